What follows belongs to an exercise in optimizing a design on an open flow for small area and a short achievable clock period; a production flow would make more cautious choices.
Where RTL was checked, it was by simulation tests only, not by an equivalence proof against the original.
The runs stand in the order in which they began. Some may have run side by side, so a run need not build on the results above it, and the first need not be the original design.
Not every run is shown, and edits may drop behaviour that the tests do not exercise.
Only the layout flow was run in runs 1 to 7, 10, 11, 16 and 17; the RTL was not checked for function there.
No driver is modelled on the clock port, so clocking that relies on it looks cheaper here than on a real chip.
Power and IR drop assume default switching activity.

$ cat design/flow/run.sh
#!/bin/bash
# synth_recipe.tcl (not shown) runs the flow's synth.tcl, then flattens the netlist and writes it again
# the make line also repeats each setting of config.mk as NAME=value (left out here)
make -C /OpenROAD-flow-scripts/flow DESIGN_CONFIG=/design/flow/config.mk WORK_HOME=/design/flow/orfs CLKGATE_MAP_FILE= SYNTH_SCRIPT=/design/flow/synth_recipe.tcl finish
$ cat design/flow/design.v
`timescale 1ns/1ps
module sync_fifo #
(
    parameter int DWIDTH = 32,
    parameter int DEPTH = 512
)
(
    input logic clk,
    input logic rst,
    input logic [DWIDTH-1:0] wr_data,
    input logic wr_en,
    input logic rd_en,
    output logic [DWIDTH-1:0] rd_data,
    output logic wr_full,
    output logic rd_empty
);
    localparam int LUT_DEPTH = DEPTH < 16 ? DEPTH : 16;
    localparam int BRAM_DEPTH = 1 << $clog2(DEPTH-LUT_DEPTH);
    localparam RAM_STYLE = BRAM_DEPTH > 32 ? "block" : "distributed";
    logic [DWIDTH-1:0] fifo_lutram[LUT_DEPTH-1:0];
    logic [$clog2(LUT_DEPTH)-1:0] lutram_rd_addr;
    logic [$clog2(LUT_DEPTH)-1:0] lutram_wr_addr;
    logic [$clog2(LUT_DEPTH):0] lutram_rd_ptr;
    logic [$clog2(LUT_DEPTH):0] lutram_wr_ptr;
    logic [DWIDTH-1:0] data_from_fifo;
    logic lutram_empty;
    logic lutram_full;
    logic input_to_output;
    logic input_to_lutram;
    if (DEPTH > 16) begin
        (* ram_style = RAM_STYLE *) logic [DWIDTH-1:0] fifo_bram[BRAM_DEPTH-1:0];
        logic [$clog2(BRAM_DEPTH)-1:0] bram_rd_addr;
        logic [$clog2(BRAM_DEPTH)-1:0] bram_wr_addr;
        logic [$clog2(BRAM_DEPTH):0] bram_rd_ptr;
        logic [$clog2(BRAM_DEPTH):0] bram_wr_ptr;
        logic [DWIDTH-1:0] bram_reg_1, bram_reg_2;
        logic bram_valid_1, bram_valid_2;
        logic bram_to_lutram, bram_to_lutram_1, bram_to_lutram_2;
        logic input_to_bram;
        logic bram_full;
        logic bram_empty;
        always_ff @(posedge clk) begin
            bram_reg_1 <= fifo_bram[bram_rd_addr];
            bram_reg_2 <= bram_reg_1;
        end
        always_ff @(posedge clk) begin
            if (rst) begin
                lutram_rd_ptr <= {{$clog2(LUT_DEPTH)+1}{1'b0}};
                lutram_wr_ptr <= {{$clog2(LUT_DEPTH)+1}{1'b0}};
                bram_rd_ptr <= {{$clog2(BRAM_DEPTH)+1}{1'b0}};
                bram_wr_ptr <= {{$clog2(BRAM_DEPTH)+1}{1'b0}};
                bram_valid_1 <= 1'b0;
                bram_valid_2 <= 1'b0;
                bram_to_lutram <= 1'b0;
                bram_to_lutram_1 <= 1'b0;
                bram_to_lutram_2 <= 1'b0;
            end
            else begin
                if (~bram_full & input_to_bram) begin
                    fifo_bram[bram_wr_addr] <= wr_data;
                    bram_wr_ptr <= bram_wr_ptr + 1'b1;
                end
                if (input_to_lutram)
                    fifo_lutram[lutram_wr_addr] <= wr_data;
                else if (bram_to_lutram_2 & bram_valid_2)
                    fifo_lutram[lutram_wr_addr] <= bram_reg_2;
                if (input_to_lutram | (bram_to_lutram_2 & bram_valid_2))
                    lutram_wr_ptr <= lutram_wr_ptr + 1'b1;
                if (bram_rd_ptr != bram_wr_ptr && bram_to_lutram)
                    bram_rd_ptr <= bram_rd_ptr + 1'b1;
                bram_valid_1 <= bram_rd_ptr != bram_wr_ptr;
                bram_valid_2 <= bram_valid_1;
                bram_to_lutram_1 <= bram_to_lutram;
                bram_to_lutram_2 <= bram_to_lutram_1;
                if (lutram_wr_ptr - lutram_rd_ptr <= 5'd8)
                    bram_to_lutram <= 1'b1;
                else
                    bram_to_lutram <= 1'b0;
                if (rd_en && lutram_rd_ptr != lutram_wr_ptr)
                    lutram_rd_ptr <= lutram_rd_ptr + 1'b1;
            end
        end
        assign wr_full = bram_full;
        assign bram_full = bram_rd_ptr == {~bram_wr_ptr[$clog2(BRAM_DEPTH)], bram_wr_addr};
        assign bram_empty = bram_rd_ptr == bram_wr_ptr && ~bram_valid_1 && ~bram_valid_2;
        assign bram_wr_addr = bram_wr_ptr[$clog2(BRAM_DEPTH)-1:0];
        assign bram_rd_addr = bram_rd_ptr[$clog2(BRAM_DEPTH)-1:0];
        assign input_to_output = lutram_empty & bram_empty & rd_en;
        assign input_to_bram = wr_en && (~bram_empty || lutram_full);
        assign input_to_lutram = (~lutram_empty | ~rd_en) & bram_empty & wr_en & ~lutram_full;
        assign rd_data = (lutram_empty & bram_empty) ? wr_data : data_from_fifo;
        assign rd_empty = lutram_empty & (~wr_en | ~bram_empty);
    end
    else begin
        always_ff @(posedge clk) begin
            if (rst) begin
                lutram_rd_ptr <= {($clog2(LUT_DEPTH)+1){1'b0}};
                lutram_wr_ptr <= {($clog2(LUT_DEPTH)+1){1'b0}};
            end
            else begin
                if (input_to_lutram) begin
                    fifo_lutram[lutram_wr_addr] <= wr_data;
                    lutram_wr_ptr <= lutram_wr_ptr + 1'b1;
                end
                if (rd_en && lutram_rd_ptr != lutram_wr_ptr)
                    lutram_rd_ptr <= lutram_rd_ptr + 1'b1;
            end
        end
        assign wr_full = lutram_full;
        assign input_to_output = lutram_empty & rd_en;
        assign input_to_lutram = ~input_to_output & wr_en & ~lutram_full;
        assign rd_data = lutram_empty ? wr_data : data_from_fifo;
        assign rd_empty = lutram_empty & ~wr_en;
    end
    assign lutram_wr_addr = lutram_wr_ptr[$clog2(LUT_DEPTH)-1:0];
    assign lutram_rd_addr = lutram_rd_ptr[$clog2(LUT_DEPTH)-1:0];
    assign lutram_full = lutram_rd_ptr == {~lutram_wr_ptr[$clog2(LUT_DEPTH)],lutram_wr_addr};
    assign lutram_empty = lutram_rd_ptr == lutram_wr_ptr;
    assign data_from_fifo = fifo_lutram[lutram_rd_addr];
endmodule
`timescale 1ns/1ps
module easy_fifo_axis_sync #
(
    parameter int DWIDTH = 32,
    parameter int DEPTH = 16,
    parameter int INPUT_REG = 0,
    parameter int OUTPUT_REG = 0
)
(
    input logic rst,
    input logic clk,
    input logic [DWIDTH-1:0] s_axis_tdata,
    input logic s_axis_tvalid,
    output logic s_axis_tready,
    output logic [DWIDTH-1:0] m_axis_tdata,
    output logic m_axis_tvalid,
    input logic m_axis_tready
);
    logic wr_clk_int, rd_clk_int;
    logic [DWIDTH-1:0] wr_data_int, rd_data_int;
    logic wr_en_int, rd_en_int;
    logic wr_full_int, rd_empty_int;
    assign wr_clk_int = clk;
    assign rd_clk_int = clk;
    if (INPUT_REG) begin
        always_ff @(posedge wr_clk_int) begin
            if (rst) begin
                wr_data_int <= {DWIDTH{1'b0}};
                wr_en_int <= 1'b0;
            end
            else if (s_axis_tready) begin
                wr_data_int <= s_axis_tdata;
                wr_en_int <= s_axis_tvalid;
            end
		end
		assign s_axis_tready = ~wr_full_int | ~wr_en_int;
    end
    else begin
        assign wr_data_int = s_axis_tdata;
        assign wr_en_int = s_axis_tvalid;
		assign s_axis_tready = ~wr_full_int;
    end
    if (OUTPUT_REG) begin
        always_ff @(posedge rd_clk_int) begin
            if (rst) begin
                m_axis_tdata <= {DWIDTH{1'b0}};
                m_axis_tvalid <= 1'b0;
            end
            else if (rd_en_int) begin
                m_axis_tdata <= rd_data_int;
                m_axis_tvalid <= ~rd_empty_int;
            end
        end
		assign rd_en_int = m_axis_tready | ~m_axis_tvalid;
    end
    else begin
        assign m_axis_tdata = rd_data_int;
        assign m_axis_tvalid = ~rd_empty_int;
		assign rd_en_int = m_axis_tready;
    end
    sync_fifo #(
        .DWIDTH   (DWIDTH),
        .DEPTH    (DEPTH)
    ) u_sync_fifo (
    	.clk      (clk),
        .rst      (rst),
        .wr_data  (wr_data_int),
        .wr_en    (wr_en_int),
        .rd_en    (rd_en_int),
        .rd_data  (rd_data_int),
        .wr_full  (wr_full_int),
        .rd_empty (rd_empty_int)
    );
endmodule
`timescale 1ns/1ps
module axis_gen #
(
    parameter int DWIDTH = 32,
    parameter bit HAS_READY = 0,
    parameter bit HAS_KEEP = 0,
    parameter bit HAS_LAST = 0,
    parameter bit HAS_STRB = 0,
    parameter int DEST_WIDTH = 0,
    parameter int USER_WIDTH = 0,
    parameter int ID_WIDTH = 0,
    parameter int DEFAULT_TIMEOUT_VAL = 65535,
    parameter int TIMEOUT_BITS = 0,
    parameter int REPEAT_BITS = 0,
    parameter bit PAUSE_ON_NRDY = 1,
    parameter int INSTR_WIDTH = 32
)
(
    input logic clk,
    input logic rst,
    input logic pause,
    input logic clear,
    output logic timeout,
    input logic [INSTR_WIDTH-1:0] instr_tdata,
    input logic instr_tvalid,
    output logic instr_tready,
    output logic [DWIDTH-1:0] traffic_tdata,
    output logic traffic_tvalid,
    output logic [DWIDTH/8-1:0] traffic_tkeep,
    output logic traffic_tlast,
    output logic [DWIDTH/8-1:0] traffic_tstrb,
    output logic [DEST_WIDTH <= 0 ? 1 : DEST_WIDTH-1:0] traffic_tdest,
    output logic [USER_WIDTH <= 0 ? 1 : USER_WIDTH-1:0] traffic_tuser,
    output logic [ID_WIDTH <= 0 ? 1 : ID_WIDTH-1:0] traffic_tid,
    input logic traffic_tready
);
    localparam int TDATA_IDX = DWIDTH-1;
    localparam int TVALID_IDX = TDATA_IDX+1;
    localparam int TREADY_IDX = TVALID_IDX+2*HAS_READY;
    localparam int TKEEP_IDX = TREADY_IDX+DWIDTH/8*HAS_KEEP;
    localparam int TLAST_IDX = TKEEP_IDX+HAS_LAST;
    localparam int TSTRB_IDX = TLAST_IDX+DWIDTH/8*HAS_STRB;
    localparam int TDEST_IDX = TSTRB_IDX+DEST_WIDTH;
    localparam int TUSER_IDX = TDEST_IDX+USER_WIDTH;
    localparam int TID_IDX = TUSER_IDX+ID_WIDTH;
    localparam int TIMEOUT_IDX = TID_IDX+TIMEOUT_BITS;
    localparam int REPEAT_IDX = TIMEOUT_IDX+REPEAT_BITS;
    localparam int TIMEOUT_WIDTH = TIMEOUT_BITS == 0 ? $clog2(DEFAULT_TIMEOUT_VAL+1) : TIMEOUT_BITS;
    localparam bit [TIMEOUT_WIDTH-1:0] TIMEOUT_VAL = (1<<TIMEOUT_WIDTH)-1 > DEFAULT_TIMEOUT_VAL ? DEFAULT_TIMEOUT_VAL : (1<<TIMEOUT_WIDTH)-1;
    logic tready_int;
    if (HAS_READY | PAUSE_ON_NRDY)
        assign tready_int = traffic_tready;
    else
        assign tready_int = 1'b1;
    logic tready_user;
    logic tready_mask;
    if (~HAS_READY) begin
        assign tready_user = 1'b1;
        assign tready_mask = 1'b0;
    end
    else begin
        always_ff @(posedge clk) begin
            if (rst) begin
                tready_user <= 1'b1;
                tready_mask <=  1'b0;
            end
            else begin
                if (instr_tvalid) begin
                    tready_user <= instr_tdata[TREADY_IDX-1];
                    tready_mask <=  instr_tdata[TREADY_IDX];
                end
                else begin
                    tready_user <= 1'b1;
                    tready_mask <=  1'b0;
                end
            end
        end
    end
    logic tready_output;
    assign tready_output = ~pause & (tready_mask | (tready_user ~^ tready_int));
    logic [INSTR_WIDTH-1:0] instr_tdata_reg;
    if (REPEAT_BITS == 0) begin
        assign instr_tready = tready_output; 
        assign instr_tdata_reg = instr_tdata & {INSTR_WIDTH{instr_tvalid}};
    end
    else begin
        logic [REPEAT_BITS-1:0] repeat_cnt;
        always_ff @(posedge clk) begin
            if (rst)
                repeat_cnt <= {REPEAT_BITS{1'b0}};
            else if (tready_output) begin
                if (repeat_cnt != {REPEAT_BITS{1'b0}})
                    repeat_cnt <= repeat_cnt - 1'b1;
                else if (instr_tvalid && instr_tdata[REPEAT_IDX-:REPEAT_BITS] != {REPEAT_BITS{1'b0}})
                    repeat_cnt <= instr_tdata[REPEAT_IDX-:REPEAT_BITS]-1'b1;
            end
        end
        always_ff @(posedge clk) begin
            if (rst)
                instr_tdata_reg <= {INSTR_WIDTH{1'b0}};
            else if (instr_tready) begin
                if (instr_tvalid)
                    instr_tdata_reg <= instr_tdata;
                else
                    instr_tdata_reg <= {INSTR_WIDTH{1'b0}};
            end
        end
        assign instr_tready = repeat_cnt == {REPEAT_BITS{1'b0}} && tready_output;
    end
    if (HAS_READY | PAUSE_ON_NRDY) begin
        logic [TIMEOUT_WIDTH-1:0] timeout_cnt;
        if (TIMEOUT_BITS == 0) begin
            always_ff @(posedge clk) begin
                if (rst)
                    timeout_cnt <= TIMEOUT_VAL;
                else if (tready_mask | (tready_user ~^ tready_int))
                    timeout_cnt <= TIMEOUT_VAL;
                else if (timeout_cnt != {TIMEOUT_WIDTH{1'b0}})
                    timeout_cnt <= timeout_cnt - 1'b1;
            end
        end
        else begin
            always_ff @(posedge clk) begin
                if (rst)
                    timeout_cnt <= TIMEOUT_VAL;
                else if (clear)
                    timeout_cnt <= TIMEOUT_VAL;
                else if (tready_mask | (tready_user ~^ tready_int))
                    if (instr_tdata[TIMEOUT_IDX-:TIMEOUT_WIDTH] == {TIMEOUT_WIDTH{1'b0}})
                        timeout_cnt <= TIMEOUT_VAL;
                    else
                        timeout_cnt <= instr_tdata[TIMEOUT_IDX-:TIMEOUT_WIDTH];
                else if (timeout_cnt != {TIMEOUT_WIDTH{1'b0}})
                    timeout_cnt <= timeout_cnt - 1'b1;
            end            
        end
        always_ff @(posedge clk) begin
            if (rst)
                timeout <= 1'b0;
            else if (clear)
                timeout <= 1'b0;
            else if (timeout_cnt == {TIMEOUT_WIDTH{1'b0}})
                timeout <= 1'b1;
        end
    end
    else
        assign timeout = 1'b0;
    always_ff @(posedge clk) begin
        if (rst)
            traffic_tdata <= {DWIDTH{1'b0}};
        else if (tready_output)
            traffic_tdata <= instr_tdata_reg[TDATA_IDX-:DWIDTH];
    end
    always_ff @(posedge clk) begin
        if (rst)
            traffic_tvalid <= 1'b0;
        else if (tready_output)
            traffic_tvalid <= instr_tdata_reg[TVALID_IDX];
    end
    if (HAS_KEEP) begin
        always_ff @(posedge clk) begin
            if (rst)
                traffic_tkeep <= {DWIDTH/8{1'b0}};
            else if (tready_output)
                traffic_tkeep <= instr_tdata_reg[TKEEP_IDX-:DWIDTH/8];
        end
    end
    else
        assign traffic_tkeep = {DWIDTH/8{1'b0}};
    if (HAS_LAST) begin
        always_ff @(posedge clk) begin
            if (rst)
                traffic_tlast <= 1'b0;
            else if (tready_output)
                traffic_tlast <= instr_tdata_reg[TLAST_IDX];
        end
    end
    else
        assign traffic_tlast = 1'b0;
    if (HAS_STRB) begin
        always_ff @(posedge clk) begin
            if (rst)
                traffic_tstrb <= {DWIDTH/8{1'b0}};
            else if (tready_output)
                traffic_tstrb <= instr_tdata_reg[TSTRB_IDX-:DWIDTH/8];
        end
    end
    else
        assign traffic_tstrb = {DWIDTH/8{1'b0}};
    if (DEST_WIDTH !=0) begin
        always_ff @(posedge clk) begin
            if (rst)
                traffic_tdest <= {DEST_WIDTH{1'b0}};
            else if (tready_output)
                traffic_tdest <= instr_tdata_reg[TDEST_IDX-:DEST_WIDTH];
        end
    end
    else
        assign traffic_tdest = {DEST_WIDTH <= 0 ? 1 : DEST_WIDTH{1'b0}};
    if (USER_WIDTH !=0) begin
        always_ff @(posedge clk) begin
            if (rst)
                traffic_tuser <= {USER_WIDTH{1'b0}};
            else if (tready_output)
                traffic_tuser <= instr_tdata_reg[TUSER_IDX-:USER_WIDTH];
        end
    end
    else
        assign traffic_tuser = {USER_WIDTH <= 0 ? 1 : USER_WIDTH{1'b0}};
    if (ID_WIDTH !=0) begin
        always_ff @(posedge clk) begin
            if (rst)
                traffic_tid <= {ID_WIDTH{1'b0}};
            else if (tready_output)
                traffic_tid <= instr_tdata_reg[TID_IDX-:ID_WIDTH];
        end
    end
    else
        assign traffic_tid = {ID_WIDTH <= 0 ? 1 : ID_WIDTH{1'b0}};
endmodule
`timescale 1ns/1ps
module axis_mon #
(
    parameter int DWIDTH = 32,
    parameter bit HAS_READY = 0,
    parameter bit HAS_KEEP = 0,
    parameter bit HAS_LAST = 0,
    parameter bit HAS_STRB = 0,
    parameter int DEST_WIDTH = 0,
    parameter int USER_WIDTH = 0,
    parameter int ID_WIDTH = 0,
    parameter bit LOOPBACK = 0,
    parameter int CMP_FIFO_DEPTH = 16,
    parameter int CNT_WIDTH = 64
)
(
    input logic clk,
    input logic rst,
    input logic [DWIDTH-1:0] tx_mon_tdata,
    input logic tx_mon_tvalid,
    input logic tx_mon_tready,
    input logic [DWIDTH/8-1:0] tx_mon_tkeep,
    input logic tx_mon_tlast,
    input logic [DWIDTH/8-1:0] tx_mon_tstrb,
    input logic [DEST_WIDTH <= 0 ? 1 : DEST_WIDTH-1:0] tx_mon_tdest,
    input logic [USER_WIDTH <= 0 ? 1 : USER_WIDTH-1:0] tx_mon_tuser,
    input logic [ID_WIDTH <= 0 ? 1 : ID_WIDTH-1:0] tx_mon_tid,
    input logic [DWIDTH-1:0] rx_mon_tdata,
    input logic rx_mon_tvalid,
    input logic rx_mon_tready,
    input logic [DWIDTH/8-1:0] rx_mon_tkeep,
    input logic rx_mon_tlast,
    input logic [DWIDTH/8-1:0] rx_mon_tstrb,
    input logic [DEST_WIDTH <= 0 ? 1 : DEST_WIDTH-1:0] rx_mon_tdest,
    input logic [USER_WIDTH <= 0 ? 1 : USER_WIDTH-1:0] rx_mon_tuser,
    input logic [ID_WIDTH <= 0 ? 1 : ID_WIDTH-1:0] rx_mon_tid,
    output logic mismatch,
    output logic [CNT_WIDTH-1:0] time_cnt,
    output logic [CNT_WIDTH-1:0] tx_pkt_cnt,
    output logic [CNT_WIDTH-1:0] tx_time_elapsed,
    output logic [CNT_WIDTH-1:0] tx_transferred_size,
    output logic [CNT_WIDTH-1:0] rx_pkt_cnt,
    output logic [CNT_WIDTH-1:0] rx_time_elapsed,
    output logic [CNT_WIDTH-1:0] rx_transferred_size,
    output logic [CNT_WIDTH-1:0] latency_sum
);
    logic [CNT_WIDTH-1:0] tx_start_time;
    logic tx_started;
    logic [$clog2(DWIDTH/8):0] tx_byte_cnt;
    always_ff @(posedge clk) begin
        if (rst)
            time_cnt <= {CNT_WIDTH{1'b0}};
        else
            time_cnt <= time_cnt + 1'b1;
    end
    always_ff @(posedge clk) begin
        if (rst) begin
            tx_started <= 1'b0;
            tx_start_time <= {CNT_WIDTH{1'b0}};
        end
        else if (~tx_started && (tx_mon_tready & tx_mon_tvalid)) begin
            tx_started <= 1'b1;
            tx_start_time <= time_cnt;
        end
    end
    always_ff @(posedge clk) begin
        if (rst)
            tx_time_elapsed <= {CNT_WIDTH{1'b0}};
        else if (tx_mon_tready & tx_mon_tvalid) begin
            if (tx_started)
                tx_time_elapsed <= time_cnt - tx_start_time;
            else
                tx_time_elapsed <= {{(CNT_WIDTH-1){1'b0}},1'b1};
        end
    end
    always_ff @(posedge clk) begin
        if (rst)
            tx_pkt_cnt <= {CNT_WIDTH{1'b0}};
        else if (tx_mon_tready & tx_mon_tvalid & tx_mon_tlast)
            tx_pkt_cnt <= tx_pkt_cnt + 1'b1;
    end
    if (HAS_KEEP) begin
        always_comb begin
            tx_byte_cnt = {($clog2(DWIDTH/8)+1){1'b0}};
            for (int i = 0; i < DWIDTH/8; i++)
                tx_byte_cnt = tx_byte_cnt + tx_mon_tkeep[i];
        end
    end
    else begin
        assign tx_byte_cnt = {1'b1,{$clog2(DWIDTH/8){1'b0}}};
    end
    always_ff @(posedge clk) begin
        if (rst)
            tx_transferred_size <= {CNT_WIDTH{1'b0}};
        else if (tx_mon_tready & tx_mon_tvalid)
            tx_transferred_size <= tx_transferred_size + tx_byte_cnt;
    end
    if (LOOPBACK) begin
        localparam int VEC_WIDTH = DWIDTH + HAS_KEEP*DWIDTH/8 + HAS_LAST + HAS_STRB*DWIDTH/8 + DEST_WIDTH + USER_WIDTH + ID_WIDTH;
        localparam int TDATA_IDX = DWIDTH-1;
        localparam int TKEEP_IDX = TDATA_IDX+DWIDTH/8*HAS_KEEP;
        localparam int TSTRB_IDX = TKEEP_IDX+DWIDTH/8*HAS_STRB;
        localparam int TLAST_IDX = TSTRB_IDX+HAS_LAST;
        localparam int TDEST_IDX = TLAST_IDX+DEST_WIDTH;
        localparam int TUSER_IDX = TDEST_IDX+USER_WIDTH;
        localparam int TID_IDX = TUSER_IDX+ID_WIDTH;
        logic [DWIDTH-1:0] tx_mon_tdata_int, rx_mon_tdata_int;
        logic [VEC_WIDTH-1:0] tx_vec_tdata, rx_vec_tdata, cmp_tdata;
        logic tx_vec_tvalid, cmp_tvalid, cmp_tready;
        logic rx_started;
        logic [CNT_WIDTH-1:0] rx_start_time;
        logic [$clog2(DWIDTH/8):0] rx_byte_cnt;
        logic [CNT_WIDTH-1:0] latency_fifo_in;
        logic latency_fifo_in_vld;
        logic [CNT_WIDTH-1:0] latency_fifo_out;
        logic latency_fifo_out_rdy;
        if (HAS_KEEP) begin
            logic [DWIDTH-1:0] tx_mon_tdata_mask, rx_mon_tdata_mask;
            genvar i;
            for (i = 0; i < DWIDTH/8; i++) begin
                assign tx_mon_tdata_mask[(i+1)*8-1-:8] = {8{tx_mon_tkeep[i]}};
                assign rx_mon_tdata_mask[(i+1)*8-1-:8] = {8{rx_mon_tkeep[i]}};
            end
            assign tx_mon_tdata_int = tx_mon_tdata & tx_mon_tdata_mask;
            assign rx_mon_tdata_int = rx_mon_tdata & rx_mon_tdata_mask;
        end
        else begin
            assign tx_mon_tdata_int = tx_mon_tdata;
            assign rx_mon_tdata_int = rx_mon_tdata;
        end
        assign tx_vec_tdata[TDATA_IDX:0] = tx_mon_tdata_int; 
        if (HAS_KEEP)
            assign tx_vec_tdata[TKEEP_IDX-:DWIDTH/8] = tx_mon_tkeep;
        if (HAS_STRB)
            assign tx_vec_tdata[TSTRB_IDX-:DWIDTH/8] = tx_mon_tstrb;
        if (HAS_LAST)
            assign tx_vec_tdata[TLAST_IDX] = tx_mon_tlast;
        if (DEST_WIDTH != 0)
            assign tx_vec_tdata[TDEST_IDX-:DEST_WIDTH] = tx_mon_tdest;
        if (USER_WIDTH != 0)
            assign tx_vec_tdata[TUSER_IDX-:USER_WIDTH] = tx_mon_tuser;
        if (ID_WIDTH != 0)
            assign tx_vec_tdata[TID_IDX-:ID_WIDTH] = tx_mon_tid;
        assign rx_vec_tdata[TDATA_IDX:0] = rx_mon_tdata_int; 
        if (HAS_KEEP)
            assign rx_vec_tdata[TKEEP_IDX-:DWIDTH/8] = rx_mon_tkeep;
        if (HAS_STRB)
            assign rx_vec_tdata[TSTRB_IDX-:DWIDTH/8] = rx_mon_tstrb;
        if (HAS_LAST)
            assign rx_vec_tdata[TLAST_IDX] = rx_mon_tlast;
        if (DEST_WIDTH != 0)
            assign rx_vec_tdata[TDEST_IDX-:DEST_WIDTH] = rx_mon_tdest;
        if (USER_WIDTH != 0)
            assign rx_vec_tdata[TUSER_IDX-:USER_WIDTH] = rx_mon_tuser;
        if (ID_WIDTH != 0) 
            assign rx_vec_tdata[TID_IDX-:ID_WIDTH] = rx_mon_tid;
        assign tx_vec_tvalid = tx_mon_tvalid&tx_mon_tready;
        easy_fifo_axis_sync #(
            .DWIDTH     (VEC_WIDTH),
            .DEPTH      (CMP_FIFO_DEPTH),
            .INPUT_REG  (1),
            .OUTPUT_REG (0)
        ) cmp_fifo (
            .*,
            .s_axis_tdata  (tx_vec_tdata),
            .s_axis_tvalid (tx_vec_tvalid),
            .s_axis_tready (),
            .m_axis_tdata  (cmp_tdata),
            .m_axis_tvalid (cmp_tvalid),
            .m_axis_tready (cmp_tready)
        );
        assign cmp_tready = rx_mon_tvalid & rx_mon_tready & ~mismatch;
        easy_fifo_axis_sync #(
            .DWIDTH     (CNT_WIDTH),
            .DEPTH      (CMP_FIFO_DEPTH),
            .INPUT_REG  (1),
            .OUTPUT_REG (0)
        ) latency_fifo (
            .*,
            .s_axis_tdata  (latency_fifo_in),
            .s_axis_tvalid (latency_fifo_in_vld),
            .s_axis_tready (),
            .m_axis_tdata  (latency_fifo_out),
            .m_axis_tvalid (),
            .m_axis_tready (latency_fifo_out_rdy)
        );
        assign latency_fifo_in = time_cnt;
        assign latency_fifo_in_vld = tx_mon_tready&tx_mon_tvalid&tx_mon_tlast&~mismatch;
        assign latency_fifo_out_rdy = rx_mon_tready&rx_mon_tvalid&rx_mon_tlast&~mismatch;
        always_ff @(posedge clk) begin
            if (rst) begin
                rx_started <= 1'b0;
                rx_start_time <= {CNT_WIDTH{1'b0}};
            end
            else if (~rx_started & rx_mon_tready & rx_mon_tvalid) begin
                rx_started <= 1'b1;
                rx_start_time <= time_cnt;
            end
        end
        always_ff @(posedge clk) begin
            if (rst)
                rx_time_elapsed <= {CNT_WIDTH{1'b0}};
            else if (rx_mon_tready & rx_mon_tvalid) begin
                if (rx_started)
                    rx_time_elapsed <= time_cnt - rx_start_time;
                else
                    rx_time_elapsed <= {{(CNT_WIDTH-1){1'b0}},1'b1};
            end
        end
        always_ff @(posedge clk) begin
            if (rst)
                mismatch <= 1'b0;
            else if ((rx_mon_tready &rx_mon_tvalid) && (rx_vec_tdata != cmp_tdata || ~cmp_tvalid))
                mismatch <= 1'b1;
        end
        always_ff @(posedge clk) begin
            if (rst)
                rx_pkt_cnt <= {CNT_WIDTH{1'b0}};
            else if (rx_mon_tready & rx_mon_tvalid & rx_mon_tlast)
                rx_pkt_cnt <= rx_pkt_cnt + 1'b1;
        end
        if (HAS_KEEP) begin
            always_comb begin
                rx_byte_cnt = {($clog2(DWIDTH/8)+1){1'b0}};
                for (int i = 0; i < DWIDTH/8; i++)
                    rx_byte_cnt = rx_byte_cnt + rx_mon_tkeep[i];
            end
        end
        else begin
            assign rx_byte_cnt = {1'b1,{$clog2(DWIDTH/8){1'b0}}};
        end
        always_ff @(posedge clk) begin
            if (rst)
                rx_transferred_size <= {CNT_WIDTH{1'b0}};
            else if (rx_mon_tready & rx_mon_tvalid)
                rx_transferred_size <= rx_transferred_size + rx_byte_cnt;
        end
        always_ff @(posedge clk) begin
            if (rst)
                latency_sum <= {CNT_WIDTH{1'b0}};
            else if (latency_fifo_out_rdy)
                latency_sum <= latency_sum + (time_cnt-latency_fifo_out);
        end
    end
    else begin
        assign mismatch = 1'b0;
        assign rx_pkt_cnt = {CNT_WIDTH{1'b0}};
        assign rx_time_elapsed = {CNT_WIDTH{1'b0}};
        assign rx_transferred_size = {CNT_WIDTH{1'b0}};
        assign latency_sum = {CNT_WIDTH{1'b0}};
    end
endmodule
`timescale 1ns/1ps
module easyobv_lb
(
    input logic clk,
    input logic rst,
    input logic pause,
    input logic clear,
    output logic timeout,
    input logic [87:0] instr_tdata,
    input logic instr_tvalid,
    output logic instr_tready,
    output logic [63:0] traffic_tdata,
    output logic traffic_tvalid,
    output logic [7:0] traffic_tkeep,
    output logic traffic_tlast,
    output logic [3:0] traffic_tdest,
    input logic traffic_tready,
    input logic [63:0] rx_mon_tdata,
    input logic rx_mon_tvalid,
    input logic rx_mon_tready,
    input logic [7:0] rx_mon_tkeep,
    input logic rx_mon_tlast,
    input logic [3:0] rx_mon_tdest,
    output logic mismatch,
    output logic [19:0] time_cnt,
    output logic [19:0] tx_pkt_cnt,
    output logic [19:0] tx_time_elapsed,
    output logic [19:0] tx_transferred_size,
    output logic [19:0] rx_pkt_cnt,
    output logic [19:0] rx_time_elapsed,
    output logic [19:0] rx_transferred_size,
    output logic [19:0] latency_sum
);
    localparam int DWIDTH = 64;
    localparam int DEST_WIDTH = 4;
    localparam int CNT_WIDTH = 20;
    logic [DWIDTH/8-1:0] traffic_tstrb;
    logic [1:0] traffic_tuser, traffic_tid;
    axis_gen #(
        .DWIDTH              (DWIDTH),
        .HAS_READY           (1'b0),
        .HAS_KEEP            (1'b1),
        .HAS_LAST            (1'b1),
        .HAS_STRB            (1'b0),
        .DEST_WIDTH          (DEST_WIDTH),
        .USER_WIDTH          (0),
        .ID_WIDTH            (0),
        .DEFAULT_TIMEOUT_VAL (65535),
        .TIMEOUT_BITS        (0),
        .REPEAT_BITS         (8),
        .PAUSE_ON_NRDY       (1'b1),
        .INSTR_WIDTH         (88)
    ) u_axis_gen (
        .clk            (clk),
        .rst            (rst),
        .pause          (pause),
        .clear          (clear),
        .timeout        (timeout),
        .instr_tdata    (instr_tdata),
        .instr_tvalid   (instr_tvalid),
        .instr_tready   (instr_tready),
        .traffic_tdata  (traffic_tdata),
        .traffic_tvalid (traffic_tvalid),
        .traffic_tkeep  (traffic_tkeep),
        .traffic_tlast  (traffic_tlast),
        .traffic_tstrb  (traffic_tstrb),
        .traffic_tdest  (traffic_tdest),
        .traffic_tuser  (traffic_tuser),
        .traffic_tid    (traffic_tid),
        .traffic_tready (traffic_tready)
    );
    axis_mon #(
        .DWIDTH         (DWIDTH),
        .HAS_READY      (1'b0),
        .HAS_KEEP       (1'b1),
        .HAS_LAST       (1'b1),
        .HAS_STRB       (1'b0),
        .DEST_WIDTH     (DEST_WIDTH),
        .USER_WIDTH     (0),
        .ID_WIDTH       (0),
        .LOOPBACK       (1'b1),
        .CMP_FIFO_DEPTH (16),
        .CNT_WIDTH      (CNT_WIDTH)
    ) u_axis_mon (
        .clk                 (clk),
        .rst                 (rst | clear),
        .tx_mon_tdata        (traffic_tdata),
        .tx_mon_tvalid       (traffic_tvalid),
        .tx_mon_tready       (traffic_tready),
        .tx_mon_tkeep        (traffic_tkeep),
        .tx_mon_tlast        (traffic_tlast),
        .tx_mon_tstrb        (traffic_tstrb),
        .tx_mon_tdest        (traffic_tdest),
        .tx_mon_tuser        (traffic_tuser),
        .tx_mon_tid          (traffic_tid),
        .rx_mon_tdata        (rx_mon_tdata),
        .rx_mon_tvalid       (rx_mon_tvalid),
        .rx_mon_tready       (rx_mon_tready),
        .rx_mon_tkeep        (rx_mon_tkeep),
        .rx_mon_tlast        (rx_mon_tlast),
        .rx_mon_tstrb        (8'h00),
        .rx_mon_tdest        (rx_mon_tdest),
        .rx_mon_tuser        (2'b00),
        .rx_mon_tid          (2'b00),
        .mismatch            (mismatch),
        .time_cnt            (time_cnt),
        .tx_pkt_cnt          (tx_pkt_cnt),
        .tx_time_elapsed     (tx_time_elapsed),
        .tx_transferred_size (tx_transferred_size),
        .rx_pkt_cnt          (rx_pkt_cnt),
        .rx_time_elapsed     (rx_time_elapsed),
        .rx_transferred_size (rx_transferred_size),
        .latency_sum         (latency_sum)
    );
endmodule
$ cat design/flow/config.mk
export PLATFORM = sky130hd
export DESIGN_NAME = easyobv_lb
export DESIGN_NICKNAME = easyobv_lb
export VERILOG_FILES = /design/flow/design.v
export SDC_FILE = /design/flow/constraint.sdc
export NUM_CORES = 4
export LEC_CHECK = 0
export CAP_MARGIN = 20
export CORE_MARGIN = 2
export CORE_UTILIZATION = 40
export SLEW_MARGIN = 20
$ cat design/flow/constraint.sdc
create_clock -name core_clock -period 7.0 [get_ports {clk}]
set_input_delay 1.4000 -clock core_clock [delete_from_list [all_inputs] [get_ports {clk}]]
set_output_delay 1.4000 -clock core_clock [all_outputs]
set_load 0.01 [all_outputs]
==> run_results.csv, run 1 <==
group,metric,value,unit
power,p_int,19500,µW
route,via_per_inst,5.77,
sta,slew-limit-headroom,18.3,%
route,wire_per_inst,29.3,µm
die,die_area,215000,µm²
route,drt_first_iter_violations,6608,
cells_and_area,drive_above_1_share,15.1,%
route,ant_nets,0,
clocking,numCtsBuffers,204,
die,coreArea,210000,µm²
worst_setup_path,crit_chain,"clkdlybuf4s50_1, ha_1, inv_1, fa_1, fa_1, fa_1, fa_1, inv_1, ha_1, a21o_1, a21oi_1, nor2b_1, o2111a_1, and2_1, and3_1, nand4_1, xor2_1, nor2_1",
logic_synthesis,ys_ff_latch,2063,
place,port_buffers,411,
die,die_w,463,µm
logic_synthesis,yosysSeqAreaShare,67.3,%
hold_path,min_path_type,"reg -> reg",
grt,grt_overflow,0,
clocking,clk_pin_slew,0.06,ns
worst_setup_path,worst_path_max_delay_cell,"fa_1",
cells_and_area,final_core_util,47.1,%
clocking,cts_resized,0,
clocking,post_cts_buffers,0,
logic_synthesis,postSynthCellCount,5651,
route,wirelength,265,mm
logic_synthesis,synth.distinct_cells,84,
worst_setup_path,cp_data_required_time,7.71,ns
clocking,cts.sinks,2063,
clocking,cts_tree,"done",
sta,rsz0062_at_grt,"false",
cells_and_area,area_growth,17.0,%
place,place.gp.congestion,0.946,
run,cap_violations,0,
outcome,status,"complete, no violations",
sta,fin_crit_sh,83.1,%
die,io_pins,414,
power,p_seq_share,52.6,%
logic_synthesis,synth_edf_count,1552,
sta,worst_pin_slew,1.22,ns
die,num_rows,168,
worst_setup_path,end_kind,"flop",
clocking,cts-htree-levels,4,
worst_setup_path,cp.arrival,6.52,ns
die,die_y,463,µm
grt,grt_pass1_wl,376,mm
logic_synthesis,yosys_warnings,6,
cells_and_area,fin_nets,6376,
clocking,cts-root-buf,"clkbuf_16",
sta,max_freq,172,MHz
sta,min_period,5.81,ns
grt,gr-usage-all-layers,24.3,%
sta,hold_violations,0,
logic_synthesis,postSynthAreaPerCell,14.9,µm²
place,dpl.hpwl,170,mm
clocking,cts_hold_repair.buffers,0,
worst_setup_path,critPathLaunchType,"primary input",
logic_synthesis,synthTopCellsByCount,"1552 x edfxtp_1, 662 x nand2_1, 511 x dfxtp_1",
logic_synthesis,syn_area,84400,µm²
die,initial_core_util,40.2,%
sta,skew,0.0656,ns
sta,finalSetupTns,0,ns
worst_setup_path,slowest_delay,0.76,ns
logic_synthesis,synth_flop_cell,"edfxtp_1",
cells_and_area,fill_cells,18400,
worst_setup_path,cp_max_fo,3,
sta,drv_slew,0,
logic_synthesis,synth.area.top_cells,"edfxtp_1 55%, dfxtp_1 12%, mux4_2 11%",
power,power_frac_comb,3.3,%
power,swShare,21.7,%
logic_synthesis,synthMostInstantiatedCell,"edfxtp_1",
clocking,clockBufferDepth,3,
route,route.vias.total,52300,
route,firstDrtPassIters,6,
power,vdd_drop_max,0.278,mV
grt,grt_max_degree,170,
logic_synthesis,yosysTopAreaCell,"edfxtp_1",
power,leakagePower,0.0323,µW
place,post_dp_cell_area,92000,µm²
logic_synthesis,synth_top_area_share,55.2,%
sta,setup_violations,0,
grt,grt_pass1_vias,51100,
power,clkPwrFrac,44.1,%
worst_setup_path,critical_path_class,"in -> reg",
power,p_sw,5390,µW
cells_and_area,largest_reg_flops,1232,
clocking,clk_latency,0.87,ns
cells_and_area,design_area,98800,µm²
grt,grt_antenna_before_repair,37,
route,drc,0,
worst_setup_path,crit_top_cell,"fa_1",
power,power_density,252,nW/µm²
logic_synthesis,async_flop_share,0,%
metrics by stage:
| step | power (µW) | worst slack, ns | std cells | hold WS [ns] |
|---|---|---|---|---|
| after CTS | 25000 | 1.36 | 9054 | 0.447 |
| after global placement | 14100 | 0.404 | 8683 | 0.437 |
| after detailed placement | 14100 | 0.452 | 8683 | 0.443 |
| after global routing | 25500 | 1.01 | 9060 | 0.459 |
| final | 24800 | 1.19 | 9066 | 0.425 |
| after floorplan | 13800 | 1.48 | 5651 | 0.432 |
layer usage:
| metal | track usage (%) | vias to the layer above | part of all wire [%] |
|---|---|---|---|
| li1 | - | 22300 | - |
| met1 | 33.6 | 26900 | 41 |
| met2 | 37.0 | 2639 | 45 |
| met3 | 6.73 | 414 | 11 |
| met4 | 7.73 | 14 | 3.4 |
| met5 | 0 | - | 0.036 |
kinds of logic after synthesis:
group,count (synthesis),synth area share (%)
xor+xnor,203,2.11
flops,2063,67.3
buf+inv,506,2.74
fa+ha+maj,118,2.02
mux,534,12.3
simple gates,1405,7.40
compound gates,822,6.15
final cells by class:
cell class / instances / area [µm²] / area share [%]
Inverter: 176 / 661 / 0.669
Sequential cell: 2063 / 56900 / 57.6
Antenna cell: 11 / 27.5 / 0.0279
Tap cell: 2805 / 3510 / 3.55
Clock buffer: 270 / 5510 / 5.58
Timing Repair Buffer: 558 / 5520 / 5.59
Clock inverter: 101 / 1160 / 1.17
Multi-Input combinational cell: 3082 / 25500 / 25.8
placed cells by master (no fill, tap or decap), drive strengths merged, types with 110 or more instances in the layout:
cell type      netlist  routed
xor2               111     111
clkdlybuf4s50        0     409
nor2               254     254
edfxtp            1552    1552
buf                124     149
nand2              662     662
dfxtp              511     511
nand3              222     222
mux4               398     398
inv                175     183
a21oi              399     399
clkbuf             206     270
mux2i              110     110
worst max-delay path, delay by kind of cell:
kind | cells | cell delay, ns
fa+ha+maj | 6 | 2.78
buf+inv | 3 | 0.81
compound gates | 3 | 0.70
simple gates | 5 | 0.68
xor+xnor | 1 | 0.15
power groups by stage:
stage | registers (µW) | clock network (µW) | logic (µW)
finish | 13100 | 11000 | 815
global route | 13100 | 11600 | 870
CTS | 13100 | 11100 | 806
detailed placement | 13300 | 0 | 801
global placement | 13300 | 0 | 797
floorplan | 13300 | 0 | 445
worst paths after layout:
| kind | startpoint | end | slack (ns) | cells after the start |
|---|---|---|---|---|
| max | rx_mon_tkeep[0] | u_axis_mon.rx_transferred_size[17] | 1.19 | 18 |
| min | u_axis_gen.instr_tdata_reg[18] | u_axis_gen.traffic_tdata[18] | 0.42 | 2 |
| max reg2reg | flop | u_axis_mon.latency_sum[16] | 1.41 | 17 |
| min reg2reg | u_axis_gen.instr_tdata_reg[18] | u_axis_gen.traffic_tdata[18] | 0.42 | 2 |
==> inputs of run 2 (changes only) <==
==> design/flow/design.v (replaced) <==
`timescale 1ns/1ps
`timescale 1ns/1ps
`timescale 1ns/1ps
module axis_gen
(
    input logic clk,
    input logic rst,
    input logic pause,
    input logic clear,
    output logic timeout,
    input logic [85:0] instr_tdata,
    input logic instr_tvalid,
    output logic instr_tready,
    output logic [63:0] traffic_tdata,
    output logic traffic_tvalid,
    output logic [7:0] traffic_tkeep,
    output logic traffic_tlast,
    output logic [3:0] traffic_tdest,
    input logic traffic_tready
);
    logic go;
    logic [7:0] repeat_cnt;
    logic repeat_zero;           
    logic [7:0] repeat_nxt;
    logic [77:0] instr_reg;
    logic [15:0] timeout_cnt;
    logic timeout_zero;          
    assign go = ~pause & traffic_tready;
    assign instr_tready = repeat_zero & go;
    always_comb begin
        repeat_nxt = repeat_cnt;
        if (go) begin
            if (~repeat_zero)
                repeat_nxt = repeat_cnt - 1'b1;
            else if (instr_tvalid && instr_tdata[85:78] != 8'd0)
                repeat_nxt = instr_tdata[85:78] - 1'b1;
        end
    end
    always_ff @(posedge clk) begin
        if (rst) begin
            repeat_cnt <= 8'd0;
            repeat_zero <= 1'b1;
        end
        else begin
            repeat_cnt <= repeat_nxt;
            repeat_zero <= repeat_nxt == 8'd0;
        end
    end
    always_ff @(posedge clk) begin
        if (rst)
            instr_reg <= '0;
        else if (instr_tready)
            instr_reg <= instr_tvalid ? instr_tdata[77:0] : 78'd0;
    end
    always_ff @(posedge clk) begin
        if (rst) begin
            traffic_tdata <= '0;
            traffic_tvalid <= 1'b0;
            traffic_tkeep <= '0;
            traffic_tlast <= 1'b0;
            traffic_tdest <= '0;
        end
        else if (go) begin
            traffic_tdata <= instr_reg[63:0];
            traffic_tvalid <= instr_reg[64];
            traffic_tkeep <= instr_reg[72:65];
            traffic_tlast <= instr_reg[73];
            traffic_tdest <= instr_reg[77:74];
        end
    end
    always_ff @(posedge clk) begin
        if (rst | traffic_tready) begin
            timeout_cnt <= 16'hffff;
            timeout_zero <= 1'b0;
        end
        else if (~timeout_zero) begin
            timeout_cnt <= timeout_cnt - 1'b1;
            timeout_zero <= timeout_cnt == 16'd1;
        end
    end
    always_ff @(posedge clk) begin
        if (rst | clear)
            timeout <= 1'b0;
        else if (timeout_zero)
            timeout <= 1'b1;
    end
endmodule
`timescale 1ns/1ps
module axis_mon
(
    input logic clk,
    input logic rst,
    input logic [63:0] tx_tdata,
    input logic tx_tvalid,
    input logic tx_tready,
    input logic [7:0] tx_tkeep,
    input logic tx_tlast,
    input logic [3:0] tx_tdest,
    input logic [63:0] rx_tdata,
    input logic rx_tvalid,
    input logic rx_tready,
    input logic [7:0] rx_tkeep,
    input logic rx_tlast,
    input logic [3:0] rx_tdest,
    output logic mismatch,
    output logic [19:0] time_cnt,
    output logic [19:0] tx_pkt_cnt,
    output logic [19:0] tx_time_elapsed,
    output logic [19:0] tx_transferred_size,
    output logic [19:0] rx_pkt_cnt,
    output logic [19:0] rx_time_elapsed,
    output logic [19:0] rx_transferred_size,
    output logic [19:0] latency_sum
);
    logic tx_hs, rx_hs;
    assign tx_hs = tx_tvalid & tx_tready;
    assign rx_hs = rx_tvalid & rx_tready;
    always_ff @(posedge clk) begin
        if (rst)
            time_cnt <= '0;
        else
            time_cnt <= time_cnt + 1'b1;
    end
    logic tx_started, rx_started;
    logic [19:0] tx_run, rx_run;
    always_ff @(posedge clk) begin
        if (rst) begin
            tx_started <= 1'b0;
            tx_run <= 20'd1;
            tx_time_elapsed <= '0;
        end
        else begin
            if (tx_hs) begin
                tx_started <= 1'b1;
                tx_time_elapsed <= tx_run;
            end
            if (tx_started)
                tx_run <= tx_run + 1'b1;
        end
    end
    always_ff @(posedge clk) begin
        if (rst) begin
            rx_started <= 1'b0;
            rx_run <= 20'd1;
            rx_time_elapsed <= '0;
        end
        else begin
            if (rx_hs) begin
                rx_started <= 1'b1;
                rx_time_elapsed <= rx_run;
            end
            if (rx_started)
                rx_run <= rx_run + 1'b1;
        end
    end
    logic [3:0] tx_bytes, rx_bytes;
    always_comb begin
        tx_bytes = '0;
        rx_bytes = '0;
        for (int i = 0; i < 8; i++) begin
            tx_bytes = tx_bytes + tx_tkeep[i];
            rx_bytes = rx_bytes + rx_tkeep[i];
        end
    end
    always_ff @(posedge clk) begin
        if (rst) begin
            tx_pkt_cnt <= '0;
            tx_transferred_size <= '0;
            rx_pkt_cnt <= '0;
            rx_transferred_size <= '0;
        end
        else begin
            if (tx_hs & tx_tlast)
                tx_pkt_cnt <= tx_pkt_cnt + 1'b1;
            if (tx_hs)
                tx_transferred_size <= tx_transferred_size + tx_bytes;
            if (rx_hs & rx_tlast)
                rx_pkt_cnt <= rx_pkt_cnt + 1'b1;
            if (rx_hs)
                rx_transferred_size <= rx_transferred_size + rx_bytes;
        end
    end
    localparam int VW = 77;
    logic [VW-1:0] tx_vec, cmp_head;
    logic [VW-1:0] cmp_mem [16];
    logic [4:0] cmp_cnt;
    logic [3:0] cmp_wp, cmp_rp;
    logic cmp_empty, cmp_one, cmp_full;
    logic cmp_push, cmp_pop, cmp_head_new;
    assign tx_vec = {tx_tdest, tx_tlast, tx_tkeep, tx_tdata};
    assign cmp_empty = cmp_cnt == 5'd0;
    assign cmp_one = cmp_cnt == 5'd1;
    assign cmp_full = cmp_cnt == 5'd17;
    assign cmp_push = tx_hs & ~cmp_full;
    assign cmp_pop = rx_hs & ~mismatch & ~cmp_empty;
    assign cmp_head_new = cmp_empty | (cmp_pop & cmp_one);
    always_ff @(posedge clk) begin
        if (rst) begin
            cmp_cnt <= '0;
            cmp_wp <= '0;
            cmp_rp <= '0;
        end
        else begin
            cmp_cnt <= cmp_cnt + cmp_push - cmp_pop;
            if (cmp_push & ~cmp_head_new)
                cmp_wp <= cmp_wp + 1'b1;
            if (cmp_pop & ~cmp_one)
                cmp_rp <= cmp_rp + 1'b1;
        end
    end
    always_ff @(posedge clk) begin
        if (cmp_head_new)
            cmp_head <= tx_vec;
        else if (cmp_pop)
            cmp_head <= cmp_mem[cmp_rp];
    end
    always_ff @(posedge clk) begin
        if (cmp_push & ~cmp_head_new)
            cmp_mem[cmp_wp] <= tx_vec;
    end
    logic rx_diff;
    always_comb begin
        rx_diff = rx_tkeep != cmp_head[71:64] || rx_tlast != cmp_head[72] || rx_tdest != cmp_head[76:73];
        for (int b = 0; b < 8; b++)
            if (cmp_head[64+b] && rx_tdata[b*8+:8] != cmp_head[b*8+:8])
                rx_diff = 1'b1;
    end
    always_ff @(posedge clk) begin
        if (rst)
            mismatch <= 1'b0;
        else if (rx_hs & (rx_diff | cmp_empty))
            mismatch <= 1'b1;
    end
    logic [19:0] lat_mem [16];
    logic [19:0] lat_age;
    logic [4:0] lat_cnt;
    logic [3:0] lat_wp, lat_rp;
    logic lat_empty, lat_one, lat_full;
    logic lat_in, lat_out, lat_push, lat_pop, lat_head_new;
    assign lat_in = tx_hs & tx_tlast & ~mismatch;
    assign lat_out = rx_hs & rx_tlast & ~mismatch;
    assign lat_empty = lat_cnt == 5'd0;
    assign lat_one = lat_cnt == 5'd1;
    assign lat_full = lat_cnt == 5'd17;
    assign lat_push = lat_in & ~lat_full;
    assign lat_pop = lat_out & ~lat_empty;
    assign lat_head_new = lat_empty | (lat_pop & lat_one);
    always_ff @(posedge clk) begin
        if (rst) begin
            lat_cnt <= '0;
            lat_wp <= '0;
            lat_rp <= '0;
            lat_age <= 20'hfffff;
        end
        else begin
            lat_cnt <= lat_cnt + lat_push - lat_pop;
            if (lat_push & ~lat_head_new)
                lat_wp <= lat_wp + 1'b1;
            if (lat_pop & ~lat_one)
                lat_rp <= lat_rp + 1'b1;
            if (lat_head_new)
                lat_age <= '0;
            else if (lat_pop)
                lat_age <= time_cnt - lat_mem[lat_rp];
            else
                lat_age <= lat_age + 1'b1;
        end
    end
    always_ff @(posedge clk) begin
        if (lat_push & ~lat_head_new)
            lat_mem[lat_wp] <= time_cnt;
    end
    always_ff @(posedge clk) begin
        if (rst)
            latency_sum <= '0;
        else if (lat_out)
            latency_sum <= latency_sum + lat_age + 1'b1;
    end
endmodule
`timescale 1ns/1ps
module easyobv_lb
(
    input logic clk,
    input logic rst,
    input logic pause,
    input logic clear,
    output logic timeout,
    input logic [87:0] instr_tdata,
    input logic instr_tvalid,
    output logic instr_tready,
    output logic [63:0] traffic_tdata,
    output logic traffic_tvalid,
    output logic [7:0] traffic_tkeep,
    output logic traffic_tlast,
    output logic [3:0] traffic_tdest,
    input logic traffic_tready,
    input logic [63:0] rx_mon_tdata,
    input logic rx_mon_tvalid,
    input logic rx_mon_tready,
    input logic [7:0] rx_mon_tkeep,
    input logic rx_mon_tlast,
    input logic [3:0] rx_mon_tdest,
    output logic mismatch,
    output logic [19:0] time_cnt,
    output logic [19:0] tx_pkt_cnt,
    output logic [19:0] tx_time_elapsed,
    output logic [19:0] tx_transferred_size,
    output logic [19:0] rx_pkt_cnt,
    output logic [19:0] rx_time_elapsed,
    output logic [19:0] rx_transferred_size,
    output logic [19:0] latency_sum
);
    axis_gen u_axis_gen (
        .clk            (clk),
        .rst            (rst),
        .pause          (pause),
        .clear          (clear),
        .timeout        (timeout),
        .instr_tdata    (instr_tdata[85:0]),
        .instr_tvalid   (instr_tvalid),
        .instr_tready   (instr_tready),
        .traffic_tdata  (traffic_tdata),
        .traffic_tvalid (traffic_tvalid),
        .traffic_tkeep  (traffic_tkeep),
        .traffic_tlast  (traffic_tlast),
        .traffic_tdest  (traffic_tdest),
        .traffic_tready (traffic_tready)
    );
    axis_mon u_axis_mon (
        .clk                 (clk),
        .rst                 (rst | clear),
        .tx_tdata            (traffic_tdata),
        .tx_tvalid           (traffic_tvalid),
        .tx_tready           (traffic_tready),
        .tx_tkeep            (traffic_tkeep),
        .tx_tlast            (traffic_tlast),
        .tx_tdest            (traffic_tdest),
        .rx_tdata            (rx_mon_tdata),
        .rx_tvalid           (rx_mon_tvalid),
        .rx_tready           (rx_mon_tready),
        .rx_tkeep            (rx_mon_tkeep),
        .rx_tlast            (rx_mon_tlast),
        .rx_tdest            (rx_mon_tdest),
        .mismatch            (mismatch),
        .time_cnt            (time_cnt),
        .tx_pkt_cnt          (tx_pkt_cnt),
        .tx_time_elapsed     (tx_time_elapsed),
        .tx_transferred_size (tx_transferred_size),
        .rx_pkt_cnt          (rx_pkt_cnt),
        .rx_time_elapsed     (rx_time_elapsed),
        .rx_transferred_size (rx_transferred_size),
        .latency_sum         (latency_sum)
    );
endmodule
==> run 2 against run 1 <==
Sequential power is essentially flat. Design area shrank 1.8%. Register-to-register slack gained 0.50 ns. Cell count is 8.8% lower. Hold slack improved by 0.023 ns. Maximum frequency increased by 6.4%. Routed wire length decreased by 19%. Combinational power is 12% higher. Critical path type unchanged. Critical endpoint is now u_axis_mon.rx_transferred_size[9]. Largest cell class unchanged.
==> run_results.csv, run 2 <==
group,metric,value,unit
outcome,status,"complete, no violations",
cells_and_area,fill_cells,17400,
power,leakagePower,0.0331,µW
route,wire_per_inst,26.1,µm
logic_synthesis,synth.area.top_cells,"edfxtp_1 60%, mux4_2 13%, dfxtp_1 11%",
hold_path,min_from,"u_axis_gen.instr_reg[45]",
sta,setup_slack,1.54,ns
clocking,cts_hold_repair.buffers,0,
route,drt_first_iter_violations,4163,
worst_setup_path,slowest_delay,0.80,ns
worst_setup_path,worst_path_max_delay_cell,"fa_1",
logic_synthesis,ys_ff_latch,2069,
die,die_y,457,µm
worst_setup_path,cp.depth,17,
logic_synthesis,synth_top_area_share,59.6,%
sta,worst_pin_slew,1.09,ns
logic_synthesis,yosysTopAreaCell,"edfxtp_1",
worst_setup_path,path_delay_family,"adder cells",
worst_setup_path,critPathLaunchType,"primary input",
logic_synthesis,synthMuxAreaShare,14.5,%
die,coreArea,204000,µm²
logic_synthesis,synth_flop_cell,"edfxtp_1",
worst_setup_path,reg2reg_from,"u_axis_gen.traffic_tkeep[0]",
cells_and_area,drive_above_1_share,18.6,%
worst_setup_path,rrSetupSlack,1.91,ns
worst_setup_path,r2r-end,"u_axis_mon.tx_transferred_size[13]",
worst_setup_path,crit_chain,"clkdlybuf4s50_1, ha_1, inv_1, fa_1, fa_1, fa_1, fa_1, inv_1, ha_1, a21o_1, a21oi_1, o21bai_1, nor2b_1, buf_4, and3_1, xnor2_1, nor2_1",
logic_synthesis,yosysSeqAreaShare,70.3,%
grt,grt_pass1_vias,44900,
grt,grt_pass1_wl,312,mm
logic_synthesis,synth_xor_area_share,2.85,%
logic_synthesis,synthSimpleGateAreaFrac,6.00,%
worst_setup_path,cp_max_fo,7,
route,firstDrtPassIters,5,
die,io_pins,414,
logic_synthesis,synth-compound-area-share,3.19,%
worst_setup_path,crit_top_cell,"fa_1",
hold_path,min_path_type,"reg -> reg",
cells_and_area,final_cell_mix,"1629 x edfxtp_1, 484 x mux4_2, 456 x nand2_1",
logic_synthesis,yosys_warnings,2,
clocking,cts_tree,"done",
die,die_area,209000,µm²
place,pre_cts_slack,0.691,ns
clocking,clockBufferDepth,3,
worst_setup_path,cp_data_required_time,7.66,ns
logic_synthesis,async_flop_share,0,%
power,power_density,261,nW/µm²
sta,hold_violations,0,
clocking,cts.sinks,2069,
logic_synthesis,synthAdderAreaFrac,1.64,%
sta,finalSetupTns,0,ns
clocking,cts-htree-levels,4,
power,vdd_drop_max,0.274,mV
route,via_per_inst,5.48,
hold_path,hold_depth,2,
sta,fin_crit_sh,78.0,%
die,die_w,457,µm
logic_synthesis,synth.distinct_cells,63,
logic_synthesis,synth_edf_count,1629,
logic_synthesis,synth_top_family_by_area,"multiplexers",
grt,grt_antenna_before_repair,15,
cells_and_area,final_common_cell,"edfxtp_1",
place,dpl.hpwl,126,mm
worst_setup_path,path_buf_inv,4,
worst_setup_path,startpoint,"rx_mon_tkeep[0]",
sta,rsz0062_at_grt,"false",
worst_setup_path,r2r_cells,15,
route,route.vias.total,45300,
sta,drv_slew,0,
hold_path,hold-path-endpoint,"u_axis_gen.traffic_tdata[45]",
run,cap_violations,0,
worst_setup_path,critical_path_class,"in -> reg",
clocking,cts_resized,0,
grt,gr-usage-all-layers,20.4,%
route,ant_nets,0,
sta,fin_hold_ws,0.447,ns
cells_and_area,area_growth,18.1,%
route,drc,0,
clocking,post_cts_buffers,0,
worst_setup_path,cp.arrival,6.12,ns
place,port_buffers,411,
clocking,clk_latency,0.87,ns
route,wirelength,216,mm
sta,max_freq,183,MHz
die,initial_core_util,40.2,%
sta,setup_violations,0,
sta,slew-limit-headroom,27.6,%
worst_setup_path,end_kind,"flop",
logic_synthesis,postSynthAreaPerCell,16.7,µm²
sta,skew,0.0986,ns
grt,grt_max_degree,200,
grt,grt_overflow,0,
cells_and_area,fin_nets,5667,
clocking,cts-root-buf,"clkbuf_16",
sta,min_period,5.46,ns
logic_synthesis,syn_area,82100,µm²
clocking,numCtsBuffers,210,
cells_and_area,largest_reg_flops,1232,
clocking,clk_pin_slew,0.06,ns
logic_synthesis,postSynthCellCount,4906,
logic_synthesis,synthMostInstantiatedCell,"edfxtp_1",
logic_synthesis,synthTopCellsByCount,"1629 x edfxtp_1, 484 x mux4_2, 457 x nand2_1",
place,place.gp.congestion,0.812,
die,num_rows,166,
run 2: cell type report:
type / count / area, µm² / share of cell area, %
Sequential cell: 2069 / 57700 / 59.6
Tap cell: 2688 / 3360 / 3.47
Clock buffer: 296 / 5790 / 5.97
Inverter: 91 / 343 / 0.354
Timing Repair Buffer: 526 / 5310 / 5.47
Multi-Input combinational cell: 2497 / 23300 / 24.1
Antenna cell: 3 / 7.51 / 0.00774
Clock inverter: 100 / 1070 / 1.11
run 2: worst max path at each step:
stage                                    endpoint
2_1_floorplan           u_axis_mon.cmp_mem[15][0]
3_3_place_gp   u_axis_mon.rx_transferred_size[12]
3_5_place_dp   u_axis_mon.rx_transferred_size[12]
4_1_cts         u_axis_mon.rx_transferred_size[9]
5_1_grt        u_axis_mon.rx_transferred_size[12]
6_report        u_axis_mon.rx_transferred_size[9]
run 2: cell families (layout without fill, tap and decap cells):
group / count (synthesis) / after routing
buf+inv: 340 / 1013
compound gates: 460 / 460
other cells: 0 / 3
simple gates: 1100 / 1100
fa+ha+maj: 99 / 99
flops: 2069 / 2069
mux: 571 / 571
xor+xnor: 267 / 267
run 2: worst min-delay path: stages (launching register included):
cell and delay [ns]:
dfxtp_1 0.31, nand2_1 0.05, a21oi_1 0.05
run 2: power breakdown:
part | switching, µW | total [µW] | internal (µW)
logic | 537 | 911 | 375
registers | 133 | 13400 | 13200
clock network | 4830 | 11000 | 6220
total | 5500 | 25300 | 19800
run 2: stage by stage:
step / instance area (µm²) / power, µW / utilization, % / instances
2_1_floorplan: 82100 / 14100 / - / 4906
3_3_place_gp: 90100 / 14600 / 44.1 / 7869
3_5_place_dp: 90100 / 14600 / 44.1 / 7869
4_1_cts: 96900 / 25600 / 47.4 / 8265
5_1_grt: 97000 / 26100 / 47.4 / 8269
6_report: 97000 / 25300 / 47.4 / 8270
run 2: per-layer routing:
layer / GRT usage, % / part of all wire [%]
met5: 0 / 0.052
met4: 5.82 / 2.6
met3: 4.22 / 6.3
met2: 33.5 / 49
met1: 27.4 / 42
==> inputs of run 3 (changes only) <==
--- a/design/flow/config.mk
+++ b/design/flow/config.mk
@@ -5,7 +5,9 @@
 export SDC_FILE = /design/flow/constraint.sdc
 export NUM_CORES = 4
 export LEC_CHECK = 0
+export ABC_CLOCK_PERIOD_IN_PS = 3500
 export CAP_MARGIN = 20
 export CORE_MARGIN = 2
-export CORE_UTILIZATION = 40
+export CORE_UTILIZATION = 55
+export SETUP_SLACK_MARGIN = 3.3
 export SLEW_MARGIN = 20
==> run 3 against run 2 <==
Count of clock-buffer cells in the layout shrank 18. Still clean. Clock skew shrank 0.056 ns. Critical path type unchanged. Combinational power grew 2%. Total power shrank 1.9%.
==> run_results.csv, run 3 <==
group,metric,value,unit
cells_and_area,final_cell_mix,"1629 x edfxtp_1, 484 x mux4_2, 444 x nand2_1",
worst_setup_path,end_kind,"flop",
clocking,clockBufferDepth,3,
logic_synthesis,yosys_warnings,2,
clocking,numCtsBuffers,206,
power,power_density,256,nW/µm²
power,power,24900,µW
logic_synthesis,synth_top_area_share,59.6,%
worst_setup_path,reg2reg_from,"u_axis_gen.traffic_tkeep[1]",
cells_and_area,multi_input_area,23900,µm²
sta,finalSetupTns,0,ns
die,die_y,390,µm
worst_setup_path,critPathLaunchType,"primary input",
route,met3_wirelength,15.1,mm
sta,min_period,4.29,ns
route,wirelength,208,mm
worst_setup_path,path_delay_family,"adder cells",
hold_path,hold-path-endpoint,"u_axis_gen.traffic_tdata[29]",
cells_and_area,fin_nets,5758,
die,die_w,390,µm
run,cap_violations,0,
worst_setup_path,startpoint,"rx_mon_tkeep[1]",
die,io_pins,414,
sta,fin_crit_sh,61.3,%
cells_and_area,final_common_cell,"edfxtp_1",
worst_setup_path,r2r-end,"u_axis_mon.tx_transferred_size[18]",
logic_synthesis,synthMostInstantiatedCell,"edfxtp_1",
hold_path,min_path_type,"reg -> reg",
cells_and_area,fin_cells,7600,
sta,skew,0.0430,ns
sta,slew-limit-headroom,31.9,%
sta,drv_slew,0,
logic_synthesis,yosysSeqAreaShare,70.3,%
die,coreArea,148000,µm²
worst_setup_path,rrSetupSlack,2.92,ns
die,initial_core_util,55.5,%
grt,gr-usage-all-layers,27.4,%
logic_synthesis,synth_flop_cell,"edfxtp_1",
logic_synthesis,synthTopCellsByCount,"1629 x edfxtp_1, 484 x mux4_2, 457 x nand2_1",
power,leakagePower,0.0337,µW
worst_setup_path,cp_max_fo,4,
logic_synthesis,synth.area.top_cells,"edfxtp_1 60%, mux4_2 13%, dfxtp_1 11%",
clocking,cts_tree,"done",
logic_synthesis,ys_ff_latch,2069,
grt,grt_max_degree,118,
clocking,clk_latency,0.84,ns
clocking,cts-root-buf,"clkbuf_16",
cells_and_area,ff_latch_area,57800,µm²
logic_synthesis,synth_edf_count,1629,
place,place.gp.congestion,0.831,
hold_path,hold_depth,2,
hold_path,min_from,"u_axis_gen.instr_reg[29]",
sta,hold_violations,0,
logic_synthesis,async_flop_share,0,%
logic_synthesis,syn_area,82100,µm²
grt,grt_antenna_before_repair,12,
clocking,clk_pin_slew,0.06,ns
clocking,cts_hold_repair.buffers,0,
outcome,status,"complete, no violations",
sta,fin_hold_ws,0.438,ns
route,met2_length,102,mm
grt,grt_overflow,0,
worst_setup_path,slowest_delay,0.50,ns
worst_setup_path,worst_path_max_delay_cell,"fa_1",
sta,rsz0062_at_grt,"true",
logic_synthesis,synth.distinct_cells,63,
route,drt_first_iter_violations,4034,
cells_and_area,drive_above_1_share,22.8,%
sta,setup_violations,0,
clocking,cts.sinks,2069,
route,wl_met1,86.2,mm
grt,grt_pass1_wl,305,mm
power,vdd_drop_max,0.242,mV
cells_and_area,final_core_util,65.7,%
worst_setup_path,r2r_cells,15,
grt,grt_pass1_vias,45200,
place,dpl.hpwl,118,mm
worst_setup_path,critical_path_class,"in -> reg",
worst_setup_path,crit_top_cell,"fa_1",
cells_and_area,fill_cells,10400,
cells_and_area,area_growth,18.5,%
route,firstDrtPassIters,5,
route,wire_per_inst,27.3,µm
logic_synthesis,postSynthAreaPerCell,16.7,µm²
route,route.vias.total,45900,
worst_setup_path,crit_chain,"buf_8, ha_4, inv_2, fa_1, fa_1, fa_2, fa_1, inv_2, buf_6, fa_2, a21oi_2, nor2_2, nor2_4, buf_4, buf_6, or3_1, a21oi_1",
logic_synthesis,yosysTopAreaCell,"edfxtp_1",
route,highest_layer,"met5",
clocking,cts-htree-levels,4,
sta,worst_pin_slew,1.02,ns
logic_synthesis,postSynthCellCount,4906,
worst_setup_path,cp_data_required_time,7.66,ns
cells_and_area,largest_reg_flops,1232,
route,drc,0,
die,num_rows,141,
place,dp_cells,7105,
worst_setup_path,path_buf_inv,6,
die,die_area,152000,µm²
place,port_buffers,411,
route,via_per_inst,6.04,
worst_setup_path,cp.arrival,4.95,ns
route,ant_nets,0,
sta,max_freq,233,MHz
==> run 3: cell count changes in the layout (fill, tap and decap cells not counted), sizes merged, moves of 2 or more <==
cell / previous run / this run
buf: 117 / 206
clkinv: 73 / 92
clkbuf: 296 / 279
clkdlybuf4s50: 409 / 399
dlymetal6s2s: 0 / 5
clkinvlp: 10 / 6
nor2: 246 / 250
bufbuf: 0 / 3
bufinv: 11 / 9
inv: 97 / 95
==> run 3: worst max path at each step <==
| stage | end | cells past startpoint |
|---|---|---|
| 3_3_place_gp | u_axis_mon.rx_transferred_size[13] | 16 |
| 6_report | u_axis_mon.rx_transferred_size[18] | 17 |
| 4_1_cts | u_axis_mon.rx_transferred_size[13] | 16 |
| 2_1_floorplan | u_axis_mon.rx_transferred_size[13] | 15 |
| 3_5_place_dp | u_axis_mon.rx_transferred_size[13] | 16 |
| 5_1_grt | u_axis_mon.rx_transferred_size[13] | 16 |
==> run 3: worst register-to-register path, cell delays in order (launching register included) <==
cell      delay (ns)
dfxtp_4         0.35
ha_4            0.26
inv_2           0.03
fa_1            0.49
fa_1            0.46
fa_2            0.39
fa_2            0.50
buf_6           0.14
fa_2            0.38
nor2b_4         0.14
o21ai_2         0.06
nand2b_1        0.16
buf_4           0.15
nand2_2         0.06
or3_1           0.32
a21oi_1         0.13
==> run 3: routing by layer <==
layer | global-route usage (%) | up-vias
met5 | 0 | -
met4 | 6.87 | 18
met3 | 5.31 | 292
met2 | 44.4 | 1582
met1 | 38.6 | 23800
li1 | - | 20200
==> run 3: cell type report <==
type | count | area share, %
diodes | 3 | 0.00772
clock buffers | 278 | 5.77
clock inverters | 111 | 0.891
inverters | 91 | 0.352
multi-input cells | 2502 | 24.6
flip-flops and latches | 2069 | 59.5
well taps | 1930 | 2.48
repair buffers | 616 | 6.44
==> run 3: report_power, final <==
part           internal, µW  switching [µW]  total [µW]
Combinational           391             538         929
Clock                  5960            4600       10600
Sequential            13200             136       13400
Total                 19600            5270       24900
==> run 3: through the flow <==
stage / instance area (µm²) / setup slack [ns]
after floorplan: 82300 / 2.16
after global placement: 89100 / 1.28
after detailed placement: 89100 / 1.27
after CTS: 96900 / 2.71
after global routing: 97300 / 2.62
final: 97300 / 2.71
==> run 3: what timing repair did <==
action / CTS / global route
cloned: 9 / 0
gates resized for setup: 161 / 79
setup buffers: 76 / 18
pin swaps: 55 / 38
setup endpoints to repair: 1189 / 647
==> run 3: logic make-up after synthesis <==
group           after synthesis  share of synthesized area, %
compound gates              460                          3.19
xor+xnor                    267                          2.85
fa+ha+maj                    99                          1.64
buf+inv                     340                          1.58
flops                      2069                          70.3
mux                         571                          14.5
simple gates               1100                          6.00
==> inputs of run 4 (changes only) <==
--- a/design/flow/design.v
+++ b/design/flow/design.v
@@ -153,15 +153,23 @@
                 rx_run <= rx_run + 1'b1;
         end
     end
-    logic [3:0] tx_bytes, rx_bytes;
-    always_comb begin
-        tx_bytes = '0;
-        rx_bytes = '0;
-        for (int i = 0; i < 8; i++) begin
-            tx_bytes = tx_bytes + tx_tkeep[i];
-            rx_bytes = rx_bytes + rx_tkeep[i];
-        end
-    end
+    function automatic logic [3:0] keep_count(input logic [7:0] k);
+        logic [1:0] a, b, c, d;
+        logic [2:0] e, f;
+        a = k[0] + k[1];
+        b = k[2] + k[3];
+        c = k[4] + k[5];
+        d = k[6] + k[7];
+        e = a + b;
+        f = c + d;
+        keep_count = e + f;
+    endfunction
+    logic [4:0] tx_lo, rx_lo;
+    logic [15:0] tx_hi_inc, rx_hi_inc;
+    assign tx_lo = tx_transferred_size[3:0] + keep_count(tx_tkeep);
+    assign rx_lo = rx_transferred_size[3:0] + keep_count(rx_tkeep);
+    assign tx_hi_inc = tx_transferred_size[19:4] + 1'b1;
+    assign rx_hi_inc = rx_transferred_size[19:4] + 1'b1;
     always_ff @(posedge clk) begin
         if (rst) begin
             tx_pkt_cnt <= '0;
@@ -173,11 +181,11 @@
             if (tx_hs & tx_tlast)
                 tx_pkt_cnt <= tx_pkt_cnt + 1'b1;
             if (tx_hs)
-                tx_transferred_size <= tx_transferred_size + tx_bytes;
+                tx_transferred_size <= {tx_lo[4] ? tx_hi_inc : tx_transferred_size[19:4], tx_lo[3:0]};
             if (rx_hs & rx_tlast)
                 rx_pkt_cnt <= rx_pkt_cnt + 1'b1;
             if (rx_hs)
-                rx_transferred_size <= rx_transferred_size + rx_bytes;
+                rx_transferred_size <= {rx_lo[4] ? rx_hi_inc : rx_transferred_size[19:4], rx_lo[3:0]};
         end
     end
     localparam int VW = 77;
@@ -208,11 +216,17 @@
                 cmp_rp <= cmp_rp + 1'b1;
         end
     end
+    logic [VW-1:0] cmp_rd;
+    always_comb begin
+        cmp_rd = '0;
+        for (int i = 0; i < 16; i++)
+            cmp_rd = cmp_rd | ({VW{cmp_rp == i}} & cmp_mem[i]);
+    end
     always_ff @(posedge clk) begin
         if (cmp_head_new)
             cmp_head <= tx_vec;
         else if (cmp_pop)
-            cmp_head <= cmp_mem[cmp_rp];
+            cmp_head <= cmp_rd;
     end
     always_ff @(posedge clk) begin
         if (cmp_push & ~cmp_head_new)
@@ -245,6 +259,12 @@
     assign lat_push = lat_in & ~lat_full;
     assign lat_pop = lat_out & ~lat_empty;
     assign lat_head_new = lat_empty | (lat_pop & lat_one);
+    logic [19:0] lat_rd;
+    always_comb begin
+        lat_rd = '0;
+        for (int i = 0; i < 16; i++)
+            lat_rd = lat_rd | ({20{lat_rp == i}} & lat_mem[i]);
+    end
     always_ff @(posedge clk) begin
         if (rst) begin
             lat_cnt <= '0;
@@ -261,7 +281,7 @@
             if (lat_head_new)
                 lat_age <= '0;
             else if (lat_pop)
-                lat_age <= time_cnt - lat_mem[lat_rp];
+                lat_age <= time_cnt - lat_rd;
             else
                 lat_age <= lat_age + 1'b1;
         end
==> design/flow/config.mk (replaced) <==
export PLATFORM = sky130hd
export DESIGN_NAME = easyobv_lb
export DESIGN_NICKNAME = easyobv_lb
export VERILOG_FILES = /design/flow/design.v
export SDC_FILE = /design/flow/constraint.sdc
export NUM_CORES = 4
export LEC_CHECK = 0
export CAP_MARGIN = 20
export CORE_MARGIN = 2
export CORE_UTILIZATION = 55
export SETUP_SLACK_MARGIN = 3.5
export SLEW_MARGIN = 20
==> run 4 against run 3 <==
Sequential share of layout area increased by 1.3 points. Clock power about the same. Cell count increased by 7.7%. Combinational power increased by 26%. Sequential power about the same. First-iteration DRC count increased by 65%. Utilization increased by 1.4 points. Via count increased by 14%. Design area decreased by 2.2%. Flip-flop and latch count decreased by 8. Critical path type unchanged. Highest routed layer is now met4.
==> run_results.csv, run 4 <==
group,metric,value,unit
worst_setup_path,path_buf_inv,4,
logic_synthesis,synth_flop_cell,"edfxtp_1",
place,post_dp_cell_area,85600,µm²
die,initial_core_util,55.5,%
sta,fin_crit_sh,59.2,%
logic_synthesis,yosysTopAreaCell,"edfxtp_1",
cells_and_area,area_growth,21.1,%
cells_and_area,fin_nets,6383,
outcome,status,"complete, no violations",
clocking,cts_tree,"done",
worst_setup_path,worst_path_max_delay_cell,"fa_1",
place,dp_cells,7648,
route,via_per_inst,6.37,
route,ant_nets,0,
hold_path,min_path_type,"reg -> reg",
grt,grt_pass1_vias,48900,
worst_setup_path,reg2reg_from,"u_axis_mon.lat_rp[1]",
clocking,clk_pin_slew,0.06,ns
power,p_seq_share,53.3,%
logic_synthesis,ys_ff_latch,2061,
power,leakagePower,0.0299,µW
cells_and_area,fill_cells,10200,
run,cap_violations,0,
die,die_w,382,µm
worst_setup_path,critPathLaunchType,"primary input",
power,p_sw,5630,µW
power,power_frac_comb,4.6,%
logic_synthesis,yosys_warnings,2,
worst_setup_path,path_delay_family,"adder cells",
sta,setup_slack,2.86,ns
place,pre_cts_slack,1.44,ns
route,firstDrtPassIters,7,
worst_setup_path,critical_path_class,"in -> reg",
logic_synthesis,async_flop_share,0,%
clocking,cts-htree-levels,4,
hold_path,hold-path-endpoint,"u_axis_gen.traffic_tdata[28]",
power,p_int,19800,µW
power,power_density,267,nW/µm²
worst_setup_path,cp.arrival,4.81,ns
hold_path,hold_depth,2,
power,power,25400,µW
cells_and_area,largest_reg_flops,1232,
sta,setup_violations,0,
cells_and_area,ff_latch_area,57800,µm²
sta,rsz0062_at_grt,"true",
worst_setup_path,cp_max_fo,5,
route,route.vias.total,52200,
route,wire_per_inst,30.8,µm
power,clkPwrFrac,42.1,%
cells_and_area,multi_input_area,21200,µm²
logic_synthesis,synth.area.top_cells,"edfxtp_1 62%, dfxtp_1 11%, a22oi_1 4.2%",
die,coreArea,142000,µm²
grt,grt_overflow,0,
place,port_buffers,411,
worst_setup_path,crit_chain,"buf_8, fa_1, inv_1, fa_1, fa_1, inv_2, fa_2, fa_2, a21o_1, a21oi_4, nor2_4, nand4_1, buf_6, nor3_2, xnor2_1, nor2_1",
place,place.gp.congestion,0.832,
logic_synthesis,postSynthAreaPerCell,14.2,µm²
clocking,clockBufferDepth,3,
logic_synthesis,synth.distinct_cells,68,
worst_setup_path,r2r_cells,21,
route,drt_first_iter_violations,6640,
logic_synthesis,syn_area,78600,µm²
worst_setup_path,rrSetupSlack,2.87,ns
clocking,cts-root-buf,"clkbuf_16",
cells_and_area,final_cell_mix,"1629 x edfxtp_1, 462 x nand2_1, 434 x a22oi_1",
logic_synthesis,synth_edf_count,1629,
hold_path,min_from,"u_axis_gen.instr_reg[28]",
die,io_pins,414,
sta,hold_violations,0,
sta,skew,0.0391,ns
clocking,clk_latency,0.84,ns
cells_and_area,drive_above_1_share,14.2,%
grt,grt_antenna_before_repair,14,
die,die_y,382,µm
grt,gr-usage-all-layers,32.8,%
cells_and_area,fin_cells,8188,
grt,grt_pass1_wl,344,mm
power,vdd_drop_max,0.185,mV
worst_setup_path,slowest_delay,0.52,ns
clocking,cts.sinks,2061,
worst_setup_path,crit_top_cell,"fa_1",
power,swShare,22.1,%
logic_synthesis,yosysSeqAreaShare,73.2,%
route,drc,0,
sta,drv_slew,0,
cells_and_area,design_area,95200,µm²
place,dpl.hpwl,137,mm
logic_synthesis,synthMostInstantiatedCell,"edfxtp_1",
route,wirelength,252,mm
sta,slew-limit-headroom,23.8,%
sta,finalSetupTns,0,ns
worst_setup_path,end_kind,"flop",
clocking,numCtsBuffers,203,
logic_synthesis,synth_top_area_share,62.2,%
sta,worst_pin_slew,1.14,ns
worst_setup_path,r2r-end,"u_axis_mon.lat_age[10]",
logic_synthesis,synthTopCellsByCount,"1629 x edfxtp_1, 477 x nand2_1, 443 x a22oi_1",
logic_synthesis,postSynthCellCount,5536,
die,die_area,146000,µm²
cells_and_area,final_common_cell,"edfxtp_1",
sta,min_period,4.14,ns
grt,grt_max_degree,224,
worst_setup_path,cp_data_required_time,7.66,ns
sta,max_freq,241,MHz
die,num_rows,138,
-- run 4: cell types whose count changed after synthesis, moves of 39 or more --
cell      before  now
nand4_1       53  110
mux4_2       484    0
nand3_1      166  205
nor2_1       246  366
and3_1        34   76
mux2_2        78    1
a221oi_1       2  164
a22o_1         0  166
a21oi_1      278  338
clkbuf_1     198  237
a22oi_1        4  443
-- run 4: worst max-delay path by stage --
stage,startpoint,slack [ns],cells past startpoint,end
floorplan,rx_mon_tkeep[0],2.34,14,u_axis_mon.rx_transferred_size[13]
global placement,rx_mon_tkeep[0],1.44,15,u_axis_mon.rx_transferred_size[13]
detailed placement,rx_mon_tkeep[0],1.44,15,u_axis_mon.rx_transferred_size[13]
CTS,rx_mon_tkeep[0],2.80,16,u_axis_mon.rx_transferred_size[13]
global route,rx_mon_tkeep[0],2.76,16,u_axis_mon.rx_transferred_size[13]
finish,rx_mon_tkeep[0],2.86,16,u_axis_mon.rx_transferred_size[11]
-- run 4: kinds of logic after synthesis --
| family | synth area share (%) |
|---|---|
| flip-flops | 73.2 |
| AND/OR/NAND/NOR | 8.10 |
| AO/OA/AOI/OAI | 11.8 |
| buffers and inverters | 1.94 |
| XOR/XNOR | 2.97 |
| adder cells (fa/ha/maj) | 1.80 |
| multiplexers | 0.193 |
-- run 4: area by class of cell --
class / count / area share [%]
sequential: 2061 / 60.7
multi-input combinational: 3093 / 22.3
timing repair buffer: 672 / 7.36
clock buffer: 280 / 5.82
tap: 1890 / 2.48
clock inverter: 106 / 1.01
inverter: 74 / 0.301
antenna: 12 / 0.0315
-- run 4: routing by layer --
layer	vias up	GRT usage, %	part of all wire, %
met3	354	9.48	12
met1	26300	46.6	40
met5	-	0	0
met2	3007	49.5	45
li1	22500	-	-
met4	0	9.36	2.6
-- run 4: timing repair --
item                                    in CTS  in global routing
gates resized for setup                    343                189
endpoints found under the setup margin    1709                381
pin swaps                                   97                102
cloned                                       4                 12
hold buffers                                 0                  0
buffers inserted                           100                 26
-- run 4: tightest hold or removal path, stage by stage (launching register included) --
cell and delay, ns:
dfxtp_1 0.31, nand2_1 0.05, a21oi_1 0.05
-- run 4: power groups by stage --
stage	clock network (µW)	registers (µW)	logic (µW)
floorplan	0	13700	652
global placement	0	13800	1110
detailed placement	0	13800	1130
CTS	10800	13600	1140
global route	11200	13600	1260
finish	10700	13600	1170
-- run 4: through the flow --
stage | util [%] | hold slack [ns]
final | 67.1 | 0.443
after global routing | 67.1 | 0.464
after CTS | 66.3 | 0.444
after detailed placement | 60.4 | 0.443
after global placement | 60.4 | 0.437
after floorplan | - | 0.432
==> inputs of run 5 (changes only) <==
--- a/design/flow/config.mk
+++ b/design/flow/config.mk
@@ -7,6 +7,7 @@
 export LEC_CHECK = 0
 export CAP_MARGIN = 20
 export CORE_MARGIN = 2
-export CORE_UTILIZATION = 55
+export CORE_UTILIZATION = 65
+export CTS_BUF_LIST = sky130_fd_sc_hd__clkbuf_4 sky130_fd_sc_hd__clkbuf_8
 export SETUP_SLACK_MARGIN = 3.5
 export SLEW_MARGIN = 20
==> run 5 against run 4 <==
First-iteration DRC count rose by 16%. Clock skew increased by 0.034 ns. Critical path depth grew 2. Die area down 15%. Largest cell class unchanged. Routed wire length is 5.2% lower. Global-route usage is 5.4 points higher. Synthesized cell count unchanged. Cell count is 1.1% lower. Setup slack worse by 0.085 ns.
==> run_results.csv, run 5 <==
group,metric,value,unit
worst_setup_path,crit_chain,"inv_4, ha_4, and3b_2, buf_6, a22o_1, a221oi_2, nand3_2, nor2_4, ha_4, nor2b_4, o21ai_2, nand2b_1, a21o_1, a41oi_4, o211ai_1, a21oi_1, xor2_1, o221ai_1",
sta,rsz0062_at_grt,"true",
logic_synthesis,synthAdderAreaFrac,1.80,%
die,coreArea,120000,µm²
worst_setup_path,critPathLaunchType,"flop",
sta,hold_violations,0,
logic_synthesis,synthMuxAreaShare,0.193,%
logic_synthesis,postSynthAreaPerCell,14.2,µm²
route,via_per_inst,6.59,
route,wire_per_inst,29.5,µm
die,initial_core_util,65.5,%
sta,setup_violations,0,
grt,grt_antenna_before_repair,9,
logic_synthesis,synth_top_area_share,62.2,%
logic_synthesis,yosysSeqAreaShare,73.2,%
route,drt_first_iter_violations,7672,
clocking,cts_tree,"done",
logic_synthesis,synth_flop_cell,"edfxtp_1",
grt,grt_overflow,0,
sta,skew,0.0730,ns
power,clkPwrFrac,41.0,%
power,vdd_drop_max,0.254,mV
cells_and_area,largest_reg_flops,1232,
route,ant_nets,0,
run,cap_violations,0,
power,power_frac_comb,4.5,%
worst_setup_path,cp_data_required_time,7.83,ns
power,leakagePower,0.0305,µW
clocking,cts-root-buf,"clkbuf_8",
clocking,clk_pin_slew,0.07,ns
logic_synthesis,synth_edf_count,1629,
die,die_area,124000,µm²
logic_synthesis,ys_ff_latch,2061,
worst_setup_path,cp.arrival,5.06,ns
worst_setup_path,crit_top_cell,"ha_4",
die,die_y,352,µm
die,die_w,352,µm
clocking,clockBufferDepth,4,
die,num_rows,127,
power,p_seq_share,54.4,%
sta,fin_hold_ws,0.438,ns
place,place.gp.congestion,0.873,
worst_setup_path,end_kind,"flop",
worst_setup_path,worst_path_max_delay_cell,"dfxtp_4",
logic_synthesis,postSynthCellCount,5536,
route,route.vias.total,53400,
hold_path,min_path_type,"reg -> reg",
sta,max_freq,236,MHz
grt,grt_pass1_vias,50800,
cells_and_area,final_cell_mix,"1629 x edfxtp_1, 464 x nand2_1, 441 x a22oi_1",
sta,fin_crit_sh,60.4,%
outcome,status,"complete, no violations",
place,dpl.hpwl,126,mm
worst_setup_path,critical_path_class,"reg -> reg",
cells_and_area,final_common_cell,"edfxtp_1",
cells_and_area,fin_nets,6524,
sta,slew-limit-headroom,26.1,%
route,drc,0,
worst_setup_path,slowest_delay,0.39,ns
power,swShare,22.3,%
route,firstDrtPassIters,7,
die,io_pins,414,
logic_synthesis,synth_xor_area_share,2.97,%
sta,worst_pin_slew,1.11,ns
power,power,24900,µW
power,power_density,264,nW/µm²
grt,grt_pass1_wl,337,mm
logic_synthesis,synthTopCellsByCount,"1629 x edfxtp_1, 477 x nand2_1, 443 x a22oi_1",
logic_synthesis,syn_area,78600,µm²
power,p_int,19400,µW
logic_synthesis,synth_top_family_by_area,"compound AO/OA/AOI/OAI gates",
worst_setup_path,cp_max_fo,5,
clocking,cts-htree-levels,5,
grt,gr-usage-all-layers,38.2,%
clocking,cts.sinks,2061,
logic_synthesis,async_flop_share,0,%
sta,drv_slew,0,
logic_synthesis,synth-compound-area-share,11.8,%
clocking,clk_latency,1.04,ns
cells_and_area,drive_above_1_share,17.7,%
logic_synthesis,yosys_warnings,2,
logic_synthesis,synthMostInstantiatedCell,"edfxtp_1",
place,port_buffers,411,
route,wirelength,239,mm
logic_synthesis,synthSimpleGateAreaFrac,8.10,%
logic_synthesis,yosysTopAreaCell,"edfxtp_1",
power,p_sw,5550,µW
cells_and_area,area_growth,20.1,%
sta,min_period,4.23,ns
logic_synthesis,synth.distinct_cells,68,
clocking,numCtsBuffers,331,
logic_synthesis,synth.area.top_cells,"edfxtp_1 62%, dfxtp_1 11%, a22oi_1 4.2%",
sta,finalSetupTns,0,ns
grt,grt_max_degree,155,
[run 5: cell counts after synthesis]
No cell type changed its count.
[run 5: layer usage]
layer / up-vias / GRT usage (%) / wire length (µm) / part of all wire, %
li1: 22800 / - / - / -
met4: 0 / 13.9 / 8580 / 3.6
met3: 549 / 12.8 / 35100 / 15
met1: 26300 / 52.5 / 88100 / 37
met2: 3795 / 57.2 / 107000 / 45
met5: - / 0 / 0 / 0
[run 5: path summary, 6_finish.rpt]
path / slack [ns] / cells past startpoint / to / startpoint
hold reg to reg: 0.44 / 2 / u_axis_gen.traffic_tdest[1] / u_axis_gen.instr_reg[75]
setup / recovery: 2.77 / 18 / u_axis_mon.lat_age[16] / u_axis_mon.lat_rp[1]
hold / removal: 0.44 / 2 / u_axis_gen.traffic_tdest[1] / u_axis_gen.instr_reg[75]
setup reg to reg: 2.77 / 18 / u_axis_mon.lat_age[16] / u_axis_mon.lat_rp[1]
[run 5: cell type report]
cell class / count / area (µm²)
antenna: 9 / 22.5
clock buffer: 494 / 5990
clock inverter: 74 / 468
fill: 6949 / 25500
inverter: 74 / 289
multi-input combinational: 3081 / 20900
sequential: 2061 / 57900
tap: 1612 / 2020
timing repair buffer: 697 / 6820
[run 5: power groups by stage]
stage               combinational, µW  clock, µW  sequential [µW]
floorplan                         652          0            13700
global placement                 1050          0            13900
detailed placement               1070          0            13900
CTS                              1110      10200            13600
global route                     1220      10800            13600
finish                           1130      10200            13600
[run 5: timing repair]
item                                    in CTS  in global routing
endpoints found under the setup margin    1684                333
gates cloned                                 4                  1
gates resized for setup                    443                113
setup buffers                              125                 45
hold endpoints to repair                     0                  0
pin swaps                                   72                 82
hold buffers                                 0                  0
[run 5: cells by family after synthesis]
logic type                 after synthesis
AOI/OAI and AO/OA                     1300
buffers and inverters                  395
adders and majority gates              105
and+or+nand+nor                       1393
xor gates and xnor gates               267
DFF                                   2061
muxes                                   15
[run 5: metrics by stage]
step                util [%]  setup WS (ns)  cell area (µm²)  instances
detailed placement      70.8           1.54            85000       7350
CTS                     78.0           3.04            93600       8047
finish                  78.7           2.77            94400       8102
global placement        70.8           1.52            85000       7350
floorplan                  -           2.34            78900       5536
global route            78.7           2.73            94400       8100
[run 5: critical path, delay by kind of cell (launching register included)]
kind | cells | cell delay (ns)
DFF | 1 | 0.39
AOI/OAI and AO/OA | 8 | 1.81
xor gates and xnor gates | 1 | 0.31
buffers and inverters | 2 | 0.18
adders and majority gates | 2 | 0.40
and+or+nand+nor | 5 | 0.90
==> inputs of run 6 (changes only) <==
--- a/design/flow/design.v
+++ b/design/flow/design.v
@@ -1,5 +1,43 @@
 `timescale 1ns/1ps
 `timescale 1ns/1ps
+module keep_add
+(
+    input logic [3:0] lo,
+    input logic [7:0] keep,
+    output logic [4:0] sum
+);
+    logic [7:0] t;
+    logic [8:0] e;
+    always_comb begin
+        t = keep;
+        {t[0], t[1]} = {t[0] | t[1], t[0] & t[1]};
+        {t[2], t[3]} = {t[2] | t[3], t[2] & t[3]};
+        {t[4], t[5]} = {t[4] | t[5], t[4] & t[5]};
+        {t[6], t[7]} = {t[6] | t[7], t[6] & t[7]};
+        {t[0], t[2]} = {t[0] | t[2], t[0] & t[2]};
+        {t[1], t[3]} = {t[1] | t[3], t[1] & t[3]};
+        {t[4], t[6]} = {t[4] | t[6], t[4] & t[6]};
+        {t[5], t[7]} = {t[5] | t[7], t[5] & t[7]};
+        {t[1], t[2]} = {t[1] | t[2], t[1] & t[2]};
+        {t[5], t[6]} = {t[5] | t[6], t[5] & t[6]};
+        {t[0], t[4]} = {t[0] | t[4], t[0] & t[4]};
+        {t[1], t[5]} = {t[1] | t[5], t[1] & t[5]};
+        {t[2], t[6]} = {t[2] | t[6], t[2] & t[6]};
+        {t[3], t[7]} = {t[3] | t[7], t[3] & t[7]};
+        {t[2], t[4]} = {t[2] | t[4], t[2] & t[4]};
+        {t[3], t[5]} = {t[3] | t[5], t[3] & t[5]};
+        {t[1], t[2]} = {t[1] | t[2], t[1] & t[2]};
+        {t[3], t[4]} = {t[3] | t[4], t[3] & t[4]};
+        {t[5], t[6]} = {t[5] | t[6], t[5] & t[6]};
+        e[0] = ~t[0];
+        for (int j = 1; j < 8; j++)
+            e[j] = t[j-1] & ~t[j];
+        e[8] = t[7];
+        sum = '0;
+        for (int j = 0; j < 9; j++)
+            sum = sum | ({5{e[j]}} & ({1'b0, lo} + 5'(j)));
+    end
+endmodule
 `timescale 1ns/1ps
 module axis_gen
 (
@@ -153,23 +191,18 @@
                 rx_run <= rx_run + 1'b1;
         end
     end
-    function automatic logic [3:0] keep_count(input logic [7:0] k);
-        logic [1:0] a, b, c, d;
-        logic [2:0] e, f;
-        a = k[0] + k[1];
-        b = k[2] + k[3];
-        c = k[4] + k[5];
-        d = k[6] + k[7];
-        e = a + b;
-        f = c + d;
-        keep_count = e + f;
-    endfunction
     logic [4:0] tx_lo, rx_lo;
     logic [15:0] tx_hi_inc, rx_hi_inc;
-    assign tx_lo = tx_transferred_size[3:0] + keep_count(tx_tkeep);
-    assign rx_lo = rx_transferred_size[3:0] + keep_count(rx_tkeep);
-    assign tx_hi_inc = tx_transferred_size[19:4] + 1'b1;
-    assign rx_hi_inc = rx_transferred_size[19:4] + 1'b1;
+    keep_add u_tx_add (.lo(tx_transferred_size[3:0]), .keep(tx_tkeep), .sum(tx_lo));
+    keep_add u_rx_add (.lo(rx_transferred_size[3:0]), .keep(rx_tkeep), .sum(rx_lo));
+    always_comb begin
+        tx_hi_inc[0] = 1'b1;
+        rx_hi_inc[0] = 1'b1;
+        for (int i = 1; i < 16; i++) begin
+            tx_hi_inc[i] = tx_hi_inc[i-1] & tx_transferred_size[3+i];
+            rx_hi_inc[i] = rx_hi_inc[i-1] & rx_transferred_size[3+i];
+        end
+    end
     always_ff @(posedge clk) begin
         if (rst) begin
             tx_pkt_cnt <= '0;
@@ -181,11 +214,11 @@
             if (tx_hs & tx_tlast)
                 tx_pkt_cnt <= tx_pkt_cnt + 1'b1;
             if (tx_hs)
-                tx_transferred_size <= {tx_lo[4] ? tx_hi_inc : tx_transferred_size[19:4], tx_lo[3:0]};
+                tx_transferred_size <= {tx_transferred_size[19:4] ^ (tx_hi_inc & {16{tx_lo[4]}}), tx_lo[3:0]};
             if (rx_hs & rx_tlast)
                 rx_pkt_cnt <= rx_pkt_cnt + 1'b1;
             if (rx_hs)
-                rx_transferred_size <= {rx_lo[4] ? rx_hi_inc : rx_transferred_size[19:4], rx_lo[3:0]};
+                rx_transferred_size <= {rx_transferred_size[19:4] ^ (rx_hi_inc & {16{rx_lo[4]}}), rx_lo[3:0]};
         end
     end
     localparam int VW = 77;
--- a/design/flow/config.mk
+++ b/design/flow/config.mk
@@ -7,7 +7,8 @@
 export LEC_CHECK = 0
 export CAP_MARGIN = 20
 export CORE_MARGIN = 2
-export CORE_UTILIZATION = 65
-export CTS_BUF_LIST = sky130_fd_sc_hd__clkbuf_4 sky130_fd_sc_hd__clkbuf_8
+export CORE_UTILIZATION = 55
+export CTS_CLUSTER_DIAMETER = 100
+export CTS_CLUSTER_SIZE = 30
 export SETUP_SLACK_MARGIN = 3.5
 export SLEW_MARGIN = 20
==> run 6 against run 5 <==
Utilization fell by 15 points. Die area rose by 20%. Flip-flop and latch count did not move. Design area fell by 3.3%. Routed wire length rose by 1.2%. Highest routed layer is now met5. Synthesized cell count rose by 3.9%. Non-clock buffer count fell by 46. Register-to-register slack improved by 0.24 ns.
==> run_results.csv, run 6 <==
group,metric,value,unit
outcome,status,"complete, no violations",
clocking,cts_tree,"done",
worst_setup_path,crit_chain,"inv_4, ha_4, and3b_2, buf_12, a22o_1, a221oi_2, nand4_1, ha_2, fa_2, nor2b_1, o21a_1, o21ai_2, a21oi_2, buf_4, o21ai_1, nand2b_1, a31oi_1, xor2_1, o221ai_1",
logic_synthesis,ys_ff_latch,2061,
place,port_buffers,411,
hold_path,min_path_type,"reg -> reg",
cells_and_area,fill_cells,10900,
die,die_y,385,µm
route,drc,0,
sta,hold_violations,0,
run,cap_violations,0,
logic_synthesis,synth.distinct_cells,79,
clocking,clk_pin_slew,0.12,ns
sta,skew,0.0326,ns
place,place.gp.congestion,0.854,
grt,grt_max_degree,95,
logic_synthesis,synth_edf_count,1629,
grt,grt_antenna_before_repair,16,
route,firstDrtPassIters,8,
cells_and_area,largest_reg_flops,1232,
route,drt_first_iter_violations,6679,
worst_setup_path,critical_path_class,"reg -> reg",
sta,rsz0062_at_grt,"true",
sta,setup_slack,3.01,ns
power,leakagePower,0.0274,µW
logic_synthesis,synth_flop_cell,"edfxtp_1",
logic_synthesis,postSynthCellCount,5753,
logic_synthesis,yosys_warnings,3,
route,ant_nets,0,
cells_and_area,drive_above_1_share,10.3,%
clocking,cts.sinks,2061,
logic_synthesis,postSynthAreaPerCell,13.9,µm²
cells_and_area,final_common_cell,"edfxtp_1",
sta,setup_violations,0,
logic_synthesis,synth_top_area_share,61.4,%
grt,gr-usage-all-layers,32.0,%
clocking,clockBufferDepth,3,
die,die_area,148000,µm²
logic_synthesis,async_flop_share,0,%
logic_synthesis,syn_area,79700,µm²
power,power_density,230,nW/µm²
sta,slew-limit-headroom,19.4,%
cells_and_area,fin_nets,6452,
route,wirelength,242,mm
sta,worst_pin_slew,1.20,ns
die,coreArea,144000,µm²
clocking,clk_latency,0.74,ns
worst_setup_path,worst_path_max_delay_cell,"dfxtp_4",
worst_setup_path,critPathLaunchType,"flop",
sta,fin_crit_sh,57.0,%
worst_setup_path,slowest_delay,0.41,ns
logic_synthesis,yosysTopAreaCell,"edfxtp_1",
clocking,numCtsBuffers,79,
logic_synthesis,synthMostInstantiatedCell,"edfxtp_1",
worst_setup_path,endpoint,"u_axis_mon.lat_age[12]",
worst_setup_path,cp.arrival,4.58,ns
die,initial_core_util,55.4,%
grt,grt_overflow,0,
grt,grt_pass1_wl,343,mm
die,num_rows,139,
worst_setup_path,r2r_cells,19,
worst_setup_path,end_kind,"flop",
route,wire_per_inst,29.8,µm
sta,min_period,3.99,ns
die,die_w,385,µm
sta,finalSetupTns,0,ns
worst_setup_path,cp_data_required_time,7.58,ns
power,vdd_drop_max,0.187,mV
worst_setup_path,reg2reg_from,"u_axis_mon.lat_rp[1]",
cells_and_area,final_cell_mix,"1629 x edfxtp_1, 496 x nand2_1, 487 x a22oi_1",
route,route.vias.total,52200,
sta,max_freq,250,MHz
clocking,cts-htree-levels,3,
logic_synthesis,synth.area.top_cells,"edfxtp_1 61%, dfxtp_1 11%, a22oi_1 4.6%",
clocking,cts-root-buf,"clkbuf_16",
sta,drv_slew,0,
die,io_pins,414,
place,pre_cts_slack,1.70,ns
logic_synthesis,yosysSeqAreaShare,72.2,%
worst_setup_path,rrSetupSlack,3.01,ns
worst_setup_path,r2r-end,"u_axis_mon.lat_age[12]",
grt,grt_pass1_vias,48600,
logic_synthesis,synthTopCellsByCount,"1629 x edfxtp_1, 514 x nand2_1, 488 x a22oi_1",
worst_setup_path,cp_max_fo,8,
worst_setup_path,startpoint,"u_axis_mon.lat_rp[1]",
route,via_per_inst,6.42,
cells_and_area,area_growth,14.5,%
place,dpl.hpwl,133,mm
run 6: critical path, delay by kind of cell (launching register included):
kind | cells | cell delay [ns]
AOI/OAI and AO/OA | 8 | 1.16
xor gates and xnor gates | 1 | 0.24
adders and majority gates | 3 | 0.87
buffers and inverters | 3 | 0.35
DFF | 1 | 0.41
and+or+nand+nor | 4 | 0.82
run 6: cell type report:
cell class                 count  area, µm²  area share (%)
clock inverter                 6        108           0.118
tap                         1903       2380            2.61
inverter                      90        350           0.384
clock buffer                 134       2230            2.44
timing repair buffer         651       6590            7.22
sequential                  2061      57700            63.2
timing repair inverter         1       6.26         0.00685
multi-input combinational   3282      21900            24.0
antenna                        4       10.0          0.0110
run 6: routing by layer:
metal / part of all wire [%] / vias to the layer above / wire length, µm / global-route usage [%]
li1: - / 22800 / - / -
met1: 43 / 26500 / 103000 / 48.5
met2: 45 / 2570 / 108000 / 48.6
met3: 11 / 253 / 26400 / 6.41
met4: 1.8 / 6 / 4370 / 5.87
met5: 0.018 / - / 44 / 0
run 6: how the worst min path moves through the flow:
stage,start,endpoint,slack [ns],depth (start not counted)
2_1_floorplan,u_axis_gen.instr_reg[70],u_axis_gen.traffic_tkeep[5],0.43,2
3_3_place_gp,u_axis_gen.instr_reg[20],u_axis_gen.traffic_tdata[20],0.44,2
3_5_place_dp,u_axis_gen.instr_reg[23],u_axis_gen.traffic_tdata[23],0.44,2
4_1_cts,u_axis_gen.instr_reg[76],u_axis_gen.traffic_tdest[2],0.45,2
5_1_grt,u_axis_gen.instr_reg[48],u_axis_gen.traffic_tdata[48],0.47,2
6_report,u_axis_gen.instr_reg[76],u_axis_gen.traffic_tdest[2],0.45,2
run 6: report_power, final:
part	internal, µW	leakage, µW	switching (µW)
combinational	516	0.00978	862
sequential	13400	0.0166	294
clock	2280	0.00111	3650
total	16100	0.0274	4810
run 6: repair_timing:
item | CTS | global route
resized for setup | 292 | 124
cloned | 18 | 0
hold buffers | 0 | 0
pin swaps | 69 | 65
endpoints found under the setup margin | 1775 | 397
buffers inserted | 70 | 35
run 6: cells by family (layout without fill, tap and decap cells):
group / count (synthesis) / after routing / share of synthesized area, %
other: 0 / 4 / 0
AOI/OAI and AO/OA: 1377 / 1377 / 12.2
buffers and inverters: 419 / 882 / 1.99
DFF: 2061 / 2061 / 72.2
and+or+nand+nor: 1504 / 1513 / 8.71
xor gates and xnor gates: 266 / 266 / 2.92
muxes: 11 / 11 / 0.141
adders and majority gates: 115 / 115 / 1.84
run 6: per-stage QoR:
| step | std cells | cell area, µm² | utilization (%) | hold WS (ns) | power, µW |
|---|---|---|---|---|---|
| after detailed placement | 7865 | 86500 | 60.1 | 0.443 | 15200 |
| final | 8132 | 91300 | 63.5 | 0.446 | 21000 |
| after CTS | 8093 | 90500 | 62.9 | 0.448 | 21000 |
| after global placement | 7865 | 86500 | 60.1 | 0.437 | 15200 |
| after global routing | 8132 | 91300 | 63.5 | 0.469 | 21500 |
| after floorplan | 5753 | 80000 | - | 0.432 | 14500 |
==> inputs of run 7 (changes only) <==
==> design/flow/flow/run.sh (new file) <==
#!/bin/bash
# The standard layout, with plain buf_1 cells as the port buffers instead of the
# delay buffers buffer_ports picks by default.
set -euo pipefail
export BUFFER_PORTS_ARGS="-buffer_cell sky130_fd_sc_hd__buf_1"
bash standard.sh > standard_flow.log 2>&1
==> design/flow/standard.sh (new file) <==
#!/bin/bash
# synth_recipe.tcl (not shown) runs the flow's synth.tcl, then flattens the netlist and writes it again
# the make line also repeats each setting of config.mk as NAME=value (left out here)
make -C /OpenROAD-flow-scripts/flow DESIGN_CONFIG=/design/flow/config.mk WORK_HOME=/design/flow/orfs CLKGATE_MAP_FILE= SYNTH_SCRIPT=/design/flow/synth_recipe.tcl "${@:-finish}"
removed: design/flow/run.sh
==> run 7 against run 6 <==
Combinational power decreased by 4%. Routed wire length grew 1.0%. Critical path type unchanged. Die area is the same. Flip-flop and latch count stayed put. First-iteration DRC count is 1.1% higher.
==> run_results.csv, run 7 <==
group,metric,value,unit
clocking,cts-root-buf,"clkbuf_16",
worst_setup_path,critical_path_class,"reg -> reg",
clocking,cts_tree,"done",
route,firstDrtPassIters,6,
place,dpl.hpwl,134,mm
grt,grt_pass1_vias,48600,
die,num_rows,139,
logic_synthesis,ys_ff_latch,2061,
worst_setup_path,cp_data_required_time,7.60,ns
cells_and_area,final_cell_mix,"1629 x edfxtp_1, 495 x nand2_1, 487 x a22oi_1",
sta,max_freq,252,MHz
logic_synthesis,yosysSeqAreaShare,72.2,%
cells_and_area,final_common_cell,"edfxtp_1",
sta,drv_slew,0,
die,io_pins,414,
hold_path,min_path_type,"reg -> reg",
logic_synthesis,synth_top_area_share,61.4,%
logic_synthesis,synth.area.top_cells,"edfxtp_1 61%, dfxtp_1 11%, a22oi_1 4.6%",
route,drc,0,
route,via_per_inst,6.46,
route,wirelength,244,mm
cells_and_area,area_growth,11.2,%
sta,fin_crit_sh,56.7,%
grt,gr-usage-all-layers,32.2,%
place,dp_cells,7863,
die,die_y,385,µm
cells_and_area,fin_cells,8133,
grt,grt_overflow,0,
die,coreArea,144000,µm²
logic_synthesis,synth_flop_cell,"edfxtp_1",
logic_synthesis,async_flop_share,0,%
grt,grt_antenna_before_repair,12,
route,wire_per_inst,30.1,µm
power,vdd_drop_max,0.188,mV
die,die_area,148000,µm²
sta,worst_pin_slew,1.22,ns
cells_and_area,drive_above_1_share,9.03,%
clocking,clk_latency,0.74,ns
logic_synthesis,postSynthAreaPerCell,13.9,µm²
outcome,status,"complete, no violations",
sta,slew-limit-headroom,18.1,%
route,drt_first_iter_violations,6750,
place,place.gp.congestion,0.864,
logic_synthesis,syn_area,79700,µm²
logic_synthesis,yosys_warnings,3,
run,cap_violations,0,
die,die_w,385,µm
route,ant_nets,0,
logic_synthesis,synth_edf_count,1629,
worst_setup_path,end_kind,"flop",
clocking,clk_pin_slew,0.11,ns
clocking,cts-htree-levels,3,
sta,setup_violations,0,
logic_synthesis,synth.distinct_cells,79,
power,leakagePower,0.0264,µW
place,port_buffers,411,
cells_and_area,fill_cells,11200,
die,initial_core_util,55.4,%
cells_and_area,fin_nets,6451,
sta,min_period,3.97,ns
logic_synthesis,synthTopCellsByCount,"1629 x edfxtp_1, 514 x nand2_1, 488 x a22oi_1",
clocking,numCtsBuffers,79,
sta,finalSetupTns,0,ns
worst_setup_path,cp.arrival,4.57,ns
cells_and_area,largest_reg_flops,1232,
logic_synthesis,postSynthCellCount,5753,
logic_synthesis,synthMostInstantiatedCell,"edfxtp_1",
power,power_density,236,nW/µm²
worst_setup_path,cp_max_fo,7,
worst_setup_path,critPathLaunchType,"flop",
grt,grt_max_degree,93,
sta,rsz0062_at_grt,"true",
grt,grt_pass1_wl,345,mm
clocking,cts.sinks,2061,
clocking,cts_hold_repair.buffers,0,
sta,hold_violations,0,
clocking,clockBufferDepth,3,
logic_synthesis,yosysTopAreaCell,"edfxtp_1",
sta,skew,0.0368,ns
route,route.vias.total,52500,
-- run 7: cell counts after synthesis --
No cell type changed its count.
-- run 7: area by class of cell --
cell class | instances | area [µm²] | share of cell area, %
multi-input cells | 3284 | 21800 | 24.6
inverters | 90 | 359 | 0.405
repair buffers | 647 | 4130 | 4.66
clock buffers | 136 | 2230 | 2.52
clock inverters | 7 | 82.6 | 0.0932
well taps | 1903 | 2380 | 2.69
diodes | 3 | 7.51 | 0.00847
flip-flops and latches | 2061 | 57600 | 65.0
repair inverters | 2 | 17.5 | 0.0198
-- run 7: report_power, final --
part / total [µW] / leakage (µW) / switching [µW] / internal [µW]
clock network: 5950 / 0.00111 / 3700 / 2250
registers: 13700 / 0.0165 / 294 / 13400
logic: 1320 / 0.00882 / 871 / 447
total: 20900 / 0.0264 / 4870 / 16100
-- run 7: worst paths after layout --
check / cells past startpoint / startpoint / endpoint / slack (ns)
hold reg to reg: 2 / u_axis_gen.instr_reg[72] / u_axis_gen.traffic_tkeep[7] / 0.46
setup reg to reg: 19 / u_axis_mon.lat_rp[0] / u_axis_mon.lat_age[14] / 3.03
hold / removal: 2 / u_axis_gen.instr_reg[72] / u_axis_gen.traffic_tkeep[7] / 0.46
setup / recovery: 19 / u_axis_mon.lat_rp[0] / u_axis_mon.lat_age[14] / 3.03
-- run 7: layer usage --
metal	GRT usage [%]	vias to the layer above	part of all wire, %
met4	7.07	2	2.1
met3	5.75	271	11
met5	0	-	0.0053
met1	49.0	26700	42
li1	-	22800	-
met2	48.8	2701	45
-- run 7: cell families after synthesis --
logic type | share of synthesized area (%)
DFF | 72.2
and+or+nand+nor | 8.71
AOI/OAI and AO/OA | 12.2
buffers and inverters | 1.99
xor gates and xnor gates | 2.92
adders and majority gates | 1.84
muxes | 0.141
-- run 7: what timing repair did --
item | CTS | global route
endpoints found under the setup margin | 862 | 165
resized for setup | 153 | 134
pin swaps | 69 | 77
setup buffers | 78 | 27
cloned | 17 | 2
-- run 7: through the flow --
step	util, %	total power, µW	setup WS, ns	hold WS, ns	area, µm²
5_1_grt	61.6	21500	2.90	0.477	88600
2_1_floorplan	-	14500	2.14	0.432	80000
3_5_place_dp	58.4	15100	1.96	0.444	83900
4_1_cts	61.1	20900	2.89	0.455	87900
3_3_place_gp	58.3	15100	2.08	0.437	83900
6_report	61.6	20900	3.03	0.456	88600
-- run 7: worst max-delay path: stages (launching register included) --
cell      delay, ns
dfxtp_4        0.38
buf_6          0.12
ha_4           0.16
and3b_2        0.23
buf_12         0.15
a22o_1         0.22
a221oi_4       0.20
nand4_1        0.37
ha_2           0.34
fa_2           0.34
nor2b_1        0.12
o21a_1         0.17
o21ai_2        0.10
a21oi_2        0.20
buf_4          0.15
nor2_4         0.03
o21ai_2        0.14
a21oi_2        0.07
xor2_1         0.20
o221ai_1       0.13
==> inputs of run 8 (changes only) <==
--- a/design/flow/design.v
+++ b/design/flow/design.v
@@ -1,13 +1,11 @@
 `timescale 1ns/1ps
 `timescale 1ns/1ps
-module keep_add
+module keep_therm
 (
-    input logic [3:0] lo,
     input logic [7:0] keep,
-    output logic [4:0] sum
+    output logic [7:0] therm
 );
     logic [7:0] t;
-    logic [8:0] e;
     always_comb begin
         t = keep;
         {t[0], t[1]} = {t[0] | t[1], t[0] & t[1]};
@@ -29,15 +27,61 @@
         {t[1], t[2]} = {t[1] | t[2], t[1] & t[2]};
         {t[3], t[4]} = {t[3] | t[4], t[3] & t[4]};
         {t[5], t[6]} = {t[5] | t[6], t[5] & t[6]};
-        e[0] = ~t[0];
+        therm = t;
+    end
+endmodule
+module therm_add
+(
+    input logic [3:0] lo,
+    input logic [7:0] therm,
+    output logic [4:0] sum
+);
+    logic [8:0] e;
+    always_comb begin
+        e[0] = ~therm[0];
         for (int j = 1; j < 8; j++)
-            e[j] = t[j-1] & ~t[j];
-        e[8] = t[7];
+            e[j] = therm[j-1] & ~therm[j];
+        e[8] = therm[7];
         sum = '0;
         for (int j = 0; j < 9; j++)
             sum = sum | ({5{e[j]}} & ({1'b0, lo} + 5'(j)));
     end
 endmodule
+module inc_flip
+(
+    input logic [15:0] hi,
+    output logic [15:0] flip
+);
+    always_comb begin
+        flip[0] = 1'b1;
+        for (int i = 1; i < 16; i++)
+            flip[i] = flip[i-1] & hi[i-1];
+    end
+endmodule
+module cond_inc
+(
+    input logic [15:0] hi,
+    input logic [15:0] flip,
+    input logic carry,
+    output logic [15:0] hi_nxt
+);
+    assign hi_nxt = hi ^ (flip & {16{carry}});
+endmodule
+module size_next
+(
+    input logic [19:0] size,
+    input logic [7:0] keep,
+    output logic [19:0] size_nxt
+);
+    logic [7:0] therm;
+    logic [4:0] lo;
+    logic [15:0] flip;
+    keep_therm u_therm (.keep(keep), .therm(therm));
+    therm_add u_add (.lo(size[3:0]), .therm(therm), .sum(lo));
+    inc_flip u_flip (.hi(size[19:4]), .flip(flip));
+    cond_inc u_inc (.hi(size[19:4]), .flip(flip), .carry(lo[4]), .hi_nxt(size_nxt[19:4]));
+    assign size_nxt[3:0] = lo[3:0];
+endmodule
 `timescale 1ns/1ps
 module axis_gen
 (
@@ -191,18 +235,9 @@
                 rx_run <= rx_run + 1'b1;
         end
     end
-    logic [4:0] tx_lo, rx_lo;
-    logic [15:0] tx_hi_inc, rx_hi_inc;
-    keep_add u_tx_add (.lo(tx_transferred_size[3:0]), .keep(tx_tkeep), .sum(tx_lo));
-    keep_add u_rx_add (.lo(rx_transferred_size[3:0]), .keep(rx_tkeep), .sum(rx_lo));
-    always_comb begin
-        tx_hi_inc[0] = 1'b1;
-        rx_hi_inc[0] = 1'b1;
-        for (int i = 1; i < 16; i++) begin
-            tx_hi_inc[i] = tx_hi_inc[i-1] & tx_transferred_size[3+i];
-            rx_hi_inc[i] = rx_hi_inc[i-1] & rx_transferred_size[3+i];
-        end
-    end
+    logic [19:0] tx_size_nxt, rx_size_nxt;
+    size_next u_tx_size (.size(tx_transferred_size), .keep(tx_tkeep), .size_nxt(tx_size_nxt));
+    size_next u_rx_size (.size(rx_transferred_size), .keep(rx_tkeep), .size_nxt(rx_size_nxt));
     always_ff @(posedge clk) begin
         if (rst) begin
             tx_pkt_cnt <= '0;
@@ -214,18 +249,18 @@
             if (tx_hs & tx_tlast)
                 tx_pkt_cnt <= tx_pkt_cnt + 1'b1;
             if (tx_hs)
-                tx_transferred_size <= {tx_transferred_size[19:4] ^ (tx_hi_inc & {16{tx_lo[4]}}), tx_lo[3:0]};
+                tx_transferred_size <= tx_size_nxt;
             if (rx_hs & rx_tlast)
                 rx_pkt_cnt <= rx_pkt_cnt + 1'b1;
             if (rx_hs)
-                rx_transferred_size <= {rx_transferred_size[19:4] ^ (rx_hi_inc & {16{rx_lo[4]}}), rx_lo[3:0]};
+                rx_transferred_size <= rx_size_nxt;
         end
     end
     localparam int VW = 77;
     logic [VW-1:0] tx_vec, cmp_head;
     logic [VW-1:0] cmp_mem [16];
     logic [4:0] cmp_cnt;
-    logic [3:0] cmp_wp, cmp_rp;
+    logic [15:0] cmp_wp, cmp_rp;    
     logic cmp_empty, cmp_one, cmp_full;
     logic cmp_push, cmp_pop, cmp_head_new;
     assign tx_vec = {tx_tdest, tx_tlast, tx_tkeep, tx_tdata};
@@ -238,22 +273,22 @@
     always_ff @(posedge clk) begin
         if (rst) begin
             cmp_cnt <= '0;
-            cmp_wp <= '0;
-            cmp_rp <= '0;
+            cmp_wp <= 16'd1;
+            cmp_rp <= 16'd1;
         end
         else begin
             cmp_cnt <= cmp_cnt + cmp_push - cmp_pop;
             if (cmp_push & ~cmp_head_new)
-                cmp_wp <= cmp_wp + 1'b1;
+                cmp_wp <= {cmp_wp[14:0], cmp_wp[15]};
             if (cmp_pop & ~cmp_one)
-                cmp_rp <= cmp_rp + 1'b1;
+                cmp_rp <= {cmp_rp[14:0], cmp_rp[15]};
         end
     end
     logic [VW-1:0] cmp_rd;
     always_comb begin
         cmp_rd = '0;
         for (int i = 0; i < 16; i++)
-            cmp_rd = cmp_rd | ({VW{cmp_rp == i}} & cmp_mem[i]);
+            cmp_rd = cmp_rd | ({VW{cmp_rp[i]}} & cmp_mem[i]);
     end
     always_ff @(posedge clk) begin
         if (cmp_head_new)
@@ -262,8 +297,9 @@
             cmp_head <= cmp_rd;
     end
     always_ff @(posedge clk) begin
-        if (cmp_push & ~cmp_head_new)
-            cmp_mem[cmp_wp] <= tx_vec;
+        for (int i = 0; i < 16; i++)
+            if (cmp_push & ~cmp_head_new & cmp_wp[i])
+                cmp_mem[i] <= tx_vec;
     end
     logic rx_diff;
     always_comb begin
@@ -279,30 +315,32 @@
             mismatch <= 1'b1;
     end
     logic [19:0] lat_mem [16];
-    logic [19:0] lat_age;
+    logic [19:0] lat_age, lat_next;
     logic [4:0] lat_cnt;
-    logic [3:0] lat_wp, lat_rp;
-    logic lat_empty, lat_one, lat_full;
+    logic [3:0] lat_wp;
+    logic [15:0] lat_rp3;           
+    logic lat_empty, lat_one, lat_two_up, lat_three_up, lat_full;
     logic lat_in, lat_out, lat_push, lat_pop, lat_head_new;
     assign lat_in = tx_hs & tx_tlast & ~mismatch;
     assign lat_out = rx_hs & rx_tlast & ~mismatch;
     assign lat_empty = lat_cnt == 5'd0;
     assign lat_one = lat_cnt == 5'd1;
+    assign lat_three_up = lat_cnt >= 5'd3;
     assign lat_full = lat_cnt == 5'd17;
     assign lat_push = lat_in & ~lat_full;
     assign lat_pop = lat_out & ~lat_empty;
     assign lat_head_new = lat_empty | (lat_pop & lat_one);
-    logic [19:0] lat_rd;
+    logic [19:0] lat_rd3;
     always_comb begin
-        lat_rd = '0;
+        lat_rd3 = '0;
         for (int i = 0; i < 16; i++)
-            lat_rd = lat_rd | ({20{lat_rp == i}} & lat_mem[i]);
+            lat_rd3 = lat_rd3 | ({20{lat_rp3[i]}} & lat_mem[i]);
     end
     always_ff @(posedge clk) begin
         if (rst) begin
             lat_cnt <= '0;
             lat_wp <= '0;
-            lat_rp <= '0;
+            lat_rp3 <= 16'd2;
             lat_age <= 20'hfffff;
         end
         else begin
@@ -310,16 +348,22 @@
             if (lat_push & ~lat_head_new)
                 lat_wp <= lat_wp + 1'b1;
             if (lat_pop & ~lat_one)
-                lat_rp <= lat_rp + 1'b1;
+                lat_rp3 <= {lat_rp3[14:0], lat_rp3[15]};
             if (lat_head_new)
                 lat_age <= '0;
             else if (lat_pop)
-                lat_age <= time_cnt - lat_rd;
+                lat_age <= time_cnt - lat_next;
             else
                 lat_age <= lat_age + 1'b1;
         end
     end
     always_ff @(posedge clk) begin
+        if (lat_pop & lat_three_up)
+            lat_next <= lat_rd3;
+        else if (lat_pop | (lat_push & lat_one))
+            lat_next <= time_cnt;
+    end
+    always_ff @(posedge clk) begin
         if (lat_push & ~lat_head_new)
             lat_mem[lat_wp] <= time_cnt;
     end
--- a/design/flow/config.mk
+++ b/design/flow/config.mk
@@ -8,7 +8,9 @@
 export CAP_MARGIN = 20
 export CORE_MARGIN = 2
 export CORE_UTILIZATION = 55
-export CTS_CLUSTER_DIAMETER = 100
-export CTS_CLUSTER_SIZE = 30
-export SETUP_SLACK_MARGIN = 3.5
+export CTS_CLUSTER_DIAMETER = 80
+export CTS_CLUSTER_SIZE = 24
+export SETUP_SLACK_MARGIN = 3.8
 export SLEW_MARGIN = 20
+export SYNTH_HIERARCHICAL = 1
+export SYNTH_MINIMUM_KEEP_SIZE = 0
==> run 8 against run 7 <==
Still clean. Combinational power shrank 45%. Setup slack improved by 0.46 ns. First-iteration DRC count is 5.8% lower. Utilization up 0.15 points.
==> run_results.csv, run 8 <==
group,metric,value,unit
logic_synthesis,synth.area.top_cells,"edfxtp_1 60%, dfxtp_1 11%, a22oi_1 4.1%",
worst_setup_path,critical_path_class,"in -> out",
sta,finalSetupTns,0,ns
worst_setup_path,cp_data_required_time,5.60,ns
outcome,status,"complete, no violations",
cells_and_area,final_cell_mix,"1649 x edfxtp_1, 652 x nand2_1, 447 x a22oi_1",
place,dpl.hpwl,140,mm
hold_path,min_from,"u_axis_gen.instr_reg[28]",
worst_setup_path,end_kind,"primary output",
clocking,clk_pin_slew,0.10,ns
worst_setup_path,crit_chain,"buf_12, buf_8, and2b_4, nand2_8, clkinv_4, buf_6",
worst_setup_path,reg2reg_from,"u_axis_mon.cmp_cnt[2]",
logic_synthesis,synth_edf_count,1649,
worst_setup_path,critPathLaunchType,"primary input",
clocking,cts-htree-levels,3,
power,p_sw,4730,µW
power,vdd_drop_max,0.238,mV
die,die_y,391,µm
power,power_frac_comb,3.3,%
hold_path,hold-path-endpoint,"u_axis_gen.traffic_tdata[28]",
worst_setup_path,cp.arrival,2.11,ns
sta,fin_crit_sh,50.2,%
power,power_density,240,nW/µm²
die,io_pins,414,
grt,grt_max_degree,185,
logic_synthesis,yosys_warnings,12,
logic_synthesis,yosysTopAreaCell,"edfxtp_1",
die,die_area,153000,µm²
power,swShare,21.5,%
cells_and_area,design_area,91500,µm²
grt,grt_pass1_vias,50500,
die,coreArea,148000,µm²
power,leakagePower,0.0306,µW
route,firstDrtPassIters,6,
clocking,cts-root-buf,"clkbuf_16",
sta,slew-limit-headroom,21.3,%
sta,rsz0062_at_grt,"true",
sta,min_period,3.51,ns
route,drc,0,
sta,worst_pin_slew,1.18,ns
sta,drv_slew,0,
grt,grt_overflow,0,
route,ant_nets,0,
clocking,numCtsBuffers,109,
place,port_buffers,411,
cells_and_area,fin_nets,6593,
clocking,cts.sinks,2117,
grt,grt_pass1_wl,357,mm
worst_setup_path,worst_path_max_delay_cell,"and2b_4",
worst_setup_path,rrSetupSlack,3.74,ns
cells_and_area,area_growth,11.2,%
sta,setup_violations,0,
sta,fin_hold_ws,0.424,ns
die,initial_core_util,55.6,%
logic_synthesis,synth_top_area_share,60.1,%
logic_synthesis,synthTopCellsByCount,"1649 x edfxtp_1, 682 x nand2_1, 468 x dfxtp_1",
logic_synthesis,async_flop_share,0,%
worst_setup_path,slowest_delay,0.18,ns
logic_synthesis,ys_ff_latch,2117,
logic_synthesis,synth_flop_cell,"edfxtp_1",
route,wirelength,251,mm
grt,gr-usage-all-layers,32.2,%
sta,skew,0.0469,ns
sta,hold_violations,0,
clocking,clockBufferDepth,3,
logic_synthesis,postSynthCellCount,5976,
route,via_per_inst,6.53,
hold_path,hold_depth,2,
die,die_w,391,µm
route,route.vias.total,54600,
cells_and_area,drive_above_1_share,10.1,%
clocking,cts_tree,"done",
hold_path,min_path_type,"reg -> reg",
clocking,clk_latency,0.78,ns
sta,max_freq,285,MHz
logic_synthesis,synth.distinct_cells,102,
logic_synthesis,synthMostInstantiatedCell,"edfxtp_1",
die,num_rows,141,
logic_synthesis,yosysSeqAreaShare,71.5,%
logic_synthesis,postSynthAreaPerCell,13.8,µm²
worst_setup_path,r2r-end,"u_axis_mon.cmp_mem[8][53]",
route,wire_per_inst,30.1,µm
logic_synthesis,syn_area,82300,µm²
cells_and_area,largest_reg_flops,1232,
place,place.gp.congestion,0.836,
power,p_seq_share,62.0,%
grt,grt_antenna_before_repair,15,
route,drt_first_iter_violations,6360,
power,p_int,17200,µW
run,cap_violations,0,
worst_setup_path,cp_max_fo,5,
cells_and_area,final_common_cell,"edfxtp_1",
place,post_dp_cell_area,86400,µm²
worst_setup_path,r2r_cells,8,
power,clkPwrFrac,34.7,%
run 8: changes by cell type after synthesis, sizes merged, moves of 25 or more:
cell / change
a22oi: -41
buf: +39
dfxtp: +36
ha: -25
nand2: +179
nand4: +44
nor2: -180
o22a: +79
xor2: -26
run 8: kinds of logic (layout without fill, tap and decap cells):
logic type      count (synthesis)  after routing  synth area share (%)
buf+inv                       465            895                  2.33
xor+xnor                      257            257                  2.73
compound gates               1484           1484                  12.9
fa+ha+maj                      92             92                  1.43
mux                            21             21                 0.267
flops                        2117           2117                  71.5
other cells                     2              9               0.00912
simple gates                 1538           1554                  8.82
run 8: Yosys stat by module, one instance, submodules excluded, a selection:
module / cells inside / times used
therm_add: 73 / 2
cond_inc: 34 / 2
keep_therm: 50 / 2
axis_mon: 4731 / 1
easyobv_lb: 1 / 1
inc_flip: 29 / 2
axis_gen: 872 / 1
run 8: cell type report:
| class | count | area, µm² |
|---|---|---|
| flip-flops and latches | 2117 | 59000 |
| fillers | 11400 | 56700 |
| multi-input cells | 3410 | 22400 |
| repair buffers | 581 | 3400 |
| clock buffers | 162 | 3120 |
| well taps | 1930 | 2410 |
| clock inverters | 39 | 587 |
| inverters | 105 | 459 |
| repair inverters | 8 | 60.1 |
| diodes | 7 | 17.5 |
run 8: worst max-delay path by stage:
stage                    from                          to  slack (ns)  depth (start not counted)
2_1_floorplan  traffic_tready    u_axis_mon.cmp_mem[0][0]        3.43                          7
3_3_place_gp   traffic_tready  u_axis_mon.cmp_mem[13][66]        1.84                          7
3_5_place_dp   traffic_tready  u_axis_mon.cmp_mem[13][57]        1.80                          7
4_1_cts        traffic_tready                instr_tready        3.40                          6
5_1_grt        traffic_tready                instr_tready        3.47                          6
6_report       traffic_tready                instr_tready        3.49                          6
run 8: timing repair:
item                                    4_1_cts  5_1_grt
gates cloned                                 24        1
hold buffers                                  0        0
pin swaps                                    17       35
setup buffers                                28       21
gates resized for setup                     123      114
endpoints found under the setup margin     1790     1118
run 8: critical path: cells and delay by family:
family	cells	cell delay, ns
buffers and inverters	4	0.42
AND/OR/NAND/NOR	2	0.28
run 8: power by group through the flow:
stage	registers, µW	clock network, µW	logic [µW]
2_1_floorplan	13800	0	449
3_3_place_gp	13900	0	686
3_5_place_dp	13900	0	690
4_1_cts	13600	7700	710
5_1_grt	13600	8120	786
6_report	13600	7620	729
run 8: through the flow:
stage | util (%) | setup WS [ns] | cells | power (µW)
5_1_grt | 61.8 | 3.47 | 8356 | 22500
2_1_floorplan | - | 3.43 | 5976 | 14300
3_3_place_gp | 58.3 | 1.84 | 8076 | 14600
3_5_place_dp | 58.3 | 1.80 | 8077 | 14600
4_1_cts | 61.3 | 3.40 | 8330 | 22000
6_report | 61.8 | 3.49 | 8359 | 22000
run 8: per-layer routing:
metal | part of all wire (%) | wire, µm | GRT usage (%) | vias to the layer above
met5 | 0 | 0 | 0 | -
met4 | 2.2 | 5560 | 7.70 | 0
met3 | 12 | 28900 | 6.51 | 275
met2 | 44 | 112000 | 48.3 | 2947
met1 | 42 | 105000 | 48.5 | 27700
li1 | - | - | - | 23700
==> inputs of run 9 (changes only) <==
--- a/design/flow/config.mk
+++ b/design/flow/config.mk
@@ -10,7 +10,7 @@
 export CORE_UTILIZATION = 55
 export CTS_CLUSTER_DIAMETER = 80
 export CTS_CLUSTER_SIZE = 24
-export SETUP_SLACK_MARGIN = 3.8
+export SETUP_SLACK_MARGIN = 3.5
 export SLEW_MARGIN = 20
 export SYNTH_HIERARCHICAL = 1
 export SYNTH_MINIMUM_KEEP_SIZE = 0
==> run 9 against run 8 <==
Still clean. Register-to-register slack got worse by 0.13 ns. Count of clock-buffer cells in the layout decreased by 9. Critical path depth stayed put. Routed wire length is 1.3% lower. Die area unchanged. Combinational power fell by 3.6%. Flip-flop and latch count is the same. Critical endpoint unchanged. Largest power group unchanged.
==> run_results.csv, run 9 <==
group,metric,value,unit
logic_synthesis,yosysSeqAreaShare,71.5,%
sta,max_freq,287,MHz
power,power_density,238,nW/µm²
clocking,clk_latency,0.76,ns
grt,grt_pass1_wl,353,mm
cells_and_area,largest_reg_flops,1232,
logic_synthesis,synthMostInstantiatedCell,"edfxtp_1",
logic_synthesis,ys_ff_latch,2117,
logic_synthesis,postSynthAreaPerCell,13.8,µm²
cells_and_area,final_core_util,61.0,%
worst_setup_path,cp_max_fo,4,
cells_and_area,ff_latch_area,59000,µm²
worst_setup_path,critPathLaunchType,"primary input",
logic_synthesis,postSynthCellCount,5976,
grt,met3_usage,5.61,%
place,post_dp_cell_area,86500,µm²
place,port_buffers,411,
sta,min_period,3.48,ns
die,initial_core_util,55.6,%
clocking,numCtsBuffers,106,
power,power,21500,µW
place,place.gp.congestion,0.847,
cells_and_area,final_cell_mix,"1649 x edfxtp_1, 662 x nand2_1, 447 x a22oi_1, 447 x dfxtp_1, 400 x buf_1",
clocking,cts_tree,"done",
die,coreArea,148000,µm²
cells_and_area,final_common_cell,"edfxtp_1",
cells_and_area,fin_nets,6574,
cells_and_area,fill_cells,11500,
clocking,cts.sinks,2117,
worst_setup_path,critical_path_class,"in -> out",
worst_setup_path,cp.arrival,2.08,ns
power,leakagePower,0.0299,µW
sta,worst_pin_slew,1.14,ns
grt,met2_usage,47.8,%
grt,grt_max_degree,234,
route,firstDrtPassIters,6,
grt,gr-usage-all-layers,31.8,%
logic_synthesis,synth.distinct_cells,102,
clocking,clk_pin_slew,0.09,ns
route,drc,0,
cells_and_area,multi_input_area,22000,µm²
sta,fin_crit_sh,49.7,%
worst_setup_path,cp_data_required_time,5.60,ns
route,drt_first_iter_violations,6709,
grt,grt_antenna_before_repair,17,
grt,grt_overflow,0,
logic_synthesis,synth.area.top_cells,"edfxtp_1 60%, dfxtp_1 11%, a22oi_1 4.1%",
sta,fin_hold_ws,0.453,ns
logic_synthesis,synth_top_area_share,60.1,%
logic_synthesis,synth_flop_cell,"edfxtp_1",
place,dpl.hpwl,140,mm
sta,drv_slew,0,
outcome,status,"complete, no violations",
die,die_y,391,µm
clocking,cts-htree-levels,3,
logic_synthesis,synth_edf_count,1649,
cells_and_area,drive_above_1_share,7.90,%
sta,rsz0062_at_grt,"true",
logic_synthesis,yosys_warnings,12,
route,wirelength,248,mm
route,route.vias.total,54400,
hold_path,min_path_type,"reg -> reg",
grt,grt.busiest_layer,"met1",
cells_and_area,area_growth,9.85,%
logic_synthesis,async_flop_share,0,%
route,via_per_inst,6.53,
sta,slew-limit-headroom,23.9,%
cells_and_area,design_area,90400,µm²
route,ant_nets,0,
die,die_area,153000,µm²
grt,use_met1,49.0,%
worst_setup_path,end_kind,"primary output",
clocking,cts-root-buf,"clkbuf_16",
route,wire_per_inst,29.8,µm
sta,finalSetupTns,0,ns
sta,setup_violations,0,
die,die_w,391,µm
grt,grt_pass1_vias,50400,
sta,skew,0.0310,ns
sta,hold_violations,0,
die,io_pins,414,
run,cap_violations,0,
clocking,clockBufferDepth,3,
power,vdd_drop_max,0.199,mV
clocking,cts_hold_repair.buffers,0,
logic_synthesis,syn_area,82300,µm²
logic_synthesis,synthTopCellsByCount,"1649 x edfxtp_1, 682 x nand2_1, 468 x dfxtp_1",
die,num_rows,141,
logic_synthesis,yosysTopAreaCell,"edfxtp_1",
==> run 9: changes by cell type in the layout (fill, tap and decap cells not counted), moves of 9 or more <==
cell,delta
dfxtp_1,+69
dfxtp_2,-67
nand2_4,-17
buf_4,+14
xnor2_1,+14
xnor2_2,-14
buf_6,-12
buf_12,-10
nand2_1,+10
a21oi_1,+9
a21oi_2,-9
==> run 9: where the power goes <==
part / switching, µW / total, µW / internal [µW]
Combinational: 454 / 703 / 249
Clock: 4040 / 7190 / 3150
Sequential: 128 / 13600 / 13500
==> run 9: critical path, cell delays in order <==
cell	delay, ns
buf_12	0.13
buf_8	0.13
and2b_4	0.16
nand2_2	0.09
inv_2	0.04
buf_2	0.13
==> run 9: layout make-up <==
class | instances | share of cell area (%)
clock buffers | 153 | 3.28
repair inverters | 6 | 0.0415
flip-flops and latches | 2117 | 65.2
diodes | 5 | 0.0138
well taps | 1930 | 2.67
repair buffers | 575 | 3.51
inverters | 105 | 0.499
clock inverters | 34 | 0.443
multi-input cells | 3402 | 24.4
==> run 9: logic make-up after synthesis <==
| logic type | synth area share (%) |
|---|---|
| other | 0.00912 |
| AOI/OAI and AO/OA | 12.9 |
| adders and majority gates | 1.43 |
| DFF | 71.5 |
| buffers and inverters | 2.33 |
| xor gates and xnor gates | 2.73 |
| and+or+nand+nor | 8.82 |
| muxes | 0.267 |
==> run 9: routing by layer <==
layer	vias to the layer above	routed length [µm]
met5	-	11
met3	282	27000
met2	2824	110000
met1	27600	106000
met4	2	5070
li1	23600	-
==> run 9: per-module statistics from Yosys, one instance, submodules excluded, excerpt <==
module	cell area, µm²	flops+latches	copies in the design
keep_therm	315	0	2
axis_mon	72900	1934	1
easyobv_lb	6.26	0	1
axis_gen	7000	183	1
cond_inc	244	0	2
therm_add	498	0	2
inc_flip	173	0	2
==> run 9: final timing paths <==
kind	from	to	slack, ns	cells after the start
min	u_axis_gen.instr_reg[68]	u_axis_gen.traffic_tkeep[3]	0.45	2
max reg2reg	u_axis_gen.traffic_tvalid	u_axis_mon.lat_mem[2][7]	3.61	6
min reg2reg	u_axis_gen.instr_reg[68]	u_axis_gen.traffic_tkeep[3]	0.45	2
max	traffic_tready	instr_tready	3.52	6
==> run 9: metrics by stage <==
| step | instances | setup WS, ns |
|---|---|---|
| global route | 8325 | 3.49 |
| detailed placement | 8093 | 1.82 |
| floorplan | 5976 | 3.22 |
| finish | 8327 | 3.52 |
| CTS | 8309 | 3.51 |
| global placement | 8091 | 1.83 |
==> run 9: repair_timing <==
action / in CTS / in global routing
pin swaps: 14 / 0
setup buffers: 18 / 9
setup endpoints to repair: 1504 / 350
cloned: 11 / 3
resized for setup: 31 / 24
==> inputs of run 10 (changes only) <==
--- a/design/flow/design.v
+++ b/design/flow/design.v
@@ -82,6 +82,26 @@
     cond_inc u_inc (.hi(size[19:4]), .flip(flip), .carry(lo[4]), .hi_nxt(size_nxt[19:4]));
     assign size_nxt[3:0] = lo[3:0];
 endmodule
+module fifo_count
+(
+    input logic [4:0] cnt,
+    input logic push,
+    input logic pop,
+    output logic [4:0] cnt_nxt
+);
+    logic [4:0] cnt_inc, cnt_dec;
+    count_step u_inc (.cnt(cnt), .down(1'b0), .cnt_nxt(cnt_inc));
+    count_step u_dec (.cnt(cnt), .down(1'b1), .cnt_nxt(cnt_dec));
+    assign cnt_nxt = (push & ~pop) ? cnt_inc : (pop & ~push) ? cnt_dec : cnt;
+endmodule
+module count_step
+(
+    input logic [4:0] cnt,
+    input logic down,
+    output logic [4:0] cnt_nxt
+);
+    assign cnt_nxt = down ? cnt - 1'b1 : cnt + 1'b1;
+endmodule
 `timescale 1ns/1ps
 module axis_gen
 (
@@ -107,8 +127,10 @@
     logic [77:0] instr_reg;
     logic [15:0] timeout_cnt;
     logic timeout_zero;          
+    logic instr_en;
     assign go = ~pause & traffic_tready;
-    assign instr_tready = repeat_zero & go;
+    assign instr_en = repeat_zero & go;
+    ready_gate u_ready (.repeat_zero(repeat_zero), .pause(pause), .traffic_tready(traffic_tready), .ready(instr_tready));
     always_comb begin
         repeat_nxt = repeat_cnt;
         if (go) begin
@@ -125,13 +147,18 @@
         end
         else begin
             repeat_cnt <= repeat_nxt;
-            repeat_zero <= repeat_nxt == 8'd0;
+            if (go) begin
+                if (~repeat_zero)
+                    repeat_zero <= repeat_cnt == 8'd1;
+                else if (instr_tvalid && instr_tdata[85:78] != 8'd0)
+                    repeat_zero <= instr_tdata[85:78] == 8'd1;
+            end
         end
     end
     always_ff @(posedge clk) begin
         if (rst)
             instr_reg <= '0;
-        else if (instr_tready)
+        else if (instr_en)
             instr_reg <= instr_tvalid ? instr_tdata[77:0] : 78'd0;
     end
     always_ff @(posedge clk) begin
@@ -167,6 +194,15 @@
             timeout <= 1'b1;
     end
 endmodule
+module ready_gate
+(
+    input logic repeat_zero,
+    input logic pause,
+    input logic traffic_tready,
+    output logic ready
+);
+    assign ready = repeat_zero & ~pause & traffic_tready;
+endmodule
 `timescale 1ns/1ps
 module axis_mon
 (
@@ -270,6 +306,8 @@
     assign cmp_push = tx_hs & ~cmp_full;
     assign cmp_pop = rx_hs & ~mismatch & ~cmp_empty;
     assign cmp_head_new = cmp_empty | (cmp_pop & cmp_one);
+    logic [4:0] cmp_cnt_nxt;
+    fifo_count u_cmp_cnt (.cnt(cmp_cnt), .push(cmp_push), .pop(cmp_pop), .cnt_nxt(cmp_cnt_nxt));
     always_ff @(posedge clk) begin
         if (rst) begin
             cmp_cnt <= '0;
@@ -277,7 +315,7 @@
             cmp_rp <= 16'd1;
         end
         else begin
-            cmp_cnt <= cmp_cnt + cmp_push - cmp_pop;
+            cmp_cnt <= cmp_cnt_nxt;
             if (cmp_push & ~cmp_head_new)
                 cmp_wp <= {cmp_wp[14:0], cmp_wp[15]};
             if (cmp_pop & ~cmp_one)
@@ -330,6 +368,8 @@
     assign lat_push = lat_in & ~lat_full;
     assign lat_pop = lat_out & ~lat_empty;
     assign lat_head_new = lat_empty | (lat_pop & lat_one);
+    logic [4:0] lat_cnt_nxt;
+    fifo_count u_lat_cnt (.cnt(lat_cnt), .push(lat_push), .pop(lat_pop), .cnt_nxt(lat_cnt_nxt));
     logic [19:0] lat_rd3;
     always_comb begin
         lat_rd3 = '0;
@@ -344,7 +384,7 @@
             lat_age <= 20'hfffff;
         end
         else begin
-            lat_cnt <= lat_cnt + lat_push - lat_pop;
+            lat_cnt <= lat_cnt_nxt;
             if (lat_push & ~lat_head_new)
                 lat_wp <= lat_wp + 1'b1;
             if (lat_pop & ~lat_one)
==> design/flow/config.mk (replaced) <==
export PLATFORM = sky130hd
export DESIGN_NAME = easyobv_lb
export DESIGN_NICKNAME = easyobv_lb
export VERILOG_FILES = /design/flow/design.v
export SDC_FILE = /design/flow/constraint.sdc
export NUM_CORES = 4
export LEC_CHECK = 0
export CAP_MARGIN = 40
export CORE_MARGIN = 2
export CORE_UTILIZATION = 55
export CTS_CLUSTER_DIAMETER = 80
export CTS_CLUSTER_SIZE = 24
export SETUP_SLACK_MARGIN = 3.6
export SLEW_MARGIN = 60
export SYNTH_HIERARCHICAL = 1
export SYNTH_MINIMUM_KEEP_SIZE = 0
==> run 10 against run 9 <==
Still clean. Global-route usage decreased by 1.5 points. Non-clock buffer count increased by 56. Register-to-register slack improved by 0.08 ns. Area after synthesis increased by 0.47%. Routed wire length decreased by 4.0%. Largest cell class unchanged.
==> run_results.csv, run 10 <==
group,metric,value,unit
sta,min_period,3.40,ns
clocking,cts.sinks,2117,
place,dpl.hpwl,137,mm
power,vdd_drop_max,0.221,mV
sta,finalSetupTns,0,ns
die,initial_core_util,55.3,%
sta,drv_slew,0,
logic_synthesis,synth.area.top_cells,"edfxtp_1 60%, dfxtp_1 11%, a22oi_1 4.4%",
worst_setup_path,cp.arrival,2.00,ns
logic_synthesis,async_flop_share,0,%
logic_synthesis,synth_top_area_share,59.9,%
grt,grt_antenna_before_repair,6,
die,die_y,392,µm
cells_and_area,largest_reg_flops,1232,
logic_synthesis,yosysSeqAreaShare,71.2,%
outcome,status,"complete, no violations",
sta,setup_violations,0,
place,port_buffers,411,
worst_setup_path,path_delay_family,"buffers and inverters",
route,firstDrtPassIters,7,
sta,worst_pin_slew,0.623,ns
die,coreArea,150000,µm²
route,via_per_inst,6.32,
worst_setup_path,path_buf_inv,3,
logic_synthesis,syn_area,82700,µm²
run,cap_violations,0,
sta,skew,0.0436,ns
worst_setup_path,end_kind,"primary output",
grt,grt_pass1_vias,50700,
cells_and_area,final_core_util,62.0,%
sta,slew-limit-headroom,58.5,%
route,route.vias.total,54000,
die,num_rows,142,
grt,grt_max_degree,79,
clocking,cts-root-buf,"clkbuf_16",
worst_setup_path,cp_max_fo,4,
clocking,clockBufferDepth,3,
die,die_w,392,µm
sta,hold_violations,0,
grt,grt_overflow,0,
worst_setup_path,crit_chain,"buf_6, buf_12, and3b_1, buf_2",
die,io_pins,414,
clocking,clk_latency,0.78,ns
clocking,clk_pin_slew,0.10,ns
logic_synthesis,ys_ff_latch,2117,
route,wirelength,238,mm
logic_synthesis,postSynthAreaPerCell,13.7,µm²
clocking,cts_tree,"done",
power,leakagePower,0.0312,µW
route,drc,0,
logic_synthesis,synthTopCellsByCount,"1649 x edfxtp_1, 676 x nand2_1, 480 x a22oi_1",
route,wire_per_inst,27.9,µm
worst_setup_path,worst_path_max_delay_cell,"and3b_1",
worst_setup_path,critPathLaunchType,"primary input",
logic_synthesis,postSynthCellCount,6041,
logic_synthesis,synthMostInstantiatedCell,"edfxtp_1",
logic_synthesis,synth.distinct_cells,95,
place,place.gp.congestion,0.819,
clocking,cts_hold_repair.buffers,0,
cells_and_area,drive_above_1_share,10.0,%
die,die_area,154000,µm²
grt,gr-usage-all-layers,30.3,%
cells_and_area,final_common_cell,"edfxtp_1",
sta,max_freq,295,MHz
sta,rsz0062_at_grt,"true",
clocking,numCtsBuffers,109,
cells_and_area,fin_nets,6700,
hold_path,min_path_type,"reg -> reg",
power,power_density,230,nW/µm²
worst_setup_path,cp_data_required_time,5.60,ns
logic_synthesis,yosysTopAreaCell,"edfxtp_1",
logic_synthesis,yosys_warnings,12,
grt,grt_pass1_wl,341,mm
clocking,cts-htree-levels,3,
worst_setup_path,slowest_delay,0.18,ns
cells_and_area,fill_cells,11600,
route,drt_first_iter_violations,5576,
route,ant_nets,0,
sta,fin_crit_sh,48.5,%
cells_and_area,final_cell_mix,"1649 x edfxtp_1, 654 x nand2_1, 480 x a22oi_1",
logic_synthesis,synth_flop_cell,"edfxtp_1",
logic_synthesis,synth_edf_count,1649,
cells_and_area,area_growth,12.0,%
worst_setup_path,critical_path_class,"in -> out",
==> run 10: changes by cell type after synthesis, moves of 10 or more <==
cell,delta
mux2i_1,+22
a211oi_1,+11
a41oi_1,-14
a22o_1,-14
a221oi_1,-15
a22oi_1,+33
a21oi_1,+10
xnor2_1,+12
nor2b_1,+10
and3_1,-23
nor2_1,+13
buf_1,+10
nand3_1,+12
==> run 10: power by group <==
group / total [µW] / switching (µW) / leakage, µW / internal [µW]
clock network: 7320 / 4090 / 0.00172 / 3230
logic: 511 / 324 / 0.00836 / 187
registers: 13500 / 63.2 / 0.0211 / 13400
==> run 10: cell type report <==
cell class,count,area (µm²),share of cell area (%)
diodes,2,5.00,0.00540
repair buffers,631,4540,4.90
well taps,2016,2520,2.72
flip-flops and latches,2117,59000,63.7
inverters,102,439,0.474
clock buffers,166,3160,3.41
multi-input cells,3476,22600,24.4
clock inverters,40,374,0.404
==> run 10: cells by family (layout without fill, tap and decap cells) <==
kind of cell / Yosys count / count (layout) / share of synthesized area (%)
XOR/XNOR: 270 / 270 / 2.86
buffers and inverters: 468 / 939 / 2.34
multiplexers: 42 / 42 / 0.516
adder cells (fa/ha/maj): 94 / 94 / 1.47
other: 6 / 24 / 0.0272
AND/OR/NAND/NOR: 1546 / 1550 / 8.75
flip-flops: 2117 / 2117 / 71.2
AO/OA/AOI/OAI: 1498 / 1498 / 12.9
==> run 10: per-module statistics from Yosys (local to each module, per instance), a selection <==
module      flip-flops and latches  times used
axis_gen                       183           1
axis_mon                      1934           1
cond_inc                         0           2
count_step                       0           4
easyobv_lb                       0           1
fifo_count                       0           2
inc_flip                         0           2
keep_therm                       0           2
ready_gate                       0           1
therm_add                        0           2
==> run 10: metrics by stage <==
step / cells / power (µW) / setup WS (ns) / cell area, µm² / hold slack (ns)
2_1_floorplan: 6057 / 14100 / 3.26 / 83200 / 0.432
3_3_place_gp: 8227 / 14200 / 1.66 / 86800 / 0.436
3_5_place_dp: 8313 / 14200 / 2.21 / 88600 / 0.434
4_1_cts: 8532 / 21400 / 3.61 / 92400 / 0.436
5_1_grt: 8548 / 21900 / 3.60 / 92700 / 0.447
6_report: 8550 / 21300 / 3.60 / 92700 / 0.431
==> run 10: repair_timing <==
action | 4_1_cts | 5_1_grt
resized for setup | 18 | 29
endpoints found under the setup margin | 993 | 372
cloned | 2 | 4
pin swaps | 4 | 9
buffers inserted | 11 | 9
==> run 10: final timing paths <==
kind | startpoint | endpoint | slack (ns) | cells past startpoint
worst max-delay path | traffic_tready | instr_tready | 3.60 | 4
worst min-delay path | u_axis_gen.instr_reg[25] | u_axis_gen.traffic_tdata[25] | 0.43 | 2
worst max register to register | u_axis_mon.cmp_cnt[1] | u_axis_mon.cmp_mem[7][53] | 3.69 | 10
worst min register to register | u_axis_gen.instr_reg[25] | u_axis_gen.traffic_tdata[25] | 0.43 | 2
==> run 10: metal layers <==
| layer | track usage [%] | share of wire, % |
|---|---|---|
| met1 | 44.7 | 42 |
| met3 | 4.69 | 9.2 |
| met5 | 0 | 0.0038 |
| met4 | 7.00 | 2.1 |
| met2 | 47.6 | 46 |
==> run 10: tightest hold or removal path, cell delays in order (launching register included) <==
cell	delay, ns
dfxtp_1	0.32
nand2_1	0.05
a21oi_1	0.05
==> inputs of run 11 (changes only) <==
--- a/design/flow/design.v
+++ b/design/flow/design.v
@@ -102,6 +102,14 @@
 );
     assign cnt_nxt = down ? cnt - 1'b1 : cnt + 1'b1;
 endmodule
+module rst_or
+(
+    input logic a,
+    input logic b,
+    output logic y
+);
+    assign y = a | b;
+endmodule
 `timescale 1ns/1ps
 module axis_gen
 (
@@ -155,22 +163,43 @@
             end
         end
     end
+    logic instr_en_hi;
+    ready_gate u_en_hi (.repeat_zero(repeat_zero), .pause(pause), .traffic_tready(traffic_tready), .ready(instr_en_hi));
     always_ff @(posedge clk) begin
         if (rst)
-            instr_reg <= '0;
+            instr_reg[38:0] <= '0;
         else if (instr_en)
-            instr_reg <= instr_tvalid ? instr_tdata[77:0] : 78'd0;
+            instr_reg[38:0] <= instr_tvalid ? instr_tdata[38:0] : 39'd0;
+    end
+    always_ff @(posedge clk) begin
+        if (rst)
+            instr_reg[77:39] <= '0;
+        else if (instr_en_hi)
+            instr_reg[77:39] <= instr_tvalid ? instr_tdata[77:39] : 39'd0;
+    end
+    logic go_lo, go_hi;
+    go_gate u_go_lo (.pause(pause), .traffic_tready(traffic_tready), .go(go_lo));
+    go_gate u_go_hi (.pause(pause), .traffic_tready(traffic_tready), .go(go_hi));
+    always_ff @(posedge clk) begin
+        if (rst)
+            traffic_tdata[31:0] <= '0;
+        else if (go_lo)
+            traffic_tdata[31:0] <= instr_reg[31:0];
+    end
+    always_ff @(posedge clk) begin
+        if (rst)
+            traffic_tdata[63:32] <= '0;
+        else if (go_hi)
+            traffic_tdata[63:32] <= instr_reg[63:32];
     end
     always_ff @(posedge clk) begin
         if (rst) begin
-            traffic_tdata <= '0;
             traffic_tvalid <= 1'b0;
             traffic_tkeep <= '0;
             traffic_tlast <= 1'b0;
             traffic_tdest <= '0;
         end
         else if (go) begin
-            traffic_tdata <= instr_reg[63:0];
             traffic_tvalid <= instr_reg[64];
             traffic_tkeep <= instr_reg[72:65];
             traffic_tlast <= instr_reg[73];
@@ -203,11 +232,20 @@
 );
     assign ready = repeat_zero & ~pause & traffic_tready;
 endmodule
+module go_gate
+(
+    input logic pause,
+    input logic traffic_tready,
+    output logic go
+);
+    assign go = ~pause & traffic_tready;
+endmodule
 `timescale 1ns/1ps
 module axis_mon
 (
     input logic clk,
-    input logic rst,
+    input logic sys_rst,
+    input logic clear,
     input logic [63:0] tx_tdata,
     input logic tx_tvalid,
     input logic tx_tready,
@@ -230,11 +268,27 @@
     output logic [19:0] rx_transferred_size,
     output logic [19:0] latency_sum
 );
+    logic rst_0;
+    rst_or u_rst_0 (.a(sys_rst), .b(clear), .y(rst_0));
+    logic rst_1;
+    rst_or u_rst_1 (.a(sys_rst), .b(clear), .y(rst_1));
+    logic rst_2;
+    rst_or u_rst_2 (.a(sys_rst), .b(clear), .y(rst_2));
+    logic rst_3;
+    rst_or u_rst_3 (.a(sys_rst), .b(clear), .y(rst_3));
+    logic rst_4;
+    rst_or u_rst_4 (.a(sys_rst), .b(clear), .y(rst_4));
+    logic rst_5;
+    rst_or u_rst_5 (.a(sys_rst), .b(clear), .y(rst_5));
+    logic rst_6;
+    rst_or u_rst_6 (.a(sys_rst), .b(clear), .y(rst_6));
+    logic rst_7;
+    rst_or u_rst_7 (.a(sys_rst), .b(clear), .y(rst_7));
     logic tx_hs, rx_hs;
     assign tx_hs = tx_tvalid & tx_tready;
     assign rx_hs = rx_tvalid & rx_tready;
     always_ff @(posedge clk) begin
-        if (rst)
+        if (rst_0)
             time_cnt <= '0;
         else
             time_cnt <= time_cnt + 1'b1;
@@ -242,7 +296,7 @@
     logic tx_started, rx_started;
     logic [19:0] tx_run, rx_run;
     always_ff @(posedge clk) begin
-        if (rst) begin
+        if (rst_1) begin
             tx_started <= 1'b0;
             tx_run <= 20'd1;
             tx_time_elapsed <= '0;
@@ -257,7 +311,7 @@
         end
     end
     always_ff @(posedge clk) begin
-        if (rst) begin
+        if (rst_2) begin
             rx_started <= 1'b0;
             rx_run <= 20'd1;
             rx_time_elapsed <= '0;
@@ -275,17 +329,25 @@
     size_next u_tx_size (.size(tx_transferred_size), .keep(tx_tkeep), .size_nxt(tx_size_nxt));
     size_next u_rx_size (.size(rx_transferred_size), .keep(rx_tkeep), .size_nxt(rx_size_nxt));
     always_ff @(posedge clk) begin
-        if (rst) begin
+        if (rst_3) begin
             tx_pkt_cnt <= '0;
             tx_transferred_size <= '0;
-            rx_pkt_cnt <= '0;
-            rx_transferred_size <= '0;
         end
         else begin
             if (tx_hs & tx_tlast)
                 tx_pkt_cnt <= tx_pkt_cnt + 1'b1;
             if (tx_hs)
                 tx_transferred_size <= tx_size_nxt;
+        end
+    end
+    logic rst_8;
+    rst_or u_rst_8 (.a(sys_rst), .b(clear), .y(rst_8));
+    always_ff @(posedge clk) begin
+        if (rst_8) begin
+            rx_pkt_cnt <= '0;
+            rx_transferred_size <= '0;
+        end
+        else begin
             if (rx_hs & rx_tlast)
                 rx_pkt_cnt <= rx_pkt_cnt + 1'b1;
             if (rx_hs)
@@ -309,7 +371,7 @@
     logic [4:0] cmp_cnt_nxt;
     fifo_count u_cmp_cnt (.cnt(cmp_cnt), .push(cmp_push), .pop(cmp_pop), .cnt_nxt(cmp_cnt_nxt));
     always_ff @(posedge clk) begin
-        if (rst) begin
+        if (rst_4) begin
             cmp_cnt <= '0;
             cmp_wp <= 16'd1;
             cmp_rp <= 16'd1;
@@ -347,7 +409,7 @@
                 rx_diff = 1'b1;
     end
     always_ff @(posedge clk) begin
-        if (rst)
+        if (rst_5)
             mismatch <= 1'b0;
         else if (rx_hs & (rx_diff | cmp_empty))
             mismatch <= 1'b1;
@@ -377,7 +439,7 @@
             lat_rd3 = lat_rd3 | ({20{lat_rp3[i]}} & lat_mem[i]);
     end
     always_ff @(posedge clk) begin
-        if (rst) begin
+        if (rst_6) begin
             lat_cnt <= '0;
             lat_wp <= '0;
             lat_rp3 <= 16'd2;
@@ -408,7 +470,7 @@
             lat_mem[lat_wp] <= time_cnt;
     end
     always_ff @(posedge clk) begin
-        if (rst)
+        if (rst_7)
             latency_sum <= '0;
         else if (lat_out)
             latency_sum <= latency_sum + lat_age + 1'b1;
@@ -465,7 +527,8 @@
     );
     axis_mon u_axis_mon (
         .clk                 (clk),
-        .rst                 (rst | clear),
+        .sys_rst             (rst),
+        .clear               (clear),
         .tx_tdata            (traffic_tdata),
         .tx_tvalid           (traffic_tvalid),
         .tx_tready           (traffic_tready),
==> design/flow/config.mk (replaced) <==
export PLATFORM = sky130hd
export DESIGN_NAME = easyobv_lb
export DESIGN_NICKNAME = easyobv_lb
export VERILOG_FILES = /design/flow/design.v
export SDC_FILE = /design/flow/constraint.sdc
export NUM_CORES = 4
export LEC_CHECK = 0
export CAP_MARGIN = 20
export CORE_MARGIN = 2
export CORE_UTILIZATION = 55
export CTS_CLUSTER_DIAMETER = 80
export CTS_CLUSTER_SIZE = 24
export SETUP_SLACK_MARGIN = 3.9
export SLEW_MARGIN = 20
export SYNTH_HIERARCHICAL = 1
export SYNTH_MINIMUM_KEEP_SIZE = 0
==> run 11 against run 10 <==
Still clean on timing, DRC and antenna. Register-to-register slack better by 0.33 ns. Area after synthesis is 0.31% higher. Clock skew is 0.0074 ns lower. Maximum frequency is 1.4% higher. Synthesized cell count is 1.1% lower. Hold slack better by 0.015 ns. Count of clock-buffer cells in the layout is 7 lower. Combinational power is 2% higher. Critical path type unchanged. Largest power group unchanged.
==> run_results.csv, run 11 <==
group,metric,value,unit
outcome,status,"complete, no violations",
place,dpl.hpwl,134,mm
grt,grt_antenna_before_repair,9,
die,die_y,392,µm
clocking,clk_pin_slew,0.09,ns
cells_and_area,fin_cells,8488,
sta,min_period,3.35,ns
logic_synthesis,synth_edf_count,1649,
sta,worst_pin_slew,1.08,ns
sta,hold_violations,0,
power,vdd_drop_max,0.189,mV
die,die_area,154000,µm²
die,num_rows,142,
worst_setup_path,worst_path_max_delay_cell,"and3b_1",
worst_setup_path,crit_top_cell,"buf_12",
worst_setup_path,path_delay_family,"buffers and inverters",
cells_and_area,final_core_util,62.0,%
sta,max_freq,299,MHz
place,dp_cells,8197,
sta,slew-limit-headroom,27.9,%
cells_and_area,drive_above_1_share,10.7,%
sta,rsz0062_at_grt,"true",
worst_setup_path,cp_data_required_time,5.60,ns
worst_setup_path,cp_max_fo,2,
worst_setup_path,end_kind,"primary output",
sta,drv_slew,0,
cells_and_area,fill_cells,11700,
cells_and_area,final_common_cell,"edfxtp_1",
worst_setup_path,slowest_delay,0.18,ns
place,place.gp.congestion,0.820,
power,leakagePower,0.0277,µW
grt,grt_pass1_vias,50600,
route,drt_first_iter_violations,5946,
grt,grt_overflow,0,
route,route.vias.total,54000,
logic_synthesis,postSynthCellCount,5974,
run,cap_violations,0,
worst_setup_path,rrSetupSlack,4.02,ns
place,port_buffers,411,
logic_synthesis,synthMuxAreaShare,1.30,%
worst_setup_path,crit_chain,"buf_12, buf_12, and3b_1, buf_2",
logic_synthesis,yosysSeqAreaShare,71.0,%
clocking,clk_latency,0.77,ns
grt,grt_pass1_wl,349,mm
route,via_per_inst,6.37,
worst_setup_path,critPathLaunchType,"primary input",
cells_and_area,final_cell_mix,"1649 x edfxtp_1, 469 x a22oi_1, 458 x nand2_1",
logic_synthesis,synthAdderAreaFrac,1.46,%
route,wirelength,246,mm
route,firstDrtPassIters,6,
hold_path,min_path_type,"reg -> reg",
logic_synthesis,synthMostInstantiatedCell,"edfxtp_1",
clocking,cts.sinks,2117,
clocking,cts-htree-levels,3,
grt,grt_max_degree,65,
logic_synthesis,synth.distinct_cells,98,
logic_synthesis,ys_ff_latch,2117,
route,drc,0,
worst_setup_path,path_buf_inv,3,
logic_synthesis,synth_xor_area_share,2.80,%
logic_synthesis,synthTopCellsByCount,"1649 x edfxtp_1, 490 x nand2_1, 469 x a22oi_1",
grt,gr-usage-all-layers,31.2,%
die,coreArea,150000,µm²
cells_and_area,diodes,0,
clocking,cts-root-buf,"clkbuf_16",
sta,fin_crit_sh,47.9,%
route,ant_nets,0,
cells_and_area,area_growth,11.9,%
sta,skew,0.0361,ns
logic_synthesis,syn_area,83000,µm²
clocking,numCtsBuffers,109,
logic_synthesis,synth_top_area_share,59.7,%
die,initial_core_util,55.4,%
worst_setup_path,cp.arrival,1.95,ns
logic_synthesis,async_flop_share,0,%
cells_and_area,largest_reg_flops,1232,
logic_synthesis,yosys_warnings,12,
logic_synthesis,synth_flop_cell,"edfxtp_1",
logic_synthesis,synth_top_family_by_area,"compound AO/OA/AOI/OAI gates",
route,wire_per_inst,29.0,µm
power,power_density,231,nW/µm²
die,io_pins,414,
logic_synthesis,synth-compound-area-share,12.6,%
cells_and_area,fin_nets,6643,
logic_synthesis,yosysTopAreaCell,"edfxtp_1",
logic_synthesis,synthSimpleGateAreaFrac,8.59,%
logic_synthesis,synth.area.top_cells,"edfxtp_1 60%, dfxtp_1 11%, a22oi_1 4.2%",
sta,setup_violations,0,
die,die_w,392,µm
sta,finalSetupTns,0,ns
worst_setup_path,critical_path_class,"in -> out",
logic_synthesis,postSynthAreaPerCell,13.9,µm²
clocking,cts_tree,"done",
power,power,21500,µW
clocking,clockBufferDepth,3,
==> run 11: cell count changes in the layout (fill, tap and decap cells not counted), moves of 34 or more <==
cell	change
a21oi_1	-90
mux2i_1	+66
nor2b_1	+34
nand2_1	-196
buf_4	+52
nor2_1	+89
==> run 11: area by class of cell <==
class	instances	area [µm²]	area share, %
inverters	107	458	0.493
well taps	2016	2520	2.72
clock inverters	44	536	0.577
repair buffers	619	4010	4.32
clock buffers	159	3090	3.32
flip-flops and latches	2117	59100	63.6
repair inverters	4	30.0	0.0323
multi-input cells	3422	23100	24.9
==> run 11: power breakdown <==
| part | internal (µW) | switching [µW] | total (µW) | leakage (µW) |
|---|---|---|---|---|
| Clock | 3380 | 4090 | 7470 | 0.00178 |
| Sequential | 13400 | 65.5 | 13500 | 0.0168 |
| Combinational | 199 | 319 | 519 | 0.00911 |
| Total | 17000 | 4480 | 21500 | 0.0277 |
==> run 11: cells by family (layout without fill, tap and decap cells) <==
family                   after synthesis  in the layout
flip-flops                          2117           2117
AND/OR/NAND/NOR                     1485           1495
AO/OA/AOI/OAI                       1439           1439
multiplexers                         107            107
buffers and inverters                461            933
XOR/XNOR                             265            265
adder cells (fa/ha/maj)               94             94
other                                  6             22
==> run 11: worst paths after layout <==
path	end	cells after the start	startpoint
worst max-delay path	instr_tready	4	traffic_tready
worst min-delay path	u_axis_gen.traffic_tdest[3]	2	u_axis_gen.instr_reg[77]
worst max register to register	u_axis_mon.tx_transferred_size[8]	14	u_axis_gen.traffic_tkeep[2]
worst min register to register	u_axis_gen.traffic_tdest[3]	2	u_axis_gen.instr_reg[77]
==> run 11: per-layer routing <==
layer / track usage [%] / routed length [µm] / vias up
met3: 7.32 / 27000 / 285
li1: - / - / 23800
met5: 0 / 13 / -
met1: 45.5 / 103000 / 27300
met2: 47.8 / 111000 / 2651
met4: 6.90 / 5640 / 2
==> run 11: worst reg2reg max path, delay by kind of cell (launching register included) <==
| family | cells | cell delay [ns] |
|---|---|---|
| fa+ha+maj | 1 | 0.41 |
| xor+xnor | 1 | 0.12 |
| buf+inv | 2 | 0.39 |
| flops | 1 | 0.38 |
| compound gates | 6 | 1.03 |
| simple gates | 4 | 0.54 |
==> run 11: repair_timing <==
action / CTS / global route
gates resized for setup: 216 / 110
setup buffers: 47 / 17
endpoints found under the setup margin: 1778 / 921
pin swaps: 37 / 39
cloned: 16 / 8
hold buffers: 0 / 0
==> run 11: stage by stage <==
stage | hold slack [ns] | cell area [µm²] | setup WS (ns)
floorplan | 0.427 | 83400 | 3.26
global placement | 0.435 | 87200 | 1.78
detailed placement | 0.438 | 87200 | 1.78
CTS | 0.446 | 92100 | 3.65
global route | 0.477 | 92900 | 3.64
finish | 0.446 | 92900 | 3.65
==> run 11: Yosys stat by module (local to each module, per instance), a selection <==
module,copies in the design,cell area [µm²],cells inside
go_gate,2,13.8,1
rst_or,9,6.26,1
count_step,4,146,18
axis_mon,1,72400,4680
keep_therm,2,315,50
therm_add,2,498,73
==> inputs of run 12 (changes only) <==
--- a/design/flow/design.v
+++ b/design/flow/design.v
@@ -47,6 +47,19 @@
             sum = sum | ({5{e[j]}} & ({1'b0, lo} + 5'(j)));
     end
 endmodule
+module therm_carry
+(
+    input logic [3:0] lo,
+    input logic [7:0] therm,
+    output logic carry
+);
+    always_comb begin
+        carry = 1'b0;
+        for (int l = 8; l < 16; l++)
+            if (lo == l)
+                carry = therm[15-l];
+    end
+endmodule
 module inc_flip
 (
     input logic [15:0] hi,
@@ -75,11 +88,13 @@
 );
     logic [7:0] therm;
     logic [4:0] lo;
+    logic carry;
     logic [15:0] flip;
     keep_therm u_therm (.keep(keep), .therm(therm));
     therm_add u_add (.lo(size[3:0]), .therm(therm), .sum(lo));
+    therm_carry u_carry (.lo(size[3:0]), .therm(therm), .carry(carry));
     inc_flip u_flip (.hi(size[19:4]), .flip(flip));
-    cond_inc u_inc (.hi(size[19:4]), .flip(flip), .carry(lo[4]), .hi_nxt(size_nxt[19:4]));
+    cond_inc u_inc (.hi(size[19:4]), .flip(flip), .carry(carry), .hi_nxt(size_nxt[19:4]));
     assign size_nxt[3:0] = lo[3:0];
 endmodule
 module fifo_count
@@ -378,9 +393,9 @@
         end
         else begin
             cmp_cnt <= cmp_cnt_nxt;
-            if (cmp_push & ~cmp_head_new)
+            if (cmp_push & ~cmp_empty)
                 cmp_wp <= {cmp_wp[14:0], cmp_wp[15]};
-            if (cmp_pop & ~cmp_one)
+            if (cmp_pop & (~cmp_one | cmp_push))
                 cmp_rp <= {cmp_rp[14:0], cmp_rp[15]};
         end
     end
@@ -398,7 +413,7 @@
     end
     always_ff @(posedge clk) begin
         for (int i = 0; i < 16; i++)
-            if (cmp_push & ~cmp_head_new & cmp_wp[i])
+            if (cmp_push & ~cmp_empty & cmp_wp[i])
                 cmp_mem[i] <= tx_vec;
     end
     logic rx_diff;
@@ -447,9 +462,9 @@
         end
         else begin
             lat_cnt <= lat_cnt_nxt;
-            if (lat_push & ~lat_head_new)
+            if (lat_push & ~lat_empty)
                 lat_wp <= lat_wp + 1'b1;
-            if (lat_pop & ~lat_one)
+            if (lat_pop & (~lat_one | lat_push))
                 lat_rp3 <= {lat_rp3[14:0], lat_rp3[15]};
             if (lat_head_new)
                 lat_age <= '0;
@@ -466,7 +481,7 @@
             lat_next <= time_cnt;
     end
     always_ff @(posedge clk) begin
-        if (lat_push & ~lat_head_new)
+        if (lat_push & ~lat_empty)
             lat_mem[lat_wp] <= time_cnt;
     end
     always_ff @(posedge clk) begin
==> run 12 against run 11 <==
Total power down 0.46%. Routed wire length up 0.92%. Still clean on timing, DRC and antenna. Critical path depth unchanged. Largest power group unchanged. Critical endpoint unchanged. Clock skew up 0.018 ns.
==> run_results.csv, run 12 <==
group,metric,value,unit
worst_setup_path,end_kind,"primary output",
power,leakagePower,0.0277,µW
worst_setup_path,cp_data_required_time,5.60,ns
route,route.vias.total,54300,
clocking,clk_latency,0.78,ns
grt,met2_usage,48.9,%
cells_and_area,multi_input_area,23300,µm²
clocking,clk_pin_slew,0.10,ns
die,initial_core_util,55.5,%
clocking,numCtsBuffers,108,
clocking,cts_hold_repair.buffers,0,
power,power_density,231,nW/µm²
worst_setup_path,critical_path_class,"in -> out",
sta,drv_slew,0,
grt,grt_pass1_vias,50800,
clocking,clockBufferDepth,3,
grt,grt_pass1_wl,352,mm
route,firstDrtPassIters,5,
sta,fin_crit_sh,48.0,%
route,wire_per_inst,29.2,µm
grt,grt_antenna_before_repair,10,
cells_and_area,area_growth,11.0,%
clocking,cts_tree,"done",
power,vdd_drop_max,0.267,mV
power,p_seq_share,63.1,%
die,num_rows,142,
hold_path,hold-path-endpoint,"u_axis_gen.traffic_tdest[2]",
power,p_int,16800,µW
worst_setup_path,cp.arrival,1.96,ns
logic_synthesis,postSynthCellCount,6021,
logic_synthesis,postSynthAreaPerCell,13.8,µm²
cells_and_area,drive_above_1_share,10.0,%
clocking,cts-root-buf,"clkbuf_16",
sta,finalSetupTns,0,ns
outcome,status,"complete, no violations",
worst_setup_path,rrSetupSlack,3.95,ns
logic_synthesis,syn_area,83300,µm²
hold_path,min_path_type,"reg -> reg",
route,drt_first_iter_violations,6212,
hold_path,min_from,"u_axis_gen.instr_reg[76]",
sta,hold_violations,0,
grt,grt.busiest_layer,"met2",
grt,grt_overflow,0,
worst_setup_path,reg2reg_from,"u_axis_mon.cmp_rp[9]",
grt,grt_max_degree,80,
die,die_y,393,µm
route,ant_nets,0,
cells_and_area,fin_nets,6651,
worst_setup_path,slowest_delay,0.17,ns
die,die_w,393,µm
worst_setup_path,startpoint,"traffic_tready",
sta,worst_pin_slew,1.10,ns
cells_and_area,final_core_util,61.6,%
grt,use_met1,46.3,%
sta,skew,0.0546,ns
power,clkPwrFrac,34.4,%
sta,rsz0062_at_grt,"true",
cells_and_area,final_common_cell,"edfxtp_1",
place,dpl.hpwl,136,mm
sta,max_freq,298,MHz
run,cap_violations,0,
sta,min_period,3.36,ns
worst_setup_path,crit_chain,"clkbuf_16, buf_12, and3b_1, buf_2",
power,swShare,21.3,%
route,drc,0,
grt,gr-usage-all-layers,31.4,%
power,power_frac_comb,2.6,%
worst_setup_path,critPathLaunchType,"primary input",
route,via_per_inst,6.39,
cells_and_area,ff_latch_area,59100,µm²
logic_synthesis,yosys_warnings,13,
worst_setup_path,r2r-end,"u_axis_mon.cmp_head[40]",
place,port_buffers,411,
sta,slew-limit-headroom,26.9,%
cells_and_area,largest_reg_flops,1232,
die,io_pins,414,
sta,setup_violations,0,
die,coreArea,150000,µm²
clocking,cts.sinks,2117,
route,wirelength,249,mm
power,p_sw,4540,µW
worst_setup_path,r2r_cells,5,
worst_setup_path,worst_path_max_delay_cell,"and3b_1",
cells_and_area,final_cell_mix,"1649 x edfxtp_1, 421 x a22oi_1, 407 x nor2_1",
worst_setup_path,cp_max_fo,3,
hold_path,hold_depth,2,
die,die_area,155000,µm²
cells_and_area,fill_cells,11600,
place,place.gp.congestion,0.829,
clocking,cts-htree-levels,3,
grt,met3_usage,5.79,%
-- run 12: worst max-delay path: cells and delay by family --
kind | cells | cell delay, ns
and+or+nand+nor | 1 | 0.17
buffers and inverters | 3 | 0.38
-- run 12: worst max path at each step --
stage | end | slack, ns
global placement | u_axis_mon.cmp_mem[10][62] | 1.94
finish | instr_tready | 3.64
CTS | instr_tready | 3.63
detailed placement | u_axis_mon.cmp_mem[10][56] | 1.93
floorplan | u_axis_mon.cmp_head[10] | 3.05
global route | instr_tready | 3.63
-- run 12: area by class of cell --
type	count	area share, %
Antenna cell	4	0.0108
Clock buffer	164	3.31
Clock inverter	39	0.475
Inverter	117	0.537
Multi-Input combinational cell	3455	25.2
Sequential cell	2117	63.9
Tap cell	2016	2.73
Timing Repair Buffer	585	3.79
Timing Repair inverter	6	0.0487
-- run 12: routing by layer --
layer  vias to the layer above  part of all wire, %
met2                      2549                   46
met4                         4                  2.4
met1                     27600                   42
met3                       299                   10
met5                         -               0.0093
li1                      23800                    -
-- run 12: through the flow --
step	instances	total power, µW	instance area (µm²)	hold WS [ns]	setup WS, ns
final	8503	21400	92500	0.444	3.64
after detailed placement	8240	14300	87700	0.437	1.93
after floorplan	6037	14100	83800	0.427	3.05
after CTS	8483	21400	91900	0.444	3.63
after global routing	8499	21900	92500	0.456	3.63
after global placement	8240	14300	87700	0.436	1.94
-- run 12: repair_timing --
action / CTS / global route
hold endpoints to repair: 0 / 0
pin swaps: 9 / 29
endpoints found under the setup margin: 1708 / 613
setup buffers: 30 / 13
gates resized for setup: 140 / 109
cloned: 10 / 3
-- run 12: power groups by stage --
stage | Combinational, µW | Sequential [µW] | Clock, µW
3_3_place_gp | 517 | 13800 | 0
3_5_place_dp | 525 | 13800 | 0
4_1_cts | 535 | 13500 | 7430
2_1_floorplan | 333 | 13700 | 0
5_1_grt | 599 | 13500 | 7850
6_report | 547 | 13500 | 7340
==> inputs of run 13 (changes only) <==
--- a/design/flow/config.mk
+++ b/design/flow/config.mk
@@ -7,7 +7,7 @@
 export LEC_CHECK = 0
 export CAP_MARGIN = 20
 export CORE_MARGIN = 2
-export CORE_UTILIZATION = 55
+export CORE_UTILIZATION = 70
 export CTS_CLUSTER_DIAMETER = 80
 export CTS_CLUSTER_SIZE = 24
 export SETUP_SLACK_MARGIN = 3.9
==> run 13 against run 12 <==
Largest cell class unchanged. Register-to-register slack barely moved. Routed wire length fell by 5.4%. Via count rose by 1.8%. Critical endpoint unchanged. Combinational power fell by 2%. Critical path depth did not move. Global-route usage rose by 6.3 points. Non-clock buffer count rose by 14. Sequential share of layout area rose by 0.62 points.
==> run_results.csv, run 13 <==
group,metric,value,unit
outcome,status,"complete, no violations",
worst_setup_path,reg2reg_from,"u_axis_mon.cmp_cnt[4]",
logic_synthesis,postSynthAreaPerCell,13.8,µm²
die,die_y,349,µm
grt,grt_pass1_wl,337,mm
sta,hold_violations,0,
worst_setup_path,critical_path_class,"in -> out",
power,power_density,226,nW/µm²
sta,drv_slew,0,
grt,gr-usage-all-layers,37.7,%
sta,setup_violations,0,
sta,skew,0.0286,ns
cells_and_area,fin_cells,8020,
clocking,cts_tree,"done",
worst_setup_path,r2r_cells,5,
hold_path,min_path_type,"reg -> reg",
cells_and_area,largest_reg_flops,1232,
route,wirelength,235,mm
sta,worst_pin_slew,1.22,ns
cells_and_area,final_cell_mix,"1649 x edfxtp_1, 421 x a22oi_1, 405 x nor2_1",
grt,grt_pass1_vias,51400,
route,drc,0,
clocking,numCtsBuffers,99,
sta,rsz0062_at_grt,"true",
logic_synthesis,syn_area,83300,µm²
worst_setup_path,rrSetupSlack,3.94,ns
clocking,clk_pin_slew,0.09,ns
grt,grt_antenna_before_repair,5,
worst_setup_path,r2r-end,"u_axis_mon.cmp_mem[9][25]",
clocking,cts-root-buf,"clkbuf_16",
worst_setup_path,cp.arrival,1.96,ns
worst_setup_path,cp_max_fo,3,
grt,grt_overflow,0,
sta,fin_crit_sh,48.0,%
clocking,cts-htree-levels,3,
cells_and_area,drive_above_1_share,9.80,%
clocking,clk_latency,0.74,ns
die,die_area,122000,µm²
grt,grt_max_degree,171,
worst_setup_path,startpoint,"traffic_tready",
place,port_buffers,411,
route,via_per_inst,6.90,
place,dpl.hpwl,128,mm
sta,slew-limit-headroom,18.7,%
logic_synthesis,postSynthCellCount,6021,
die,coreArea,118000,µm²
die,num_rows,126,
run,cap_violations,0,
power,leakagePower,0.0274,µW
die,io_pins,414,
cells_and_area,area_growth,9.87,%
sta,finalSetupTns,0,ns
worst_setup_path,critPathLaunchType,"primary input",
worst_setup_path,end_kind,"primary output",
route,wire_per_inst,29.3,µm
route,drt_first_iter_violations,8852,
route,route.vias.total,55300,
clocking,cts_hold_repair.buffers,0,
place,dp_cells,7747,
clocking,cts.sinks,2117,
die,initial_core_util,70.6,%
cells_and_area,final_common_cell,"edfxtp_1",
clocking,clockBufferDepth,3,
worst_setup_path,endpoint,"instr_tready",
logic_synthesis,yosys_warnings,13,
route,ant_nets,0,
hold_path,hold_depth,2,
place,place.gp.congestion,0.881,
sta,max_freq,298,MHz
sta,min_period,3.36,ns
route,firstDrtPassIters,6,
cells_and_area,fin_nets,6660,
die,die_w,349,µm
worst_setup_path,cp_data_required_time,5.60,ns
power,vdd_drop_max,0.245,mV
==> run 13: cell types whose count changed in the layout (fill, tap and decap cells not counted), sizes merged <==
cell	before	now
inv	123	103
buf	578	591
clkbuf	170	183
clkinv	16	7
nor2	429	433
bufinv	2	0
bufbuf	1	0
clkinvlp	21	22
diode	4	3
nand2	434	433
==> run 13: how the worst min path moves through the flow <==
| stage | start | to | slack (ns) |
|---|---|---|---|
| 6_report | u_axis_gen.instr_reg[76] | u_axis_gen.traffic_tdest[2] | 0.45 |
| 5_1_grt | u_axis_gen.instr_reg[76] | u_axis_gen.traffic_tdest[2] | 0.47 |
| 4_1_cts | u_axis_gen.instr_reg[76] | u_axis_gen.traffic_tdest[2] | 0.45 |
| 3_5_place_dp | u_axis_gen.instr_reg[76] | u_axis_gen.traffic_tdest[2] | 0.44 |
| 3_3_place_gp | u_axis_gen.instr_reg[66] | u_axis_gen.traffic_tkeep[1] | 0.43 |
| 2_1_floorplan | u_axis_gen.instr_reg[77] | u_axis_gen.traffic_tdest[3] | 0.43 |
==> run 13: layout make-up <==
cell class                 instances  area [µm²]
antenna                            3        7.51
clock buffer                     175        2900
clock inverter                     8        92.6
fill                            7053       26500
inverter                         117         495
multi-input combinational       3458       23400
sequential                      2117       59100
tap                             1536        1920
timing repair buffer             599        3660
timing repair inverter             7        47.5
==> run 13: critical path, cell delays in order <==
cell,delay [ns]
buf_12,0.10
buf_12,0.12
and3b_2,0.21
buf_6,0.12
==> run 13: through the flow <==
step	total power [µW]	hold WS (ns)	setup slack (ns)	util (%)	area [µm²]
6_report	20700	0.450	3.64	77.5	91600
3_3_place_gp	14300	0.434	1.63	73.6	86900
5_1_grt	21100	0.468	3.60	77.5	91500
2_1_floorplan	14100	0.427	3.05	-	83800
3_5_place_dp	14300	0.440	1.62	73.6	86900
4_1_cts	20700	0.447	3.65	76.8	90700
==> run 13: layer usage <==
layer | wire, µm | global-route usage (%)
met2 | 105000 | 57.5
met1 | 87300 | 54.6
met5 | 12 | 0
met3 | 33900 | 8.93
met4 | 8430 | 11.8
==> run 13: what timing repair did <==
item	CTS	global route
gates resized for setup	128	128
buffers inserted	31	33
setup endpoints to repair	1829	855
gates cloned	18	5
pin swaps	16	27
==> run 13: power by group <==
group,internal (µW),switching [µW]
registers,13400,69.4
logic,198,337
clock network,2860,3790
==> inputs of run 14 (changes only) <==
--- a/design/flow/design.v
+++ b/design/flow/design.v
@@ -125,6 +125,14 @@
 );
     assign y = a | b;
 endmodule
+module and_gate
+(
+    input logic a,
+    input logic b,
+    output logic y
+);
+    assign y = a & b;
+endmodule
 `timescale 1ns/1ps
 module axis_gen
 (
@@ -411,9 +419,13 @@
         else if (cmp_pop)
             cmp_head <= cmp_rd;
     end
+    logic [15:0] cmp_we;
+    for (genvar i = 0; i < 16; i++) begin : g_cmp_we
+        and_gate u_we (.a(tx_tready), .b(tx_tvalid & ~cmp_full & ~cmp_empty & cmp_wp[i]), .y(cmp_we[i]));
+    end
     always_ff @(posedge clk) begin
         for (int i = 0; i < 16; i++)
-            if (cmp_push & ~cmp_empty & cmp_wp[i])
+            if (cmp_we[i])
                 cmp_mem[i] <= tx_vec;
     end
     logic rx_diff;
@@ -432,7 +444,7 @@
     logic [19:0] lat_mem [16];
     logic [19:0] lat_age, lat_next;
     logic [4:0] lat_cnt;
-    logic [3:0] lat_wp;
+    logic [15:0] lat_wp;            
     logic [15:0] lat_rp3;           
     logic lat_empty, lat_one, lat_two_up, lat_three_up, lat_full;
     logic lat_in, lat_out, lat_push, lat_pop, lat_head_new;
@@ -456,14 +468,14 @@
     always_ff @(posedge clk) begin
         if (rst_6) begin
             lat_cnt <= '0;
-            lat_wp <= '0;
+            lat_wp <= 16'd1;
             lat_rp3 <= 16'd2;
             lat_age <= 20'hfffff;
         end
         else begin
             lat_cnt <= lat_cnt_nxt;
             if (lat_push & ~lat_empty)
-                lat_wp <= lat_wp + 1'b1;
+                lat_wp <= {lat_wp[14:0], lat_wp[15]};
             if (lat_pop & (~lat_one | lat_push))
                 lat_rp3 <= {lat_rp3[14:0], lat_rp3[15]};
             if (lat_head_new)
@@ -480,9 +492,14 @@
         else if (lat_pop | (lat_push & lat_one))
             lat_next <= time_cnt;
     end
+    logic [15:0] lat_we;
+    for (genvar i = 0; i < 16; i++) begin : g_lat_we
+        and_gate u_we (.a(tx_tready), .b(tx_tvalid & tx_tlast & ~mismatch & ~lat_full & ~lat_empty & lat_wp[i]), .y(lat_we[i]));
+    end
     always_ff @(posedge clk) begin
-        if (lat_push & ~lat_empty)
-            lat_mem[lat_wp] <= time_cnt;
+        for (int i = 0; i < 16; i++)
+            if (lat_we[i])
+                lat_mem[i] <= time_cnt;
     end
     always_ff @(posedge clk) begin
         if (rst_7)
==> design/flow/flow/run.sh (replaced) <==
#!/bin/bash
# The standard layout, with two changes: plain buf_1 cells as the port buffers instead
# of the delay buffers buffer_ports picks by default, and, after clock tree synthesis,
# the gate that drives the instr_tready port takes its inputs straight from the port
# buffers (eco.tcl) rather than through the buffers placement put after them.
set -euo pipefail
export BUFFER_PORTS_ARGS="-buffer_cell sky130_fd_sc_hd__buf_1"
bash standard.sh cts > standard_cts.log 2>&1
R=orfs/results/sky130hd/easyobv_lb/base
printf 'read_db %s\nsource flow/eco.tcl\nwrite_db %s\n' $R/4_cts.odb $R/4_cts.odb > eco_run.tcl
openroad -no_init -exit eco_run.tcl > eco.log 2>&1
bash standard.sh > standard_finish.log 2>&1
==> design/flow/flow/eco.tcl (new file) <==
# Shorten the input-to-output path to instr_tready: its gate takes its inputs
# straight from the port buffers, and the gate and the output buffer are upsized.
proc drv_inst {net} {
  foreach it [$net getITerms] {
    if {[$it isOutputSignal]} { return [$it getInst] }
  }
  return ""
}
proc in_net {inst} {
  foreach it [$inst getITerms] {
    if {[$it isInputSignal] && [$it getNet] != "NULL"} { return [$it getNet] }
  }
  return ""
}
set block [ord::get_db_block]
set obuf [drv_inst [[$block findBTerm instr_tready] getNet]]
set gate [drv_inst [in_net $obuf]]
puts "output buffer [$obuf getName] [[$obuf getMaster] getName], gate [$gate getName] [[$gate getMaster] getName]"
foreach it [$gate getITerms] {
  if {![$it isInputSignal]} continue
  set net [$it getNet]
  set d [drv_inst $net]
  # walk back through buffers to the port buffer
  while {$d != "" && [string match "*buf*" [[$d getMaster] getName]] && ![string match "input*" [$d getName]]} {
    set up [in_net $d]
    set dd [drv_inst $up]
    if {$dd == ""} break
    set net $up
    set d $dd
  }
  if {$net != [$it getNet]} {
    puts "  [$it getMTerm] ([[$it getMTerm] getName]): [[$it getNet] getName] -> [$net getName]"
    $it disconnect
    $it connect $net
  }
}
==> run 14 against run 13 <==
Still clean. Design area decreased by 0.36%. Maximum frequency rose by 2.6%. Sequential share of layout area is 0.51 points higher. Total power is 0.63% higher. Critical path type unchanged.
==> run_results.csv, run 14 <==
group,metric,value,unit
clocking,cts.sinks,2129,
worst_setup_path,cp_max_fo,3,
power,swShare,20.6,%
cells_and_area,final_cell_mix,"1649 x edfxtp_1, 444 x nand2_1, 424 x a22oi_1",
die,die_y,350,µm
cells_and_area,design_area,91200,µm²
logic_synthesis,yosys_warnings,14,
grt,grt_antenna_before_repair,18,
logic_synthesis,syn_area,83800,µm²
sta,slew-limit-headroom,23.2,%
cells_and_area,fill_cells,7191,
cells_and_area,drive_above_1_share,9.00,%
clocking,cts-root-buf,"clkbuf_16",
die,die_area,122000,µm²
route,wire_per_inst,30.4,µm
die,initial_core_util,70.8,%
sta,drv_slew,0,
power,p_seq_share,65.1,%
place,place.gp.congestion,0.870,
route,route.vias.total,56100,
power,power_density,228,nW/µm²
power,vdd_drop_max,0.291,mV
route,wirelength,246,mm
place,dpl.hpwl,131,mm
sta,hold_violations,0,
place,port_buffers,411,
worst_setup_path,critical_path_class,"in -> out",
power,p_int,16500,µW
clocking,cts_hold_repair.buffers,0,
grt,grt_max_degree,76,
sta,rsz0062_at_grt,"true",
cells_and_area,fin_nets,6649,
worst_setup_path,critPathLaunchType,"primary input",
power,clkPwrFrac,32.1,%
cells_and_area,area_growth,8.89,%
worst_setup_path,cp.arrival,1.88,ns
sta,fin_crit_sh,46.8,%
sta,finalSetupTns,0,ns
logic_synthesis,postSynthCellCount,6058,
power,leakagePower,0.0273,µW
clocking,clk_pin_slew,0.08,ns
clocking,cts-htree-levels,3,
cells_and_area,final_common_cell,"edfxtp_1",
logic_synthesis,postSynthAreaPerCell,13.8,µm²
hold_path,min_path_type,"reg -> reg",
run,cap_violations,0,
clocking,clockBufferDepth,3,
route,via_per_inst,6.93,
clocking,numCtsBuffers,101,
power,p_sw,4280,µW
worst_setup_path,rrSetupSlack,3.88,ns
sta,skew,0.0313,ns
sta,max_freq,305,MHz
route,firstDrtPassIters,8,
clocking,clk_latency,0.75,ns
worst_setup_path,cp_data_required_time,5.60,ns
sta,worst_pin_slew,1.15,ns
grt,grt_pass1_vias,52300,
worst_setup_path,end_kind,"primary output",
grt,grt_overflow,0,
die,io_pins,414,
grt,grt_pass1_wl,349,mm
outcome,status,"complete, no violations",
die,die_w,350,µm
route,ant_nets,0,
route,drc,0,
cells_and_area,largest_reg_flops,1232,
power,power_frac_comb,2.8,%
grt,gr-usage-all-layers,39.3,%
clocking,cts_tree,"done",
die,num_rows,126,
route,drt_first_iter_violations,8215,
die,coreArea,118000,µm²
place,post_dp_cell_area,86900,µm²
sta,setup_violations,0,
sta,min_period,3.28,ns
[run 14: area by class of cell]
| cell class | count | area [µm²] | share of cell area, % |
|---|---|---|---|
| antenna | 14 | 35.0 | 0.0384 |
| clock buffer | 174 | 2850 | 3.12 |
| clock inverter | 13 | 150 | 0.165 |
| inverter | 92 | 345 | 0.379 |
| multi-input combinational | 3521 | 23600 | 25.9 |
| sequential | 2129 | 59300 | 65.0 |
| tap | 1600 | 2000 | 2.19 |
| timing repair buffer | 547 | 2940 | 3.23 |
[run 14: power by group through the flow]
stage / Clock [µW] / Sequential [µW] / Combinational [µW]
floorplan: 0 / 13800 / 336
global placement: 0 / 13800 / 514
global route: 7090 / 13500 / 616
CTS: 6680 / 13500 / 551
finish: 6670 / 13500 / 576
detailed placement: 0 / 13800 / 524
[run 14: critical path, stage by stage]
cell and delay [ns]:
clkbuf_16 0.15, and3b_1 0.18, buf_2 0.14
[run 14: per-stage QoR]
stage / setup slack, ns / power, µW / hold WS, ns / instances / util (%)
3_3_place_gp: 2.50 / 14300 / 0.435 / 7833 / 73.4
6_report: 3.72 / 20800 / 0.456 / 8090 / 77.1
4_1_cts: 3.61 / 20800 / 0.449 / 8050 / 76.5
5_1_grt: 3.72 / 21200 / 0.476 / 8085 / 77.0
3_5_place_dp: 2.46 / 14400 / 0.443 / 7833 / 73.4
2_1_floorplan: 3.36 / 14100 / 0.427 / 6074 / -
[run 14: what timing repair did]
| action | CTS | global route |
|---|---|---|
| gates resized for setup | 145 | 132 |
| endpoints found under the setup margin | 1177 | 602 |
| pin swaps | 12 | 36 |
| cloned | 22 | 7 |
| buffers inserted | 8 | 19 |
[run 14: worst paths after layout]
check	end	cells after the start	from
worst max-delay path	instr_tready	3	traffic_tready
worst min register to register	u_axis_gen.traffic_tkeep[2]	2	u_axis_gen.instr_reg[67]
worst min-delay path	u_axis_gen.traffic_tkeep[2]	2	u_axis_gen.instr_reg[67]
worst max register to register	u_axis_mon.cmp_mem[11][49]	5	u_axis_mon.cmp_cnt[1]
[run 14: per-layer routing]
| layer | GRT usage (%) | routed length [µm] | share of wire [%] |
|---|---|---|---|
| met3 | 10.1 | 35300 | 14 |
| met1 | 55.2 | 89800 | 37 |
| met5 | 0 | 60 | 0.024 |
| met4 | 15.2 | 11300 | 4.6 |
| met2 | 59.6 | 109000 | 44 |
==> inputs of run 15 (changes only) <==
--- a/design/flow/config.mk
+++ b/design/flow/config.mk
@@ -7,7 +7,7 @@
 export LEC_CHECK = 0
 export CAP_MARGIN = 20
 export CORE_MARGIN = 2
-export CORE_UTILIZATION = 70
+export CORE_UTILIZATION = 55
 export CTS_CLUSTER_DIAMETER = 80
 export CTS_CLUSTER_SIZE = 24
 export SETUP_SLACK_MARGIN = 3.9
==> run 15 against run 14 <==
Critical endpoint unchanged. Still clean. Clock skew rose by 0.0058 ns. Synthesized cell count did not move. First-iteration DRC count fell by 27%. Area after synthesis did not move. Largest cell class unchanged.
==> run_results.csv, run 15 <==
group,metric,value,unit
outcome,status,"complete, no violations",
logic_synthesis,yosys_warnings,14,
clocking,clk_latency,0.78,ns
sta,drv_slew,0,
logic_synthesis,postSynthCellCount,6058,
route,met2_length,117,mm
sta,slew-limit-headroom,21.3,%
die,die_y,394,µm
route,wl_met1,109,mm
clocking,cts.sinks,2129,
logic_synthesis,postSynthAreaPerCell,13.8,µm²
route,route.vias.total,54900,
clocking,clk_pin_slew,0.10,ns
worst_setup_path,worst_path_max_delay_cell,"and3b_1",
sta,max_freq,305,MHz
worst_setup_path,crit_chain,"clkbuf_16, and3b_1, buf_2",
place,pre_cts_slack,2.31,ns
worst_setup_path,critical_path_class,"in -> out",
route,highest_layer,"met5",
cells_and_area,fill_cells,11900,
die,io_pins,414,
cells_and_area,final_cell_mix,"1649 x edfxtp_1, 443 x nand2_1, 424 x a22oi_1",
clocking,clockBufferDepth,3,
worst_setup_path,critPathLaunchType,"primary input",
cells_and_area,area_growth,10.7,%
sta,setup_violations,0,
route,met3_wirelength,24.2,mm
worst_setup_path,slowest_delay,0.18,ns
grt,grt_overflow,0,
cells_and_area,design_area,92800,µm²
place,port_buffers,411,
run,cap_violations,0,
worst_setup_path,cp.arrival,1.88,ns
route,drt_first_iter_violations,6006,
sta,setup_slack,3.72,ns
place,post_dp_cell_area,87500,µm²
sta,finalSetupTns,0,ns
grt,grt_max_degree,65,
clocking,numCtsBuffers,112,
cells_and_area,fin_nets,6667,
sta,rsz0062_at_grt,"true",
sta,hold_violations,0,
route,drc,0,
grt,grt_antenna_before_repair,12,
sta,fin_crit_sh,46.9,%
logic_synthesis,syn_area,83800,µm²
die,die_area,155000,µm²
route,wire_per_inst,30.1,µm
place,dpl.hpwl,138,mm
die,coreArea,152000,µm²
grt,gr-usage-all-layers,32.1,%
hold_path,min_path_type,"reg -> reg",
cells_and_area,drive_above_1_share,10.4,%
route,via_per_inst,6.42,
power,power_density,235,nW/µm²
worst_setup_path,cp_data_required_time,5.60,ns
clocking,cts-root-buf,"clkbuf_16",
power,vdd_drop_max,0.226,mV
clocking,cts_tree,"done",
sta,worst_pin_slew,1.18,ns
sta,min_period,3.28,ns
place,place.gp.congestion,0.876,
cells_and_area,final_common_cell,"edfxtp_1",
worst_setup_path,cp_max_fo,4,
die,initial_core_util,55.3,%
worst_setup_path,end_kind,"primary output",
clocking,cts_hold_repair.buffers,0,
die,num_rows,143,
grt,grt_pass1_vias,51100,
die,die_w,394,µm
route,ant_nets,0,
clocking,cts-htree-levels,3,
sta,skew,0.0372,ns
grt,grt_pass1_wl,365,mm
route,firstDrtPassIters,5,
power,leakagePower,0.0278,µW
route,wirelength,257,mm
cells_and_area,largest_reg_flops,1232,
run 15: power by group:
| part | total, µW | internal, µW | switching, µW |
|---|---|---|---|
| combinational | 576 | 205 | 371 |
| sequential | 13500 | 13500 | 70.1 |
| clock | 7640 | 3410 | 4230 |
| total | 21800 | 17100 | 4670 |
run 15: metal layers:
metal | vias up | global-route usage (%)
li1 | 23800 | -
met1 | 28000 | 47.7
met2 | 2668 | 50.2
met3 | 315 | 5.00
met4 | 2 | 6.92
met5 | - | 0
run 15: worst max-delay path, delay by kind of cell:
kind          cells  cell delay, ns
simple gates      1            0.18
buf+inv           2            0.28
run 15: path summary, 6_finish.rpt:
kind / startpoint / to / slack (ns) / cells after the start
hold reg to reg: u_axis_mon.cmp_wp[9] / u_axis_mon.cmp_wp[10] / 0.45 / 2
hold / removal: u_axis_mon.cmp_wp[9] / u_axis_mon.cmp_wp[10] / 0.45 / 2
setup / recovery: traffic_tready / instr_tready / 3.72 / 3
setup reg to reg: u_axis_mon.cmp_cnt[1] / u_axis_mon.cmp_head[19] / 3.84 / 6
run 15: repair_timing:
| item | CTS | global route |
|---|---|---|
| hold endpoints to repair | 0 | 0 |
| pin swaps | 10 | 37 |
| resized for setup | 164 | 148 |
| buffers inserted | 15 | 21 |
| gates cloned | 11 | 5 |
| endpoints found under the setup margin | 1691 | 820 |
run 15: final cells by class:
cell class / count / area (µm²) / area share, %
antenna: 2 / 5.00 / 0.00540
sequential: 2129 / 59400 / 64.0
timing repair buffer: 567 / 3180 / 3.43
clock buffer: 170 / 3240 / 3.50
inverter: 92 / 345 / 0.372
multi-input combinational: 3508 / 23600 / 25.4
clock inverter: 44 / 522 / 0.563
tap: 2030 / 2540 / 2.74
run 15: through the flow:
stage               instances  hold WS, ns  utilization [%]  power (µW)
detailed placement       8272        0.442             57.8       14400
global placement         8272        0.440             57.8       14400
floorplan                6074        0.427                -       14100
finish                   8542        0.450             61.2       21800
global route             8542        0.472             61.2       22400
CTS                      8512        0.449             60.7       21800
==> inputs of run 16 (changes only) <==
--- a/design/flow/design.v
+++ b/design/flow/design.v
@@ -385,9 +385,6 @@
     logic cmp_empty, cmp_one, cmp_full;
     logic cmp_push, cmp_pop, cmp_head_new;
     assign tx_vec = {tx_tdest, tx_tlast, tx_tkeep, tx_tdata};
-    assign cmp_empty = cmp_cnt == 5'd0;
-    assign cmp_one = cmp_cnt == 5'd1;
-    assign cmp_full = cmp_cnt == 5'd17;
     assign cmp_push = tx_hs & ~cmp_full;
     assign cmp_pop = rx_hs & ~mismatch & ~cmp_empty;
     assign cmp_head_new = cmp_empty | (cmp_pop & cmp_one);
@@ -395,6 +392,18 @@
     fifo_count u_cmp_cnt (.cnt(cmp_cnt), .push(cmp_push), .pop(cmp_pop), .cnt_nxt(cmp_cnt_nxt));
     always_ff @(posedge clk) begin
         if (rst_4) begin
+            cmp_empty <= 1'b1;
+            cmp_one <= 1'b0;
+            cmp_full <= 1'b0;
+        end
+        else begin
+            cmp_empty <= cmp_cnt_nxt == 5'd0;
+            cmp_one <= cmp_cnt_nxt == 5'd1;
+            cmp_full <= cmp_cnt_nxt == 5'd17;
+        end
+    end
+    always_ff @(posedge clk) begin
+        if (rst_4) begin
             cmp_cnt <= '0;
             cmp_wp <= 16'd1;
             cmp_rp <= 16'd1;
@@ -450,15 +459,25 @@
     logic lat_in, lat_out, lat_push, lat_pop, lat_head_new;
     assign lat_in = tx_hs & tx_tlast & ~mismatch;
     assign lat_out = rx_hs & rx_tlast & ~mismatch;
-    assign lat_empty = lat_cnt == 5'd0;
-    assign lat_one = lat_cnt == 5'd1;
-    assign lat_three_up = lat_cnt >= 5'd3;
-    assign lat_full = lat_cnt == 5'd17;
     assign lat_push = lat_in & ~lat_full;
     assign lat_pop = lat_out & ~lat_empty;
     assign lat_head_new = lat_empty | (lat_pop & lat_one);
     logic [4:0] lat_cnt_nxt;
     fifo_count u_lat_cnt (.cnt(lat_cnt), .push(lat_push), .pop(lat_pop), .cnt_nxt(lat_cnt_nxt));
+    always_ff @(posedge clk) begin
+        if (rst_6) begin
+            lat_empty <= 1'b1;
+            lat_one <= 1'b0;
+            lat_three_up <= 1'b0;
+            lat_full <= 1'b0;
+        end
+        else begin
+            lat_empty <= lat_cnt_nxt == 5'd0;
+            lat_one <= lat_cnt_nxt == 5'd1;
+            lat_three_up <= lat_cnt_nxt >= 5'd3;
+            lat_full <= lat_cnt_nxt == 5'd17;
+        end
+    end
     logic [19:0] lat_rd3;
     always_comb begin
         lat_rd3 = '0;
--- a/design/flow/config.mk
+++ b/design/flow/config.mk
@@ -7,7 +7,7 @@
 export LEC_CHECK = 0
 export CAP_MARGIN = 20
 export CORE_MARGIN = 2
-export CORE_UTILIZATION = 55
+export CORE_UTILIZATION = 70
 export CTS_CLUSTER_DIAMETER = 80
 export CTS_CLUSTER_SIZE = 24
 export SETUP_SLACK_MARGIN = 3.9
==> run 16 against run 15 <==
Count of clock-buffer cells in the layout fell by 6. Die area fell by 21%. Sequential share of layout area rose by 1.7 points. Maximum frequency fell by 1.4%. Critical path type is now in -> reg. Critical endpoint is now u_axis_mon.cmp_mem[9][11]. Largest power group unchanged. Highest routed layer unchanged.
==> run_results.csv, run 16 <==
group,metric,value,unit
worst_setup_path,critical_path_class,"in -> reg",
sta,hold_violations,0,
worst_setup_path,crit_chain,"clkbuf_16, buf_4, buf_4, and2_4, buf_6",
grt,grt_max_degree,109,
power,power_frac_comb,2.5,%
cells_and_area,fill_cells,7315,
grt,met3_usage,10.1,%
grt,grt_pass1_wl,337,mm
clocking,clk_latency,0.75,ns
route,wire_per_inst,29.8,µm
sta,worst_pin_slew,1.21,ns
worst_setup_path,cp_max_fo,43,
logic_synthesis,syn_area,83700,µm²
cells_and_area,fin_nets,6614,
clocking,cts-htree-levels,3,
route,drc,0,
sta,fin_hold_ws,0.448,ns
logic_synthesis,postSynthCellCount,6060,
clocking,cts-root-buf,"clkbuf_16",
place,place.gp.congestion,0.856,
grt,grt_antenna_before_repair,5,
logic_synthesis,postSynthAreaPerCell,13.8,µm²
place,port_buffers,411,
worst_setup_path,slowest_delay,0.79,ns
sta,finalSetupTns,0,ns
hold_path,min_from,"u_axis_gen.instr_reg[69]",
hold_path,min_path_type,"reg -> reg",
die,die_y,350,µm
worst_setup_path,cp.arrival,3.69,ns
power,p_int,16500,µW
cells_and_area,area_growth,8.13,%
die,initial_core_util,70.7,%
sta,rsz0062_at_grt,"true",
die,num_rows,126,
clocking,numCtsBuffers,100,
route,wirelength,239,mm
clocking,cts_tree,"done",
power,p_seq_share,65.5,%
cells_and_area,largest_reg_flops,1232,
die,coreArea,118000,µm²
worst_setup_path,critPathLaunchType,"primary input",
sta,fin_crit_sh,47.6,%
sta,setup_violations,0,
clocking,cts.sinks,2136,
die,io_pins,414,
logic_synthesis,yosys_warnings,14,
cells_and_area,fin_cells,8033,
die,die_area,122000,µm²
power,leakagePower,0.0266,µW
power,clkPwrFrac,32.0,%
cells_and_area,final_core_util,76.5,%
route,via_per_inst,6.91,
cells_and_area,drive_above_1_share,8.09,%
worst_setup_path,end_kind,"flop",
power,power_density,229,nW/µm²
sta,min_period,3.33,ns
cells_and_area,final_common_cell,"edfxtp_1",
sta,slew-limit-headroom,18.7,%
worst_setup_path,cp_data_required_time,7.36,ns
route,drt_first_iter_violations,8294,
place,dpl.hpwl,129,mm
sta,drv_slew,0,
power,p_sw,4220,µW
grt,met2_usage,56.8,%
run,cap_violations,0,
die,die_w,350,µm
route,ant_nets,0,
power,vdd_drop_max,0.242,mV
clocking,clk_pin_slew,0.09,ns
grt,use_met1,55.3,%
worst_setup_path,crit_top_cell,"buf_4",
sta,setup_slack,3.67,ns
grt,grt_pass1_vias,51200,
grt,grt_overflow,0,
route,route.vias.total,55500,
worst_setup_path,reg2reg_from,"u_axis_mon.time_cnt[6]",
outcome,status,"complete, no violations",
grt,gr-usage-all-layers,37.8,%
grt,grt.busiest_layer,"met2",
power,swShare,20.3,%
place,dp_cells,7822,
sta,max_freq,300,MHz
place,pre_cts_slack,2.51,ns
sta,skew,0.0445,ns
worst_setup_path,startpoint,"traffic_tready",
clocking,clockBufferDepth,3,
route,firstDrtPassIters,7,
cells_and_area,final_cell_mix,"1649 x edfxtp_1, 527 x nand2_1, 512 x a22oi_1",
worst_setup_path,worst_path_max_delay_cell,"and2_4",
-- run 16: changes by cell type in the layout (fill, tap and decap cells not counted), moves of 33 or more --
cell,delta
a221oi_1,-50
a22o_1,-48
a22oi_1,+88
a41oi_1,-33
nand2_1,+84
nand4_1,+65
nor2_1,-121
o22a_1,+59
-- run 16: worst paths after layout --
path / cells after the start / slack, ns / to
worst min-delay path: 2 / 0.45 / u_axis_gen.traffic_tkeep[4]
worst min register to register: 2 / 0.45 / u_axis_gen.traffic_tkeep[4]
worst max-delay path: 5 / 3.67 / u_axis_mon.cmp_mem[9][11]
worst max register to register: 8 / 4.01 / u_axis_mon.lat_age[17]
-- run 16: layout make-up --
cell class	instances	area, µm²	share of cell area [%]
antenna	5	12.5	0.0138
clock buffer	164	2790	3.08
clock inverter	9	143	0.158
inverter	85	324	0.358
multi-input combinational	3511	23200	25.6
sequential	2136	59500	65.7
tap	1600	2000	2.21
timing repair buffer	523	2620	2.89
-- run 16: through the flow --
stage          cell area [µm²]  total power, µW
3_3_place_gp             86700            14300
5_1_grt                  90500            21200
4_1_cts                  90100            20700
6_report                 90500            20700
3_5_place_dp             86700            14400
2_1_floorplan            83900            14200
-- run 16: per-layer routing --
layer	vias to the layer above	wire, µm
met5	-	27
met4	4	8000
met3	494	37200
met2	4008	105000
met1	27200	88900
li1	23800	-
-- run 16: what timing repair did --
action                                  in CTS  in global routing
endpoints found under the setup margin     873                494
gates resized for setup                    142                 89
gates cloned                                 9                 11
buffers inserted                             8                  5
pin swaps                                    9                 30
hold buffers                                 0                  0
-- run 16: power groups by stage --
stage | registers [µW] | logic, µW | clock network [µW]
after floorplan | 13800 | 331 | 0
after global placement | 13900 | 472 | 0
after detailed placement | 13900 | 481 | 0
after CTS | 13600 | 496 | 6640
after global routing | 13600 | 563 | 7040
final | 13600 | 516 | 6620
-- run 16: critical path: cells and delay by family --
kind / cells / cell delay, ns
buffers and inverters: 4 / 1.42
and+or+nand+nor: 1 / 0.79
==> inputs of run 17 (changes only) <==
--- a/design/flow/config.mk
+++ b/design/flow/config.mk
@@ -8,8 +8,8 @@
 export CAP_MARGIN = 20
 export CORE_MARGIN = 2
 export CORE_UTILIZATION = 70
-export CTS_CLUSTER_DIAMETER = 80
-export CTS_CLUSTER_SIZE = 24
+export CTS_CLUSTER_DIAMETER = 90
+export CTS_CLUSTER_SIZE = 28
 export SETUP_SLACK_MARGIN = 3.9
 export SLEW_MARGIN = 20
 export SYNTH_HIERARCHICAL = 1
==> run 17 against run 16 <==
Critical path type is now in -> out. Largest power group unchanged. Sequential share of layout area is 0.26 points higher. Total power is 2.1% lower. Setup slack better by 0.083 ns. Register-to-register slack hardly changed. Maximum frequency is 2.6% higher. First-iteration DRC count is 5.5% lower. Still clean. Routed wire length is 0.40% lower.
==> run_results.csv, run 17 <==
group,metric,value,unit
outcome,status,"complete, no violations",
place,place.gp.congestion,0.856,
clocking,cts-htree-levels,3,
worst_setup_path,r2r_cells,8,
grt,grt_pass1_vias,51400,
logic_synthesis,postSynthCellCount,6060,
cells_and_area,final_common_cell,"edfxtp_1",
sta,fin_crit_sh,46.4,%
grt,grt_antenna_before_repair,8,
clocking,cts.sinks,2136,
place,pre_cts_slack,2.51,ns
route,wl_met1,88.4,mm
route,met2_length,104,mm
cells_and_area,area_growth,7.70,%
power,vdd_drop_max,0.190,mV
worst_setup_path,cp.arrival,1.85,ns
cells_and_area,fill_cells,7323,
grt,gr-usage-all-layers,37.8,%
route,via_per_inst,6.90,
place,post_dp_cell_area,86700,µm²
die,die_y,350,µm
worst_setup_path,critPathLaunchType,"primary input",
die,coreArea,118000,µm²
route,drt_first_iter_violations,7834,
die,die_w,350,µm
hold_path,hold_depth,2,
route,firstDrtPassIters,6,
cells_and_area,fin_nets,6601,
sta,setup_slack,3.75,ns
route,ant_nets,0,
worst_setup_path,critical_path_class,"in -> out",
route,wirelength,238,mm
worst_setup_path,cp_data_required_time,5.60,ns
die,io_pins,414,
sta,setup_violations,0,
worst_setup_path,rrSetupSlack,4.01,ns
die,die_area,122000,µm²
worst_setup_path,r2r-end,"u_axis_mon.lat_age[17]",
sta,max_freq,308,MHz
route,highest_layer,"met5",
power,power,20300,µW
sta,drv_slew,0,
grt,grt_pass1_wl,337,mm
hold_path,min_from,"u_axis_gen.instr_reg[69]",
logic_synthesis,postSynthAreaPerCell,13.8,µm²
clocking,clk_pin_slew,0.11,ns
route,wire_per_inst,29.7,µm
grt,grt_max_degree,109,
logic_synthesis,syn_area,83700,µm²
power,leakagePower,0.0264,µW
clocking,numCtsBuffers,86,
place,port_buffers,411,
cells_and_area,design_area,90200,µm²
hold_path,hold-path-endpoint,"u_axis_gen.traffic_tkeep[4]",
worst_setup_path,end_kind,"primary output",
sta,finalSetupTns,0,ns
die,num_rows,126,
clocking,cts_tree,"done",
clocking,cts-root-buf,"clkbuf_16",
power,power_density,225,nW/µm²
worst_setup_path,reg2reg_from,"u_axis_mon.time_cnt[6]",
sta,worst_pin_slew,1.17,ns
worst_setup_path,cp_max_fo,7,
route,met3_wirelength,37.7,mm
clocking,clockBufferDepth,3,
die,initial_core_util,70.7,%
cells_and_area,largest_reg_flops,1232,
sta,rsz0062_at_grt,"true",
cells_and_area,final_cell_mix,"1649 x edfxtp_1, 527 x nand2_1, 512 x a22oi_1",
place,dpl.hpwl,129,mm
cells_and_area,drive_above_1_share,7.87,%
clocking,cts_hold_repair.buffers,0,
sta,skew,0.0320,ns
logic_synthesis,yosys_warnings,14,
clocking,clk_latency,0.73,ns
run,cap_violations,0,
route,drc,0,
sta,slew-limit-headroom,22.0,%
route,route.vias.total,55300,
sta,min_period,3.25,ns
hold_path,min_path_type,"reg -> reg",
sta,hold_violations,0,
grt,grt_overflow,0,
## run 17: cell types whose count changed in the layout (fill, tap and decap cells not counted), sizes merged
cell and delta:
diode -2, clkinv -3, bufinv -1, nand2b +1, clkbuf -12
## run 17: stage by stage
step	hold WS, ns	std cells	utilization, %
floorplan	0.427	6076	-
global placement	0.433	7822	73.2
detailed placement	0.441	7822	73.2
CTS	0.436	7998	75.7
global route	0.458	8013	76.2
finish	0.427	8016	76.2
## run 17: final cells by class
cell class	count	area, µm²	area share, %
flip-flops and latches	2136	59500	65.9
multi-input cells	3512	23200	25.7
repair buffers	523	2650	2.94
clock buffers	152	2480	2.76
well taps	1600	2000	2.22
inverters	85	324	0.359
clock inverters	5	58.8	0.0652
diodes	3	7.51	0.00832
## run 17: worst max-delay path by stage
stage | from | to | slack [ns] | depth (start not counted)
6_report | traffic_tready | instr_tready | 3.75 | 3
4_1_cts | traffic_tready | instr_tready | 3.57 | 3
5_1_grt | pause | instr_tready | 3.72 | 3
3_5_place_dp | rx_mon_tlast | u_axis_mon.lat_next[19] | 2.51 | 8
3_3_place_gp | traffic_tready | u_axis_mon.cmp_mem[7][54] | 2.57 | 4
2_1_floorplan | rx_mon_tkeep[3] | u_axis_mon.rx_transferred_size[13] | 3.43 | 13
## run 17: timing repair
| action | CTS | global route |
|---|---|---|
| buffers inserted | 8 | 5 |
| gates cloned | 11 | 10 |
| resized for setup | 139 | 96 |
| setup endpoints to repair | 868 | 477 |
| endpoints found under the hold margin | 0 | 0 |
| pin swaps | 13 | 15 |
## run 17: power breakdown
part | leakage, µW | switching, µW | internal (µW)
Clock | 0.00122 | 3720 | 2470
Sequential | 0.0169 | 77.8 | 13500
Combinational | 0.00824 | 319 | 198
## run 17: critical path, cell delays in order
cell     delay (ns)
buf_16         0.13
and3b_1        0.17
buf_2          0.13
## run 17: routing by layer
metal  vias up  track usage (%)
met2      4003             56.7
met3       459             10.6
li1      23700                -
met1     27100             54.9
met4         2             10.4
met5         -                0
==> inputs of run 18 (changes only) <==
--- a/design/flow/design.v
+++ b/design/flow/design.v
@@ -125,14 +125,6 @@
 );
     assign y = a | b;
 endmodule
-module and_gate
-(
-    input logic a,
-    input logic b,
-    output logic y
-);
-    assign y = a & b;
-endmodule
 `timescale 1ns/1ps
 module axis_gen
 (
@@ -429,9 +421,7 @@
             cmp_head <= cmp_rd;
     end
     logic [15:0] cmp_we;
-    for (genvar i = 0; i < 16; i++) begin : g_cmp_we
-        and_gate u_we (.a(tx_tready), .b(tx_tvalid & ~cmp_full & ~cmp_empty & cmp_wp[i]), .y(cmp_we[i]));
-    end
+    assign cmp_we = cmp_wp & {16{~cmp_full}};
     always_ff @(posedge clk) begin
         for (int i = 0; i < 16; i++)
             if (cmp_we[i])
@@ -512,9 +502,7 @@
             lat_next <= time_cnt;
     end
     logic [15:0] lat_we;
-    for (genvar i = 0; i < 16; i++) begin : g_lat_we
-        and_gate u_we (.a(tx_tready), .b(tx_tvalid & tx_tlast & ~mismatch & ~lat_full & ~lat_empty & lat_wp[i]), .y(lat_we[i]));
-    end
+    assign lat_we = lat_wp & {16{~lat_full}};
     always_ff @(posedge clk) begin
         for (int i = 0; i < 16; i++)
             if (lat_we[i])
--- a/design/flow/config.mk
+++ b/design/flow/config.mk
@@ -8,8 +8,8 @@
 export CAP_MARGIN = 20
 export CORE_MARGIN = 2
 export CORE_UTILIZATION = 70
-export CTS_CLUSTER_DIAMETER = 90
-export CTS_CLUSTER_SIZE = 28
+export CTS_CLUSTER_DIAMETER = 80
+export CTS_CLUSTER_SIZE = 24
 export SETUP_SLACK_MARGIN = 3.9
 export SLEW_MARGIN = 20
 export SYNTH_HIERARCHICAL = 1
==> run 18 against run 17 <==
Synthesized cell count increased by 1.8%. Design area is 0.33% higher. Area after synthesis is 0.28% lower. Sequential share of layout area down 0.21 points. Setup slack gained 0.023 ns.
==> run_results.csv, run 18 <==
group,metric,value,unit
outcome,status,"complete, no violations",
die,coreArea,118000,µm²
clocking,cts.sinks,2136,
sta,fin_hold_ws,0.442,ns
hold_path,min_path_type,"reg -> reg",
grt,met2_usage,56.9,%
logic_synthesis,yosys_warnings,14,
place,port_buffers,411,
power,power_frac_comb,2.4,%
sta,fin_crit_sh,46.0,%
worst_setup_path,reg2reg_from,"u_axis_mon.time_cnt[0]",
worst_setup_path,crit_chain,"buf_12, and3b_1, buf_2",
sta,drv_slew,0,
clocking,numCtsBuffers,100,
die,die_area,122000,µm²
hold_path,min_from,"u_axis_gen.instr_reg[72]",
route,via_per_inst,6.78,
worst_setup_path,path_buf_inv,2,
worst_setup_path,cp_max_fo,2,
cells_and_area,area_growth,8.36,%
worst_setup_path,slowest_delay,0.20,ns
grt,grt.busiest_layer,"met2",
logic_synthesis,postSynthAreaPerCell,13.5,µm²
route,drt_first_iter_violations,7106,
place,post_dp_cell_area,86700,µm²
cells_and_area,design_area,90500,µm²
clocking,clk_latency,0.75,ns
logic_synthesis,postSynthCellCount,6172,
worst_setup_path,worst_path_max_delay_cell,"and3b_1",
grt,grt_antenna_before_repair,11,
hold_path,hold-path-endpoint,"u_axis_gen.traffic_tkeep[7]",
die,die_y,349,µm
cells_and_area,drive_above_1_share,7.96,%
sta,setup_violations,0,
clocking,cts-htree-levels,3,
route,wirelength,224,mm
power,p_seq_share,65.5,%
run,cap_violations,0,
grt,met3_usage,7.14,%
sta,slew-limit-headroom,19.6,%
power,swShare,20.1,%
power,clkPwrFrac,32.1,%
sta,hold_violations,0,
die,initial_core_util,70.6,%
grt,grt_pass1_vias,51600,
place,place.gp.congestion,0.900,
cells_and_area,final_cell_mix,"1649 x edfxtp_1, 573 x a22oi_1, 523 x nand2_1",
hold_path,hold_depth,2,
route,route.vias.total,54900,
route,wire_per_inst,27.7,µm
sta,worst_pin_slew,1.21,ns
place,dpl.hpwl,121,mm
sta,skew,0.0446,ns
sta,max_freq,310,MHz
worst_setup_path,r2r_cells,13,
route,ant_nets,0,
grt,gr-usage-all-layers,36.1,%
route,drc,0,
logic_synthesis,syn_area,83500,µm²
sta,min_period,3.22,ns
sta,rsz0062_at_grt,"true",
die,io_pins,414,
worst_setup_path,rrSetupSlack,4.03,ns
grt,use_met1,51.6,%
clocking,clk_pin_slew,0.09,ns
clocking,cts_tree,"done",
worst_setup_path,critical_path_class,"in -> out",
cells_and_area,final_common_cell,"edfxtp_1",
route,firstDrtPassIters,6,
grt,grt_pass1_wl,327,mm
die,num_rows,126,
power,vdd_drop_max,0.240,mV
cells_and_area,fin_nets,6726,
worst_setup_path,end_kind,"primary output",
cells_and_area,largest_reg_flops,1232,
power,p_int,16600,µW
worst_setup_path,critPathLaunchType,"primary input",
worst_setup_path,cp.arrival,1.82,ns
grt,grt_overflow,0,
power,power_density,229,nW/µm²
power,p_sw,4160,µW
clocking,cts-root-buf,"clkbuf_16",
grt,grt_max_degree,155,
worst_setup_path,path_delay_family,"buffers and inverters",
worst_setup_path,r2r-end,"u_axis_mon.lat_age[12]",
die,die_w,349,µm
power,leakagePower,0.0320,µW
clocking,clockBufferDepth,3,
worst_setup_path,cp_data_required_time,5.60,ns
sta,finalSetupTns,0,ns
## run 18: worst min-delay path, stage by stage, from the launching register on
cell	delay, ns
dfxtp_1	0.32
nand2_1	0.05
a21oi_1	0.05
## run 18: worst max-delay path by stage
stage,from,end,slack [ns],cells past startpoint
floorplan,u_axis_mon.cmp_full,u_axis_mon.cmp_mem[0][0],2.59,2
global placement,rx_mon_tvalid,u_axis_mon.lat_next[19],2.71,7
detailed placement,rx_mon_tvalid,u_axis_mon.lat_next[19],2.63,7
CTS,pause,instr_tready,3.63,3
global route,pause,instr_tready,3.76,3
finish,pause,instr_tready,3.78,3
## run 18: routing by layer
| metal | vias up | part of all wire (%) |
|---|---|---|
| met4 | 8 | 3.5 |
| met3 | 464 | 13 |
| li1 | 23900 | - |
| met5 | - | 0.024 |
| met2 | 3435 | 46 |
| met1 | 27100 | 38 |
## run 18: power by group through the flow
stage / registers (µW) / logic, µW / clock network [µW]
6_report: 13600 / 506 / 6660
3_3_place_gp: 13900 / 467 / 0
4_1_cts: 13600 / 486 / 6720
5_1_grt: 13600 / 557 / 7140
3_5_place_dp: 13900 / 477 / 0
2_1_floorplan: 13900 / 330 / 0
## run 18: metrics by stage
step / total power, µW / util, % / std cells / setup slack (ns)
global placement: 14300 / 73.4 / 7878 / 2.71
finish: 20700 / 76.5 / 8099 / 3.78
CTS: 20800 / 76.1 / 8071 / 3.63
floorplan: 14200 / - / 6188 / 2.59
global route: 21300 / 76.5 / 8096 / 3.76
detailed placement: 14300 / 73.4 / 7878 / 2.63
## run 18: layout make-up
type                       count  area, µm²
antenna                        8       20.0
timing repair buffer         533       2640
inverter                      93        349
multi-input combinational   3605      23100
sequential                  2136      59500
fill                        7330      27800
clock buffer                 178       2900
clock inverter                10        120
tap                         1536       1920
## run 18: what timing repair did
item	in CTS	in global routing
setup buffers	2	19
gates cloned	3	1
resized for setup	102	97
setup endpoints to repair	207	128
hold buffers	0	0
pin swaps	5	25
==> inputs of run 19 (changes only) <==
--- a/design/flow/config.mk
+++ b/design/flow/config.mk
@@ -8,8 +8,8 @@
 export CAP_MARGIN = 20
 export CORE_MARGIN = 2
 export CORE_UTILIZATION = 70
-export CTS_CLUSTER_DIAMETER = 80
-export CTS_CLUSTER_SIZE = 24
+export CTS_CLUSTER_DIAMETER = 90
+export CTS_CLUSTER_SIZE = 28
 export SETUP_SLACK_MARGIN = 3.9
 export SLEW_MARGIN = 20
 export SYNTH_HIERARCHICAL = 1
==> run 19 against run 18 <==
Non-clock buffer count up 2. Clock skew down 0.018 ns. First-iteration DRC count up 0.73%. Utilization down 0.39 points. Routed wire length down 0.29%. Global-route usage down 0.18 points. Largest cell class unchanged. Largest power group unchanged. Highest routed layer unchanged.
==> run_results.csv, run 19 <==
group,metric,value,unit
sta,fin_crit_sh,46.0,%
sta,skew,0.0264,ns
sta,drv_slew,0,
cells_and_area,design_area,90000,µm²
grt,use_met1,51.9,%
worst_setup_path,r2r-end,"u_axis_mon.lat_age[12]",
sta,finalSetupTns,0,ns
worst_setup_path,cp_max_fo,2,
place,post_dp_cell_area,86700,µm²
clocking,cts.sinks,2136,
grt,grt_antenna_before_repair,9,
grt,grt_pass1_vias,51400,
route,wirelength,224,mm
route,route.vias.total,54700,
worst_setup_path,rrSetupSlack,4.03,ns
hold_path,hold-path-endpoint,"u_axis_gen.traffic_tkeep[7]",
power,vdd_drop_max,0.221,mV
cells_and_area,largest_reg_flops,1232,
die,die_w,349,µm
cells_and_area,final_common_cell,"edfxtp_1",
worst_setup_path,critPathLaunchType,"primary input",
die,die_area,122000,µm²
hold_path,hold_depth,2,
grt,grt_pass1_wl,326,mm
logic_synthesis,syn_area,83500,µm²
power,power_density,224,nW/µm²
logic_synthesis,postSynthCellCount,6172,
cells_and_area,final_cell_mix,"1649 x edfxtp_1, 573 x a22oi_1, 523 x nand2_1",
die,die_y,349,µm
cells_and_area,fill_cells,7437,
logic_synthesis,postSynthAreaPerCell,13.5,µm²
clocking,cts-root-buf,"clkbuf_16",
route,firstDrtPassIters,5,
worst_setup_path,reg2reg_from,"u_axis_mon.time_cnt[0]",
run,cap_violations,0,
grt,met2_usage,56.6,%
sta,max_freq,311,MHz
sta,rsz0062_at_grt,"true",
worst_setup_path,r2r_cells,13,
route,drt_first_iter_violations,7158,
clocking,clockBufferDepth,3,
outcome,status,"complete, no violations",
die,initial_core_util,70.6,%
sta,slew-limit-headroom,17.9,%
sta,min_period,3.22,ns
clocking,cts_hold_repair.buffers,0,
sta,hold_violations,0,
clocking,numCtsBuffers,86,
worst_setup_path,crit_chain,"buf_12, and3b_1, buf_2",
cells_and_area,final_core_util,76.1,%
clocking,clk_pin_slew,0.11,ns
sta,setup_violations,0,
worst_setup_path,critical_path_class,"in -> out",
grt,grt_overflow,0,
place,place.gp.congestion,0.900,
sta,worst_pin_slew,1.23,ns
clocking,cts-htree-levels,3,
die,coreArea,118000,µm²
hold_path,min_from,"u_axis_gen.instr_reg[72]",
worst_setup_path,cp.arrival,1.82,ns
logic_synthesis,yosys_warnings,14,
clocking,cts_tree,"done",
grt,grt.busiest_layer,"met2",
route,drc,0,
cells_and_area,area_growth,7.81,%
worst_setup_path,worst_path_max_delay_cell,"and3b_1",
hold_path,min_path_type,"reg -> reg",
place,dpl.hpwl,121,mm
grt,gr-usage-all-layers,36.0,%
route,wire_per_inst,27.7,µm
place,port_buffers,411,
cells_and_area,fin_nets,6714,
worst_setup_path,cp_data_required_time,5.60,ns
worst_setup_path,slowest_delay,0.20,ns
worst_setup_path,end_kind,"primary output",
route,via_per_inst,6.77,
die,io_pins,414,
cells_and_area,drive_above_1_share,7.77,%
power,leakagePower,0.0318,µW
grt,grt_max_degree,155,
sta,fin_hold_ws,0.445,ns
grt,met3_usage,6.64,%
route,ant_nets,0,
die,num_rows,126,
clocking,clk_latency,0.72,ns
-- run 19: timing repair --
action	CTS	global route
setup endpoints to repair	198	216
gates cloned	3	1
gates resized for setup	90	111
setup buffers	3	20
pin swaps	6	25
-- run 19: final cells by class --
class,count,area [µm²],area share (%)
inverters,93,353,0.392
clock inverters,6,73.8,0.0820
flip-flops and latches,2136,59500,66.1
repair buffers,535,2660,2.95
clock buffers,153,2450,2.72
diodes,13,32.5,0.0361
multi-input cells,3605,23100,25.6
well taps,1536,1920,2.13
-- run 19: worst max-delay path by stage --
stage,slack (ns),end,depth (start not counted),from
after CTS,3.69,u_axis_mon.lat_age[18],13,u_axis_mon.time_cnt[0]
after floorplan,2.59,u_axis_mon.cmp_mem[0][0],2,u_axis_mon.cmp_full
final,3.78,instr_tready,3,pause
after detailed placement,2.63,u_axis_mon.lat_next[19],7,rx_mon_tvalid
after global placement,2.71,u_axis_mon.lat_next[19],7,rx_mon_tvalid
after global routing,3.76,instr_tready,3,pause
-- run 19: metrics by stage --
| step | total power, µW | worst slack (ns) | instances |
|---|---|---|---|
| after CTS | 20200 | 3.69 | 8043 |
| after floorplan | 14200 | 2.59 | 6188 |
| after detailed placement | 14300 | 2.63 | 7878 |
| after global placement | 14300 | 2.71 | 7878 |
| after global routing | 20700 | 3.76 | 8068 |
| final | 20200 | 3.78 | 8077 |
-- run 19: power by group --
part | internal (µW) | switching [µW]
clock network | 2430 | 3690
logic | 199 | 308
registers | 13500 | 66.0
-- run 19: critical path: cells and delay by family --
| family | cells | cell delay (ns) |
|---|---|---|
| buffers and inverters | 2 | 0.23 |
| AND/OR/NAND/NOR | 1 | 0.20 |
-- run 19: per-layer routing --
metal	up-vias	routed length [µm]
met1	26900	85300
met5	-	23
met4	4	7500
met2	3509	103000
met3	418	27500
li1	23800	-
==> inputs of run 20 (changes only) <==
--- a/design/flow/config.mk
+++ b/design/flow/config.mk
@@ -10,7 +10,7 @@
 export CORE_UTILIZATION = 70
 export CTS_CLUSTER_DIAMETER = 90
 export CTS_CLUSTER_SIZE = 28
-export SETUP_SLACK_MARGIN = 3.9
+export SETUP_SLACK_MARGIN = 4.1
 export SLEW_MARGIN = 20
 export SYNTH_HIERARCHICAL = 1
 export SYNTH_MINIMUM_KEEP_SIZE = 0
==> run 20 against run 19 <==
Area after synthesis unchanged. Utilization up 0.85 points. Critical endpoint unchanged. Setup slack worse by 0.016 ns. Still clean on timing, DRC and antenna. Sequential share of layout area down 0.49 points.
==> run_results.csv, run 20 <==
group,metric,value,unit
worst_setup_path,critical_path_class,"in -> out",
sta,min_period,3.24,ns
clocking,cts-htree-levels,3,
place,dpl.hpwl,125,mm
worst_setup_path,startpoint,"pause",
worst_setup_path,critPathLaunchType,"primary input",
route,ant_nets,0,
grt,grt_pass1_wl,328,mm
die,coreArea,118000,µm²
clocking,cts_tree,"done",
sta,hold_violations,0,
route,wire_per_inst,28.0,µm
clocking,clk_latency,0.73,ns
sta,setup_violations,0,
worst_setup_path,r2r_cells,4,
worst_setup_path,worst_path_max_delay_cell,"and3b_1",
run,cap_violations,0,
clocking,cts-root-buf,"clkbuf_16",
worst_setup_path,endpoint,"instr_tready",
worst_setup_path,cp.arrival,1.84,ns
hold_path,min_from,"u_axis_gen.instr_reg[74]",
worst_setup_path,reg2reg_from,"u_axis_mon.cmp_full",
clocking,clk_pin_slew,0.11,ns
clocking,clockBufferDepth,3,
clocking,cts.sinks,2136,
grt,grt_pass1_vias,50900,
place,port_buffers,411,
power,leakagePower,0.0321,µW
outcome,status,"complete, no violations",
die,die_y,349,µm
die,num_rows,126,
route,route.vias.total,55000,
clocking,numCtsBuffers,87,
route,drt_first_iter_violations,7373,
place,post_dp_cell_area,86800,µm²
sta,fin_crit_sh,46.2,%
cells_and_area,final_common_cell,"edfxtp_1",
sta,rsz0062_at_grt,"true",
grt,grt_overflow,0,
sta,worst_pin_slew,1.21,ns
cells_and_area,design_area,91000,µm²
worst_setup_path,crit_chain,"buf_12, and3b_1, buf_2",
die,die_w,349,µm
clocking,cts_hold_repair.buffers,0,
power,vdd_drop_max,0.195,mV
route,via_per_inst,6.78,
cells_and_area,area_growth,9.02,%
sta,max_freq,309,MHz
cells_and_area,largest_reg_flops,1232,
power,power,20300,µW
worst_setup_path,end_kind,"primary output",
die,io_pins,414,
logic_synthesis,syn_area,83500,µm²
worst_setup_path,r2r-end,"u_axis_mon.cmp_mem[4][38]",
cells_and_area,fin_nets,6757,
cells_and_area,drive_above_1_share,9.21,%
die,die_area,122000,µm²
logic_synthesis,yosys_warnings,14,
hold_path,min_path_type,"reg -> reg",
worst_setup_path,cp_data_required_time,5.60,ns
sta,slew-limit-headroom,19.6,%
sta,skew,0.0387,ns
route,wirelength,227,mm
logic_synthesis,postSynthCellCount,6172,
die,initial_core_util,70.6,%
sta,finalSetupTns,0,ns
grt,gr-usage-all-layers,36.4,%
worst_setup_path,slowest_delay,0.21,ns
logic_synthesis,postSynthAreaPerCell,13.5,µm²
place,place.gp.congestion,0.853,
power,power_density,223,nW/µm²
route,drc,0,
route,firstDrtPassIters,6,
sta,drv_slew,0,
worst_setup_path,cp_max_fo,2,
grt,grt_max_degree,155,
grt,grt_antenna_before_repair,19,
worst_setup_path,rrSetupSlack,4.15,ns
cells_and_area,final_cell_mix,"1649 x edfxtp_1, 573 x a22oi_1, 523 x nand2_1",
run 20: worst min-delay path by stage:
stage | end | depth (start not counted)
2_1_floorplan | u_axis_gen.traffic_tvalid | 2
3_3_place_gp | u_axis_gen.traffic_tkeep[4] | 2
3_5_place_dp | u_axis_gen.traffic_tdest[1] | 2
4_1_cts | u_axis_gen.traffic_tdest[0] | 2
5_1_grt | u_axis_gen.traffic_tlast | 2
6_report | u_axis_gen.traffic_tdest[0] | 2
run 20: final cells by class:
class / count / area, µm²
repair buffers: 577 / 3230
well taps: 1536 / 1920
clock inverters: 6 / 92.6
fillers: 7305 / 27200
inverters: 93 / 352
flip-flops and latches: 2136 / 59700
clock buffers: 155 / 2520
multi-input cells: 3605 / 23200
diodes: 6 / 15.0
run 20: through the flow:
step           hold slack, ns  util, %  setup slack, ns  instances
4_1_cts                 0.443     76.4             3.70       8077
3_3_place_gp            0.434     73.4             2.46       7889
3_5_place_dp            0.439     73.4             2.45       7889
5_1_grt                 0.474     77.0             3.75       8113
6_report                0.440     77.0             3.76       8114
2_1_floorplan           0.427        -             3.43       6188
run 20: power breakdown:
group	switching (µW)	total (µW)	internal [µW]
registers	64.3	13600	13500
logic	318	526	208
clock network	3740	6240	2500
run 20: routing by layer:
layer | share of wire [%] | up-vias | GRT usage, %
met5 | 0.046 | - | 0
met4 | 3.2 | 16 | 10.6
met3 | 13 | 428 | 6.27
met2 | 45 | 3662 | 56.3
met1 | 38 | 27000 | 54.1
li1 | - | 23900 | -
run 20: repair_timing:
item / 4_1_cts / 5_1_grt
buffers inserted: 22 / 27
setup endpoints to repair: 306 / 260
pin swaps: 9 / 28
gates cloned: 5 / 3
gates resized for setup: 276 / 123
run 20: worst max-delay path: cells and delay by family:
family	cells	cell delay, ns
simple gates	1	0.21
buf+inv	2	0.23
==> inputs of run 21 (changes only) <==
--- a/design/flow/config.mk
+++ b/design/flow/config.mk
@@ -7,10 +7,10 @@
 export LEC_CHECK = 0
 export CAP_MARGIN = 20
 export CORE_MARGIN = 2
-export CORE_UTILIZATION = 70
+export CORE_UTILIZATION = 80
 export CTS_CLUSTER_DIAMETER = 90
 export CTS_CLUSTER_SIZE = 28
-export SETUP_SLACK_MARGIN = 4.1
+export SETUP_SLACK_MARGIN = 3.9
 export SLEW_MARGIN = 20
 export SYNTH_HIERARCHICAL = 1
 export SYNTH_MINIMUM_KEEP_SIZE = 0
==> run 21 against run 20 <==
Clock skew shrank 0.013 ns. Die area shrank 12%. Total power is essentially flat. Sequential power is essentially flat. Setup slack lost 0.0056 ns. Non-clock buffer count shrank 43. Count of clock-buffer cells in the layout grew 1. First-iteration DRC count grew 25%. Combinational power is essentially flat. Flip-flop and latch count is the same. Sequential share of layout area grew 0.60 points. Critical endpoint unchanged.
==> run_results.csv, run 21 <==
group,metric,value,unit
hold_path,min_from,"u_axis_gen.instr_reg[77]",
outcome,status,"complete, no violations",
die,coreArea,103000,µm²
hold_path,hold_depth,2,
grt,grt_antenna_before_repair,8,
power,vdd_drop_max,0.223,mV
sta,setup_violations,0,
worst_setup_path,cp_max_fo,3,
grt,grt_pass1_vias,55200,
power,power,20300,µW
sta,min_period,3.24,ns
sta,max_freq,308,MHz
sta,fin_hold_ws,0.440,ns
route,wire_per_inst,29.3,µm
die,num_rows,118,
logic_synthesis,yosys_warnings,14,
grt,grt_overflow,0,
cells_and_area,multi_input_area,23000,µm²
cells_and_area,final_common_cell,"edfxtp_1",
route,firstDrtPassIters,6,
route,drc,0,
die,die_area,107000,µm²
die,initial_core_util,80.7,%
logic_synthesis,syn_area,83500,µm²
worst_setup_path,r2r_cells,4,
sta,slew-limit-headroom,21.7,%
power,power_density,226,nW/µm²
worst_setup_path,reg2reg_from,"u_axis_mon.cmp_full",
place,port_buffers,411,
power,leakagePower,0.0317,µW
route,ant_nets,0,
cells_and_area,fill_cells,4680,
place,pre_cts_slack,2.37,ns
clocking,numCtsBuffers,86,
worst_setup_path,r2r-end,"u_axis_mon.cmp_mem[9][75]",
sta,drv_slew,0,
clocking,cts.sinks,2136,
clocking,clockBufferDepth,3,
sta,finalSetupTns,0,ns
place,dpl.hpwl,125,mm
die,die_y,327,µm
route,wirelength,232,mm
cells_and_area,final_cell_mix,"1649 x edfxtp_1, 573 x a22oi_1, 524 x nand2_1",
cells_and_area,area_growth,7.62,%
worst_setup_path,end_kind,"primary output",
clocking,cts_hold_repair.buffers,0,
sta,skew,0.0260,ns
cells_and_area,largest_reg_flops,1232,
clocking,clk_pin_slew,0.10,ns
hold_path,hold-path-endpoint,"u_axis_gen.traffic_tdest[3]",
clocking,cts-htree-levels,3,
grt,grt_max_degree,155,
worst_setup_path,critPathLaunchType,"primary input",
logic_synthesis,postSynthCellCount,6172,
route,drt_first_iter_violations,9239,
grt,gr-usage-all-layers,42.4,%
cells_and_area,drive_above_1_share,7.51,%
route,route.vias.total,57300,
run,cap_violations,0,
route,via_per_inst,7.24,
logic_synthesis,postSynthAreaPerCell,13.5,µm²
worst_setup_path,cp_data_required_time,5.60,ns
worst_setup_path,critical_path_class,"in -> out",
grt,grt_pass1_wl,336,mm
worst_setup_path,cp.arrival,1.84,ns
cells_and_area,final_core_util,86.8,%
sta,fin_crit_sh,46.3,%
sta,worst_pin_slew,1.17,ns
sta,setup_slack,3.76,ns
cells_and_area,fin_nets,6712,
sta,hold_violations,0,
clocking,cts-root-buf,"clkbuf_16",
clocking,cts_tree,"done",
place,place.gp.congestion,0.871,
sta,rsz0062_at_grt,"true",
clocking,clk_latency,0.73,ns
worst_setup_path,rrSetupSlack,4.00,ns
die,io_pins,414,
die,die_w,327,µm
cells_and_area,ff_latch_area,59500,µm²
hold_path,min_path_type,"reg -> reg",
-- run 21: through the flow --
stage,std cells,area [µm²]
floorplan,6188,83700
global placement,7719,86500
detailed placement,7720,86500
CTS,7894,89500
global route,7911,89900
finish,7911,89900
-- run 21: worst max-delay path by stage --
stage / depth (start not counted) / from / end / slack [ns]
6_report: 3 / pause / instr_tready / 3.76
5_1_grt: 14 / rx_mon_tkeep[0] / u_axis_mon.rx_transferred_size[5] / 3.70
4_1_cts: 4 / traffic_tready / instr_tready / 3.67
3_5_place_dp: 12 / rx_mon_tkeep[3] / u_axis_mon.rx_transferred_size[7] / 2.37
3_3_place_gp: 8 / traffic_tready / u_axis_mon.lat_next[16] / 2.50
2_1_floorplan: 2 / u_axis_mon.cmp_full / u_axis_mon.cmp_mem[0][0] / 2.59
-- run 21: routing by layer --
metal / vias up / GRT usage, % / share of wire, %
met3: 946 / 10.9 / 16
met2: 5325 / 66.1 / 46
met1: 27200 / 57.0 / 33
li1: 23800 / - / -
met5: - / 0 / 0.0030
met4: 2 / 19.8 / 5.3
-- run 21: where the power goes --
part	switching (µW)	total, µW	internal, µW	leakage, µW
Clock	3680	6190	2520	0.00123
Combinational	322	523	201	0.00838
Sequential	68.0	13600	13500	0.0221
Total	4070	20300	16200	0.0317
-- run 21: cell type report --
class / instances / share of cell area [%]
clock inverter: 4 / 0.0919
tap: 1380 / 1.92
inverter: 93 / 0.393
multi-input combinational: 3604 / 25.6
antenna: 4 / 0.0111
sequential: 2136 / 66.2
clock buffer: 156 / 2.79
timing repair buffer: 534 / 2.99
-- run 21: timing repair --
| action | 4_1_cts | 5_1_grt |
|---|---|---|
| cloned | 2 | 1 |
| gates resized for setup | 121 | 76 |
| pin swaps | 8 | 10 |
| setup endpoints to repair | 215 | 128 |
| buffers inserted | 12 | 12 |
-- run 21: worst max-delay path, cell delays in order --
cell,delay [ns]
buf_12,0.10
and3b_1,0.21
buf_2,0.13
==> inputs of run 22 (changes only) <==
--- a/design/flow/config.mk
+++ b/design/flow/config.mk
@@ -7,7 +7,7 @@
 export LEC_CHECK = 0
 export CAP_MARGIN = 20
 export CORE_MARGIN = 2
-export CORE_UTILIZATION = 80
+export CORE_UTILIZATION = 75
 export CTS_CLUSTER_DIAMETER = 90
 export CTS_CLUSTER_SIZE = 28
 export SETUP_SLACK_MARGIN = 3.9
==> run 22 against run 21 <==
Via count decreased by 3.3%. Count of clock-buffer cells in the layout decreased by 3. Critical path depth unchanged. Register-to-register slack got worse by 0.07 ns. Cell count increased by 1.4%. Die area increased by 6.6%. Critical endpoint unchanged. Largest cell class unchanged.
==> run_results.csv, run 22 <==
group,metric,value,unit
outcome,status,"complete, no violations",
cells_and_area,area_growth,7.70,%
sta,finalSetupTns,0,ns
worst_setup_path,rrSetupSlack,3.93,ns
worst_setup_path,worst_path_max_delay_cell,"and3b_1",
sta,worst_pin_slew,1.15,ns
clocking,cts.sinks,2136,
cells_and_area,fin_cells,8022,
sta,skew,0.0264,ns
logic_synthesis,yosys_warnings,14,
worst_setup_path,slowest_delay,0.20,ns
cells_and_area,final_cell_mix,"1649 x edfxtp_1, 573 x a22oi_1, 526 x nand2_1",
sta,fin_crit_sh,46.0,%
place,dp_cells,7829,
die,coreArea,111000,µm²
worst_setup_path,critPathLaunchType,"primary input",
route,firstDrtPassIters,8,
worst_setup_path,r2r_cells,10,
route,route.vias.total,55400,
route,via_per_inst,6.90,
sta,hold_violations,0,
worst_setup_path,critical_path_class,"in -> out",
worst_setup_path,endpoint,"instr_tready",
grt,grt_max_degree,143,
die,io_pins,414,
route,wirelength,223,mm
die,num_rows,122,
clocking,clk_pin_slew,0.11,ns
clocking,cts_tree,"done",
worst_setup_path,r2r-end,"u_axis_mon.lat_age[17]",
power,vdd_drop_max,0.216,mV
place,dpl.hpwl,122,mm
worst_setup_path,end_kind,"primary output",
worst_setup_path,crit_chain,"buf_12, and3b_1, buf_2",
clocking,cts-root-buf,"clkbuf_16",
sta,rsz0062_at_grt,"true",
worst_setup_path,reg2reg_from,"u_axis_mon.time_cnt[10]",
logic_synthesis,postSynthAreaPerCell,13.5,µm²
route,ant_nets,0,
grt,grt_overflow,0,
cells_and_area,fin_nets,6710,
cells_and_area,final_common_cell,"edfxtp_1",
die,die_y,338,µm
hold_path,min_path_type,"reg -> reg",
die,die_area,114000,µm²
route,drt_first_iter_violations,7639,
cells_and_area,largest_reg_flops,1232,
die,initial_core_util,75.6,%
place,port_buffers,411,
sta,setup_violations,0,
clocking,clk_latency,0.73,ns
logic_synthesis,syn_area,83500,µm²
worst_setup_path,cp.arrival,1.82,ns
clocking,clockBufferDepth,3,
grt,grt_pass1_wl,325,mm
logic_synthesis,postSynthCellCount,6172,
grt,gr-usage-all-layers,38.6,%
die,die_w,338,µm
worst_setup_path,cp_data_required_time,5.60,ns
grt,grt_pass1_vias,52000,
run,cap_violations,0,
worst_setup_path,startpoint,"pause",
clocking,cts-htree-levels,3,
power,power_density,224,nW/µm²
hold_path,hold_depth,2,
sta,slew-limit-headroom,23.2,%
clocking,numCtsBuffers,86,
cells_and_area,drive_above_1_share,7.59,%
sta,drv_slew,0,
sta,min_period,3.22,ns
sta,max_freq,311,MHz
route,drc,0,
place,place.gp.congestion,0.903,
power,leakagePower,0.0317,µW
grt,grt_antenna_before_repair,19,
route,wire_per_inst,27.8,µm
worst_setup_path,cp_max_fo,2,
==> run 22: power by group <==
group          internal [µW]  switching, µW  total (µW)
logic                    196            306         502
registers              13500           65.9       13600
clock network           2430           3660        6090
==> run 22: worst min-delay path by stage <==
stage	endpoint	start
after detailed placement	u_axis_gen.traffic_tvalid	u_axis_gen.instr_reg[64]
after floorplan	u_axis_gen.traffic_tvalid	u_axis_gen.instr_reg[64]
after CTS	u_axis_gen.traffic_tkeep[5]	u_axis_gen.instr_reg[70]
after global placement	u_axis_gen.traffic_tkeep[1]	u_axis_gen.instr_reg[66]
final	u_axis_gen.traffic_tkeep[0]	u_axis_gen.instr_reg[65]
after global routing	u_axis_gen.traffic_tkeep[1]	u_axis_gen.instr_reg[66]
==> run 22: routing by layer <==
metal,GRT usage (%),routed length (µm),vias up
met5,0,98,-
met4,13.9,9790,14
met3,8.12,31600,638
met2,60.6,102000,4185
met1,54.3,79000,26800
li1,-,-,23800
==> run 22: area by class of cell <==
cell class | instances | area, µm²
sequential | 2136 | 59500
clock buffer | 153 | 2460
antenna | 9 | 22.5
timing repair buffer | 532 | 2660
clock inverter | 7 | 67.6
tap | 1488 | 1860
inverter | 93 | 353
fill | 6155 | 20600
multi-input combinational | 3604 | 23000
==> run 22: critical path: cells and delay by family <==
kind	cells	cell delay, ns
buffers and inverters	2	0.23
AND/OR/NAND/NOR	1	0.20
==> run 22: per-stage QoR <==
stage	utilization, %	hold WS, ns	area, µm²	total power, µW	setup WS (ns)
after detailed placement	78.4	0.439	86700	14300	2.42
after floorplan	-	0.427	83700	14200	2.59
final	81.4	0.447	89900	20200	3.78
after global placement	78.4	0.434	86700	14300	2.46
after CTS	80.9	0.448	89400	20200	3.68
after global routing	81.4	0.468	89900	20600	3.77
==> run 22: timing repair <==
item,CTS,global route
setup endpoints to repair,201,117
resized for setup,98,101
cloned,3,0
setup buffers,6,13
pin swaps,5,12
hold buffers,0,0
==> inputs of run 23 (changes only) <==
--- a/design/flow/config.mk
+++ b/design/flow/config.mk
@@ -7,10 +7,10 @@
 export LEC_CHECK = 0
 export CAP_MARGIN = 20
 export CORE_MARGIN = 2
-export CORE_UTILIZATION = 75
+export CORE_UTILIZATION = 70
 export CTS_CLUSTER_DIAMETER = 90
 export CTS_CLUSTER_SIZE = 28
-export SETUP_SLACK_MARGIN = 3.9
+export SETUP_SLACK_MARGIN = 3.8
 export SLEW_MARGIN = 20
 export SYNTH_HIERARCHICAL = 1
 export SYNTH_MINIMUM_KEEP_SIZE = 0
==> run 23 against run 22 <==
Still clean on timing, DRC and antenna. Utilization shrank 5.6 points. Count of clock-buffer cells in the layout shrank 5. Critical path depth is the same. Setup slack gained 0.00075 ns. Clock power grew 0.8%. Clock skew grew 0.0042 ns. Register-to-register slack lost 0.05 ns. Design area shrank 0.43%. Largest cell class unchanged.
==> run_results.csv, run 23 <==
group,metric,value,unit
sta,hold_violations,0,
clocking,numCtsBuffers,86,
cells_and_area,fill_cells,7466,
place,place.gp.congestion,0.870,
clocking,clk_latency,0.72,ns
logic_synthesis,yosys_warnings,14,
clocking,cts_tree,"done",
logic_synthesis,syn_area,83500,µm²
power,leakagePower,0.0315,µW
route,route.vias.total,54400,
route,wirelength,221,mm
clocking,cts-root-buf,"clkbuf_16",
worst_setup_path,critical_path_class,"in -> out",
worst_setup_path,cp_data_required_time,5.60,ns
die,coreArea,118000,µm²
worst_setup_path,end_kind,"primary output",
worst_setup_path,worst_path_max_delay_cell,"and3b_1",
route,wire_per_inst,27.5,µm
sta,max_freq,311,MHz
clocking,cts-htree-levels,3,
sta,setup_slack,3.78,ns
clocking,clk_pin_slew,0.10,ns
sta,min_period,3.22,ns
outcome,status,"complete, no violations",
grt,grt_antenna_before_repair,8,
route,firstDrtPassIters,6,
run,cap_violations,0,
sta,slew-limit-headroom,22.9,%
cells_and_area,final_common_cell,"edfxtp_1",
worst_setup_path,critPathLaunchType,"primary input",
cells_and_area,final_cell_mix,"1649 x edfxtp_1, 573 x a22oi_1, 528 x nand2_1",
grt,gr-usage-all-layers,35.8,%
die,die_y,349,µm
worst_setup_path,path_buf_inv,2,
place,dpl.hpwl,121,mm
place,pre_cts_slack,2.25,ns
sta,worst_pin_slew,1.15,ns
power,power_density,226,nW/µm²
grt,grt_overflow,0,
sta,setup_violations,0,
grt,grt_pass1_vias,50900,
die,die_area,122000,µm²
grt,grt_pass1_wl,323,mm
sta,drv_slew,0,
power,vdd_drop_max,0.184,mV
die,initial_core_util,70.6,%
logic_synthesis,postSynthAreaPerCell,13.5,µm²
cells_and_area,area_growth,7.23,%
cells_and_area,drive_above_1_share,6.41,%
cells_and_area,fin_nets,6696,
sta,fin_crit_sh,46.0,%
route,drc,0,
worst_setup_path,cp.arrival,1.82,ns
sta,skew,0.0306,ns
clocking,cts.sinks,2136,
worst_setup_path,slowest_delay,0.19,ns
sta,rsz0062_at_grt,"true",
logic_synthesis,postSynthCellCount,6172,
die,num_rows,126,
route,ant_nets,0,
cells_and_area,design_area,89500,µm²
cells_and_area,largest_reg_flops,1232,
die,io_pins,414,
hold_path,min_path_type,"reg -> reg",
place,post_dp_cell_area,86700,µm²
worst_setup_path,cp_max_fo,2,
sta,finalSetupTns,0,ns
grt,grt_max_degree,155,
worst_setup_path,crit_chain,"buf_12, and3b_1, buf_2",
cells_and_area,final_core_util,75.7,%
route,via_per_inst,6.76,
clocking,clockBufferDepth,3,
die,die_w,349,µm
worst_setup_path,path_delay_family,"buffers and inverters",
place,port_buffers,411,
route,drt_first_iter_violations,7435,
run 23: path summary, 6_finish.rpt:
kind | startpoint | endpoint | slack, ns | cells after the start
min reg2reg | u_axis_gen.instr_reg[68] | u_axis_gen.traffic_tkeep[3] | 0.45 | 2
max | pause | instr_tready | 3.78 | 3
max reg2reg | u_axis_mon.cmp_full | u_axis_mon.cmp_mem[5][57] | 3.88 | 3
min | u_axis_gen.instr_reg[68] | u_axis_gen.traffic_tkeep[3] | 0.45 | 2
run 23: area by class of cell:
cell class              count  area (µm²)  area share (%)
well taps                1536        1920            2.15
inverters                  93         349           0.390
diodes                      3        7.51         0.00838
repair buffers            519        2440            2.72
clock buffers             148        2470            2.76
flip-flops and latches   2136       59400            66.4
multi-input cells        3603       22900            25.6
clock inverters             5        65.1          0.0727
run 23: timing repair:
action	4_1_cts	5_1_grt
pin swaps	3	6
gates resized for setup	44	65
setup endpoints to repair	158	68
hold endpoints to repair	0	0
hold buffers	0	0
cloned	1	1
setup buffers	2	2
run 23: worst min-delay path: stages (launching register included):
cell and delay [ns]:
dfxtp_1 0.32, nand2_1 0.05, a21oi_1 0.05
run 23: where the power goes:
group          switching, µW  internal [µW]  leakage (µW)
combinational            301            190       0.00817
clock                   3680           2460       0.00121
sequential              67.3          13500        0.0221
total                   4050          16200        0.0315
run 23: per-layer routing:
metal	vias to the layer above	GRT usage [%]	wire length (µm)
met5	-	0	71
met4	10	9.90	7080
met1	26700	51.3	84000
met2	3503	56.8	102000
li1	23800	-	-
met3	424	6.92	28100
run 23: through the flow:
step / cells / hold slack, ns / total power (µW)
after detailed placement: 7881 / 0.438 / 14300
after global routing: 8042 / 0.470 / 20700
final: 8043 / 0.449 / 20200
after global placement: 7881 / 0.432 / 14300
after CTS: 8037 / 0.449 / 20200
after floorplan: 6188 / 0.427 / 14200
==> inputs of run 24 (changes only) <==
--- a/design/flow/config.mk
+++ b/design/flow/config.mk
@@ -10,7 +10,7 @@
 export CORE_UTILIZATION = 70
 export CTS_CLUSTER_DIAMETER = 90
 export CTS_CLUSTER_SIZE = 28
-export SETUP_SLACK_MARGIN = 3.8
+export SETUP_SLACK_MARGIN = 3.7
 export SLEW_MARGIN = 20
 export SYNTH_HIERARCHICAL = 1
 export SYNTH_MINIMUM_KEEP_SIZE = 0
==> run 24 against run 23 <==
Routed wire length is 0.12% higher. Synthesized cell count stayed put. First-iteration DRC count fell by 4.5%. Utilization decreased by 0.086 points. Maximum frequency is 1.9% lower. Cell count is 0.14% higher. Sequential share of layout area is essentially flat. Hold slack improved by 0.0042 ns. Global-route usage grew 0.17 points. Design area is 0.11% lower.
==> run_results.csv, run 24 <==
group,metric,value,unit
route,wirelength,222,mm
cells_and_area,final_common_cell,"edfxtp_1",
sta,worst_pin_slew,1.12,ns
route,ant_nets,0,
sta,fin_hold_ws,0.453,ns
clocking,clk_latency,0.74,ns
worst_setup_path,critPathLaunchType,"primary input",
sta,hold_violations,0,
logic_synthesis,syn_area,83500,µm²
worst_setup_path,cp_data_required_time,5.60,ns
clocking,cts-root-buf,"clkbuf_16",
logic_synthesis,postSynthAreaPerCell,13.5,µm²
route,highest_layer,"met5",
worst_setup_path,path_delay_family,"buffers and inverters",
die,io_pins,414,
worst_setup_path,worst_path_max_delay_cell,"and3b_1",
route,met2_length,102,mm
power,clkPwrFrac,30.1,%
power,p_int,16100,µW
cells_and_area,fin_nets,6705,
sta,rsz0062_at_grt,"true",
route,wl_met1,84.2,mm
worst_setup_path,startpoint,"pause",
clocking,cts_tree,"done",
route,via_per_inst,6.76,
die,die_area,122000,µm²
power,p_sw,4060,µW
route,wire_per_inst,27.5,µm
worst_setup_path,cp.arrival,1.88,ns
power,power_density,225,nW/µm²
clocking,cts.sinks,2136,
cells_and_area,fin_cells,8054,
sta,skew,0.0305,ns
worst_setup_path,critical_path_class,"in -> out",
power,leakagePower,0.0315,µW
place,port_buffers,411,
route,firstDrtPassIters,6,
cells_and_area,fill_cells,7460,
cells_and_area,area_growth,7.11,%
clocking,clk_pin_slew,0.10,ns
hold_path,min_from,"u_axis_gen.instr_reg[71]",
outcome,status,"complete, no violations",
die,coreArea,118000,µm²
die,initial_core_util,70.6,%
grt,grt_pass1_vias,51400,
grt,grt_overflow,0,
clocking,numCtsBuffers,86,
grt,grt_antenna_before_repair,12,
clocking,cts_hold_repair.buffers,0,
sta,setup_violations,0,
sta,finalSetupTns,0,ns
worst_setup_path,cp_max_fo,9,
sta,drv_slew,0,
clocking,clockBufferDepth,3,
logic_synthesis,yosys_warnings,14,
power,power_frac_comb,2.4,%
route,route.vias.total,54500,
worst_setup_path,end_kind,"primary output",
grt,grt_max_degree,107,
sta,min_period,3.28,ns
power,vdd_drop_max,0.225,mV
sta,max_freq,305,MHz
grt,grt_pass1_wl,325,mm
power,swShare,20.2,%
grt,gr-usage-all-layers,35.9,%
place,place.gp.congestion,0.852,
worst_setup_path,slowest_delay,0.22,ns
die,die_y,349,µm
logic_synthesis,postSynthCellCount,6172,
clocking,cts-htree-levels,3,
hold_path,min_path_type,"reg -> reg",
cells_and_area,drive_above_1_share,5.91,%
route,drc,0,
place,dpl.hpwl,122,mm
power,p_seq_share,67.4,%
worst_setup_path,rrSetupSlack,3.92,ns
worst_setup_path,reg2reg_from,"u_axis_gen.traffic_tkeep[1]",
worst_setup_path,path_buf_inv,2,
sta,slew-limit-headroom,25.1,%
place,dp_cells,7890,
cells_and_area,final_cell_mix,"1649 x edfxtp_1, 573 x a22oi_1, 529 x nand2_1",
die,num_rows,126,
run,cap_violations,0,
route,drt_first_iter_violations,7100,
die,die_w,349,µm
route,met3_wirelength,28.3,mm
cells_and_area,largest_reg_flops,1232,
sta,fin_crit_sh,46.9,%
worst_setup_path,crit_chain,"buf_6, and3b_1, buf_2",
run 24: routing by layer:
layer | up-vias | track usage [%]
met5 | - | 0
met4 | 16 | 10.3
met3 | 454 | 7.38
met2 | 3478 | 57.2
met1 | 26700 | 51.1
li1 | 23800 | -
run 24: area by class of cell:
cell class | instances | area, µm² | share of cell area, %
antenna | 5 | 12.5 | 0.0140
clock buffer | 142 | 2360 | 2.64
clock inverter | 11 | 118 | 0.132
inverter | 93 | 349 | 0.390
multi-input combinational | 3603 | 22800 | 25.5
sequential | 2136 | 59400 | 66.4
tap | 1536 | 1920 | 2.15
timing repair buffer | 528 | 2480 | 2.77
run 24: power groups by stage:
stage / registers (µW) / clock network [µW] / logic (µW)
2_1_floorplan: 13900 / 0 / 330
3_3_place_gp: 13900 / 0 / 467
3_5_place_dp: 13900 / 0 / 477
4_1_cts: 13600 / 6110 / 482
5_1_grt: 13600 / 6490 / 539
6_report: 13600 / 6070 / 489
run 24: final timing paths:
| kind | to | cells past startpoint |
|---|---|---|
| max | instr_tready | 3 |
| min | u_axis_gen.traffic_tkeep[6] | 2 |
| max reg2reg | u_axis_mon.tx_transferred_size[19] | 12 |
| min reg2reg | u_axis_gen.traffic_tkeep[6] | 2 |
run 24: metrics by stage:
step	setup WS, ns	util [%]	power, µW	instance area [µm²]
after floorplan	2.38	-	14200	83600
after global placement	2.22	73.4	14300	86800
after detailed placement	2.19	73.4	14300	86800
after CTS	3.67	75.5	20200	89300
after global routing	3.65	75.6	20600	89400
final	3.72	75.6	20100	89400
run 24: worst reg2reg max path: cells and delay by family, from the launching register on:
family                 cells  cell delay [ns]
AO/OA/AOI/OAI              4             1.22
buffers and inverters      2             0.60
AND/OR/NAND/NOR            4             0.53
flip-flops                 1             0.32
multiplexers               1             0.17
XOR/XNOR                   1             0.17
run 24: what timing repair did:
item / in CTS / in global routing
hold endpoints to repair: 0 / 0
buffers inserted: 2 / 2
cloned: 1 / 1
setup endpoints to repair: 145 / 83
pin swaps: 2 / 5
gates resized for setup: 21 / 36

==> re-timing with driven ports <==
In the flow no input, the clock included, has a driving cell. The finished layouts below were timed again as built, in two steps. Step 1, drivers: a clkbuf_16 drives clk and a buf_2 each remaining input, both assumed. Step 2, shift: input delay + t, output delay - t, t = (earliest + latest rising clock arrival at the registers) / 2. This alone moves slack from input paths to output paths. Three values: no drivers, after step 1, after step 2; two values: the first two.
run	shift t [ns]	slack for setup (ns)	worst register clock-pin slew, ns
run 1	0.943	1.185 / 1.261 / 0.318	0.07 / 0.07
run 2	0.909	1.537 / 1.604 / 0.695	0.07 / 0.07
run 3	0.895	2.710 / 2.730 / 1.835	0.07 / 0.07
run 4	0.903	2.856 / 2.865 / 1.967	0.07 / 0.07
run 5	1.084	2.772 / 2.772 / 1.906	0.07 / 0.07
run 6	0.809	3.008 / 3.008 / 2.673	0.12 / 0.12
run 7	0.813	3.029 / 3.029 / 2.554	0.12 / 0.12
run 8	0.836	3.489 / 3.442 / 2.753	0.10 / 0.10
run 9	0.827	3.519 / 3.454 / 2.763	0.10 / 0.10
run 10	0.853	3.604 / 3.573 / 2.851	0.10 / 0.10
run 11	0.837	3.650 / 3.589 / 2.954	0.10 / 0.10
run 12	0.841	3.639 / 3.598 / 2.997	0.10 / 0.10
run 13	0.812	3.639 / 3.592 / 3.090	0.10 / 0.10
run 14	0.806	3.723 / 3.559 / 2.953	0.10 / 0.10
run 15	0.841	3.717 / 3.602 / 3.042	0.10 / 0.10
run 16	0.806	3.671 / 3.495 / 2.689	0.10 / 0.10
run 17	0.788	3.754 / 3.537 / 2.940	0.12 / 0.12
run 18	0.803	3.777 / 3.729 / 3.097	0.10 / 0.10
run 19	0.789	3.780 / 3.734 / 3.090	0.11 / 0.11
run 20	0.799	3.764 / 3.717 / 3.190	0.11 / 0.11
run 21	0.792	3.758 / 3.706 / 2.997	0.12 / 0.12
run 22	0.794	3.780 / 3.714 / 3.085	0.11 / 0.11
run 23	0.788	3.781 / 3.732 / 3.087	0.11 / 0.11
run 24	0.802	3.719 / 3.688 / 2.955	0.11 / 0.11
After both steps setup and hold are still met in every run listed. The setup slack of run 16, which loses most, moves by -0.176 ns with the drivers and by -0.982 ns with both steps.
